What follows belongs to an exercise in optimizing a design on an open flow for small area; a production flow would make more cautious choices.
At most, simulation tests tie the RTL to the original design; equivalence was not proved.
The runs stand in the order in which they began. Some may have run side by side, so a run need not build on the results above it, and the first need not be the original design.
The series may have gaps, and a smaller design here may also do less where the tests do not look.
Only the layout flow was run in run 11; the RTL was not checked for function there.
The clock cells of runs 13 to 19 come from the design's own scripts or RTL, not from TritonCTS.
No driver is modelled on the clock port, so clock power and skew are understated where the tree is cut down; a real chip needs a root buffer or a tree.
Power figures rest on the tool's default switching activity, not on a simulated workload.

<file path="flow/design.v">
`timescale 1ns / 1ps
module MUX2X1(input in0, in1, sel, output out);
        assign out = (~sel & in0) | (sel & in1);
endmodule
`timescale 1ns / 1ps
module MUX4x1( input [0:3] in, input [1:0] s, output out);
    wire w1, w2;
    MUX2X1 m1(in[0], in[1], s[0] ,  w1);
    MUX2X1 m2(in[2], in[3], s[0] ,  w2);
    MUX2X1 m3(w1 , w2 , s[1] , out);
endmodule
`timescale 1ns / 1ps
module SevenSegDecWithEn(
input [1:0] en,
input [3:0] num,
output reg [6:0] segments,
output reg [3:0] anode_active);
always @ (en, num) begin
 if(en == 2'b00)
    anode_active = 4'b1110;
 else if(en == 2'b01)
    anode_active = 4'b1101;
 else if (en == 2'b10)
    anode_active = 4'b1011;
 else  
    anode_active = 4'b0111;
 case(num)
 0: segments = 7'b0000001;
 1: segments = 7'b1001111;
 2: segments = 7'b0010010;
 3: segments = 7'b0000110  ;
 4: segments = 7'b1001100;
 5: segments = 7'b0100100;
 6: segments = 7'b0100000;
 7: segments = 7'b0001111;
 8: segments = 7'b0000000;
 9: segments = 7'b0000100;
 default segments = 7'b1111111;
 endcase 
end
endmodule
`timescale 1ns / 1ps
module ClockDivider #(parameter n = 50000000)(input clk, rst, output reg clk_out, output tick);
parameter WIDTH = $clog2(n);
reg [WIDTH-1:0] count;
always @ (posedge clk, posedge rst) begin
if (rst == 1'b1)
    count <= 0; 
else if (count == n-1)
    count <= 0;
else
    count <= count + 1;
end
always @ (posedge clk, posedge rst) begin
    if (rst)
        clk_out <= 0;
    else if (count == n-1)
        clk_out <= ~ clk_out;
end
assign tick = (count == n-1) && !clk_out;
endmodule 
`timescale 1ns / 1ps
module BinaryCounter #(parameter n = 5, parameter x = 5) (input clk, reset, tick, en, output reg [n-1:0]count);
always @(posedge clk, posedge reset) begin
 if (reset == 1)
    count <= 1'd0; 
 else if(tick == 1 && en == 1)
 begin
    count <= count + 1; 
    if(count == x-1)
        count <= 0;
 end
 else
    count <= count;
end
endmodule
`timescale 1ns / 1ps
module Modulo10Counter #(parameter DIV = 50000000) (input clk, reset, en, output clk_out ,output [3:0]count);
    wire tick;
    ClockDivider #(DIV) c1(.clk(clk), .rst(reset), .clk_out (clk_out), .tick(tick)); 
    BinaryCounter #(4,10) b1(.clk(clk), .reset(reset), .tick(tick), .en(en), .count(count));
endmodule
`timescale 1ns / 1ps
module Modulo6Counter #(parameter DIV = 50000000) (input clk, reset, en,
    output [2:0] count
);
wire clk_out, tick;
     BinaryCounter #(3, 6) DUT (clk, reset, tick, en, count);
 ClockDivider #(DIV) clockkdiv (clk, reset,  clk_out, tick);
endmodule
`timescale 1ns / 1ps
module Modulo4Counter #(parameter DIV = 250000) (input clk, reset, en,
    output [1:0] count, output clk_out
);
wire tick;
ClockDivider #(DIV) clockkdiv (clk, reset,  clk_out, tick);
BinaryCounter #(2, 4) DUT (clk, reset, tick, en, count);     
endmodule
`timescale 1ns / 1ps
module SecMinCounter #(parameter DIV = 50000000) ( input clk,
    input reset,
    input en,
    output [3:0] seconds_units, 
    output [2:0] seconds_tens,
    output [3:0] minutes_units,
    output [2:0] minutes_tens
);
wire one_hz_clk;
reg [3:0] enable;
Modulo10Counter #(DIV) DUT ( .clk( clk) , .reset(reset), .en(enable[0]),
  .count( seconds_units )); 
Modulo6Counter #(DIV) DUT1 ( .clk( clk) , .reset(reset), .en(enable[1]),
  .count( seconds_tens ));   
Modulo10Counter #(DIV) DUT2 ( .clk(clk) , .reset(reset), .en(enable[2]),
  .count( minutes_units ));  
Modulo6Counter #(DIV) DUT3 ( .clk(clk) , .reset(reset), .en(enable[3]),
  .count( minutes_tens ));     
always @(*) begin
    enable[0] = en;
        if (seconds_units == 9 ) begin
            enable[1] = 1;
        end     
        else begin
            enable[1]=0;
        end 
        if (seconds_tens == 5 && seconds_units == 9 ) begin
            enable[2] = 1;
        end    
        else begin
            enable[2] = 0;
        end
        if (minutes_units == 9 && seconds_tens == 5 && seconds_units == 9 ) begin
            enable[3] = 1;
        end    
        else begin
            enable[3] = 0;
        end
    end
endmodule
`timescale 1ns / 1ps
module Digital_clock(input clk, reset, input [1:0] en, output [6:0] segments, output [3:0] anode);
localparam SEC_DIV = 1000;
localparam SCAN_DIV = 5;
wire clk_out;
wire [1:0] x;
wire [3:0] Mux;
wire [3:0] seconds_units;
wire [2:0] seconds_tens;
wire [3:0] minutes_units; 
wire[2:0] minutes_tens;
SevenSegDecWithEn BCD(.en(x),.num(Mux),.segments(segments), .anode_active(anode));
SecMinCounter #(SEC_DIV) secmincounter (.clk(clk), .reset(reset),.en(1'b1),.seconds_units(seconds_units), .seconds_tens(seconds_tens), .minutes_units(minutes_units), .minutes_tens(minutes_tens)); 
Modulo4Counter #(SCAN_DIV) m1(.clk(clk),.reset(reset), .en(1'b1),.count(x), .clk_out(clk_out));
MUX4x1 mux1( .in({seconds_units[0], seconds_tens[0], minutes_units[0], minutes_tens[0]}), .s(x), .out({Mux[0]}));
MUX4x1 mux2( .in({seconds_units[1], seconds_tens[1], minutes_units[1], minutes_tens[1]}), .s(x), .out({Mux[1]}));
MUX4x1 mux3( .in({seconds_units[2], seconds_tens[2], minutes_units[2], minutes_tens[2]}), .s(x), .out({Mux[2]}));
MUX4x1 mux4( .in({seconds_units[3], 1'b0, minutes_units[3], 1'b0}), .s(x), .out({Mux[3]}));
endmodule
</file>
<file path="flow/run.sh">
#!/bin/bash
# synth_recipe.tcl (not shown) runs the flow's synth.tcl, then flattens the netlist and writes it again
# the make line also repeats each setting of config.mk as NAME=value (left out here)
make -C /OpenROAD-flow-scripts/flow DESIGN_CONFIG=/design/flow/config.mk WORK_HOME=/design/flow/orfs CLKGATE_MAP_FILE= SYNTH_SCRIPT=/design/flow/synth_recipe.tcl finish
</file>
<file path="flow/config.mk">
export PLATFORM = sky130hd
export DESIGN_NAME = Digital_clock
export DESIGN_NICKNAME = Digital_clock
export VERILOG_FILES = /design/flow/design.v
export SDC_FILE = /design/flow/constraint.sdc
export NUM_CORES = 4
export LEC_CHECK = 0
export CAP_MARGIN = 20
export CORE_MARGIN = 2
export CORE_UTILIZATION = 40
export SLEW_MARGIN = 20
</file>
<file path="flow/constraint.sdc">
create_clock -name core_clock -period 10.0 [get_ports {clk}]
set_input_delay 2.0000 -clock core_clock [delete_from_list [all_inputs] [get_ports {clk}]]
set_output_delay 2.0000 -clock core_clock [all_outputs]
set_load 0.01 [all_outputs]
</file>
==> notes.md, run 1 <==
* Period utilisation layout at 0.4738
* Most used routing layer: met2
* Max-cap violations at 0
* I/O Buffers at 12
* Crit-path max FO at 7
* Count leader, synth: dfrtp_1
* Final Max Tran Viols at 0
* R2R setup slack at between 7000 and 8000 ps
* Worst EP required at 8000 ps
* Flops & latches, synth at 64
* Post-CTS Resized at 0
* Synth Area per Inst at roughly 11 um2
* Worst slew pin tran at a little over 800 ps
* Fin nets at 360
* Post-synth top area share at 0.4716
* Layout area overhead at 14.41%
* Arr. time, crit path at 2740 ps
* Max-slew headroom at 0.4411
* DRT Pass-1 Iters at 4
* Post-synthesis async set-or-reset flop share at 1.000
* Yosys warns at 7
* DRT iter0 DRCs at ~120
* Tmin final at between 4000 and 5000 ps
* Worst min-delay path endpoint: secmincounter.DUT3.clockkdiv.count[0]
* RSZ-0062 raised after global routing: false
* First-pass GRT wire length at 10.05 mm
* Min-delay src: secmincounter.DUT3.clockkdiv.count[0]
* CTS tree: done
* Die ar. at between 9000 and 10000 um2
* Vias in the first global route at 2195
* Area leader, netlist: dfrtp_1
* GRT met1 Usage at 0.2008
* Total negative slack at 0 ps
* Placer Congestion at roughly 0.8
* Post-synth EDFFs at 0
* Commonest cells post-synth: dfrtp_1 (64), nor2_1 (30), nand2_1 (21), xor2_1 (17)
* Post-route insts no fill at 450
* Chip width at 96.14 um
* R2R Path Start: secmincounter.DUT2.c1.count[0]
* Largest cells by area after synthesis: dfrtp_1 (47%), ha_1 (5.9%), xor2_1 (4.4%)
* Via-per-instance ratio at a little over 5
* Tot GR Track Use at 0.1393
* Synth Net Count at 341
* Hold_buf cts at 0
* H-tree Lvls at 3
* Diodes inserted at 0
* DR vias at approximately 2300
* Hold WS at between 400 and 500 ps
* I/O pins at 15
* Final wirelength at approximately 5.8 mm
* Final Hold Fails at 0
* DP HPWL at approximately 4 mm
* Hold Path Cell Cnt at 1
* Core area at about 8200 um2
* Setup CP Type: reg2out
* Initial core utilization at 0.4133
* Final setup fails at 0
* CP endpoint kind: primary output
* Clk buf depth at 2
* Met3 GRT Util at 0.02819
* Clk slew on worst S/H paths at 70 ps
* Cts bufs inserted at 9
* Post-CTS setup buffers at 0
* M2 GR Usage at 0.2020
* TritonCTS sink count at 64
* Post-synthesis cell area at between 3000 and 4000 um2
* Routed Antenna Nets at 0
* Largest net degree at the start of global routing at 65
* Top FF cell, synth: dfrtp_1
* Rows at 33
* Overflow after GRT at 0
* DRC Markers at 0
* Placed insts at around 430
* Sequential share of the synthesized area at 0.4716
* Path depth of the worst reg2reg path at 5
* Clock Skew at around 9.1 ps
* Yosys cell types at between 50 and 60
* Reg-to-Reg End: secmincounter.DUT2.b1.count[2]
* Peak Freq at approximately 210 MHz
* HP Class: reg2reg
* Routed length per placed instance at around 13 um
* Worst setup SP type: register
* CTS root buf: clkbuf_8
* Gate Count Post-Synth at 321
* Height of the die at approximately 96 um
* Worst skew pair latency at 330 ps
* Layout cells sized above 1 at 0.1159
* Status: no timing/DRC/antenna violations
* Initial antenna violation count at 0
## cell usage in the layout (no fill, tap or decap), drive strengths merged, types with 10 or more instances in the layout
master and instances:
xnor2 15, dfrtp 64, o21ai 10, inv 14
mux2 10, a21oi 16, nand2 22, ha 16
xor2 17, nor2 30, clkdlybuf4s50 12, clkbuf 11
nand3 16
## worst max-delay path, stage by stage (launching register included)
cell,delay [ps]
dfrtp_1,530
mux4_2,610
inv_1,150
ha_1,270
nand2_1,60
o21ai_0,90
a21oi_1,160
clkdlybuf4s50_1,550
## metal layers
layer	up-vias	wire length, um
li1	1182	-
met2	36	2555
met3	9	212
met1	1109	2972
met4	0	102
met5	-	0
## stage by stage
stage / worst slack [ps] / cell area [um2] / utilization
final: 5262 / 3885 / 0.4728
after global routing: 5072 / 3885 / 0.4728
after CTS: 5236 / 3885 / 0.4728
after detailed placement: 5621 / 3631 / 0.4419
after global placement: 5626 / 3631 / 0.4419
after floorplan: 6215 / 3396 / -
## registers in the layout, summed over array words and instances, names as in the netlist
name                                  count
secmincounter.DUT.c1.clk_out              1
secmincounter.DUT1.clockkdiv.clk_out      1
secmincounter.DUT.b1.count                4
secmincounter.DUT3.clockkdiv.count       10
m1.clockkdiv.clk_out                      1
secmincounter.DUT3.DUT.count              3
m1.clockkdiv.count                        3
secmincounter.DUT2.c1.count              10
secmincounter.DUT3.clockkdiv.clk_out      1
m1.DUT.count                              2
secmincounter.DUT2.b1.count               4
secmincounter.DUT1.clockkdiv.count       10
secmincounter.DUT1.DUT.count              3
secmincounter.DUT.c1.count               10
secmincounter.DUT2.c1.clk_out             1
## final cells by class
cell class / instances / area [um2]
Clock buffer: 11 / 151.4
Clock inverter: 5 / 102.6
Fill cell: 768 / 4332
Inverter: 14 / 52.55
Multi-Input combinational cell: 237 / 1710
Sequential cell: 64 / 1602
Tap cell: 105 / 131.4
Timing Repair Buffer: 14 / 135.1
## logic make-up (layout without fill, tap and decap cells)
kind of cell               Yosys count  count (layout)  synth area share
muxes                               16              16           0.06190
and+or+nand+nor                    129             129            0.2126
buffers and inverters               20              44           0.02468
AOI/OAI and AO/OA                   44              44           0.08549
adders and majority gates           16              16           0.05895
xor gates and xnor gates            32              32           0.08475
DFF                                 64              64            0.4716
## worst max path at each step
stage	startpoint	to	slack, ps
after global placement	m1.DUT.count[0]	segments[3]	5630
final	m1.DUT.count[0]	segments[3]	5260
after CTS	m1.DUT.count[0]	segments[3]	5240
after floorplan	m1.DUT.count[0]	segments[3]	6220
after global routing	m1.DUT.count[0]	segments[3]	5070
after detailed placement	m1.DUT.count[0]	segments[3]	5620
Power of run 1 is not shown: the default activity estimate is doubtful for this run.
==> inputs of run 2 (changes only) <==
==> flow/design.v (replaced) <==
`timescale 1ns / 1ps
module Digital_clock(input clk, reset, input [1:0] en, output [6:0] segments, output [3:0] anode);
reg [4:0] j;
reg [1:0] s;
reg [5:0] q;
reg [3:0] su, mu;
reg [2:0] st, mt;
wire step = j[3] & ~j[4];
wire ph9  = j[4] & ~j[3];
wire wrap = step & s[0] & s[1];
wire q49  = q[5] & q[4] & q[0];
wire t0 = ph9 & ~s[0] & ~s[1] & q[4] & q[3] & q[0] & ~q[2] & ~q[1] & ~q[5];
wire t1 = t0 & su[3] & su[0];
wire t2 = t1 & st[2] & st[0];
wire t3 = t2 & mu[3] & mu[0];
always @(posedge clk, posedge reset) begin
    if (reset) begin
        j <= 0; s <= 0; q <= 0; su <= 0; st <= 0; mu <= 0; mt <= 0;
    end else begin
        j <= {j[3:0], ~j[4]};
        s[0] <= s[0] ^ step;
        s[1] <= s[1] ^ (step & s[0]);
        q[0] <= q[0] ^ wrap;
        q[1] <= q[1] ^ (wrap & q[0] & ~q49);
        q[2] <= q[2] ^ (wrap & q[0] & q[1]);
        q[3] <= q[3] ^ (wrap & q[0] & q[1] & q[2]);
        q[4] <= q[4] ^ (wrap & q[0] & (q[1] & q[2] & q[3] | q49));
        q[5] <= q[5] ^ (wrap & q[0] & (q[1] & q[2] & q[3] & q[4] | q49));
        su[0] <= su[0] ^ t0;
        su[1] <= su[1] ^ (t0 & su[0] & ~su[3]);
        su[2] <= su[2] ^ (t0 & su[0] & su[1]);
        su[3] <= su[3] ^ (t0 & su[0] & (su[1] & su[2] | su[3]));
        st[0] <= st[0] ^ t1;
        st[1] <= st[1] ^ (t1 & st[0] & ~st[2]);
        st[2] <= st[2] ^ (t1 & st[0] & (st[1] | st[2]));
        mu[0] <= mu[0] ^ t2;
        mu[1] <= mu[1] ^ (t2 & mu[0] & ~mu[3]);
        mu[2] <= mu[2] ^ (t2 & mu[0] & mu[1]);
        mu[3] <= mu[3] ^ (t2 & mu[0] & (mu[1] & mu[2] | mu[3]));
        mt[0] <= mt[0] ^ t3;
        mt[1] <= mt[1] ^ (t3 & mt[0] & ~mt[2]);
        mt[2] <= mt[2] ^ (t3 & mt[0] & (mt[1] | mt[2]));
    end
end
wire A = ~s[0] & (s[1] ? mu[3] : su[3]);
wire B = s[1] ? (s[0] ? mt[2] : mu[2]) : (s[0] ? st[2] : su[2]);
wire C = s[1] ? (s[0] ? mt[1] : mu[1]) : (s[0] ? st[1] : su[1]);
wire D = s[1] ? (s[0] ? mt[0] : mu[0]) : (s[0] ? st[0] : su[0]);
wire bcd  = B & C & D;
wire bncnd = B & ~C & ~D;
wire zero3 = ~A & ~B & ~C;
assign segments[6] = zero3 & D | bncnd;                
assign segments[5] = B & (C ^ D);                      
assign segments[4] = ~B & C & ~D;                      
assign segments[3] = zero3 & D | bncnd | bcd;          
assign segments[2] = D | B & ~C;                       
assign segments[1] = ~A & ~B & D | ~B & C | C & D;     
assign segments[0] = zero3 | bcd;                      
assign anode = {~(s[1] & s[0]), ~(s[1] & ~s[0]), ~(~s[1] & s[0]), ~(~s[1] & ~s[0])};
endmodule
==> flow/flow/run.sh (new file) <==
#!/bin/bash
# Own layout flow: the standard ORFS flow with two changes.
#  1. Technology mapping uses an area-oriented ABC script (flow/abc_area.script)
#     in place of ORFS's delay-oriented one; the rest of synthesis is unchanged,
#     so the registers keep the standard synthesis's names and cell types.
#  2. Ports are buffered with sky130_fd_sc_hd__buf_1 (every port still gets a buffer).
# Each step's output goes to a log file of its own in this folder.
set -euo pipefail
here=$(pwd)
rm -rf "$here/scripts"
cp -r "$FLOW_HOME/scripts" "$here/scripts"
cp "$here/flow/abc_area.script" "$here/scripts/abc_speed.script"
knobs=(SCRIPTS_DIR="$here/scripts" "BUFFER_PORTS_ARGS=-buffer_cell sky130_fd_sc_hd__buf_1")
bash standard.sh "${knobs[@]}" synth > "$here/synth.log" 2>&1
bash standard.sh "${knobs[@]}" finish > "$here/layout.log" 2>&1
==> flow/flow/abc_area.script (new file) <==
&get -n
&st
&dch
&nf -R 1000
&put
==> flow/standard.sh (new file) <==
#!/bin/bash
# synth_recipe.tcl (not shown) runs the flow's synth.tcl, then flattens the netlist and writes it again
# the make line also repeats each setting of config.mk as NAME=value (left out here)
make -C /OpenROAD-flow-scripts/flow DESIGN_CONFIG=/design/flow/config.mk WORK_HOME=/design/flow/orfs CLKGATE_MAP_FILE= SYNTH_SCRIPT=/design/flow/synth_recipe.tcl "${@:-finish}"
--- a/flow/config.mk
+++ b/flow/config.mk
@@ -7,5 +7,6 @@
 export LEC_CHECK = 0
 export CAP_MARGIN = 20
 export CORE_MARGIN = 2
-export CORE_UTILIZATION = 40
+export CORE_UTILIZATION = 85
+export CTS_BUF_LIST = sky130_fd_sc_hd__clkbuf_4
 export SLEW_MARGIN = 20
removed: flow/run.sh
==> run 2 against run 1 <==
Against the previous run:
- synthesized cell count down 66%
- area after synthesis down 65%
- the run now fails in global placement (3_3_place_gp)
==> notes.md, run 2 <==
* Area leader, netlist: dfrtp_1 (unchanged)
* Post-synthesis cell area at 1201 um2 (was 3396 um2)
* Synth Net Count at 121 (was 341)
* Flops & latches, synth at 27 (was 64)
* Height of the die at 41.59 um (was 96.14 um)
* Stop stage: global placement (3_3_place_gp)
* Initial core utilization at 0.9117 (was 0.4133)
* Post-synthesis async set-or-reset flop share at 1.000 (unchanged)
* Sequential share of the synthesized area at 0.5625 (was 0.4716)
* Yosys cell types at 22 (was 51)
* Count leader, synth: dfrtp_1 (unchanged)
* Rows at 13 (was 33)
* Top FF cell, synth: dfrtp_1 (unchanged)
* Chip width at 41.59 um (was 96.14 um)
* Largest cells by area after synthesis: dfrtp_1 (56%), ha_1 (9.4%), xnor2_1 (5.1%) (was dfrtp_1 (47%), ha_1 (5.9%), xor2_1 (4.4%))
* Gate Count Post-Synth at 108 (was 321)
* I/O pins at 15 (unchanged)
* I/O Buffers at 12 (unchanged)
* Post-synth top area share at 0.5625 (was 0.4716)
* Commonest cells post-synth: dfrtp_1 (27), nand2_1 (15), ha_1 (9) (was dfrtp_1 (64), nor2_1 (30), nand2_1 (21), xor2_1 (17))
* Yosys warns at 1 (was 7)
* Status: stopped before the end (was no timing/DRC/antenna violations)
* Post-synth EDFFs at 0 (unchanged)
* Synth Area per Inst at 11.12 um2 (was 10.58 um2)
* Halt Reason: [ERROR GPL-0301] Utilization 100.484 % exceeds 100%.
run 2: logic make-up after synthesis:
family          Yosys count  share of synthesized area
fa+ha+maj                 9                    0.09375
compound gates           16                    0.07395
mux                       1                    0.01875
simple gates             41                     0.1739
buf+inv                   6                    0.01875
xor+xnor                  8                    0.05834
flops                    27                     0.5625
==> inputs of run 3 (changes only) <==
--- a/flow/config.mk
+++ b/flow/config.mk
@@ -7,6 +7,7 @@
 export LEC_CHECK = 0
 export CAP_MARGIN = 20
 export CORE_MARGIN = 2
-export CORE_UTILIZATION = 85
-export CTS_BUF_LIST = sky130_fd_sc_hd__clkbuf_4
+export CORE_UTILIZATION = 70
+export CTS_BUF_LIST = sky130_fd_sc_hd__clkbuf_8
+export CTS_CLUSTER_SIZE = 30
 export SLEW_MARGIN = 20
==> run 3 against run 2 <==
Against the previous run:
- now clean on timing, DRC and antenna
- area after synthesis unchanged
- synthesized cell count unchanged
==> notes.md, run 3 <==
* Height of the die at 45.43 um (was 41.59 um)
* Synth Area in XOR/XNOR at 0.05833 (unchanged)
* Place WS at between 6000 and 7000 ps
* Most frequent cells in the layout: dfrtp_1 (27), nand2_1 (15), buf_1 (12), ha_1 (9)
* Clock Skew at ~3.2 ps
* H-tree Lvls at 1
* Clock share of power at 0.344
* CP max-delay cell: mux4_2
* Worst skew pair latency at approximately 270 ps
* CP endpoint kind: primary output
* I/O pins at 15 (unchanged)
* Setup CP Type: reg2out
* Final Max Tran Viols at 0
* Count leader, synth: dfrtp_1 (unchanged)
* Arr. time, crit path at roughly 2300 ps
* Tmin final at ~4300 ps
* Vias in the first global route at about 840
* Most flops, register: q
* Tot GR Track Use at 0.2561
* Clk slew on worst S/H paths at around 80 ps
* Simple-gate area share of the yosys netlist at 0.1740 (unchanged)
* Sequential share of the synthesized area at 0.5625 (unchanged)
* Yosys cell types at 22 (unchanged)
* Rows at 14 (was 13)
* Routed length per placed instance at ~15 um
* Layout cells sized above 1 at 0.03226
* Largest net degree at the start of global routing at 28
* Final worst slack at 5676 ps
* Most common cell after layout, fill and taps aside: dfrtp_1
* Diodes inserted at 0
* Cts bufs inserted at 3
* CTS root buf: clkbuf_8
* I/O Buffers at 12 (unchanged)
* Period utilisation layout at 0.4324
* Via-per-instance ratio at approximately 5.9
* Post-CTS setup buffers at 0
* Critical Path, Cell by Cell: mux4_2 -> a221oi_1 -> nand2_1 -> a21oi_1 -> nand2b_1 -> buf_1
* Placer Congestion at 0.8214
* Initial core utilization at 0.7705 (was 0.9117)
* Synth Net Count at 121 (unchanged)
* P_leak at 0.6467 nW
* Max-cap violations at 0
* Max reg flops at 6
* Crit-path max FO at 8
* Top FF cell, synth: dfrtp_1 (unchanged)
* Largest cells by area after synthesis: dfrtp_1 (56%), ha_1 (9.4%), xnor2_1 (5.1%) (unchanged)
* Initial antenna violation count at 0
* Hold_buf cts at 0
* Cell Pwr Density at approximately 130 nW/um2
* Worst setup SP type: register
* Pint at approximately 0.00014 W
* Total negative slack at 0 ps
* Synth Area per Inst at 11.12 um2 (unchanged)
* Flops & latches, synth at 27 (unchanged)
* Final Hold Fails at 0
* Commonest cells post-synth: dfrtp_1 (27), nand2_1 (15), ha_1 (9) (unchanged)
* Yosys warns at 1 (unchanged)
* Mux contribution to synthesized area at 0.01875 (unchanged)
* RSZ-0062 raised after global routing: false
* Final wirelength at 2.119 mm
* Post-synthesis cell area at 1201 um2 (unchanged)
* Gate Count Post-Synth at 108 (unchanged)
* Post-synth top area share at 0.5625 (unchanged)
* Core area at between 1500 and 2000 um2
* Fin nets at between 100 and 150
* HP Class: reg2reg
* Peak Freq at roughly 230 MHz
* TritonCTS sink count at 27
* Status: no timing/DRC/antenna violations (was stopped before the end)
* Final setup fails at 0
* Die ar. at 2063 um2
* Overflow after GRT at 0
* Sw Pwr at between 0.00003 and 0.00004 W
* CTS tree: done
* Layout area overhead at 9.167%
* Max-slew headroom at 0.3914
* Largest family of logic cells by synthesized area: simple AND/OR/NAND/NOR gates (unchanged)
* Worst EP required at ~8000 ps
* Comb pwr share at 0.012
* DRT Pass-1 Iters at 4
* Worst slew pin tran at ~910 ps
* Biggest regs: q x6, j x5
* Clk buf depth at 2
* Post-Synth Adder-Cell Area at 0.09375 (unchanged)
* Chip width at 45.43 um (was 41.59 um)
* DRT iter0 DRCs at 32
* VDD IR max at 0.0001251 V
* Total power draw at roughly 0.00017 W
* Switching Share at 0.1931
* DR vias at 824
* Post-synth EDFFs at 0 (unchanged)
* Area leader, netlist: dfrtp_1 (unchanged)
* Synth Area in Compound Gates at 0.07396 (unchanged)
* DRC Markers at 0
* Post-CTS Resized at 0
* First-pass GRT wire length at between 3 and 4 mm
* Flop pwr share at 0.644
* DP HPWL at between 1.5 and 2 mm
* Slowest stage delay, CP at slightly above 600 ps
* Routed Antenna Nets at 0
* Post-synthesis async set-or-reset flop share at 1.000 (unchanged)
==> run 3: cell counts after synthesis <==
No cell type changed its count.
==> run 3: path summary, 6_finish.rpt <==
kind	from	endpoint	slack (ps)	cells past startpoint
worst max-delay path	s[0]	segments[3]	5680	6
worst min-delay path	j[1]	j[2]	360	0
worst max register to register	s[0]	mt[1]	7170	11
worst min register to register	j[1]	j[2]	360	0
max in group asynchronous	reset	q[1]	7800	2
min in group asynchronous	reset	j[3]	1780	2
==> run 3: layer usage <==
metal  global-route usage  vias to the layer above  share of wire
met1               0.3396                      391           0.43
met5                    0                        -              0
li1                     -                      401              -
met3              0.03571                        5          0.050
met2               0.4225                       27           0.50
met4               0.1059                        0          0.018
==> run 3: through the flow <==
step	utilization	instance area, um2	cells	hold slack [ps]
after floorplan	-	1201	108	331.2
after global placement	0.8122	1266	136	332.4
after detailed placement	0.8122	1266	136	337.8
after CTS	0.8411	1311	140	366.6
after global routing	0.8411	1311	140	369.9
final	0.8411	1311	140	360.4
==> run 3: worst max-delay path, delay by kind of cell, from the launching register on <==
kind | cells | cell delay [ps]
flops | 1 | 510
buf+inv | 1 | 150
mux | 1 | 610
compound gates | 2 | 550
simple gates | 2 | 250
==> run 3: cell families after synthesis <==
family	Yosys count
AO/OA/AOI/OAI	16
multiplexers	1
adder cells (fa/ha/maj)	9
buffers and inverters	6
XOR/XNOR	8
AND/OR/NAND/NOR	41
flip-flops	27
==> run 3: power by group through the flow <==
stage	Clock, W	Combinational (W)	Sequential, W
floorplan	0	0.00000162	0.000111
global placement	0	0.00000217	0.000111
detailed placement	0	0.00000227	0.000111
CTS	0.0000588	0.00000225	0.000109
global route	0.0000624	0.00000264	0.000109
finish	0.0000582	0.00000210	0.000109
==> run 3: area by class of cell <==
class | count | area (um2)
Sequential cell | 27 | 675.6
Fill cell | 83 | 247.7
Inverter | 6 | 22.52
Tap cell | 16 | 20.02
Multi-Input combinational cell | 75 | 503.0
Clock inverter | 1 | 3.754
Clock buffer | 3 | 41.29
Timing Repair Buffer | 12 | 45.04
==> inputs of run 4 (changes only) <==
--- a/flow/config.mk
+++ b/flow/config.mk
@@ -7,7 +7,7 @@
 export LEC_CHECK = 0
 export CAP_MARGIN = 20
 export CORE_MARGIN = 2
-export CORE_UTILIZATION = 70
+export CORE_UTILIZATION = 85
 export CTS_BUF_LIST = sky130_fd_sc_hd__clkbuf_8
 export CTS_CLUSTER_SIZE = 30
 export SLEW_MARGIN = 20
==> run 4 against run 3 <==
Against the previous run:
- the flow now stops in global placement (3_3_place_gp)
- area after synthesis is the same
- synthesized cell count unchanged
==> notes.md, run 4 <==
* Halt Reason: [ERROR GPL-0301] Utilization 100.484 % exceeds 100%.
* Post-synth top area share at 0.5625 (unchanged)
* Largest cells by area after synthesis: dfrtp_1 (56%), ha_1 (9.4%), xnor2_1 (5.1%) (unchanged)
* Yosys warns at 1 (unchanged)
* Post-synthesis cell area at 1201 um2 (unchanged)
* Count leader, synth: dfrtp_1 (unchanged)
* Top FF cell, synth: dfrtp_1 (unchanged)
* Gate Count Post-Synth at 108 (unchanged)
* Area leader, netlist: dfrtp_1 (unchanged)
* Commonest cells post-synth: dfrtp_1 (27), nand2_1 (15), ha_1 (9) (unchanged)
* Stop stage: global placement (3_3_place_gp)
* Synth Area per Inst at 11.12 um2 (unchanged)
* Height of the die at 41.59 um (was 45.43 um)
* Synth Net Count at 121 (unchanged)
* Post-synthesis async set-or-reset flop share at 1.000 (unchanged)
* Rows at 13 (was 14)
* Sequential share of the synthesized area at 0.5625 (unchanged)
* Flops & latches, synth at 27 (unchanged)
* Chip width at 41.59 um (was 45.43 um)
* Post-synth EDFFs at 0 (unchanged)
* I/O pins at 15 (unchanged)
* Status: stopped before the end (was no timing/DRC/antenna violations)
* I/O Buffers at 12 (unchanged)
* Yosys cell types at 22 (unchanged)
* Initial core utilization at 0.9117 (was 0.7705)
==> run 4: cells by family after synthesis <==
| logic type | after synthesis | share of synthesized area |
|---|---|---|
| compound gates | 16 | 0.07395 |
| xor+xnor | 8 | 0.05834 |
| fa+ha+maj | 9 | 0.09375 |
| buf+inv | 6 | 0.01875 |
| flops | 27 | 0.5625 |
| mux | 1 | 0.01875 |
| simple gates | 41 | 0.1739 |
==> inputs of run 5 (changes only) <==
--- a/flow/config.mk
+++ b/flow/config.mk
@@ -8,6 +8,6 @@
 export CAP_MARGIN = 20
 export CORE_MARGIN = 2
 export CORE_UTILIZATION = 85
-export CTS_BUF_LIST = sky130_fd_sc_hd__clkbuf_8
+export CTS_BUF_LIST = sky130_fd_sc_hd__clkbuf_16
 export CTS_CLUSTER_SIZE = 30
 export SLEW_MARGIN = 20
==> run 5 against run 4 <==
Against the previous run:
- the flow again stops in global placement (3_3_place_gp)
- synthesized cell count did not move
- area after synthesis stayed put
==> notes.md, run 5 <==
* Status: stopped before the end (unchanged)
* Stop stage: global placement (3_3_place_gp) (unchanged)
* Halt Reason: [ERROR GPL-0301] Utilization 100.484 % exceeds 100%. (unchanged)
* Initial core utilization at 0.9117 (unchanged)
* Height of the die at 41.59 um (unchanged)
* Post-synthesis async set-or-reset flop share at 1.000 (unchanged)
* I/O pins at 15 (unchanged)
* Flops & latches, synth at 27 (unchanged)
* Sequential share of the synthesized area at 0.5625 (unchanged)
* Post-synthesis cell area at 1201 um2 (unchanged)
* Gate Count Post-Synth at 108 (unchanged)
* Rows at 13 (unchanged)
* Largest cells by area after synthesis: dfrtp_1 (56%), ha_1 (9.4%), xnor2_1 (5.1%) (unchanged)
* Count leader, synth: dfrtp_1 (unchanged)
* Synth Net Count at 121 (unchanged)
* Post-synth top area share at 0.5625 (unchanged)
* I/O Buffers at 12 (unchanged)
* Yosys warns at 1 (unchanged)
* Post-synth EDFFs at 0 (unchanged)
* Chip width at 41.59 um (unchanged)
* Commonest cells post-synth: dfrtp_1 (27), nand2_1 (15), ha_1 (9) (unchanged)
* Yosys cell types at 22 (unchanged)
* Top FF cell, synth: dfrtp_1 (unchanged)
* Area leader, netlist: dfrtp_1 (unchanged)
* Synth Area per Inst at 11.12 um2 (unchanged)
## run 5: cell counts after synthesis
No cell type changed its count.
## run 5: cell families after synthesis
| family | synth area share |
|---|---|
| adder cells (fa/ha/maj) | 0.09375 |
| flip-flops | 0.5625 |
| XOR/XNOR | 0.05834 |
| multiplexers | 0.01875 |
| buffers and inverters | 0.01875 |
| AO/OA/AOI/OAI | 0.07395 |
| AND/OR/NAND/NOR | 0.1739 |
==> inputs of run 6 (changes only) <==
==> flow/config.mk (replaced) <==
export PLATFORM = sky130hd
export DESIGN_NAME = Digital_clock
export DESIGN_NICKNAME = Digital_clock
export VERILOG_FILES = /design/flow/design.v
export SDC_FILE = /design/flow/constraint.sdc
export NUM_CORES = 4
export LEC_CHECK = 0
export CAP_MARGIN = 20
export CORE_AREA = 3 3 61 61
export CTS_BUF_LIST = sky130_fd_sc_hd__clkbuf_8
export DIE_AREA = 0 0 64 64
export SLEW_MARGIN = 20
==> run 6 against run 5 <==
Against the previous run:
- synthesized cell count unchanged
- area after synthesis unchanged
- now clean on timing, DRC and antenna
==> notes.md, run 6 <==
* Status: no timing/DRC/antenna violations (was stopped before the end)
* Largest net degree at the start of global routing at 28
* Tmin final at ~4300 ps
* Final core occ at 0.4316
* Most common cell after layout, fill and taps aside: dfrtp_1
* Arr. time, crit path at roughly 2400 ps
* Most flops, register: q
* CTS root buf: clkbuf_8
* Flops & latches, synth at 27 (unchanged)
* Die ar. at 4096 um2
* P_leak at about 0.64 nW
* Max reg flops at 6
* Chip width at 64 um (was 41.59 um)
* Cell Pwr Density at between 100 and 150 nW/um2
* VDD IR max at 0.0001078 V
* First-pass GRT wire length at ~3.7 mm
* Synth Area in Compound Gates at 0.07396 (unchanged)
* DRT Pass-1 Iters at 4
* Layout area overhead at 12.40%
* CP endpoint kind: primary output
* Critical Path, Cell by Cell: mux4_2 -> a221oi_1 -> nand2_1 -> a21oi_1 -> nand2b_1 -> buf_1
* Clock Skew at 2.980 ps
* Post-Synth Adder-Cell Area at 0.09375 (unchanged)
* I/O pins at 15 (unchanged)
* Worst setup startpoint: s[0]
* Via-per-instance ratio at 4.929
* DRT iter0 DRCs at 40
* Final wirelength at between 2 and 2.5 mm
* DRC Markers at 0
* Biggest regs: q x6, j x5
* R2R Path Start: s[0]
* Post-CTS setup buffers at 0
* Max-cap violations at 0
* Post-synth top area share at 0.5625 (unchanged)
* Setup CP Type: reg2out
* Synth Area per Inst at 11.12 um2 (unchanged)
* Design Area, Final at around 1400 um2
* Routed length per placed instance at roughly 13 um
* Tot GR Track Use at 0.1146
* Top FF cell, synth: dfrtp_1 (unchanged)
* Count leader, synth: dfrtp_1 (unchanged)
* Final Hold Fails at 0
* Rows at 20 (was 13)
* Height of the die at 64 um (was 41.59 um)
* CP max-delay cell: mux4_2
* Diodes inserted at 0
* Path depth of the worst reg2reg path at 11
* Clk slew on worst S/H paths at 90 ps
* H-tree Lvls at 1
* Most frequent cells in the layout: dfrtp_1 (27), nand2_1 (15), buf_1 (12), ha_1 (9)
* Initial antenna violation count at 0
* Clk buf depth at 2
* I/O Buffers at 12 (unchanged)
* Final setup fails at 0
* CTS tree: done
* Mux contribution to synthesized area at 0.01875 (unchanged)
* Synth Net Count at 121 (unchanged)
* Min-delay src: j[2]
* Post-synthesis async set-or-reset flop share at 1.000 (unchanged)
* Worst skew pair latency at ~270 ps
* Worst setup SP type: register
* Worst EP required at 8000 ps
* Final Max Tran Viols at 0
* Commonest cells post-synth: dfrtp_1 (27), nand2_1 (15), ha_1 (9) (unchanged)
* DP HPWL at around 1.6 mm
* Placer Congestion at approximately 0.74
* Total negative slack at 0 ps
* Yosys warns at 1 (unchanged)
* Simple-gate area share of the yosys netlist at 0.1740 (unchanged)
* Yosys cell types at 22 (unchanged)
* HP Class: reg2reg
* TritonCTS sink count at 27
* Post-synth EDFFs at 0 (unchanged)
* Initial core utilization at 0.3840 (was 0.9117)
* Fin nets at ~140
* RSZ-0062 raised after global routing: false
* Overflow after GRT at 0
* Cts bufs inserted at 3
* Largest family of logic cells by synthesized area: simple AND/OR/NAND/NOR gates (unchanged)
* Hold_buf cts at 0
* Slowest stage delay, CP at around 600 ps
* Largest cells by area after synthesis: dfrtp_1 (56%), ha_1 (9.4%), xnor2_1 (5.1%) (unchanged)
* Area leader, netlist: dfrtp_1 (unchanged)
* Routed Antenna Nets at 0
* Post-CTS Resized at 0
* Gate Count Post-Synth at 108 (unchanged)
* Layout cells sized above 1 at 0.04032
* DR vias at between 800 and 900
* Placement-stage cell area at around 1300 um2
* Vias in the first global route at between 800 and 900
* Hold Path Cell Cnt at 0
* Total power draw at between 0.00015 and 0.0002 W
* Crit-path max FO at 8
* Core area at between 3000 and 4000 um2
* Worst slew pin tran at a little over 900 ps
* Sequential share of the synthesized area at 0.5625 (unchanged)
* Synth Area in XOR/XNOR at 0.05833 (unchanged)
* Period utilisation layout at 0.4350
* Max-slew headroom at 0.3724
* Post-synthesis cell area at 1201 um2 (unchanged)
* Peak Freq at around 230 MHz
[run 6: cell counts after synthesis]
Identical to the previous run, type by type.
[run 6: per-stage QoR]
stage          setup slack (ps)  hold slack [ps]  std cells
2_1_floorplan              6152            331.2        108
3_3_place_gp               6101            336.8        164
3_5_place_dp               5973            336.3        164
4_1_cts                    5655            362.5        168
5_1_grt                    5493            371.4        168
6_report                   5650            357.3        168
[run 6: layout make-up]
cell class | count | area [um2]
fillers | 309 | 1778
flip-flops and latches | 27 | 675.6
multi-input cells | 75 | 503.0
well taps | 44 | 55.05
repair buffers | 12 | 45.04
clock buffers | 3 | 41.29
inverters | 6 | 22.52
clock inverters | 1 | 7.507
[run 6: final timing paths]
check / end / slack (ps)
max in group asynchronous: q[5] / 7790
worst max register to register: mt[1] / 7160
min in group asynchronous: mu[0] / 1780
worst max-delay path: segments[3] / 5650
worst min register to register: j[3] / 360
worst min-delay path: j[3] / 360
[run 6: where the power goes]
part | switching, W | internal [W] | leakage (nW)
registers | 0 | 0.000109 | 0.362
logic | 0.00000203 | 0.000000120 | 0.258
clock network | 0.0000338 | 0.0000283 | 0.0217
[run 6: cells by family (layout without fill, tap and decap cells)]
family          Yosys count  after routing
compound gates           16             16
xor+xnor                  8              8
fa+ha+maj                 9              9
buf+inv                   6             22
flops                    27             27
mux                       1              1
simple gates             41             41
[run 6: layer usage]
layer  vias to the layer above  wire length [um]  GRT usage
met4                         0                10    0.03235
met5                         -                 0          0
li1                        405                 -          -
met3                         2                67    0.03339
met2                        10              1080     0.2013
met1                       411               971     0.1349
[run 6: critical path, delay by kind of cell, from the launching register on]
kind / cells / cell delay, ps
multiplexers: 1 / 600
AND/OR/NAND/NOR: 2 / 270
AO/OA/AOI/OAI: 2 / 560
flip-flops: 1 / 500
buffers and inverters: 1 / 150
==> inputs of run 7 (changes only) <==
==> flow/design.v (replaced) <==
`timescale 1ns / 1ps
module Digital_clock(input clk, reset, input [1:0] en, output reg [6:0] segments, output reg [3:0] anode);
reg [3:0] p;
reg [1:0] s;
reg [5:0] q;
reg [3:0] su, mu;
reg [2:0] st, mt;
wire ph4 = p[2] & ~p[1] & p[0];
wire ph9 = ~p[3] & ~p[1];
wire wrap = ph4 & (s[1] & ~s[0]);
wire t0 = ph9 & (~s[1] & ~s[0]) & (q[4] & q[3] & ~q[2] & ~q[1] & q[0]);
wire t1 = t0 & (~su[3] & su[1] & ~su[0]);
wire t2 = t1 & (~st[2] & ~st[0]);
wire t3 = t2 & (~mu[3] & mu[1] & ~mu[0]);
always @(posedge clk, posedge reset) begin
    if (reset) begin
        p <= 4'd3; s <= 2'd0; q <= 6'd0; su <= 4'd13; mu <= 4'd13; st <= 3'd1; mt <= 3'd1;
    end else begin
        p[0] <= p[0] ^ ((p[3] & p[1]) | (p[3] & ~p[2]));
        p[1] <= p[0];
        p[2] <= p[1];
        p[3] <= p[2];
        s[0] <= ph4 ? (~s[1]) : s[0];
        s[1] <= ph4 ? (s[0]) : s[1];
        q[0] <= wrap ? (~q[0]) : q[0];
        q[1] <= q[1] ^ (wrap & ((~q[5] & q[0]) | (~q[4] & q[0])));
        q[2] <= q[2] ^ (wrap & (q[1] & q[0]));
        q[3] <= q[3] ^ (wrap & (q[2] & q[1] & q[0]));
        q[4] <= q[4] ^ (wrap & ((q[5] & q[4] & q[0]) | (q[3] & q[2] & q[1] & q[0])));
        q[5] <= q[5] ^ (wrap & ((q[5] & q[4] & q[0]) | (q[4] & q[3] & q[2] & q[1] & q[0])));
        su[0] <= su[0] ^ (t0 & ((~su[3] & ~su[0]) | (~su[3] & su[1])));
        su[1] <= t0 ? (su[0]) : su[1];
        su[2] <= t0 ? (su[1]) : su[2];
        su[3] <= t0 ? (su[2]) : su[3];
        st[0] <= t1 ? (~st[2]) : st[0];
        st[1] <= t1 ? (st[0]) : st[1];
        st[2] <= t1 ? (st[1]) : st[2];
        mu[0] <= mu[0] ^ (t2 & ((~mu[3] & ~mu[0]) | (~mu[3] & mu[1])));
        mu[1] <= t2 ? (mu[0]) : mu[1];
        mu[2] <= t2 ? (mu[1]) : mu[2];
        mu[3] <= t2 ? (mu[2]) : mu[3];
        mt[0] <= t3 ? (~mt[2]) : mt[0];
        mt[1] <= t3 ? (mt[0]) : mt[1];
        mt[2] <= t3 ? (mt[1]) : mt[2];
    end
end
reg [3:0] d;
always @(*) begin
    case (s)
        2'd0: begin anode = 4'b1110; d = su; end
        2'd1: begin anode = 4'b1101; d = {1'b1, st[2], st[1], st[0]}; end
        2'd3: begin anode = 4'b1011; d = mu; end
        2'd2: begin anode = 4'b0111; d = {1'b1, mt[2], mt[1], mt[0]}; end
        default: begin anode = 4'b1110; d = su; end
    endcase
    segments[0] = (~d[1] & d[0]) | (d[3] & ~d[2] & d[0]);
    segments[1] = (~d[3] & ~d[1] & d[0]) | (d[3] & d[1]) | (d[2] & d[1] & d[0]);
    segments[2] = (~d[3] & ~d[1] & d[0]) | (d[3] & ~d[0]) | (d[3] & ~d[2] & d[1]) | (d[2] & ~d[0]);
    segments[3] = (~d[3] & ~d[1] & d[0]) | (d[3] & ~d[2] & d[1]) | (d[2] & ~d[1] & ~d[0]);
    segments[4] = d[2] & d[1] & d[0];
    segments[5] = ~d[2] & ~d[0];
    segments[6] = (d[3] & ~d[2] & d[1]) | (d[2] & ~d[1] & ~d[0]);
end
endmodule
==> flow/flow/run.sh (replaced) <==
#!/bin/bash
# Own layout flow: the standard ORFS flow with these changes.
#  1. Technology mapping uses an area-oriented ABC script (flow/abc_area.script)
#     in place of ORFS's delay-oriented one; the rest of synthesis is unchanged,
#     so the registers keep the standard synthesis's names and cell types.
#  2. Ports are buffered with sky130_fd_sc_hd__buf_1 (every port still gets a buffer).
#  3. If flow/cts_args.txt exists, it gives clock_tree_synthesis's arguments.
# Each step's output goes to a log file of its own in this folder.
set -euo pipefail
here=$(pwd)
rm -rf "$here/scripts"
cp -r "$FLOW_HOME/scripts" "$here/scripts"
cp "$here/flow/abc_area.script" "$here/scripts/abc_speed.script"
knobs=(SCRIPTS_DIR="$here/scripts" "BUFFER_PORTS_ARGS=-buffer_cell sky130_fd_sc_hd__buf_1")
if [[ -f "$here/flow/cts_args.txt" ]]; then
  knobs+=("CTS_ARGS=$(tr '\n' ' ' < "$here/flow/cts_args.txt")")
fi
bash standard.sh "${knobs[@]}" synth > "$here/synth.log" 2>&1
bash standard.sh "${knobs[@]}" finish > "$here/layout.log" 2>&1
==> run 7 against run 6 <==
Against the previous run:
- flip-flop and latch count fell by 1
- via count fell by 1.6%
- hold slack improved by 30 ps
- core utilization fell by 0.52 points
==> notes.md, run 7 <==
* Status: no timing/DRC/antenna violations (unchanged)
* TritonCTS sink count at 26 (was 27)
* Diodes inserted at 0 (unchanged)
* Initial core utilization at 0.3768 (was 0.3840)
* Max-slew headroom at 0.4136 (was 0.3724)
* Final core occ at 0.4264 (was 0.4316)
* Tot GR Track Use at 0.1098 (was 0.1146)
* Worst slew pin tran at 874.1 ps (was 935.6 ps)
* Routed length per placed instance at 12.33 um (was 12.67 um)
* Final Hold Fails at 0 (unchanged)
* Final Max Tran Viols at 0 (unchanged)
* R2R Path Start: s[0] (unchanged)
* Setup CP Type: reg2out (unchanged)
* Post-CTS Resized at 0 (unchanged)
* Reg-to-Reg End: mt[2] (was mt[1])
* I/O Buffers at 12 (unchanged)
* Layout area overhead at 13.16% (was 12.40%)
* Count leader, synth: dfrtp_1 (unchanged)
* Chip width at 64 um (unchanged)
* CTS tree: done (unchanged)
* Initial antenna violation count at 0 (unchanged)
* Via-per-instance ratio at 4.939 (was 4.929)
* Area leader, netlist: dfrtp_1 (unchanged)
* CP endpoint kind: primary output (unchanged)
* Period utilisation layout at 0.4348 (was 0.4350)
* Worst setup SP type: register (unchanged)
* Core area at 3128 um2 (unchanged)
* Largest cells by area after synthesis: dfrtp_1 (34%), dfstp_2 (22%), mux2_1 (9.6%) (was dfrtp_1 (56%), ha_1 (9.4%), xnor2_1 (5.1%))
* Placer Congestion at 0.7823 (was 0.7420)
* I/O pins at 15 (unchanged)
* First-pass GRT wire length at 3.491 mm (was 3.698 mm)
* DRC Markers at 0 (unchanged)
* Switching Share at 0.1918 (was 0.2069)
* CP top delay family: compound AO/OA/AOI/OAI gates (was multiplexers)
* Largest net degree at the start of global routing at 27 (was 28)
* Gate Count Post-Synth at 105 (was 108)
* Most common cell after layout, fill and taps aside: dfrtp_1 (unchanged)
* VDD IR max at 0.00006077 V (was 0.0001078 V)
* Max-cap violations at 0 (unchanged)
* Worst EP required at 8000 ps (about the same)
* DR vias at 815 (was 828)
* Crit-path max FO at 8 (unchanged)
* Pint at 0.0001406 W (was 0.0001375 W)
* Register area at 663.1 um2 (was 675.6 um2)
* Cell Pwr Density at 130.4 nW/um2 (was 128.4 nW/um2)
* Max reg flops at 6 (unchanged)
* Flops & latches, synth at 26 (was 27)
* Arr. time, crit path at 2350 ps (about the same)
* Cts bufs inserted at 3 (unchanged)
* Hold_buf cts at 0 (unchanged)
* Clk slew on worst S/H paths at 90 ps (about the same)
* Peak Freq at 230.0 MHz (was 229.9 MHz)
* Synth Net Count at 109 (was 121)
* Yosys warns at 1 (unchanged)
* Routed Antenna Nets at 0 (unchanged)
* Worst setup startpoint: s[0] (unchanged)
* Hold Path Cell Cnt at 0 (unchanged)
* Comb pwr share at 0.012 (about the same)
* Place WS at 5956 ps (was 5973 ps)
* Flop pwr share at 0.605 (was 0.629)
* Yosys cell types at 29 (was 22)
* Design Area, Final at 1334 um2 (was 1350 um2)
* DP HPWL at 1.556 mm (was 1.643 mm)
* Fin nets at 126 (was 138)
* Clock Skew at 4.892 ps (was 2.980 ps)
* Post-synth EDFFs at 0 (unchanged)
* Height of the die at 64 um (unchanged)
* Post-synth top area share at 0.3397 (was 0.5625)
* Most frequent cells in the layout: dfrtp_1 (16), buf_1 (12), nand2_1 (10), mux2_1 (10), dfstp_2 (10) (was dfrtp_1 (27), nand2_1 (15), buf_1 (12), ha_1 (9))
* Top FF cell, synth: dfrtp_1 (unchanged)
* Synth Area per Inst at 11.23 um2 (was 11.12 um2)
* Layout cells sized above 1 at 0.1157 (was 0.04032)
* Slowest stage delay, CP at 480 ps (was 600 ps)
* Vias in the first global route at 826 (was 849)
* Final wirelength at 2.034 mm (was 2.129 mm)
* P_leak at 0.5741 nW (was 0.6416 nW)
* Post-synthesis async set-or-reset flop share at 1.000 (unchanged)
* Buffer and inverter count on the worst path at 1 (unchanged)
* Total negative slack at 0 ps (unchanged)
* Rows at 20 (unchanged)
* Most flops, register: q (unchanged)
* Clock share of power at 0.383 (was 0.358)
* Tmin final at 4348 ps (was 4350 ps)
* Sw Pwr at 0.00003337 W (was 0.00003586 W)
* Multi-input logic area at 485.5 um2 (was 503.0 um2)
* HP Class: reg2reg (unchanged)
* Overflow after GRT at 0 (unchanged)
* DRT iter0 DRCs at 47 (was 40)
* DRT Pass-1 Iters at 4 (unchanged)
* R2R setup slack at 6920 ps (was 7160 ps)
* Worst min-delay path endpoint: p[1] (was j[3])
* Die ar. at 4096 um2 (unchanged)
* Commonest cells post-synth: dfrtp_1 (16), dfstp_2 (10), mux2_1 (10), nand2_1 (10), o21ai_0 (9) (was dfrtp_1 (27), nand2_1 (15), ha_1 (9))
* Sequential share of the synthesized area at 0.5626 (was 0.5625)
* Path depth of the worst reg2reg path at 7 (was 11)
* Placement-stage cell area at 1279 um2 (was 1301 um2)
* CP max-delay cell: o21ai_0 (was mux4_2)
* Final setup fails at 0 (unchanged)
* Critical Path, Cell by Cell: or2_0 -> o21ai_0 -> o221ai_1 -> o22ai_1 -> a21o_1 -> buf_1 (was mux4_2 -> a221oi_1 -> nand2_1 -> a21oi_1 -> nand2b_1 -> buf_1)
* Worst skew pair latency at 270 ps (about the same)
* Final worst slack at 5652 ps (was 5650 ps)
* Min-delay src: p[0] (was j[2])
* Fillcell total at 304 (was 309)
* RSZ-0062 raised after global routing: false (unchanged)
* Post-CTS setup buffers at 0 (unchanged)
* Post-synthesis cell area at 1179 um2 (was 1201 um2)
[run 7: worst max-delay path by stage]
stage	slack [ps]	depth (start not counted)	endpoint
2_1_floorplan	6200	5	segments[3]
3_3_place_gp	6090	6	segments[3]
3_5_place_dp	5960	6	segments[3]
4_1_cts	5640	6	segments[3]
5_1_grt	5400	6	segments[3]
6_report	5650	6	segments[3]
[run 7: area by class of cell]
cell class / count / share of cell area
Sequential cell: 26 / 0.4972
Tap cell: 44 / 0.04128
Timing Repair Buffer: 12 / 0.03377
Clock buffer: 4 / 0.04128
Inverter: 8 / 0.02251
Multi-Input combinational cell: 71 / 0.3640
[run 7: stage by stage]
stage / hold WS, ps / instances / total power, W
4_1_cts: 389.2 / 165 / 0.0001765
6_report: 387.0 / 165 / 0.0001740
3_3_place_gp: 370.6 / 161 / 0.0001094
3_5_place_dp: 376.6 / 161 / 0.0001094
5_1_grt: 393.3 / 165 / 0.0001819
2_1_floorplan: 367.0 / 105 / 0.0001087
[run 7: kinds of logic after synthesis]
kind of cell    synth area share
compound gates            0.1232
xor+xnor                 0.05944
buf+inv                  0.02548
flops                     0.5626
mux                      0.09554
simple gates              0.1338
[run 7: metal layers]
metal	vias up	track usage	wire, um
li1	409	-	-
met1	375	0.1382	1048
met3	5	0.02109	99
met5	-	0	0
met2	26	0.1703	831
met4	0	0.07278	54
[run 7: power groups by stage]
stage / combinational (W) / clock [W] / sequential, W
floorplan: 0.00000153 / 0 / 0.000107
global placement: 0.00000219 / 0 / 0.000107
detailed placement: 0.00000226 / 0 / 0.000107
CTS: 0.00000226 / 0.0000689 / 0.000105
global route: 0.00000258 / 0.0000740 / 0.000105
finish: 0.00000204 / 0.0000666 / 0.000105
[run 7: worst register-to-register path, delay by kind of cell (launching register included)]
kind          cells  cell delay, ps
mux               1             330
flops             1             420
simple gates      6            2210
==> inputs of run 8 (changes only) <==
==> flow/flow/cts_args.txt (new file) <==
-sink_clustering_enable -repair_clock_nets -buf_list sky130_fd_sc_hd__clkbuf_4 -dont_use_dummy_load -sink_clustering_size 10
--- a/flow/config.mk
+++ b/flow/config.mk
@@ -7,6 +7,6 @@
 export LEC_CHECK = 0
 export CAP_MARGIN = 20
 export CORE_AREA = 3 3 61 61
-export CTS_BUF_LIST = sky130_fd_sc_hd__clkbuf_8
 export DIE_AREA = 0 0 64 64
+export PLACE_DENSITY = 0.9
 export SLEW_MARGIN = 20
==> run 8 against run 7 <==
Against the previous run:
- die area did not move
- clock-buffer cell count decreased by 1
- register-to-register slack worse by 30 ps
- sequential share of layout area up 1.2 points
- non-clock buffer count unchanged
- global-route usage increased by 0.46 points
- highest routed layer unchanged
- critical path type unchanged
==> notes.md, run 8 <==
* Status: no timing/DRC/antenna violations (unchanged)
* I/O pins at 15 (unchanged)
* First-pass GRT wire length at 3.774 mm (was 3.491 mm)
* Register area at 663.1 um2 (unchanged)
* Arr. time, crit path at 2400 ps (was 2350 ps)
* Count leader, synth: dfrtp_1 (unchanged)
* Most common cell after layout, fill and taps aside: dfrtp_1 (unchanged)
* Area leader, netlist: dfrtp_1 (unchanged)
* Post-synthesis async set-or-reset flop share at 1.000 (unchanged)
* Initial antenna violation count at 0 (unchanged)
* Placer Congestion at 0.7710 (was 0.7823)
* Most frequent cells in the layout: dfrtp_1 (16), buf_1 (12), nand2_1 (10), mux2_1 (10), dfstp_2 (10) (unchanged)
* Die ar. at 4096 um2 (unchanged)
* Cts bufs inserted at 3 (unchanged)
* Vias in the first global route at 878 (was 826)
* Max-slew headroom at 0.4319 (was 0.4136)
* Flops & latches, synth at 26 (unchanged)
* DRT iter0 DRCs at 57 (was 47)
* Core area at 3128 um2 (unchanged)
* Fillcell total at 299 (was 304)
* Initial core utilization at 0.3768 (unchanged)
* Post-CTS setup buffers at 0 (unchanged)
* Crit-path max FO at 6 (was 8)
* Multi-input logic area at 485.5 um2 (unchanged)
* DP HPWL at 1.707 mm (was 1.556 mm)
* Routed length per placed instance at 13.17 um (was 12.33 um)
* Rows at 20 (unchanged)
* Yosys warns at 1 (unchanged)
* Worst min-delay path endpoint: p[1] (unchanged)
* Synth Net Count at 109 (unchanged)
* Worst skew pair latency at 300 ps (was 270 ps)
* Setup CP Type: reg2out (unchanged)
* Final Hold Fails at 0 (unchanged)
* R2R setup slack at 6890 ps (was 6920 ps)
* Largest net degree at the start of global routing at 27 (unchanged)
* Max-cap violations at 0 (unchanged)
* Placed insts at 161 (unchanged)
* I/O Buffers at 12 (unchanged)
* Post-synth EDFFs at 0 (unchanged)
* Hold_buf cts at 0 (unchanged)
* Largest cells by area after synthesis: dfrtp_1 (34%), dfstp_2 (22%), mux2_1 (9.6%) (unchanged)
* Tot GR Track Use at 0.1144 (was 0.1098)
* DR vias at 841 (was 815)
* RSZ-0062 raised after global routing: false (unchanged)
* Final wirelength at 2.160 mm (was 2.034 mm)
* Diodes inserted at 0 (unchanged)
* Worst setup SP type: register (unchanged)
* Min-delay src: p[0] (unchanged)
* Total negative slack at 0 ps (unchanged)
* Post-route insts no fill at 164 (was 165)
* Chip width at 64 um (unchanged)
* Clk slew on worst S/H paths at 120 ps (was 90 ps)
* CTS tree: done (unchanged)
* Final setup fails at 0 (unchanged)
* R2R Path Start: s[0] (unchanged)
* Overflow after GRT at 0 (unchanged)
* Final Max Tran Viols at 0 (unchanged)
* Routed Antenna Nets at 0 (unchanged)
* Max reg flops at 6 (unchanged)
* Peak Freq at 227.1 MHz (was 230.0 MHz)
* Synth Area per Inst at 11.23 um2 (unchanged)
* HP Class: reg2reg (unchanged)
* Post-synth top area share at 0.3397 (unchanged)
* Gate Count Post-Synth at 105 (unchanged)
* Post-synthesis cell area at 1179 um2 (unchanged)
* Yosys cell types at 29 (unchanged)
* Height of the die at 64 um (unchanged)
* Post-CTS Resized at 0 (unchanged)
* Sequential share of the synthesized area at 0.5626 (unchanged)
* Layout cells sized above 1 at 0.1083 (was 0.1157)
* Top FF cell, synth: dfrtp_1 (unchanged)
* Via-per-instance ratio at 5.128 (was 4.939)
* Tmin final at 4403 ps (was 4348 ps)
* CP endpoint kind: primary output (unchanged)
* Path depth of the worst reg2reg path at 7 (unchanged)
* Reg-to-Reg End: mt[2] (unchanged)
* Commonest cells post-synth: dfrtp_1 (16), dfstp_2 (10), mux2_1 (10), nand2_1 (10), o21ai_0 (9) (unchanged)
* Worst EP required at 8000 ps (about the same)
* Most flops, register: q (unchanged)
* TritonCTS sink count at 26 (unchanged)
* Period utilisation layout at 0.4403 (was 0.4348)
* DRC Markers at 0 (unchanged)
* Clock Skew at 5.921 ps (was 4.892 ps)
* Worst slew pin tran at 847.0 ps (was 874.1 ps)
* Layout area overhead at 10.40% (was 13.16%)
* Fin nets at 126 (unchanged)
* Hold Path Cell Cnt at 0 (unchanged)
* DRT Pass-1 Iters at 4 (unchanged)
## run 8: cell types whose count changed in the layout (fill, tap and decap cells not counted), sizes merged
cell    delta
clkbuf     -1
## run 8: cell families after synthesis
logic type / Yosys count / synth area share
buffers and inverters: 8 / 0.02548
xor gates and xnor gates: 8 / 0.05944
muxes: 10 / 0.09554
DFF: 26 / 0.5626
and+or+nand+nor: 31 / 0.1338
AOI/OAI and AO/OA: 22 / 0.1232
## run 8: critical path, stage by stage (launching register included)
cell	delay (ps)
dfrtp_1	440
and2_0	260
a222oi_1	420
o21ai_0	290
or2_0	320
o211ai_1	200
buf_1	180
## run 8: metal layers
layer  vias up  GRT usage  share of wire
met4         0    0.05121          0.020
met3         4    0.03515          0.043
met2        24     0.2065           0.53
met1       398     0.1205           0.41
li1        415          -              -
met5         -          0              0
## run 8: area by class of cell
class                      count  area share
sequential                    26      0.5096
multi-input combinational     71      0.3731
tap                           44     0.04231
timing repair buffer          12     0.03462
inverter                       8     0.02308
clock buffer                   3     0.01731
## run 8: worst max-delay path by stage
| stage | startpoint | endpoint | slack, ps |
|---|---|---|---|
| 3_5_place_dp | s[0] | segments[2] | 5990 |
| 6_report | s[1] | segments[2] | 5600 |
| 4_1_cts | s[0] | segments[3] | 5640 |
| 5_1_grt | s[0] | segments[3] | 5400 |
| 2_1_floorplan | s[0] | segments[3] | 6200 |
| 3_3_place_gp | s[0] | segments[3] | 6140 |
## run 8: stage by stage
stage / instance area, um2 / utilization / hold slack, ps / setup WS (ps)
after floorplan: 1179 / - / 367.0 / 6202
after global placement: 1279 / 0.4088 / 371.1 / 6137
after detailed placement: 1279 / 0.4088 / 374.4 / 5991
final: 1301 / 0.4160 / 395.2 / 5597
after global routing: 1301 / 0.4160 / 404.3 / 5403
after CTS: 1301 / 0.4160 / 396.4 / 5635
Power of run 8 is not shown: the default activity estimate is doubtful for this run.
==> inputs of run 9 (changes only) <==
==> flow/flow/cts_args.txt (replaced) <==
-sink_clustering_enable -repair_clock_nets -buf_list sky130_fd_sc_hd__clkbuf_4 -dont_use_dummy_load
==> run 9 against run 8 <==
Against the previous run:
- still clean on timing, DRC and antenna
- cell area unchanged
- hold slack did not move
- routed wire length unchanged
- first-iteration DRC count stayed put
- die area unchanged
- flip-flop and latch count did not move
- clock skew did not move
- critical path type unchanged
==> notes.md, run 9 <==
* Status: no timing/DRC/antenna violations (unchanged)
* Gate Count Post-Synth at 105 (unchanged)
* Core area at 3128 um2 (unchanged)
* DRT Pass-1 Iters at 4 (unchanged)
* Routed length per placed instance at 13.17 um (unchanged)
* Clock Skew at 5.921 ps (unchanged)
* Final wirelength at 2.160 mm (unchanged)
* Post-CTS setup buffers at 0 (unchanged)
* Sequential share of the synthesized area at 0.5626 (unchanged)
* Buffer and inverter count on the worst path at 1 (unchanged)
* Most flops, register: q (unchanged)
* Most common cell after layout, fill and taps aside: dfrtp_1 (unchanged)
* Via-per-instance ratio at 5.128 (unchanged)
* Largest net degree at the start of global routing at 27 (unchanged)
* DR vias at 841 (unchanged)
* Post-synthesis async set-or-reset flop share at 1.000 (unchanged)
* Largest cells by area after synthesis: dfrtp_1 (34%), dfstp_2 (22%), mux2_1 (9.6%) (unchanged)
* Layout area overhead at 10.40% (unchanged)
* Die ar. at 4096 um2 (unchanged)
* CP endpoint kind: primary output (unchanged)
* Routed Antenna Nets at 0 (unchanged)
* Slowest stage delay, CP at 440 ps (about the same)
* Diodes inserted at 0 (unchanged)
* Total negative slack at 0 ps (unchanged)
* First-pass GRT wire length at 3.774 mm (unchanged)
* Yosys cell types at 29 (unchanged)
* TritonCTS sink count at 26 (unchanged)
* Layout cells sized above 1 at 0.1083 (unchanged)
* Max-slew headroom at 0.4319 (unchanged)
* I/O pins at 15 (unchanged)
* Cts bufs inserted at 3 (unchanged)
* Crit-path max FO at 6 (unchanged)
* Synth Net Count at 109 (unchanged)
* Period utilisation layout at 0.4403 (unchanged)
* Max reg flops at 6 (unchanged)
* Worst skew pair latency at 300 ps (about the same)
* I/O Buffers at 12 (unchanged)
* Initial core utilization at 0.3768 (unchanged)
* RSZ-0062 raised after global routing: false (unchanged)
* Commonest cells post-synth: dfrtp_1 (16), dfstp_2 (10), mux2_1 (10), nand2_1 (10), o21ai_0 (9) (unchanged)
* Tmin final at 4403 ps (unchanged)
* Hold WS at 395.2 ps (unchanged)
* Flops & latches, synth at 26 (unchanged)
* Final core occ at 0.4160 (unchanged)
* Clk slew on worst S/H paths at 120 ps (about the same)
* Post-synthesis cell area at 1179 um2 (unchanged)
* CP max-delay cell: dfrtp_1 (unchanged)
* Worst slew pin tran at 847.0 ps (unchanged)
* Vias in the first global route at 878 (unchanged)
* Height of the die at 64 um (unchanged)
* Top FF cell, synth: dfrtp_1 (unchanged)
* DRC Markers at 0 (unchanged)
* Rows at 20 (unchanged)
* Post-CTS Resized at 0 (unchanged)
* Count leader, synth: dfrtp_1 (unchanged)
* Tot GR Track Use at 0.1144 (unchanged)
* Overflow after GRT at 0 (unchanged)
* Critical Path, Cell by Cell: and2_0 -> a222oi_1 -> o21ai_0 -> or2_0 -> o211ai_1 -> buf_1 (unchanged)
* Yosys warns at 1 (unchanged)
* Final Max Tran Viols at 0 (unchanged)
* Synth Area per Inst at 11.23 um2 (unchanged)
* Peak Freq at 227.1 MHz (unchanged)
* CTS tree: done (unchanged)
* Fin nets at 126 (unchanged)
* Hold_buf cts at 0 (unchanged)
* Most frequent cells in the layout: dfrtp_1 (16), buf_1 (12), nand2_1 (10), mux2_1 (10), dfstp_2 (10) (unchanged)
* CP top delay family: compound AO/OA/AOI/OAI gates (unchanged)
* DRT iter0 DRCs at 57 (unchanged)
* Final setup fails at 0 (unchanged)
* DP HPWL at 1.707 mm (unchanged)
* Arr. time, crit path at 2400 ps (about the same)
* Max-cap violations at 0 (unchanged)
* Post-synth EDFFs at 0 (unchanged)
* Worst setup SP type: register (unchanged)
* Post-synth top area share at 0.3397 (unchanged)
* HP Class: reg2reg (unchanged)
* Setup CP Type: reg2out (unchanged)
* Final Hold Fails at 0 (unchanged)
* Area leader, netlist: dfrtp_1 (unchanged)
* Placer Congestion at 0.7710 (unchanged)
* Worst EP required at 8000 ps (about the same)
* Initial antenna violation count at 0 (unchanged)
* Chip width at 64 um (unchanged)
[run 9: worst register-to-register path, delay by kind of cell, from the launching register on]
kind | cells | cell delay (ps)
simple gates | 6 | 2220
flops | 1 | 440
mux | 1 | 350
[run 9: area by class of cell]
cell class,count,area [um2]
Fill cell,299,1827
Sequential cell,26,663.1
Multi-Input combinational cell,71,485.5
Tap cell,44,55.05
Timing Repair Buffer,12,45.04
Inverter,8,30.03
Clock buffer,3,22.52
[run 9: final timing paths]
check | slack (ps) | to | from | cells past startpoint
worst max-delay path | 5600 | segments[2] | s[1] | 6
worst min-delay path | 400 | p[1] | p[0] | 0
worst max register to register | 6890 | mt[2] | s[0] | 7
worst min register to register | 400 | p[1] | p[0] | 0
max in group asynchronous | 7880 | st[2] | reset | 2
min in group asynchronous | 1710 | q[4] | reset | 2
[run 9: metal layers]
metal | global-route usage | part of all wire
met1 | 0.1205 | 0.41
met2 | 0.2065 | 0.53
met3 | 0.03515 | 0.043
met4 | 0.05121 | 0.020
met5 | 0 | 0
[run 9: per-stage QoR]
step / instances / instance area (um2) / setup WS [ps]
after floorplan: 105 / 1179 / 6202
after global placement: 161 / 1279 / 6137
after detailed placement: 161 / 1279 / 5991
after CTS: 164 / 1301 / 5635
after global routing: 164 / 1301 / 5403
final: 164 / 1301 / 5597
[run 9: kinds of logic (layout without fill, tap and decap cells)]
kind of cell / Yosys count / after routing / share of synthesized area
and+or+nand+nor: 31 / 31 / 0.1338
DFF: 26 / 26 / 0.5626
AOI/OAI and AO/OA: 22 / 22 / 0.1232
muxes: 10 / 10 / 0.09554
xor gates and xnor gates: 8 / 8 / 0.05944
buffers and inverters: 8 / 23 / 0.02548
Power of run 9 is not shown: the default activity estimate is doubtful for this run.
==> inputs of run 10 (changes only) <==
==> flow/flow/cts_args.txt (replaced) <==
-sink_clustering_enable -repair_clock_nets -buf_list sky130_fd_sc_hd__clkbuf_4 -dont_use_dummy_load -sink_clustering_max_diameter 25
==> run 10 against run 9 <==
Against the previous run:
- cell area unchanged
- die area unchanged
- non-clock buffer count unchanged
- clock skew unchanged
- still clean on timing, DRC and antenna
- clock-buffer cell count unchanged
- first-iteration DRC count unchanged
- largest cell class unchanged
- synthesized cell count unchanged
- hold slack unchanged
- area after synthesis unchanged
- flip-flop and latch count unchanged
==> notes.md, run 10 <==
* I/O Buffers at 12 (unchanged)
* Initial core utilization at 0.3768 (unchanged)
* Top FF cell, synth: dfrtp_1 (unchanged)
* Diodes inserted at 0 (unchanged)
* Cts bufs inserted at 3 (unchanged)
* Final Max Tran Viols at 0 (unchanged)
* Setup CP Type: reg2out (unchanged)
* Area leader, netlist: dfrtp_1 (unchanged)
* Layout area overhead at 10.40% (unchanged)
* DRC Markers at 0 (unchanged)
* DRT iter0 DRCs at 57 (unchanged)
* Status: no timing/DRC/antenna violations (unchanged)
* Tot GR Track Use at 0.1144 (unchanged)
* DP HPWL at 1.707 mm (unchanged)
* Via-per-instance ratio at 5.128 (unchanged)
* Worst setup SP type: register (unchanged)
* Most flops, register: q (unchanged)
* Worst slew pin tran at 847.0 ps (unchanged)
* TritonCTS sink count at 26 (unchanged)
* Largest net degree at the start of global routing at 27 (unchanged)
* Path depth of the worst reg2reg path at 7 (unchanged)
* Routed Antenna Nets at 0 (unchanged)
* Yosys cell types at 29 (unchanged)
* Final wirelength at 2.160 mm (unchanged)
* Yosys warns at 1 (unchanged)
* Largest cells by area after synthesis: dfrtp_1 (34%), dfstp_2 (22%), mux2_1 (9.6%) (unchanged)
* Worst skew pair latency at 300 ps (about the same)
* Synth Area per Inst at 11.23 um2 (unchanged)
* I/O pins at 15 (unchanged)
* Tmin final at 4403 ps (unchanged)
* Rows at 20 (unchanged)
* Max-slew headroom at 0.4319 (unchanged)
* Hold Path Cell Cnt at 0 (unchanged)
* Min-delay src: p[0] (unchanged)
* Placer Congestion at 0.7710 (unchanged)
* Reg-to-Reg End: mt[2] (unchanged)
* Sequential share of the synthesized area at 0.5626 (unchanged)
* Final Hold Fails at 0 (unchanged)
* Height of the die at 64 um (unchanged)
* RSZ-0062 raised after global routing: false (unchanged)
* Crit-path max FO at 6 (unchanged)
* Hold_buf cts at 0 (unchanged)
* Worst min-delay path endpoint: p[1] (unchanged)
* Max reg flops at 6 (unchanged)
* Chip width at 64 um (unchanged)
* Synth Net Count at 109 (unchanged)
* CP endpoint kind: primary output (unchanged)
* Gate Count Post-Synth at 105 (unchanged)
* Post-synthesis async set-or-reset flop share at 1.000 (unchanged)
* DRT Pass-1 Iters at 4 (unchanged)
* Layout cells sized above 1 at 0.1083 (unchanged)
* Max-cap violations at 0 (unchanged)
* Total negative slack at 0 ps (unchanged)
* Final setup fails at 0 (unchanged)
* Period utilisation layout at 0.4403 (unchanged)
* Post-synth top area share at 0.3397 (unchanged)
* Post-synthesis cell area at 1179 um2 (unchanged)
* Count leader, synth: dfrtp_1 (unchanged)
* Routed length per placed instance at 13.17 um (unchanged)
* Fin nets at 126 (unchanged)
* CTS tree: done (unchanged)
* Overflow after GRT at 0 (unchanged)
* Vias in the first global route at 878 (unchanged)
* Peak Freq at 227.1 MHz (unchanged)
* First-pass GRT wire length at 3.774 mm (unchanged)
* R2R setup slack at 6890 ps (about the same)
* Clock Skew at 5.921 ps (unchanged)
* Clk slew on worst S/H paths at 120 ps (about the same)
* R2R Path Start: s[0] (unchanged)
* Die ar. at 4096 um2 (unchanged)
* Arr. time, crit path at 2400 ps (about the same)
* Post-synth EDFFs at 0 (unchanged)
* HP Class: reg2reg (unchanged)
* Post-CTS Resized at 0 (unchanged)
* Final worst slack at 5597 ps (unchanged)
* Most common cell after layout, fill and taps aside: dfrtp_1 (unchanged)
* Initial antenna violation count at 0 (unchanged)
* Post-CTS setup buffers at 0 (unchanged)
* Place WS at 5991 ps (unchanged)
* Worst EP required at 8000 ps (about the same)
* Core area at 3128 um2 (unchanged)
* Most frequent cells in the layout: dfrtp_1 (16), buf_1 (12), nand2_1 (10), mux2_1 (10), dfstp_2 (10) (unchanged)
* DR vias at 841 (unchanged)
* Commonest cells post-synth: dfrtp_1 (16), dfstp_2 (10), mux2_1 (10), nand2_1 (10), o21ai_0 (9) (unchanged)
* Flops & latches, synth at 26 (unchanged)
run 10: cell counts after synthesis:
Identical to the previous run, type by type.
run 10: through the flow:
step / hold WS, ps / std cells / instance area (um2) / util
3_5_place_dp: 374.4 / 161 / 1279 / 0.4088
4_1_cts: 396.4 / 164 / 1301 / 0.4160
2_1_floorplan: 367.0 / 105 / 1179 / -
6_report: 395.2 / 164 / 1301 / 0.4160
5_1_grt: 404.3 / 164 / 1301 / 0.4160
3_3_place_gp: 371.1 / 161 / 1279 / 0.4088
run 10: how the worst max path moves through the flow:
stage	startpoint	to	slack, ps	depth (start not counted)
4_1_cts	s[0]	segments[3]	5640	6
3_3_place_gp	s[0]	segments[3]	6140	6
5_1_grt	s[0]	segments[3]	5400	6
6_report	s[1]	segments[2]	5600	6
3_5_place_dp	s[0]	segments[2]	5990	6
2_1_floorplan	s[0]	segments[3]	6200	5
run 10: worst max-delay path, stage by stage (launching register included):
cell and delay [ps]:
dfrtp_1 440, and2_0 260, a222oi_1 420, o21ai_0 290, or2_0 320, o211ai_1 200
buf_1 180
run 10: cells by family (layout without fill, tap and decap cells):
logic type | count (synthesis) | after routing | synth area share
flops | 26 | 26 | 0.5626
buf+inv | 8 | 23 | 0.02548
mux | 10 | 10 | 0.09554
simple gates | 31 | 31 | 0.1338
compound gates | 22 | 22 | 0.1232
xor+xnor | 8 | 8 | 0.05944
run 10: final cells by class:
class / instances / area [um2]
Sequential cell: 26 / 663.1
Timing Repair Buffer: 12 / 45.04
Tap cell: 44 / 55.05
Clock buffer: 3 / 22.52
Inverter: 8 / 30.03
Multi-Input combinational cell: 71 / 485.5
Fill cell: 299 / 1827
run 10: routing by layer:
layer | vias to the layer above | wire, um | share of wire | global-route usage
li1 | 415 | - | - | -
met2 | 24 | 1140 | 0.53 | 0.2065
met3 | 4 | 92 | 0.043 | 0.03515
met1 | 398 | 883 | 0.41 | 0.1205
met5 | - | 0 | 0 | 0
met4 | 0 | 43 | 0.020 | 0.05121
Power of run 10 is not shown: the default activity estimate is doubtful for this run.
==> inputs of run 11 (changes only) <==
==> flow/design.v (replaced) <==
`timescale 1ns / 1ps
module Digital_clock(input clk, reset, input [1:0] en, output reg [6:0] segments, output reg [3:0] anode);
reg [3:0] p;
reg [1:0] s;
reg [5:0] q;
reg [3:0] su, mu;
reg [2:0] st, mt;
wire ph4 = p[2] & ~p[1] & p[0];
wire ph9 = ~p[3] & ~p[1];
wire wrap = ph4 & (s[1] & ~s[0]);
wire t0 = ph9 & (~s[1] & ~s[0]) & (q[4] & q[3] & ~q[2] & ~q[1] & q[0]);
wire t1 = t0 & (su[3] & ~su[2] & su[1]);
wire t2 = t1 & (st[2] & st[0]);
wire t3 = t2 & (mu[3] & ~mu[2] & mu[1]);
always @(posedge clk, posedge reset) begin
    if (reset) begin
        p <= 4'd3; s <= 2'd0; q <= 6'd0; su <= 4'd6; mu <= 4'd6; st <= 3'd6; mt <= 3'd6;
    end else begin
        p[0] <= p[0] ^ ((p[3] & p[1]) | (p[3] & ~p[2]));
        p[1] <= p[0];
        p[2] <= p[1];
        p[3] <= p[2];
        s[0] <= ph4 ? (~s[1]) : s[0];
        s[1] <= ph4 ? (s[0]) : s[1];
        q[0] <= wrap ? (~q[0]) : q[0];
        q[1] <= q[1] ^ (wrap & ((~q[5] & q[0]) | (~q[4] & q[0])));
        q[2] <= q[2] ^ (wrap & (q[1] & q[0]));
        q[3] <= q[3] ^ (wrap & (q[2] & q[1] & q[0]));
        q[4] <= q[4] ^ (wrap & ((q[5] & q[4] & q[0]) | (q[3] & q[2] & q[1] & q[0])));
        q[5] <= q[5] ^ (wrap & ((q[5] & q[4] & q[0]) | (q[4] & q[3] & q[2] & q[1] & q[0])));
        su[0] <= su[0] ^ (t0 & ((su[3] & su[1]) | (su[3] & ~su[2])));
        su[1] <= t0 ? (su[0]) : su[1];
        su[2] <= t0 ? (su[1]) : su[2];
        su[3] <= t0 ? (su[2]) : su[3];
        st[0] <= t1 ? (~st[2]) : st[0];
        st[1] <= t1 ? (st[0]) : st[1];
        st[2] <= t1 ? (st[1]) : st[2];
        mu[0] <= mu[0] ^ (t2 & ((mu[3] & mu[1]) | (mu[3] & ~mu[2])));
        mu[1] <= t2 ? (mu[0]) : mu[1];
        mu[2] <= t2 ? (mu[1]) : mu[2];
        mu[3] <= t2 ? (mu[2]) : mu[3];
        mt[0] <= t3 ? (~mt[2]) : mt[0];
        mt[1] <= t3 ? (mt[0]) : mt[1];
        mt[2] <= t3 ? (mt[1]) : mt[2];
    end
end
reg [3:0] d;
always @(*) begin
    case (s)
        2'd0: begin anode = 4'b1110; d = su; end
        2'd1: begin anode = 4'b1101; d = {1'b0, st[2], st[1], st[0]}; end
        2'd3: begin anode = 4'b1011; d = mu; end
        2'd2: begin anode = 4'b0111; d = {1'b0, mt[2], mt[1], mt[0]}; end
        default: begin anode = 4'b1110; d = su; end
    endcase
    segments[0] = d[2] & ~d[0];
    segments[1] = (d[3] & ~d[0]) | (~d[3] & ~d[1]);
    segments[2] = (~d[3] & d[0]) | (~d[2] & d[0]) | (d[2] & ~d[1] & ~d[0]) | (d[3] & d[2] & ~d[0]);
    segments[3] = (~d[3] & ~d[2] & d[1]) | (d[3] & d[2] & ~d[0]) | (d[2] & ~d[1] & ~d[0]);
    segments[4] = ~d[2] & ~d[0];
    segments[5] = d[2] & d[1] & d[0];
    segments[6] = (~d[3] & ~d[2] & d[1]) | (d[2] & ~d[1] & ~d[0]);
end
endmodule
==> flow/flow/run.sh (replaced) <==
#!/bin/bash
# Own layout flow: the standard ORFS flow (standard.sh) with these changes.
#  1. Technology mapping: synthesis is run once with each area-oriented ABC script
#     flow/abc_*.script in place of ORFS's delay-oriented one (the rest of synthesis
#     is unchanged, so the registers keep the standard synthesis's names and cell
#     types), and the layout is made from the one with the smallest cell area.
#  2. Ports are buffered with sky130_fd_sc_hd__buf_1 (every port still gets a buffer).
#  3. flow/cts_args.txt, if present, gives clock_tree_synthesis's arguments.
# Each tool run's output goes to a log file of its own in this folder.
set -euo pipefail
here=$(pwd)
common=("BUFFER_PORTS_ARGS=-buffer_cell sky130_fd_sc_hd__buf_1")
if [[ -f "$here/flow/cts_args.txt" ]]; then
  common+=("CTS_ARGS=$(tr '\n' ' ' < "$here/flow/cts_args.txt")")
fi
best=""; best_area=""
for f in "$here"/flow/abc_*.script; do
  name=$(basename "$f" .script)
  rm -rf "$here/scripts_$name" "$here/try_$name"
  cp -r "$FLOW_HOME/scripts" "$here/scripts_$name"
  cp "$f" "$here/scripts_$name/abc_speed.script"
  if bash standard.sh "${common[@]}" SCRIPTS_DIR="$here/scripts_$name" WORK_HOME="$here/try_$name" synth \
      > "$here/synth_$name.log" 2>&1; then
    area=$(awk '/Chip area for module/ {print $NF}' "$here/try_$name"/reports/*/Digital_clock/base/synth_stat.txt | tail -1)
    echo "$name $area" >> "$here/synth_areas.log"
    if [[ -n "$area" ]] && { [[ -z "$best" ]] || awk -v a="$area" -v b="$best_area" 'BEGIN{exit !(a < b)}'; }; then
      best=$name; best_area=$area
    fi
  fi
done
echo "chosen $best $best_area" >> "$here/synth_areas.log"
bash standard.sh "${common[@]}" SCRIPTS_DIR="$here/scripts_$best" finish > "$here/layout.log" 2>&1
==> flow/flow/abc_B.script (new file) <==
&get -n
&st
&syn2
&dch
&nf -R 1000 -p
&put
==> flow/flow/cts_args.txt (replaced) <==
-sink_clustering_enable -repair_clock_nets -buf_list "sky130_fd_sc_hd__clkbuf_4 sky130_fd_sc_hd__clkbuf_8" -dont_use_dummy_load
removed: flow/flow/abc_area.script
==> run 11 against run 10 <==
Against the previous run:
- the flow now stops in clock tree synthesis (4_1_cts)
- synthesized cell count grew 1.9%
- area after synthesis fell by 2.0%
==> notes.md, run 11 <==
* Rows at 20 (unchanged)
* Synth Net Count at 111 (was 109)
* Count leader, synth: dfrtp_1 (unchanged)
* Top FF cell, synth: dfrtp_1 (unchanged)
* DP HPWL at 1.547 mm (was 1.707 mm)
* Height of the die at 64 um (unchanged)
* Stop stage: clock tree synthesis (4_1_cts)
* Yosys warns at 1 (unchanged)
* Commonest cells post-synth: dfrtp_1 (16), nor2_1 (13), dfstp_2 (10), mux2_1 (8) (was dfrtp_1 (16), dfstp_2 (10), mux2_1 (10), nand2_1 (10), o21ai_0 (9))
* I/O Buffers at 12 (unchanged)
* Post-synthesis async set-or-reset flop share at 1.000 (unchanged)
* Placed insts at 163 (was 161)
* Halt Reason: [ERROR STA-0564] clock_tree_synthesis positional arguments not supported.
* Post-synthesis cell area at 1155 um2 (was 1179 um2)
* Sequential share of the synthesized area at 0.5742 (was 0.5626)
* Flops & latches, synth at 26 (unchanged)
* Post-synth top area share at 0.3467 (was 0.3397)
* Gate Count Post-Synth at 107 (was 105)
* Chip width at 64 um (unchanged)
* Placer Congestion at 0.8035 (was 0.7710)
* Area leader, netlist: dfrtp_1 (unchanged)
* Synth Area per Inst at 10.79 um2 (was 11.23 um2)
* Post-synth EDFFs at 0 (unchanged)
* Status: stopped before the end (was no timing/DRC/antenna violations)
* Largest cells by area after synthesis: dfrtp_1 (35%), dfstp_2 (23%), mux2_1 (7.8%) (was dfrtp_1 (34%), dfstp_2 (22%), mux2_1 (9.6%))
* Yosys cell types at 26 (was 29)
* I/O pins at 15 (unchanged)
* Initial core utilization at 0.3692 (was 0.3768)
-- run 11: kinds of logic after synthesis --
logic type,after synthesis,synth area share
XOR/XNOR,6,0.04551
AO/OA/AOI/OAI,23,0.1148
flip-flops,26,0.5742
multiplexers,9,0.08668
buffers and inverters,5,0.01625
AND/OR/NAND/NOR,38,0.1625
-- run 11: how the worst min path moves through the flow --
stage | startpoint | endpoint | slack (ps) | depth (start not counted)
global placement | p[0] | p[1] | 370 | 0
floorplan | p[0] | p[1] | 370 | 0
detailed placement | p[0] | p[1] | 380 | 0
-- run 11: power by group through the flow --
stage          registers, W   logic (W)  clock network, W
3_3_place_gp       0.000107  0.00000218                 0
3_5_place_dp       0.000107  0.00000226                 0
2_1_floorplan      0.000107  0.00000153                 0
-- run 11: stage by stage --
step / worst slack, ps / instance area (um2)
after detailed placement: 6107 / 1255
after global placement: 6162 / 1255
after floorplan: 6279 / 1155
==> inputs of run 12 (changes only) <==
==> flow/design.v (replaced) <==
`timescale 1ns / 1ps
module Digital_clock(input clk, reset, input [1:0] en, output reg [6:0] segments, output reg [3:0] anode);
reg [3:0] p;
reg [1:0] s;
reg [5:0] q;
reg [3:0] su, mu;
reg [2:0] st, mt;
wire ph4 = p[2] & ~p[1] & p[0];
wire ph9 = ~p[3] & ~p[1];
wire wrap = ph4 & (s[1] & ~s[0]);
wire t0 = ph9 & (~s[1] & ~s[0]) & (q[4] & q[3] & ~q[2] & ~q[1] & q[0]);
wire t1 = t0 & (su[3] & su[2] & ~su[1]);
wire t2 = t1 & (~st[2] & st[0]);
wire t3 = t2 & (mu[3] & mu[2] & ~mu[1]);
always @(posedge clk, posedge reset) begin
    if (reset) begin
        p <= 4'd3; s <= 2'd0; q <= 6'd0; su <= 4'd0; mu <= 4'd0; st <= 3'd0; mt <= 3'd0;
    end else begin
        p[0] <= p[0] ^ ((p[3] & p[1]) | (p[3] & ~p[2]));
        p[1] <= p[0];
        p[2] <= p[1];
        p[3] <= p[2];
        s[0] <= ph4 ? (~s[1]) : s[0];
        s[1] <= ph4 ? (s[0]) : s[1];
        q[0] <= wrap ? (~q[0]) : q[0];
        q[1] <= q[1] ^ (wrap & ((~q[5] & q[0]) | (~q[4] & q[0])));
        q[2] <= q[2] ^ (wrap & (q[1] & q[0]));
        q[3] <= q[3] ^ (wrap & (q[2] & q[1] & q[0]));
        q[4] <= q[4] ^ (wrap & ((q[5] & q[4] & q[0]) | (q[3] & q[2] & q[1] & q[0])));
        q[5] <= q[5] ^ (wrap & ((q[5] & q[4] & q[0]) | (q[4] & q[3] & q[2] & q[1] & q[0])));
        su[0] <= su[0] ^ (t0 & ((su[3] & ~su[1]) | (su[3] & su[2])));
        su[1] <= t0 ? (~su[0]) : su[1];
        su[2] <= t0 ? (su[1]) : su[2];
        su[3] <= t0 ? (~su[2]) : su[3];
        st[0] <= t1 ? (st[2]) : st[0];
        st[1] <= t1 ? (~st[0]) : st[1];
        st[2] <= t1 ? (st[1]) : st[2];
        mu[0] <= mu[0] ^ (t2 & ((mu[3] & ~mu[1]) | (mu[3] & mu[2])));
        mu[1] <= t2 ? (~mu[0]) : mu[1];
        mu[2] <= t2 ? (mu[1]) : mu[2];
        mu[3] <= t2 ? (~mu[2]) : mu[3];
        mt[0] <= t3 ? (mt[2]) : mt[0];
        mt[1] <= t3 ? (~mt[0]) : mt[1];
        mt[2] <= t3 ? (mt[1]) : mt[2];
    end
end
reg [3:0] d;
always @(*) begin
    case (s)
        2'd0: begin anode = 4'b1110; d = su; end
        2'd1: begin anode = 4'b1101; d = {1'b0, st[2], st[1], st[0]}; end
        2'd3: begin anode = 4'b1011; d = mu; end
        2'd2: begin anode = 4'b0111; d = {1'b0, mt[2], mt[1], mt[0]}; end
        default: begin anode = 4'b1110; d = su; end
    endcase
    segments[0] = ~d[2] & ~d[0];
    segments[1] = (d[3] & ~d[0]) | (~d[3] & d[1]);
    segments[2] = (~d[3] & d[0]) | (d[3] & ~d[2] & ~d[0]) | (~d[2] & d[1] & ~d[0]) | (d[2] & d[0]);
    segments[3] = (~d[3] & d[2] & ~d[1]) | (d[3] & ~d[2] & ~d[0]) | (~d[2] & d[1] & ~d[0]);
    segments[4] = d[2] & ~d[0];
    segments[5] = ~d[2] & ~d[1] & d[0];
    segments[6] = (~d[2] & d[1] & ~d[0]) | (~d[3] & d[2] & ~d[1]);
end
endmodule
==> flow/flow/abc_A.script (new file) <==
&get -n
&st
&dch
&nf -R 1000
&put
==> flow/flow/abc_M.script (new file) <==
&get -n
&st
&dc2
&dch -f
&nf -R 1000 -p
&put
==> flow/flow/abc_N.script (new file) <==
&get -n
&st
&dch -f
&nf -R 1000
&put
==> flow/flow/abc_O.script (new file) <==
&get -n
&st
&dch
&nf -R 1000 -Q 10
&put
==> flow/flow/abc_P.script (new file) <==
&get -n
&st
&dch
&nf -R 1000 -E 10
&put
==> flow/flow/abc_Q.script (new file) <==
&get -n
&st
&dch
&nf -R 1000 -C 32 -F 8 -A 8
&put
==> flow/flow/cts_args.txt (replaced) <==
-sink_clustering_enable -repair_clock_nets -buf_list sky130_fd_sc_hd__clkbuf_8 -dont_use_dummy_load
==> run 12 against run 11 <==
Against the previous run:
- now clean on timing, DRC and antenna
- area after synthesis fell by 1.1%
- synthesized cell count rose by 4.7%
==> notes.md, run 12 <==
* Status: no timing/DRC/antenna violations (was stopped before the end)
* Final Max Tran Viols at 0
* Place WS at 6342 ps (was 6107 ps)
* Final setup fails at 0
* Max-cap violations at 0
* Final Hold Fails at 0
* Post-CTS Resized at 0
* Path depth of the worst reg2reg path at 7
* Clock Skew at around 6.5 ps
* Critical Path, Cell by Cell: or2_0 -> o22ai_1 -> nor2_1 -> nor2_1 -> o21ai_0 -> nand2_1 -> buf_1
* Largest cells by area after synthesis: dfrtp_1 (53%), mux2_1 (4.9%), nand2_1 (4.9%) (was dfrtp_1 (35%), dfstp_2 (23%), mux2_1 (7.8%))
* Comb pwr share at 0.013
* Final wirelength at ~2.0 mm
* HP Class: reg2reg
* Max reg flops at 6
* CP dominant cell by count: nor2_1
* Initial core utilization at 0.3652 (was 0.3692)
* Core area at around 3100 um2
* DRT iter0 DRCs at 10
* DP HPWL at 1.506 mm (was 1.547 mm)
* Commonest cells post-synth: dfrtp_1 (24), nand2_1 (15), nor2_1 (12), o21ai_0 (9), o22ai_1 (7) (was dfrtp_1 (16), nor2_1 (13), dfstp_2 (10), mux2_1 (8))
* CTS tree: done
* Overflow after GRT at 0
* CP endpoint kind: primary output
* Most frequent cells in the layout: dfrtp_1 (24), nand2_1 (15), nor2_1 (12), buf_1 (12), o21ai_0 (9)
* Die ar. at just over 4000 um2
* Hold_buf cts at 0
* Synth Net Count at 116 (was 111)
* Setup CP Type: reg2out
* Peak Freq at roughly 250 MHz
* Area leader, netlist: dfrtp_1 (unchanged)
* Hold WS at just under 400 ps
* Total negative slack at 0 ps
* RSZ-0062 raised after global routing: false
* Routed length per placed instance at approximately 12 um
* Synth Area per Inst at 10.20 um2 (was 10.79 um2)
* Most common cell after layout, fill and taps aside: dfrtp_1
* Most flops, register: q
* Count leader, synth: dfrtp_1 (unchanged)
* Placement-stage cell area at 1242 um2 (was 1255 um2)
* Largest net degree at the start of global routing at 27
* Layout cells sized above 1 at 0.03937
* Cts bufs inserted at 3
* VDD IR max at approximately 0.000057 V
* Post-synthesis async set-or-reset flop share at 1.000 (unchanged)
* Post-CTS setup buffers at 0
* Worst slew pin tran at 895.3 ps
* I/O Buffers at 12 (unchanged)
* Cell Pwr Density at roughly 130 nW/um2
* Worst skew pair latency at ~270 ps
* Design Area, Final at ~1300 um2
* Top FF cell, synth: dfrtp_1 (unchanged)
* Arr. time, crit path at ~2000 ps
* Initial antenna violation count at 0
* CP max-delay cell: dfrtp_1
* Sw Pwr at ~0.000032 W
* Rows at 20 (unchanged)
* Worst EP required at 8000 ps
* Period utilisation layout at 0.3954
* Sequential share of the synthesized area at 0.5717 (was 0.5742)
* Vias in the first global route at ~800
* Pint at between 0.0001 and 0.00015 W
* Gate Count Post-Synth at 112 (was 107)
* DRT Pass-1 Iters at 4
* Crit-path max FO at 7
* Clk slew on worst S/H paths at roughly 80 ps
* Flop pwr share at 0.639
* Hold Path Cell Cnt at 0
* Worst setup SP type: register
* Worst setup startpoint: s[0]
* DR vias at ~850
* Tot GR Track Use at 0.1119
* Chip width at 64 um (unchanged)
* Post-synth EDFFs at 0 (unchanged)
* Final worst slack at about 6000 ps
* Tmin final at between 3000 and 4000 ps
* Switching Share at 0.1961
* P_leak at approximately 0.58 nW
* Layout area overhead at 12.38%
* Post-synth top area share at 0.5257 (was 0.3467)
* Placer Congestion at 0.8036 (was 0.8035)
* Flops & latches, synth at 26 (unchanged)
* Height of the die at 64 um (unchanged)
* TritonCTS sink count at 26
* I/O pins at 15 (unchanged)
* Clock share of power at 0.349
* Via-per-instance ratio at 4.988
* Yosys warns at 1 (unchanged)
* First-pass GRT wire length at between 3 and 4 mm
* Routed Antenna Nets at 0
* Total power draw at about 0.00016 W
* Diodes inserted at 0
* Post-synthesis cell area at 1142 um2 (was 1155 um2)
* Fin nets at roughly 130
* Min-delay src: p[0]
* DRC Markers at 0
* Yosys cell types at 23 (was 26)
* Max-slew headroom at 0.3995
* Slowest stage delay, CP at ~450 ps
* R2R Path Start: s[0]
==> run 12: changes by cell type after synthesis, sizes merged, moves of 2 or more <==
cell	change
mux2	-3
and3	-2
nand2	+8
dfstp	-8
dfrtp	+8
a21oi	-2
o21ai	+3
==> run 12: logic make-up after synthesis <==
logic type	after synthesis	synth area share
DFF	26	0.5717
buffers and inverters	5	0.01643
and+or+nand+nor	46	0.1939
muxes	7	0.06681
AOI/OAI and AO/OA	22	0.1051
xor gates and xnor gates	6	0.04600
==> run 12: routing by layer <==
| metal | wire (um) | global-route usage |
|---|---|---|
| met4 | 55 | 0.07278 |
| met3 | 73 | 0.02636 |
| met2 | 904 | 0.1587 |
| met1 | 967 | 0.1510 |
| met5 | 0 | 0 |
==> run 12: final timing paths <==
path,end,slack (ps)
worst max-delay path,segments[2],6050
worst min-delay path,p[1],390
worst max register to register,mt[0],6810
worst min register to register,p[1],390
max in group asynchronous,st[0],7810
min in group asynchronous,q[0],1770
==> run 12: area by class of cell <==
| cell class | instances | area, um2 |
|---|---|---|
| Tap cell | 44 | 55.05 |
| Clock buffer | 3 | 41.29 |
| Inverter | 5 | 18.77 |
| Multi-Input combinational cell | 81 | 470.5 |
| Sequential cell | 26 | 653.1 |
| Fill cell | 316 | 1844 |
| Timing Repair Buffer | 12 | 45.04 |
==> run 12: power by group through the flow <==
| stage | Sequential (W) | Clock, W | Combinational (W) |
|---|---|---|---|
| 5_1_grt | 0.000105 | 0.0000632 | 0.00000246 |
| 3_5_place_dp | 0.000107 | 0 | 0.00000227 |
| 4_1_cts | 0.000105 | 0.0000604 | 0.00000227 |
| 6_report | 0.000105 | 0.0000573 | 0.00000207 |
| 3_3_place_gp | 0.000107 | 0 | 0.00000217 |
| 2_1_floorplan | 0.000107 | 0 | 0.00000155 |
==> run 12: critical path, delay by kind of cell (launching register included) <==
kind,cells,cell delay (ps)
AOI/OAI and AO/OA,2,370
and+or+nand+nor,4,710
DFF,1,450
buffers and inverters,1,150
==> run 12: metrics by stage <==
| step | cells | util |
|---|---|---|
| floorplan | 112 | - |
| global placement | 168 | 0.3972 |
| detailed placement | 168 | 0.3972 |
| CTS | 171 | 0.4104 |
| global route | 171 | 0.4104 |
| finish | 171 | 0.4104 |
==> inputs of run 13 (changes only) <==
--- a/flow/flow/run.sh
+++ b/flow/flow/run.sh
@@ -6,6 +6,8 @@
 #     types), and the layout is made from the one with the smallest cell area.
 #  2. Ports are buffered with sky130_fd_sc_hd__buf_1 (every port still gets a buffer).
 #  3. flow/cts_args.txt, if present, gives clock_tree_synthesis's arguments.
+#  4. If flow/onebuf.tcl exists, it replaces clock_tree_synthesis: the clock tree is one
+#     clock buffer that drives every register (the rest of the CTS step is unchanged).
 # Each tool run's output goes to a log file of its own in this folder.
 set -euo pipefail
 here=$(pwd)
@@ -19,6 +21,9 @@
   rm -rf "$here/scripts_$name" "$here/try_$name"
   cp -r "$FLOW_HOME/scripts" "$here/scripts_$name"
   cp "$f" "$here/scripts_$name/abc_speed.script"
+  if [[ -f "$here/flow/onebuf.tcl" ]]; then
+    sed -i "s|^log_cmd clock_tree_synthesis .*|source $here/flow/onebuf.tcl|" "$here/scripts_$name/cts.tcl"
+  fi
   if bash standard.sh "${common[@]}" SCRIPTS_DIR="$here/scripts_$name" WORK_HOME="$here/try_$name" synth \
       > "$here/synth_$name.log" 2>&1; then
     area=$(awk '/Chip area for module/ {print $NF}' "$here/try_$name"/reports/*/Digital_clock/base/synth_stat.txt | tail -1)
==> flow/flow/onebuf.tcl (new file) <==
# Clock tree of one buffer: the clk port drives one sky130_fd_sc_hd__clkbuf_16,
# placed at the centre of the clock sinks, which drives every clock sink.
set block [ord::get_db_block]
set clk_net [[$block findBTerm clk] getNet]
set sinks [$clk_net getITerms]
set master [[ord::get_db] findMaster sky130_fd_sc_hd__clkbuf_16]
set buf [odb::dbInst_create $block $master clkbuf_0_clk]
set leaf [odb::dbNet_create $block clknet_0_clk]
$leaf setSigType CLOCK
$clk_net setSigType CLOCK
set sx 0; set sy 0; set n 0
foreach it $sinks {
  set inst [$it getInst]
  set loc [$inst getLocation]
  incr sx [lindex $loc 0]; incr sy [lindex $loc 1]; incr n
  $it disconnect
  $it connect $leaf
}
[$buf findITerm A] connect $clk_net
[$buf findITerm X] connect $leaf
$buf setLocation [expr {$sx / $n}] [expr {$sy / $n}]
$buf setPlacementStatus PLACED
global_connect
set_propagated_clock [all_clocks]
puts "onebuf: clkbuf_16 drives $n clock sinks"
removed: flow/flow/cts_args.txt
==> run 13 against run 12 <==
Against the previous run:
- core utilization down 0.52 points
- die area unchanged
- setup slack better by 110 ps
- synthesized cell count unchanged
- register-to-register slack better by 30 ps
- cell count down 1.2%
- largest cell class unchanged
- highest routed layer unchanged
==> notes.md, run 13 <==
* Status: no timing/DRC/antenna violations (unchanged)
* Final Max Tran Viols at 0 (unchanged)
* Flops & latches, synth at 26 (unchanged)
* Post-synth top area share at 0.5257 (unchanged)
* DRT Pass-1 Iters at 4 (unchanged)
* Commonest cells post-synth: dfrtp_1 (24), nand2_1 (15), nor2_1 (12), o21ai_0 (9), o22ai_1 (7) (unchanged)
* Peak Freq at 260.1 MHz (was 252.9 MHz)
* Gate Count Post-Synth at 112 (unchanged)
* HP Class: reg2reg (unchanged)
* Routed length per placed instance at 11.51 um (was 11.70 um)
* Most common cell after layout, fill and taps aside: dfrtp_1 (unchanged)
* Period utilisation layout at 0.3845 (was 0.3954)
* Path depth of the worst reg2reg path at 7 (unchanged)
* I/O pins at 15 (unchanged)
* Crit-path max FO at 7 (unchanged)
* DRT iter0 DRCs at 14 (was 10)
* Tmin final at 3845 ps (was 3954 ps)
* Routed Antenna Nets at 0 (unchanged)
* DP HPWL at 1.506 mm (unchanged)
* Min-delay src: p[0] (unchanged)
* Post-synthesis async set-or-reset flop share at 1.000 (unchanged)
* Worst slew pin tran at 891.5 ps (was 895.3 ps)
* I/O Buffers at 12 (unchanged)
* Largest cells by area after synthesis: dfrtp_1 (53%), mux2_1 (4.9%), nand2_1 (4.9%) (unchanged)
* Synth Net Count at 116 (unchanged)
* Vias in the first global route at 777 (was 798)
* Multi-input logic area at 470.5 um2 (unchanged)
* Yosys warns at 1 (unchanged)
* R2R Path Start: s[0] (unchanged)
* Tot GR Track Use at 0.09959 (was 0.1119)
* Most frequent cells in the layout: dfrtp_1 (24), nand2_1 (15), nor2_1 (12), buf_1 (12), o21ai_0 (9) (unchanged)
* Diodes inserted at 0 (unchanged)
* Rows at 20 (unchanged)
* Worst skew pair latency at 150 ps (was 270 ps)
* Most flops, register: q (unchanged)
* Sequential share of the synthesized area at 0.5717 (unchanged)
* Count leader, synth: dfrtp_1 (unchanged)
* Reg-to-Reg End: mt[0] (unchanged)
* Total negative slack at 0 ps (unchanged)
* Top FF cell, synth: dfrtp_1 (unchanged)
* Worst min-delay path endpoint: p[1] (unchanged)
* Post-synthesis cell area at 1142 um2 (unchanged)
* Final setup fails at 0 (unchanged)
* Chip width at 64 um (unchanged)
* Max-cap violations at 0 (unchanged)
* DR vias at 832 (was 853)
* Fin nets at 131 (was 133)
* Worst setup SP type: register (unchanged)
* Worst EP required at 8000 ps (about the same)
* Initial antenna violation count at 0 (unchanged)
* Height of the die at 64 um (unchanged)
* DRC Markers at 0 (unchanged)
* Setup CP Type: reg2out (unchanged)
* Max reg flops at 6 (unchanged)
* Final Hold Fails at 0 (unchanged)
* Layout cells sized above 1 at 0.02400 (was 0.03937)
* Register area at 653.1 um2 (unchanged)
* Clock Skew at 1.708 ps (was 6.490 ps)
* Hold Path Cell Cnt at 0 (unchanged)
* Synth Area per Inst at 10.20 um2 (unchanged)
* Final wirelength at 1.945 mm (was 2.000 mm)
* Max-slew headroom at 0.4020 (was 0.3995)
* CP endpoint kind: primary output (unchanged)
* Arr. time, crit path at 1850 ps (was 1950 ps)
* First-pass GRT wire length at 3.519 mm (was 3.567 mm)
* Die ar. at 4096 um2 (unchanged)
* Fillcell total at 318 (was 316)
* Initial core utilization at 0.3652 (unchanged)
* RSZ-0062 raised after global routing: false (unchanged)
* Hold_buf cts at 0 (unchanged)
* Clk slew on worst S/H paths at 90 ps (was 80 ps)
* Core area at 3128 um2 (unchanged)
* Post-CTS Resized at 0 (unchanged)
* Yosys cell types at 23 (unchanged)
* Layout area overhead at 10.95% (was 12.38%)
* Largest net degree at the start of global routing at 27 (unchanged)
* Via-per-instance ratio at 4.923 (was 4.988)
* Post-CTS setup buffers at 0 (unchanged)
* Placer Congestion at 0.8036 (unchanged)
* Post-synth EDFFs at 0 (unchanged)
* R2R setup slack at 6840 ps (was 6810 ps)
* Area leader, netlist: dfrtp_1 (unchanged)
* Overflow after GRT at 0 (unchanged)
## run 13: cell types whose count changed in the layout (fill, tap and decap cells not counted)
cell / change
clkbuf_8: -3
clkbuf_16: +1
## run 13: routing by layer
| layer | global-route usage | wire (um) | part of all wire | vias up |
|---|---|---|---|---|
| li1 | - | - | - | 417 |
| met1 | 0.1555 | 1001 | 0.51 | 406 |
| met4 | 0.008086 | 19 | 0.0098 | 0 |
| met3 | 0.005272 | 41 | 0.021 | 2 |
| met5 | 0 | 0 | 0 | - |
| met2 | 0.1574 | 883 | 0.45 | 7 |
## run 13: layout make-up
cell class,count,area share
tap,44,0.04344
inverter,5,0.01481
multi-input combinational,81,0.3712
sequential,26,0.5153
buffer,1,0.01974
timing repair buffer,12,0.03554
## run 13: worst max-delay path by stage
stage / from / to / slack (ps) / cells past startpoint
final: s[0] / segments[2] / 6150 / 7
after global routing: s[0] / segments[2] / 5940 / 7
after CTS: s[0] / segments[3] / 6140 / 7
after detailed placement: s[0] / segments[3] / 6340 / 7
after global placement: s[0] / segments[3] / 6370 / 7
after floorplan: s[0] / segments[2] / 6420 / 6
## run 13: worst max-delay path, cell delays in order (launching register included)
cell and delay, ps:
dfrtp_1 450, or2_0 360, o22ai_1 240, nor2_1 120, nor2_1 160, o21ai_0 130, nand2_1 70, buf_1 150
## run 13: stage by stage
stage	cells	hold slack, ps	cell area, um2	utilization	worst slack (ps)
5_1_grt	169	397.3	1267	0.4052	5939
4_1_cts	169	388.9	1267	0.4052	6144
6_report	169	388.3	1267	0.4052	6155
2_1_floorplan	112	367.0	1142	-	6421
3_5_place_dp	168	374.5	1242	0.3972	6342
3_3_place_gp	168	372.5	1242	0.3972	6367
## run 13: cells by family (layout without fill, tap and decap cells)
logic type	count (synthesis)	in the layout	synth area share
simple gates	46	46	0.1939
flops	26	26	0.5717
compound gates	22	22	0.1051
mux	7	7	0.06681
xor+xnor	6	6	0.04600
buf+inv	5	18	0.01643
Power of run 13 is not shown: the default activity estimate is doubtful for this run.
==> inputs of run 14 (changes only) <==
--- a/flow/flow/onebuf.tcl
+++ b/flow/flow/onebuf.tcl
@@ -1,9 +1,9 @@
-# Clock tree of one buffer: the clk port drives one sky130_fd_sc_hd__clkbuf_16,
+# Clock tree of one buffer: the clk port drives one sky130_fd_sc_hd__buf_12,
 # placed at the centre of the clock sinks, which drives every clock sink.
 set block [ord::get_db_block]
 set clk_net [[$block findBTerm clk] getNet]
 set sinks [$clk_net getITerms]
-set master [[ord::get_db] findMaster sky130_fd_sc_hd__clkbuf_16]
+set master [[ord::get_db] findMaster sky130_fd_sc_hd__buf_12]
 set buf [odb::dbInst_create $block $master clkbuf_0_clk]
 set leaf [odb::dbNet_create $block clknet_0_clk]
 $leaf setSigType CLOCK
@@ -22,4 +22,4 @@
 $buf setPlacementStatus PLACED
 global_connect
 set_propagated_clock [all_clocks]
-puts "onebuf: clkbuf_16 drives $n clock sinks"
+puts "onebuf: buf_12 drives $n clock sinks"
removed: flow/flow/abc_A.script
removed: flow/flow/abc_M.script
removed: flow/flow/abc_N.script
removed: flow/flow/abc_O.script
removed: flow/flow/abc_P.script
removed: flow/flow/abc_Q.script
==> run 14 against run 13 <==
Against the previous run:
- critical path type unchanged
- highest routed layer unchanged
- die area did not move
- synthesized cell count did not move
- via count fell by 0.48%
- critical path depth did not move
- first-iteration DRC count fell by 50%
==> notes.md, run 14 <==
* Status: no timing/DRC/antenna violations (unchanged)
* Flops & latches, synth at 26 (unchanged)
* Routed Antenna Nets at 0 (unchanged)
* Worst setup SP type: register (unchanged)
* Total negative slack at 0 ps (unchanged)
* Rows at 20 (unchanged)
* Commonest cells post-synth: dfrtp_1 (24), nand2_1 (15), nor2_1 (12), o21ai_0 (9), o22ai_1 (7) (unchanged)
* Post-synth top area share at 0.5257 (unchanged)
* Layout area overhead at 10.51% (was 10.95%)
* Tmin final at 3819 ps (was 3845 ps)
* DRT Pass-1 Iters at 4 (unchanged)
* Sequential share of the synthesized area at 0.5717 (unchanged)
* Yosys warns at 1 (unchanged)
* Initial antenna violation count at 0 (unchanged)
* I/O Buffers at 12 (unchanged)
* Count leader, synth: dfrtp_1 (unchanged)
* Setup CP Type: reg2out (unchanged)
* Final worst slack at 6181 ps (was 6155 ps)
* Diodes inserted at 0 (unchanged)
* HP Class: reg2reg (unchanged)
* Final wirelength at 1.944 mm (was 1.945 mm)
* Synth Area per Inst at 10.20 um2 (unchanged)
* Largest cells by area after synthesis: dfrtp_1 (53%), mux2_1 (4.9%), nand2_1 (4.9%) (unchanged)
* Chip width at 64 um (unchanged)
* Worst setup startpoint: s[0] (unchanged)
* Arr. time, crit path at 1820 ps (was 1850 ps)
* Overflow after GRT at 0 (unchanged)
* Area leader, netlist: dfrtp_1 (unchanged)
* Fillcell total at 318 (unchanged)
* Layout cells sized above 1 at 0.02400 (unchanged)
* Height of the die at 64 um (unchanged)
* Period utilisation layout at 0.3819 (was 0.3845)
* Post-CTS setup buffers at 0 (unchanged)
* Placer Congestion at 0.8036 (unchanged)
* Hold WS at 388.9 ps (was 388.3 ps)
* Max reg flops at 6 (unchanged)
* Final Max Tran Viols at 0 (unchanged)
* Critical Path, Cell by Cell: or2_0 -> o22ai_1 -> nor2_1 -> nor2_1 -> o21ai_0 -> nand2_1 -> buf_1 (unchanged)
* Worst skew pair latency at 130 ps (was 150 ps)
* Max-cap violations at 0 (unchanged)
* Die ar. at 4096 um2 (unchanged)
* RSZ-0062 raised after global routing: false (unchanged)
* Gate Count Post-Synth at 112 (unchanged)
* Clock Skew at 2.495 ps (was 1.708 ps)
* Crit-path max FO at 7 (unchanged)
* Initial core utilization at 0.3652 (unchanged)
* Most common cell after layout, fill and taps aside: dfrtp_1 (unchanged)
* Core area at 3128 um2 (unchanged)
* Max-slew headroom at 0.4013 (was 0.4020)
* Most frequent cells in the layout: dfrtp_1 (24), nand2_1 (15), nor2_1 (12), buf_1 (12), o21ai_0 (9) (unchanged)
* I/O pins at 15 (unchanged)
* Top FF cell, synth: dfrtp_1 (unchanged)
* Synth Net Count at 116 (unchanged)
* Slowest stage delay, CP at 460 ps (was 450 ps)
* Peak Freq at 261.8 MHz (was 260.1 MHz)
* Placed insts at 168 (unchanged)
* Min-delay src: p[0] (unchanged)
* Routed length per placed instance at 11.50 um (was 11.51 um)
* CP endpoint kind: primary output (unchanged)
* First-pass GRT wire length at 3.519 mm (unchanged)
* Post-route insts no fill at 169 (unchanged)
* DP HPWL at 1.506 mm (unchanged)
* Fin nets at 131 (unchanged)
* Worst EP required at 8000 ps (about the same)
* CP max-delay cell: dfrtp_1 (unchanged)
* Yosys cell types at 23 (unchanged)
* Post-synthesis cell area at 1142 um2 (unchanged)
* DRT iter0 DRCs at 7 (was 14)
* Final Hold Fails at 0 (unchanged)
* DR vias at 828 (was 832)
* Post-synthesis async set-or-reset flop share at 1.000 (unchanged)
* Worst slew pin tran at 892.5 ps (was 891.5 ps)
* Final setup fails at 0 (unchanged)
* Most flops, register: q (unchanged)
* Clk slew on worst S/H paths at 100 ps (was 90 ps)
* Via-per-instance ratio at 4.899 (was 4.923)
* Post-synth EDFFs at 0 (unchanged)
* Post-CTS Resized at 0 (unchanged)
* DRC Markers at 0 (unchanged)
* CP dominant cell by count: nor2_1 (unchanged)
* Hold_buf cts at 0 (unchanged)
* Largest net degree at the start of global routing at 27 (unchanged)
* Tot GR Track Use at 0.09959 (unchanged)
* Vias in the first global route at 777 (unchanged)
* R2R Path Start: s[0] (unchanged)
* Place WS at 6342 ps (unchanged)
-- run 14: per-stage QoR --
stage | util | cell area [um2]
3_3_place_gp | 0.3972 | 1242
6_report | 0.4036 | 1262
5_1_grt | 0.4036 | 1262
2_1_floorplan | - | 1142
3_5_place_dp | 0.3972 | 1242
4_1_cts | 0.4036 | 1262
-- run 14: final timing paths --
check,depth (start not counted),end,slack (ps)
worst max-delay path,7,segments[2],6180
worst min-delay path,0,p[1],390
worst max register to register,7,mt[0],6830
worst min register to register,0,p[1],390
max in group asynchronous,2,st[2],7680
min in group asynchronous,2,q[0],1910
-- run 14: cell type report --
type	count	area (um2)	share of cell area
sequential	26	653.1	0.5173
multi-input combinational	81	470.5	0.3726
tap	44	55.05	0.04361
timing repair buffer	12	45.04	0.03568
buffer	1	20.02	0.01586
inverter	5	18.77	0.01487
-- run 14: worst max-delay path, delay by kind of cell, from the launching register on --
| family | cells | cell delay, ps |
|---|---|---|
| and+or+nand+nor | 4 | 710 |
| DFF | 1 | 460 |
| buffers and inverters | 1 | 150 |
| AOI/OAI and AO/OA | 2 | 370 |
-- run 14: kinds of logic after synthesis --
kind of cell / Yosys count / synth area share
AND/OR/NAND/NOR: 46 / 0.1939
XOR/XNOR: 6 / 0.04600
multiplexers: 7 / 0.06681
flip-flops: 26 / 0.5717
buffers and inverters: 5 / 0.01643
AO/OA/AOI/OAI: 22 / 0.1051
-- run 14: metal layers --
layer,vias to the layer above,share of wire,track usage
met3,2,0.023,0.005272
met4,0,0.0098,0.008086
li1,416,-,-
met2,9,0.45,0.1574
met5,-,0,0
met1,401,0.52,0.1555
Power of run 14 is not shown: the default activity estimate is doubtful for this run.
==> inputs of run 15 (changes only) <==
--- a/flow/design.v
+++ b/flow/design.v
@@ -5,29 +5,29 @@
 reg [5:0] q;
 reg [3:0] su, mu;
 reg [2:0] st, mt;
-wire ph4 = p[2] & ~p[1] & p[0];
-wire ph9 = ~p[3] & ~p[1];
-wire wrap = ph4 & (s[1] & ~s[0]);
+wire ph4 = p[3] & p[1] & p[0];
+wire ph9 = ~p[3] & ~p[2] & ~p[0];
+wire en50 = ph4 & (s[1] & ~s[0]);
 wire t0 = ph9 & (~s[1] & ~s[0]) & (q[4] & q[3] & ~q[2] & ~q[1] & q[0]);
 wire t1 = t0 & (su[3] & su[2] & ~su[1]);
 wire t2 = t1 & (~st[2] & st[0]);
 wire t3 = t2 & (mu[3] & mu[2] & ~mu[1]);
 always @(posedge clk, posedge reset) begin
     if (reset) begin
-        p <= 4'd3; s <= 2'd0; q <= 6'd0; su <= 4'd0; mu <= 4'd0; st <= 3'd0; mt <= 3'd0;
+        p <= 4'd1; s <= 2'd0; q <= 6'd0; su <= 4'd0; mu <= 4'd0; st <= 3'd0; mt <= 3'd0;
     end else begin
-        p[0] <= p[0] ^ ((p[3] & p[1]) | (p[3] & ~p[2]));
+        p[0] <= p[0] ^ ((~p[3] & ~p[0]) | (~p[3] & p[1]));
         p[1] <= p[0];
         p[2] <= p[1];
         p[3] <= p[2];
         s[0] <= ph4 ? (~s[1]) : s[0];
         s[1] <= ph4 ? (s[0]) : s[1];
-        q[0] <= wrap ? (~q[0]) : q[0];
-        q[1] <= q[1] ^ (wrap & ((~q[5] & q[0]) | (~q[4] & q[0])));
-        q[2] <= q[2] ^ (wrap & (q[1] & q[0]));
-        q[3] <= q[3] ^ (wrap & (q[2] & q[1] & q[0]));
-        q[4] <= q[4] ^ (wrap & ((q[5] & q[4] & q[0]) | (q[3] & q[2] & q[1] & q[0])));
-        q[5] <= q[5] ^ (wrap & ((q[5] & q[4] & q[0]) | (q[4] & q[3] & q[2] & q[1] & q[0])));
+        q[0] <= en50 ? (~q[0]) : q[0];
+        q[1] <= q[1] ^ (en50 & ((~q[5] & q[0]) | (~q[4] & q[0])));
+        q[2] <= q[2] ^ (en50 & (q[1] & q[0]));
+        q[3] <= q[3] ^ (en50 & (q[2] & q[1] & q[0]));
+        q[4] <= q[4] ^ (en50 & ((q[5] & q[4] & q[0]) | (q[3] & q[2] & q[1] & q[0])));
+        q[5] <= q[5] ^ (en50 & ((q[5] & q[4] & q[0]) | (q[4] & q[3] & q[2] & q[1] & q[0])));
         su[0] <= su[0] ^ (t0 & ((su[3] & ~su[1]) | (su[3] & su[2])));
         su[1] <= t0 ? (~su[0]) : su[1];
         su[2] <= t0 ? (su[1]) : su[2];
==> flow/flow/abc_A.script (new file) <==
&get -n
&st
&dch
&nf -R 1000
&put
==> flow/flow/abc_B5.script (new file) <==
&get -n
&st
&syn2
&dch
&nf -R 1000 -p -E 10
&put
==> flow/flow/abc_B6.script (new file) <==
&get -n
&st
&syn2
&dch
&nf -R 1000
&put
==> flow/flow/abc_B8.script (new file) <==
&get -n
&st
&syn2
&if -K 4 -a
&mfs
&st
&dch
&nf -R 1000 -p
&put
==> flow/flow/abc_M.script (new file) <==
&get -n
&st
&dc2
&dch -f
&nf -R 1000 -p
&put
==> flow/flow/abc_N.script (new file) <==
&get -n
&st
&dch -f
&nf -R 1000
&put
==> flow/flow/abc_O.script (new file) <==
&get -n
&st
&dch
&nf -R 1000 -Q 10
&put
==> flow/flow/abc_P.script (new file) <==
&get -n
&st
&dch
&nf -R 1000 -E 10
&put
==> flow/flow/abc_Q.script (new file) <==
&get -n
&st
&dch
&nf -R 1000 -C 32 -F 8 -A 8
&put
==> run 15 against run 14 <==
Against the previous run:
- still clean
- routed wire length rose by 4.8%
- core utilization fell by 0.36 points
- sequential share of layout area rose by 0.37 points
- setup slack got worse by 59 ps
- register-to-register slack improved by 170 ps
- via count rose by 2.4%
- cell area fell by 0.89%
- first-iteration DRC count rose to 6.1 times the previous value
- synthesized cell count fell by 1.8%
- fmax fell by 1.5%
- critical endpoint unchanged
- highest routed layer unchanged
==> notes.md, run 15 <==
* Layout area overhead at 10.62% (was 10.51%)
* Top FF cell, synth: dfrtp_1 (unchanged)
* Overflow after GRT at 0 (unchanged)
* Routed length per placed instance at 12.20 um (was 11.50 um)
* Most frequent cells in the layout: dfrtp_1 (25), nand2_1 (16), nor2_1 (13), buf_1 (12), o21ai_0 (8) (was dfrtp_1 (24), nand2_1 (15), nor2_1 (12), buf_1 (12), o21ai_0 (9))
* Worst skew pair latency at 130 ps (about the same)
* Simple-gate area share of the yosys netlist at 0.1903 (was 0.1939)
* Largest cells by area after synthesis: dfrtp_1 (55%), mux2_1 (6.0%), nand2_1 (5.3%) (was dfrtp_1 (53%), mux2_1 (4.9%), nand2_1 (4.9%))
* Die ar. at 4096 um2 (unchanged)
* Mux contribution to synthesized area at 0.06858 (was 0.06681)
* Most flops, register: q (unchanged)
* Synth Area per Inst at 10.28 um2 (was 10.20 um2)
* First-pass GRT wire length at 3.560 mm (was 3.519 mm)
* Vias in the first global route at 770 (was 777)
* Commonest cells post-synth: dfrtp_1 (25), nand2_1 (16), nor2_1 (13), o21ai_0 (8) (was dfrtp_1 (24), nand2_1 (15), nor2_1 (12), o21ai_0 (9), o22ai_1 (7))
* Synth Net Count at 114 (was 116)
* Flops & latches, synth at 26 (unchanged)
* Via-per-instance ratio at 5.078 (was 4.899)
* Height of the die at 64 um (unchanged)
* DRT iter0 DRCs at 43 (was 7)
* I/O pins at 15 (unchanged)
* Post-synth EDFFs at 0 (unchanged)
* Final Hold Fails at 0 (unchanged)
* DRT Pass-1 Iters at 4 (unchanged)
* Multi-input logic area at 464.2 um2 (was 470.5 um2)
* Placer Congestion at 0.8257 (was 0.8036)
* Count leader, synth: dfrtp_1 (unchanged)
* CP endpoint kind: primary output (unchanged)
* Initial core utilization at 0.3616 (was 0.3652)
* Tmin final at 3878 ps (was 3819 ps)
* Yosys warns at 1 (unchanged)
* Hold_buf cts at 0 (unchanged)
* Diodes inserted at 0 (unchanged)
* I/O Buffers at 12 (unchanged)
* Clock Skew at 2.097 ps (was 2.495 ps)
* Gate Count Post-Synth at 110 (was 112)
* Sequential share of the synthesized area at 0.5763 (was 0.5717)
* CP dominant cell by count: nor2_1 (unchanged)
* Initial antenna violation count at 0 (unchanged)
* Post-synthesis cell area at 1131 um2 (was 1142 um2)
* Buffer and inverter count on the worst path at 2 (was 1)
* Peak Freq at 257.9 MHz (was 261.8 MHz)
* Worst EP required at 8000 ps (about the same)
* Post-Synth Adder-Cell Area at 0 (unchanged)
* Final Max Tran Viols at 0 (unchanged)
* DR vias at 848 (was 828)
* Area leader, netlist: dfrtp_1 (unchanged)
* Final setup fails at 0 (unchanged)
* Fillcell total at 316 (was 318)
* Final wirelength at 2.037 mm (was 1.944 mm)
* Largest net degree at the start of global routing at 27 (unchanged)
* Total negative slack at 0 ps (unchanged)
* Worst slew pin tran at 898.6 ps (was 892.5 ps)
* RSZ-0062 raised after global routing: false (unchanged)
* Tot GR Track Use at 0.1021 (was 0.09959)
* HP Class: reg2reg (unchanged)
* Synth Area in Compound Gates at 0.1206 (was 0.1051)
* Post-CTS Resized at 0 (unchanged)
* Fin nets at 129 (was 131)
* Yosys cell types at 25 (was 23)
* Clk slew on worst S/H paths at 100 ps (about the same)
* CP max-delay cell: dfrtp_1 (unchanged)
* Core area at 3128 um2 (unchanged)
* Chip width at 64 um (unchanged)
* Period utilisation layout at 0.3878 (was 0.3819)
* Worst setup SP type: register (unchanged)
* Post-synthesis async set-or-reset flop share at 1.000 (unchanged)
* CP top delay family: simple AND/OR/NAND/NOR gates (unchanged)
* R2R setup slack at 7000 ps (was 6830 ps)
* Max-slew headroom at 0.3972 (was 0.4013)
* Status: no timing/DRC/antenna violations (unchanged)
* Most common cell after layout, fill and taps aside: dfrtp_1 (unchanged)
* Crit-path max FO at 7 (unchanged)
* Max reg flops at 6 (unchanged)
* Critical Path, Cell by Cell: nor2_1 -> clkinv_1 -> o22ai_1 -> nor2_1 -> nor2_1 -> o21ai_0 -> nand2_1 -> buf_1 (was or2_0 -> o22ai_1 -> nor2_1 -> nor2_1 -> o21ai_0 -> nand2_1 -> buf_1)
* Post-synth top area share at 0.5531 (was 0.5257)
* Max-cap violations at 0 (unchanged)
* Register area at 651.9 um2 (was 653.1 um2)
* Post-CTS setup buffers at 0 (unchanged)
* DP HPWL at 1.530 mm (was 1.506 mm)
* Slowest stage delay, CP at 460 ps (about the same)
* Routed Antenna Nets at 0 (unchanged)
* Synth Area in XOR/XNOR at 0.03097 (was 0.04600)
* Setup CP Type: reg2out (unchanged)
* Layout cells sized above 1 at 0.01626 (was 0.02400)
* Rows at 20 (unchanged)
* Largest family of logic cells by synthesized area: simple AND/OR/NAND/NOR gates (unchanged)
* DRC Markers at 0 (unchanged)
* Arr. time, crit path at 1880 ps (was 1820 ps)
==> run 15: final timing paths <==
| path | startpoint | to | cells past startpoint |
|---|---|---|---|
| worst max-delay path | s[0] | segments[2] | 8 |
| worst max register to register | q[2] | mt[2] | 6 |
| worst min-delay path | p[2] | p[3] | 0 |
| max in group asynchronous | reset | mu[3] | 2 |
| worst min register to register | p[2] | p[3] | 0 |
| min in group asynchronous | reset | q[4] | 2 |
==> run 15: cell families after synthesis <==
| group | Yosys count |
|---|---|
| DFF | 26 |
| muxes | 7 |
| and+or+nand+nor | 45 |
| xor gates and xnor gates | 4 |
| AOI/OAI and AO/OA | 24 |
| buffers and inverters | 4 |
==> run 15: worst register-to-register path, stage by stage (launching register included) <==
cell,delay [ps]
dfrtp_1,410
nor4b_1,400
nand3_1,290
nand4b_1,360
nor3b_1,710
nand4b_1,330
mux2_1,400
==> run 15: cell type report <==
type,instances,share of cell area
Timing Repair Buffer,12,0.03600
Sequential cell,26,0.5210
Inverter,4,0.01200
Multi-Input combinational cell,80,0.3710
Buffer,1,0.01600
Tap cell,44,0.04400
==> run 15: per-stage QoR <==
step | cells | setup WS [ps] | utilization | instance area, um2 | hold slack (ps)
floorplan | 110 | 6421 | - | 1131 | 354.6
global placement | 166 | 6337 | 0.3936 | 1231 | 367.4
detailed placement | 166 | 6291 | 0.3936 | 1231 | 361.0
CTS | 167 | 6115 | 0.4000 | 1251 | 384.7
global route | 167 | 5821 | 0.4000 | 1251 | 390.6
finish | 167 | 6122 | 0.4000 | 1251 | 389.9
==> run 15: per-layer routing <==
| metal | wire length (um) | GRT usage |
|---|---|---|
| met1 | 997 | 0.1585 |
| met4 | 25 | 0.01078 |
| met3 | 102 | 0.008787 |
| met2 | 912 | 0.1587 |
| met5 | 0 | 0 |
Power of run 15 is not shown: the default activity estimate is doubtful for this run.
==> inputs of run 16 (changes only) <==
--- a/flow/flow/run.sh
+++ b/flow/flow/run.sh
@@ -11,6 +11,9 @@
 # Each tool run's output goes to a log file of its own in this folder.
 set -euo pipefail
 here=$(pwd)
+# keep every temporary file (Yosys/ABC make them) inside the work folder
+mkdir -p "$here/tmp"
+export TMPDIR="$here/tmp"
 common=("BUFFER_PORTS_ARGS=-buffer_cell sky130_fd_sc_hd__buf_1")
 if [[ -f "$here/flow/cts_args.txt" ]]; then
   common+=("CTS_ARGS=$(tr '\n' ' ' < "$here/flow/cts_args.txt")")
==> run 16 against run 15 <==
Against the previous run:
- routed wire length unchanged
- sequential share of layout area unchanged
- cell count unchanged
- area after synthesis unchanged
- largest cell class unchanged
==> notes.md, run 16 <==
* First-pass GRT wire length at 3.560 mm (unchanged)
* HP Class: reg2reg (unchanged)
* Post-synth EDFFs at 0 (unchanged)
* Hold WS at 389.9 ps (unchanged)
* CP max-delay cell: dfrtp_1 (unchanged)
* Sequential share of the synthesized area at 0.5763 (unchanged)
* CP dominant cell by count: nor2_1 (unchanged)
* Area leader, netlist: dfrtp_1 (unchanged)
* Final Max Tran Viols at 0 (unchanged)
* RSZ-0062 raised after global routing: false (unchanged)
* Layout cells sized above 1 at 0.01626 (unchanged)
* Top FF cell, synth: dfrtp_1 (unchanged)
* Fillcell total at 316 (unchanged)
* Status: no timing/DRC/antenna violations (unchanged)
* Most frequent cells in the layout: dfrtp_1 (25), nand2_1 (16), nor2_1 (13), buf_1 (12), o21ai_0 (8) (unchanged)
* Height of the die at 64 um (unchanged)
* Die ar. at 4096 um2 (unchanged)
* CP endpoint kind: primary output (unchanged)
* R2R setup slack at 7000 ps (about the same)
* Clk slew on worst S/H paths at 100 ps (about the same)
* Gate Count Post-Synth at 110 (unchanged)
* DRT iter0 DRCs at 43 (unchanged)
* Peak Freq at 257.9 MHz (unchanged)
* Post-CTS setup buffers at 0 (unchanged)
* Largest net degree at the start of global routing at 27 (unchanged)
* Crit-path max FO at 7 (unchanged)
* Worst skew pair latency at 130 ps (about the same)
* Tmin final at 3878 ps (unchanged)
* Rows at 20 (unchanged)
* Total negative slack at 0 ps (unchanged)
* Worst setup SP type: register (unchanged)
* Routed Antenna Nets at 0 (unchanged)
* Max reg flops at 6 (unchanged)
* Fin nets at 129 (unchanged)
* I/O Buffers at 12 (unchanged)
* Worst EP required at 8000 ps (about the same)
* Setup CP Type: reg2out (unchanged)
* Slowest stage delay, CP at 460 ps (about the same)
* Vias in the first global route at 770 (unchanged)
* DRT Pass-1 Iters at 4 (unchanged)
* Synth Net Count at 114 (unchanged)
* Hold_buf cts at 0 (unchanged)
* Placer Congestion at 0.8257 (unchanged)
* Clock Skew at 2.097 ps (unchanged)
* Via-per-instance ratio at 5.078 (unchanged)
* Reg-to-Reg End: mt[2] (unchanged)
* R2R Path Start: q[2] (unchanged)
* Arr. time, crit path at 1880 ps (about the same)
* DP HPWL at 1.530 mm (unchanged)
* Post-synth top area share at 0.5531 (unchanged)
* Critical Path, Cell by Cell: nor2_1 -> clkinv_1 -> o22ai_1 -> nor2_1 -> nor2_1 -> o21ai_0 -> nand2_1 -> buf_1 (unchanged)
* Period utilisation layout at 0.3878 (unchanged)
* Commonest cells post-synth: dfrtp_1 (25), nand2_1 (16), nor2_1 (13), o21ai_0 (8) (unchanged)
* Chip width at 64 um (unchanged)
* Initial core utilization at 0.3616 (unchanged)
* Setup crit end: segments[2] (unchanged)
* Yosys cell types at 25 (unchanged)
* Yosys warns at 1 (unchanged)
* Synth Area per Inst at 10.28 um2 (unchanged)
* Diodes inserted at 0 (unchanged)
* I/O pins at 15 (unchanged)
* Most common cell after layout, fill and taps aside: dfrtp_1 (unchanged)
* Path depth of the worst reg2reg path at 6 (unchanged)
* DR vias at 848 (unchanged)
* Final wirelength at 2.037 mm (unchanged)
* Worst slew pin tran at 898.6 ps (unchanged)
* Most flops, register: q (unchanged)
* Largest cells by area after synthesis: dfrtp_1 (55%), mux2_1 (6.0%), nand2_1 (5.3%) (unchanged)
* Post-synthesis cell area at 1131 um2 (unchanged)
* Routed length per placed instance at 12.20 um (unchanged)
* Layout area overhead at 10.62% (unchanged)
* Overflow after GRT at 0 (unchanged)
* Core area at 3128 um2 (unchanged)
* DRC Markers at 0 (unchanged)
* Final setup fails at 0 (unchanged)
* Post-CTS Resized at 0 (unchanged)
* Tot GR Track Use at 0.1021 (unchanged)
* Count leader, synth: dfrtp_1 (unchanged)
* Initial antenna violation count at 0 (unchanged)
* Final Hold Fails at 0 (unchanged)
* Flops & latches, synth at 26 (unchanged)
* Max-cap violations at 0 (unchanged)
* Post-synthesis async set-or-reset flop share at 1.000 (unchanged)
* Worst setup startpoint: s[0] (unchanged)
* Max-slew headroom at 0.3972 (unchanged)
-- run 16: kinds of logic after synthesis --
group                  Yosys count  share of synthesized area
AND/OR/NAND/NOR                 45                     0.1903
flip-flops                      26                     0.5763
AO/OA/AOI/OAI                   24                     0.1206
multiplexers                     7                    0.06858
XOR/XNOR                         4                    0.03098
buffers and inverters            4                    0.01327
-- run 16: cell type report --
| type | instances | area, um2 | area share |
|---|---|---|---|
| repair buffers | 12 | 45.04 | 0.03600 |
| flip-flops and latches | 26 | 651.9 | 0.5210 |
| multi-input cells | 80 | 464.2 | 0.3710 |
| plain buffers | 1 | 20.02 | 0.01600 |
| well taps | 44 | 55.05 | 0.04400 |
| inverters | 4 | 15.01 | 0.01200 |
-- run 16: metal layers --
| layer | GRT usage | wire (um) | vias up |
|---|---|---|---|
| li1 | - | - | 416 |
| met1 | 0.1585 | 997 | 408 |
| met5 | 0 | 0 | - |
| met4 | 0.01078 | 25 | 0 |
| met3 | 0.008787 | 102 | 2 |
| met2 | 0.1587 | 912 | 22 |
-- run 16: worst min-delay path by stage --
| stage | start | end | cells after the start | slack, ps |
|---|---|---|---|---|
| 2_1_floorplan | p[2] | p[3] | 0 | 350 |
| 3_3_place_gp | p[2] | p[3] | 0 | 370 |
| 3_5_place_dp | p[2] | p[3] | 0 | 360 |
| 4_1_cts | p[2] | p[3] | 0 | 380 |
| 5_1_grt | p[2] | p[3] | 0 | 390 |
| 6_report | p[2] | p[3] | 0 | 390 |
-- run 16: worst max-delay path: cells and delay by family, from the launching register on --
family                 cells  cell delay, ps
AO/OA/AOI/OAI              2             370
buffers and inverters      2             310
flip-flops                 1             460
AND/OR/NAND/NOR            4             610
-- run 16: per-stage QoR --
stage | std cells | cell area, um2 | setup WS (ps) | util
2_1_floorplan | 110 | 1131 | 6421 | -
3_3_place_gp | 166 | 1231 | 6337 | 0.3936
3_5_place_dp | 166 | 1231 | 6291 | 0.3936
4_1_cts | 167 | 1251 | 6115 | 0.4000
5_1_grt | 167 | 1251 | 5821 | 0.4000
6_report | 167 | 1251 | 6122 | 0.4000
Power of run 16 is not shown: the default activity estimate is doubtful for this run.
==> inputs of run 17 (changes only) <==
--- a/flow/design.v
+++ b/flow/design.v
@@ -5,23 +5,23 @@
 reg [5:0] q;
 reg [3:0] su, mu;
 reg [2:0] st, mt;
-wire ph4 = p[3] & p[1] & p[0];
-wire ph9 = ~p[3] & ~p[2] & ~p[0];
-wire en50 = ph4 & (s[1] & ~s[0]);
-wire t0 = ph9 & (~s[1] & ~s[0]) & (q[4] & q[3] & ~q[2] & ~q[1] & q[0]);
+wire ph4 = ~p[3] & ~p[1] & ~p[0];
+wire ph9 = p[3] & p[2] & p[0];
+wire en50 = ph9 & (~s[1] & s[0]);
+wire t0 = en50 & (q[4] & q[3] & ~q[2] & ~q[1] & ~q[0]);
 wire t1 = t0 & (su[3] & su[2] & ~su[1]);
 wire t2 = t1 & (~st[2] & st[0]);
 wire t3 = t2 & (mu[3] & mu[2] & ~mu[1]);
 always @(posedge clk, posedge reset) begin
     if (reset) begin
-        p <= 4'd1; s <= 2'd0; q <= 6'd0; su <= 4'd0; mu <= 4'd0; st <= 3'd0; mt <= 3'd0;
+        p <= 4'd14; s <= 2'd1; q <= 6'd0; su <= 4'd0; mu <= 4'd0; st <= 3'd0; mt <= 3'd0;
     end else begin
-        p[0] <= p[0] ^ ((~p[3] & ~p[0]) | (~p[3] & p[1]));
+        p[0] <= (~p[3] & p[0]) | (p[3] & ~p[1] & ~p[0]);
         p[1] <= p[0];
         p[2] <= p[1];
         p[3] <= p[2];
-        s[0] <= ph4 ? (~s[1]) : s[0];
-        s[1] <= ph4 ? (s[0]) : s[1];
+        s[0] <= ph4 ? (s[1]) : s[0];
+        s[1] <= ph4 ? (~s[0]) : s[1];
         q[0] <= en50 ? (~q[0]) : q[0];
         q[1] <= q[1] ^ (en50 & ((~q[5] & q[0]) | (~q[4] & q[0])));
         q[2] <= q[2] ^ (en50 & (q[1] & q[0]));
@@ -47,10 +47,10 @@
 reg [3:0] d;
 always @(*) begin
     case (s)
-        2'd0: begin anode = 4'b1110; d = su; end
-        2'd1: begin anode = 4'b1101; d = {1'b0, st[2], st[1], st[0]}; end
-        2'd3: begin anode = 4'b1011; d = mu; end
-        2'd2: begin anode = 4'b0111; d = {1'b0, mt[2], mt[1], mt[0]}; end
+        2'd1: begin anode = 4'b1110; d = su; end
+        2'd0: begin anode = 4'b1101; d = {1'b0, st[2], st[1], st[0]}; end
+        2'd2: begin anode = 4'b1011; d = mu; end
+        2'd3: begin anode = 4'b0111; d = {1'b0, mt[2], mt[1], mt[0]}; end
         default: begin anode = 4'b1110; d = su; end
     endcase
     segments[0] = ~d[2] & ~d[0];
==> run 17 against run 16 <==
Against the previous run:
- synthesized cell count is 0.91% lower
- global-route usage is 1.2 points lower
- still clean
- flip-flop and latch count unchanged
- first-iteration DRC count fell by 4.7%
==> notes.md, run 17 <==
* I/O Buffers at 12 (unchanged)
* Final wirelength at 1.810 mm (was 2.037 mm)
* Chip width at 64 um (unchanged)
* Commonest cells post-synth: dfrtp_1 (22), nor2_1 (14), nand2_1 (11), a21oi_1 (10) (was dfrtp_1 (25), nand2_1 (16), nor2_1 (13), o21ai_0 (8))
* Post-CTS setup buffers at 0 (unchanged)
* Max-cap violations at 0 (unchanged)
* Initial core utilization at 0.3592 (was 0.3616)
* HP Class: reg2reg (unchanged)
* Crit-path max FO at 6 (was 7)
* Post-synth EDFFs at 0 (unchanged)
* Layout cells sized above 1 at 0.04918 (was 0.01626)
* Tmin final at 4052 ps (was 3878 ps)
* Flops & latches, synth at 26 (unchanged)
* Path depth of the worst reg2reg path at 7 (was 6)
* Synth Net Count at 113 (was 114)
* Worst slew pin tran at 849.5 ps (was 898.6 ps)
* Area leader, netlist: dfrtp_1 (unchanged)
* Yosys warns at 1 (unchanged)
* Sequential share of the synthesized area at 0.5835 (was 0.5763)
* Diodes inserted at 0 (unchanged)
* Placer Congestion at 0.8282 (was 0.8257)
* Post-synth top area share at 0.4900 (was 0.5531)
* Setup CP Type: reg2out (unchanged)
* Post-CTS Resized at 0 (unchanged)
* Post-synthesis async set-or-reset flop share at 1.000 (unchanged)
* Layout area overhead at 11.25% (was 10.62%)
* Synth Area per Inst at 10.31 um2 (was 10.28 um2)
* Post-synthesis cell area at 1124 um2 (was 1131 um2)
* Gate Count Post-Synth at 109 (was 110)
* Yosys cell types at 24 (was 25)
* Largest net degree at the start of global routing at 27 (unchanged)
* DR vias at 822 (was 848)
* DP HPWL at 1.390 mm (was 1.530 mm)
* Final Max Tran Viols at 0 (unchanged)
* Largest cells by area after synthesis: dfrtp_1 (49%), dfstp_2 (9.4%), mux2_1 (5.0%) (was dfrtp_1 (55%), mux2_1 (6.0%), nand2_1 (5.3%))
* Most flops, register: q (unchanged)
* Clock Skew at 5.863 ps (was 2.097 ps)
* Period utilisation layout at 0.4052 (was 0.3878)
* Worst setup SP type: register (unchanged)
* CP endpoint kind: primary output (unchanged)
* Hold Path Cell Cnt at 0 (unchanged)
* Most common cell after layout, fill and taps aside: dfrtp_1 (unchanged)
* I/O pins at 15 (unchanged)
* Count leader, synth: dfrtp_1 (unchanged)
* Arr. time, crit path at 2050 ps (was 1880 ps)
* Worst skew pair latency at 130 ps (about the same)
* Max-slew headroom at 0.4302 (was 0.3972)
* Vias in the first global route at 766 (was 770)
* Final setup fails at 0 (unchanged)
* Core area at 3128 um2 (unchanged)
* First-pass GRT wire length at 3.222 mm (was 3.560 mm)
* Max reg flops at 6 (unchanged)
* Most frequent cells in the layout: dfrtp_1 (22), nor2_1 (14), buf_1 (12), nand2_1 (11), a21oi_1 (10) (was dfrtp_1 (25), nand2_1 (16), nor2_1 (13), buf_1 (12), o21ai_0 (8))
* Final Hold Fails at 0 (unchanged)
* Worst EP required at 8000 ps (about the same)
* RSZ-0062 raised after global routing: false (unchanged)
* Top FF cell, synth: dfrtp_1 (unchanged)
* Rows at 20 (unchanged)
* DRC Markers at 0 (unchanged)
* Routed Antenna Nets at 0 (unchanged)
* DRT Pass-1 Iters at 4 (unchanged)
* Overflow after GRT at 0 (unchanged)
* Tot GR Track Use at 0.09023 (was 0.1021)
* Die ar. at 4096 um2 (unchanged)
* DRT iter0 DRCs at 41 (was 43)
* Peak Freq at 246.8 MHz (was 257.9 MHz)
* Hold_buf cts at 0 (unchanged)
* Routed length per placed instance at 10.90 um (was 12.20 um)
* Fin nets at 128 (was 129)
* Total negative slack at 0 ps (unchanged)
* Clk slew on worst S/H paths at 100 ps (about the same)
* Initial antenna violation count at 0 (unchanged)
* Status: no timing/DRC/antenna violations (unchanged)
* Via-per-instance ratio at 4.952 (was 5.078)
* Height of the die at 64 um (unchanged)
## run 17: per-layer routing
layer  track usage  vias to the layer above  wire (um)
met2        0.1548                       15        830
li1              -                      411          -
met3      0.008787                        2         74
met1        0.1251                      394        878
met4       0.01348                        0         27
met5             0                        -          0
## run 17: area by class of cell
class	count	area, um2
fillers	318	1878
multi-input cells	78	455.4
repair buffers	12	45.04
flip-flops and latches	26	655.6
plain buffers	1	20.02
well taps	44	55.05
inverters	5	18.77
## run 17: cell families after synthesis
family                    count (synthesis)  synth area share
AOI/OAI and AO/OA                        27            0.1381
xor gates and xnor gates                  5           0.03897
buffers and inverters                     5           0.01671
DFF                                      26            0.5835
muxes                                     5           0.05011
and+or+nand+nor                          41            0.1726
## run 17: worst max-delay path: stages (launching register included)
cell and delay, ps:
dfstp_2 570, nor2b_1 280, clkinv_1 190, o22ai_1 220
nor2_1 110, nor2_1 170, o21ai_0 140, nand2_1 80
buf_1 140
## run 17: worst paths after layout
check	startpoint	to	slack [ps]
max	s[0]	segments[2]	5950
min	p[2]	p[3]	370
max reg2reg	s[0]	mt[2]	6490
min reg2reg	p[2]	p[3]	370
max in group asynchronous	reset	mu[1]	7700
min in group asynchronous	reset	q[3]	1890
## run 17: metrics by stage
| stage | hold slack [ps] | cells | setup WS [ps] | area (um2) | util |
|---|---|---|---|---|---|
| after floorplan | 354.1 | 109 | 6271 | 1124 | - |
| final | 370.9 | 166 | 5948 | 1250 | 0.3996 |
| after detailed placement | 359.5 | 165 | 6121 | 1224 | 0.3912 |
| after CTS | 372.0 | 166 | 5946 | 1244 | 0.3976 |
| after global placement | 354.9 | 165 | 6194 | 1224 | 0.3912 |
| after global routing | 379.5 | 166 | 5715 | 1250 | 0.3996 |
Power of run 17 is not shown: the default activity estimate is doubtful for this run.
==> inputs of run 18 (changes only) <==
--- a/flow/config.mk
+++ b/flow/config.mk
@@ -5,8 +5,8 @@
 export SDC_FILE = /design/flow/constraint.sdc
 export NUM_CORES = 4
 export LEC_CHECK = 0
-export CAP_MARGIN = 20
+export CAP_MARGIN = 0
 export CORE_AREA = 3 3 61 61
 export DIE_AREA = 0 0 64 64
 export PLACE_DENSITY = 0.9
-export SLEW_MARGIN = 20
+export SLEW_MARGIN = 0
==> run 18 against run 17 <==
Against the previous run:
- critical path depth stayed put
- via count is 0.36% lower
- first-iteration DRC count is 17% higher
- critical endpoint unchanged
- largest cell class unchanged
==> notes.md, run 18 <==
* Post-synthesis cell area at 1124 um2 (unchanged)
* Initial core utilization at 0.3592 (unchanged)
* DR vias at 819 (was 822)
* Worst slew pin tran at 1127 ps (was 849.5 ps)
* Vias in the first global route at 766 (unchanged)
* Clock Skew at 4.581 ps (was 5.863 ps)
* Yosys cell types at 24 (unchanged)
* Hold Path Cell Cnt at 0 (unchanged)
* HP Class: reg2reg (unchanged)
* Via-per-instance ratio at 4.934 (was 4.952)
* Fin nets at 128 (unchanged)
* Fillcell total at 320 (was 318)
* Post-CTS setup buffers at 0 (unchanged)
* Core area at 3128 um2 (unchanged)
* Tot GR Track Use at 0.09023 (unchanged)
* R2R setup slack at 6110 ps (was 6490 ps)
* Multi-input logic area at 449.2 um2 (was 455.4 um2)
* Max-slew headroom at 0.2421 (was 0.4302)
* Height of the die at 64 um (unchanged)
* Overflow after GRT at 0 (unchanged)
* Worst min-delay path endpoint: p[3] (unchanged)
* Period utilisation layout at 0.4050 (was 0.4052)
* Metal3 WL at 69 um (was 74 um)
* Final wirelength at 1.819 mm (was 1.810 mm)
* DRT iter0 DRCs at 48 (was 41)
* Yosys warns at 1 (unchanged)
* Placer Congestion at 0.8282 (unchanged)
* Gate Count Post-Synth at 109 (unchanged)
* Final setup fails at 0 (unchanged)
* Top sig layer: met4 (unchanged)
* CP max-delay cell: dfstp_2 (unchanged)
* Routed length per placed instance at 10.96 um (was 10.90 um)
* Final Max Tran Viols at 0 (unchanged)
* Clk slew on worst S/H paths at 100 ps (about the same)
* Final Hold Fails at 0 (unchanged)
* Initial antenna violation count at 0 (unchanged)
* Worst skew pair latency at 130 ps (about the same)
* Crit-path max FO at 6 (unchanged)
* Largest net degree at the start of global routing at 27 (unchanged)
* DP HPWL at 1.390 mm (unchanged)
* Wire length on met1 at 900 um (was 878 um)
* First-pass GRT wire length at 3.222 mm (unchanged)
* Synth Area per Inst at 10.31 um2 (unchanged)
* Hold_buf cts at 0 (unchanged)
* RSZ-0062 raised after global routing: false (unchanged)
* CP endpoint kind: primary output (unchanged)
* Area leader, netlist: dfrtp_1 (unchanged)
* Worst EP required at 8000 ps (about the same)
* Path depth of the worst reg2reg path at 7 (unchanged)
* Register area at 655.6 um2 (unchanged)
* Met2 routed wirelength at 822 um (was 830 um)
* Rows at 20 (unchanged)
* Count leader, synth: dfrtp_1 (unchanged)
* Chip width at 64 um (unchanged)
* Post-CTS Resized at 0 (unchanged)
* Synth Net Count at 113 (unchanged)
* R2R Path Start: s[0] (unchanged)
* CP dominant cell by count: nor2_1 (unchanged)
* Most common cell after layout, fill and taps aside: dfrtp_1 (unchanged)
* Tmin final at 4050 ps (was 4052 ps)
* Slowest stage delay, CP at 580 ps (was 570 ps)
* Reg-to-Reg End: mt[2] (unchanged)
* DRT Pass-1 Iters at 4 (unchanged)
* Status: no timing/DRC/antenna violations (unchanged)
* Most frequent cells in the layout: dfrtp_1 (22), nor2_1 (14), buf_1 (12), nand2_1 (11), a21oi_1 (10) (unchanged)
* Worst setup SP type: register (unchanged)
* Routed Antenna Nets at 0 (unchanged)
* Post-synth top area share at 0.4900 (unchanged)
* Post-synth EDFFs at 0 (unchanged)
* Most flops, register: q (unchanged)
* Flops & latches, synth at 26 (unchanged)
* Peak Freq at 246.9 MHz (was 246.8 MHz)
* Layout area overhead at 10.69% (was 11.25%)
* Diodes inserted at 0 (unchanged)
* Die ar. at 4096 um2 (unchanged)
* I/O Buffers at 12 (unchanged)
* Sequential share of the synthesized area at 0.5835 (unchanged)
* DRC Markers at 0 (unchanged)
* Layout cells sized above 1 at 0.04098 (was 0.04918)
* Post-synthesis async set-or-reset flop share at 1.000 (unchanged)
* Largest cells by area after synthesis: dfrtp_1 (49%), dfstp_2 (9.4%), mux2_1 (5.0%) (unchanged)
* Hold WS at 371.9 ps (was 370.9 ps)
* Max-cap violations at 0 (unchanged)
* Total negative slack at 0 ps (unchanged)
* Arr. time, crit path at 2050 ps (about the same)
* I/O pins at 15 (unchanged)
* Max reg flops at 6 (unchanged)
* Critical Path, Cell by Cell: nor2b_1 -> clkinv_1 -> o22ai_1 -> nor2_1 -> nor2_1 -> o21ai_0 -> nand2_1 -> buf_1 (unchanged)
* Setup CP Type: reg2out (unchanged)
* Min-delay src: p[2] (unchanged)
* Top FF cell, synth: dfrtp_1 (unchanged)
* Commonest cells post-synth: dfrtp_1 (22), nor2_1 (14), nand2_1 (11), a21oi_1 (10) (unchanged)
-- run 18: cell counts after synthesis --
Identical to the previous run, type by type.
-- run 18: logic make-up after synthesis --
group / after synthesis / share of synthesized area
AND/OR/NAND/NOR: 41 / 0.1726
AO/OA/AOI/OAI: 27 / 0.1381
flip-flops: 26 / 0.5835
XOR/XNOR: 5 / 0.03897
multiplexers: 5 / 0.05011
buffers and inverters: 5 / 0.01671
-- run 18: worst max path at each step --
stage	slack, ps	cells after the start	end	start
6_report	5950	8	segments[2]	s[0]
5_1_grt	5700	7	mt[2]	s[0]
4_1_cts	5950	8	segments[2]	s[0]
3_5_place_dp	6120	8	segments[2]	s[0]
3_3_place_gp	6190	8	segments[2]	s[0]
2_1_floorplan	6270	7	segments[2]	s[0]
-- run 18: critical path, delay by kind of cell, from the launching register on --
family,cells,cell delay [ps]
AO/OA/AOI/OAI,2,360
AND/OR/NAND/NOR,4,660
flip-flops,1,580
buffers and inverters,2,330
-- run 18: through the flow --
step                  util  area (um2)  cells  setup slack, ps
floorplan                -        1124    109             6271
global placement    0.3912        1224    165             6194
detailed placement  0.3912        1224    165             6121
CTS                 0.3976        1244    166             5946
global route        0.3976        1244    166             5696
finish              0.3976        1244    166             5950
-- run 18: layout make-up --
type / instances / share of cell area
Multi-Input combinational cell: 78 / 0.3612
Sequential cell: 26 / 0.5272
Timing Repair Buffer: 12 / 0.03622
Buffer: 1 / 0.01610
Tap cell: 44 / 0.04427
Inverter: 5 / 0.01509
-- run 18: routing by layer --
metal | vias to the layer above | global-route usage
met1 | 391 | 0.1251
met5 | - | 0
met4 | 0 | 0.01348
met3 | 2 | 0.008787
met2 | 13 | 0.1548
li1 | 413 | -
Power of run 18 is not shown: the default activity estimate is doubtful for this run.
==> inputs of run 19 (changes only) <==
--- a/flow/design.v
+++ b/flow/design.v
@@ -5,8 +5,8 @@
 reg [5:0] q;
 reg [3:0] su, mu;
 reg [2:0] st, mt;
-wire ph4 = ~p[3] & ~p[1] & ~p[0];
-wire ph9 = p[3] & p[2] & p[0];
+wire ph4 = p[3] & p[2] & p[1];
+wire ph9 = p[3] & ~p[2] & ~p[1];
 wire en50 = ph9 & (~s[1] & s[0]);
 wire t0 = en50 & (q[4] & q[3] & ~q[2] & ~q[1] & ~q[0]);
 wire t1 = t0 & (su[3] & su[2] & ~su[1]);
@@ -14,9 +14,9 @@
 wire t3 = t2 & (mu[3] & mu[2] & ~mu[1]);
 always @(posedge clk, posedge reset) begin
     if (reset) begin
-        p <= 4'd14; s <= 2'd1; q <= 6'd0; su <= 4'd0; mu <= 4'd0; st <= 3'd0; mt <= 3'd0;
+        p <= 4'd0; s <= 2'd1; q <= 6'd0; su <= 4'd0; mu <= 4'd0; st <= 3'd0; mt <= 3'd0;
     end else begin
-        p[0] <= (~p[3] & p[0]) | (p[3] & ~p[1] & ~p[0]);
+        p[0] <= (~p[3] & ~p[2]) | (~p[1] & p[0]) | (p[3] & p[2] & p[1]);
         p[1] <= p[0];
         p[2] <= p[1];
         p[3] <= p[2];
==> run 19 against run 18 <==
Against the previous run:
- setup slack gained 250 ps
- fmax grew 6.5%
- die area unchanged
- critical endpoint unchanged
- hold slack improved by 17 ps
- still clean
- highest routed layer unchanged
- global-route usage rose by 1.4 points
==> notes.md, run 19 <==
* Routed length per placed instance at 11.67 um (was 10.96 um)
* Clock Skew at 2.210 ps (was 4.581 ps)
* Largest family of logic cells by synthesized area: simple AND/OR/NAND/NOR gates (unchanged)
* Count leader, synth: dfrtp_1 (unchanged)
* Yosys cell types at 27 (was 24)
* VDD IR max at 0.00005273 V
* DP HPWL at 1.518 mm (was 1.390 mm)
* Sequential share of the synthesized area at 0.5815 (was 0.5835)
* Top FF cell, synth: dfrtp_1 (unchanged)
* Simple-gate area share of the yosys netlist at 0.1786 (was 0.1726)
* Worst setup SP type: register (unchanged)
* Placement-stage cell area at 1221 um2 (was 1224 um2)
* Post-Synth Adder-Cell Area at 0 (unchanged)
* Setup CP Type: reg2out (unchanged)
* Initial antenna violation count at 0 (unchanged)
* Most frequent cells in the layout: dfrtp_1 (25), nand2_1 (17), nor2_1 (12), buf_1 (12), o21ai_0 (9) (was dfrtp_1 (22), nor2_1 (14), buf_1 (12), nand2_1 (11), a21oi_1 (10))
* Post-synthesis async set-or-reset flop share at 1.000 (unchanged)
* R2R setup slack at 6670 ps (was 6110 ps)
* Flops & latches, synth at 26 (unchanged)
* Area leader, netlist: dfrtp_1 (unchanged)
* Core area at 3128 um2 (unchanged)
* Max reg flops at 6 (unchanged)
* Period utilisation layout at 0.3802 (was 0.4050)
* Worst slew pin tran at 903.5 ps (was 1127 ps)
* First-pass GRT wire length at 3.643 mm (was 3.222 mm)
* Synth Area in Compound Gates at 0.1384 (was 0.1381)
* Synth Net Count at 115 (was 113)
* Routed Antenna Nets at 0 (unchanged)
* Largest cells by area after synthesis: dfrtp_1 (56%), nand2_1 (5.7%), mux2_1 (5.0%) (was dfrtp_1 (49%), dfstp_2 (9.4%), mux2_1 (5.0%))
* Layout cells sized above 1 at 0.01613 (was 0.04098)
* RSZ-0062 raised after global routing: false (unchanged)
* Fillcell total at 305 (was 320)
* Max-slew headroom at 0.3939 (was 0.2421)
* Largest net degree at the start of global routing at 27 (unchanged)
* P_leak at around 0.56 nW
* Tmin final at 3802 ps (was 4050 ps)
* DRT iter0 DRCs at 32 (was 48)
* Path depth of the worst reg2reg path at 7 (unchanged)
* DR vias at 836 (was 819)
* R2R Path Start: s[0] (unchanged)
* Commonest cells post-synth: dfrtp_1 (25), nand2_1 (17), nor2_1 (12), o21ai_0 (9) (was dfrtp_1 (22), nor2_1 (14), nand2_1 (11), a21oi_1 (10))
* Most flops, register: q (unchanged)
* Worst skew pair latency at 130 ps (about the same)
* Final wirelength at 1.961 mm (was 1.819 mm)
* Cell Pwr Density at approximately 120 nW/um2
* Synth Area in XOR/XNOR at 0.03125 (was 0.03898)
* Post-synth EDFFs at 0 (unchanged)
* Post-CTS setup buffers at 0 (unchanged)
* Clk slew on worst S/H paths at 100 ps (about the same)
* Status: no timing/DRC/antenna violations (unchanged)
* I/O Buffers at 12 (unchanged)
* Setup crit end: segments[2] (unchanged)
* Initial core utilization at 0.3584 (was 0.3592)
* Chip width at 64 um (unchanged)
* Design Area, Final at 1241 um2 (was 1244 um2)
* Peak Freq at 263.0 MHz (was 246.9 MHz)
* Worst setup startpoint: s[0] (unchanged)
* Crit-path max FO at 6 (unchanged)
* Layout area overhead at 10.71% (was 10.69%)
* Die ar. at 4096 um2 (unchanged)
* Final Max Tran Viols at 0 (unchanged)
* DRT Pass-1 Iters at 4 (unchanged)
* Rows at 20 (unchanged)
* Height of the die at 64 um (unchanged)
* Most common cell after layout, fill and taps aside: dfrtp_1 (unchanged)
* DRC Markers at 0 (unchanged)
* Synth Area per Inst at 10.10 um2 (was 10.31 um2)
* CP endpoint kind: primary output (unchanged)
* Mux contribution to synthesized area at 0.05022 (was 0.05011)
* Final setup fails at 0 (unchanged)
* HP Class: reg2reg (unchanged)
* Final Hold Fails at 0 (unchanged)
* Diodes inserted at 0 (unchanged)
* Via-per-instance ratio at 4.976 (was 4.934)
* Yosys warns at 1 (unchanged)
* Total negative slack at 0 ps (unchanged)
* I/O pins at 15 (unchanged)
* Arr. time, crit path at 1800 ps (was 2050 ps)
* Reg-to-Reg End: mt[2] (unchanged)
* Max-cap violations at 0 (unchanged)
* Tot GR Track Use at 0.1038 (was 0.09023)
* Post-synthesis cell area at 1121 um2 (was 1124 um2)
* Post-synth top area share at 0.5580 (was 0.4900)
* Hold_buf cts at 0 (unchanged)
* Worst EP required at 8000 ps (about the same)
* Fin nets at 130 (was 128)
* Gate Count Post-Synth at 111 (was 109)
* Placer Congestion at 0.8787 (was 0.8282)
* Overflow after GRT at 0 (unchanged)
* Post-CTS Resized at 0 (unchanged)
* Vias in the first global route at 809 (was 766)
-- run 19: changes by cell type after synthesis, moves of 3 or more --
cell / previous run / this run
o21ai_0: 5 / 9
dfrtp_1: 22 / 25
a21oi_1: 10 / 6
nor2b_1: 4 / 1
dfstp_2: 4 / 1
nand2_1: 11 / 17
-- run 19: logic make-up after synthesis --
logic type	count (synthesis)
AOI/OAI and AO/OA	27
xor gates and xnor gates	4
buffers and inverters	6
DFF	26
muxes	5
and+or+nand+nor	43
-- run 19: layer usage --
layer | wire (um) | GRT usage | share of wire | up-vias
li1 | - | - | - | 418
met1 | 955 | 0.1414 | 0.49 | 406
met2 | 933 | 0.1832 | 0.48 | 10
met3 | 60 | 0.01230 | 0.031 | 2
met4 | 10 | 0.008086 | 0.0051 | 0
met5 | 0 | 0 | 0 | -
-- run 19: worst min-delay path by stage --
stage	startpoint	endpoint	slack (ps)	cells after the start
after floorplan	p[0]	p[1]	360	0
after global placement	p[0]	p[1]	370	0
after detailed placement	p[0]	p[1]	370	0
after CTS	p[0]	p[1]	390	0
after global routing	p[0]	p[1]	410	0
final	p[0]	p[1]	390	0
-- run 19: layout make-up --
type,instances,area [um2],share of cell area
inverter,6,22.52,0.01815
tap,44,55.05,0.04435
buffer,1,20.02,0.01613
timing repair buffer,12,45.04,0.03629
sequential,26,651.9,0.5252
multi-input combinational,79,446.7,0.3599
-- run 19: worst max-delay path: stages, from the launching register on --
cell      delay, ps
dfstp_2         580
nand2b_1        150
o22ai_1         230
nor2_1          120
nor2_1          200
o21ai_0         150
nand2_1         100
buf_1           150
-- run 19: power breakdown --
group / internal, W / switching [W] / total, W / leakage, nW
sequential: 0.000105 / 0 / 0.000105 / 0.345
combinational: 0.000000120 / 0.00000197 / 0.00000209 / 0.207
clock: 0.0000163 / 0.0000253 / 0.0000416 / 0.00940
total: 0.000122 / 0.0000273 / 0.000149 / 0.561
-- run 19: through the flow --
step	setup slack [ps]	std cells	power (W)	hold WS (ps)	util
2_1_floorplan	6460	111	0.0001087	360.9	-
3_3_place_gp	6386	167	0.0001093	370.1	0.3904
3_5_place_dp	6374	167	0.0001094	366.4	0.3904
4_1_cts	6196	168	0.0001509	390.2	0.3968
5_1_grt	5918	168	0.0001561	410.5	0.3968
6_report	6198	168	0.0001488	389.4	0.3968

static timing again, ports no longer ideal:
Ports are ideal in the flow. The routed layouts listed here were re-timed in OpenROAD. Step 1 (the two cells are an assumption about what drives the block):
set clk [get_ports {clk}]
set_driving_cell -lib_cell sky130_fd_sc_hd__clkbuf_16 $clk
set_driving_cell -lib_cell sky130_fd_sc_hd__buf_2 [delete_from_list [all_inputs] $clk]
Step 2 also shifts input and output timing later by t, the mid clock arrival at the registers, as if the neighbouring blocks saw the same clock. Three values: no drivers, after step 1, after step 2; two values: the first two.
run | shift t [ns] | setup slack, ns | worst hold slack (ns) | clock arrival spread, ns | slew at the worst register clock pin (ns)
run 1 | 0.358 | 5.262 / 5.232 / 5.590 | 0.456 / 0.456 / 0.456 | 0.010 / 0.010 | 0.08 / 0.08
run 3 | 0.290 | 5.676 / 5.652 / 5.942 | 0.360 / 0.360 / 0.360 | 0.003 / 0.003 | 0.08 / 0.08
run 6 | 0.291 | 5.650 / 5.627 / 5.919 | 0.357 / 0.357 / 0.357 | 0.003 / 0.003 | 0.09 / 0.09
run 7 | 0.289 | 5.652 / 5.629 / 5.919 | 0.387 / 0.387 / 0.387 | 0.005 / 0.005 | 0.09 / 0.09
run 8 | 0.320 | 5.597 / 5.577 / 5.897 | 0.395 / 0.395 / 0.395 | 0.006 / 0.006 | 0.12 / 0.12
run 9 | 0.320 | 5.597 / 5.577 / 5.897 | 0.395 / 0.395 / 0.395 | 0.006 / 0.006 | 0.12 / 0.12
run 10 | 0.320 | 5.597 / 5.577 / 5.897 | 0.395 / 0.395 / 0.395 | 0.006 / 0.006 | 0.12 / 0.12
run 12 | 0.292 | 6.046 / 6.024 / 6.316 | 0.386 / 0.386 / 0.386 | 0.006 / 0.006 | 0.08 / 0.08
run 13 | 0.182 | 6.155 / 6.127 / 6.309 | 0.388 / 0.388 / 0.388 | 0.002 / 0.002 | 0.09 / 0.09
run 14 | 0.160 | 6.181 / 6.150 / 6.310 | 0.389 / 0.389 / 0.389 | 0.003 / 0.003 | 0.10 / 0.10
run 15 | 0.163 | 6.122 / 6.090 / 6.253 | 0.390 / 0.390 / 0.390 | 0.003 / 0.002 | 0.10 / 0.10
run 16 | 0.163 | 6.122 / 6.090 / 6.253 | 0.390 / 0.390 / 0.390 | 0.003 / 0.002 | 0.10 / 0.10
run 17 | 0.160 | 5.948 / 5.917 / 6.077 | 0.371 / 0.371 / 0.371 | 0.006 / 0.006 | 0.10 / 0.10
run 18 | 0.160 | 5.950 / 5.920 / 6.079 | 0.372 / 0.372 / 0.372 | 0.004 / 0.005 | 0.10 / 0.10
run 19 | 0.161 | 6.198 / 6.168 / 6.329 | 0.389 / 0.389 / 0.389 | 0.002 / 0.002 | 0.10 / 0.10
After both steps setup and hold are still met in every run listed.
